This design comes from an exercise in tuning for small area on the open sky130 flow, not from production work.
Where RTL was checked, it was by simulation tests only, not by an equivalence proof against the original.
Order is by start time. A run may have started before the one above it ended, and the first run may already hold edits.
Some runs may be left out. An edit can pass the tests and still lose a function that they never use.
Function not checked in run 11: the RTL went through the layout flow alone.
No driver is modelled on the clock port, so clocking that relies on it looks cheaper here than on a real chip.

==> design.v <==
module sent_tx_gen_ticks(
	input clk,
	input reset,
	output reg ticks
	);
	localparam divide = 4;
	reg [7:0] counter;
	always @(posedge clk or posedge reset) begin
		if(reset) begin
			ticks <= 0;
			counter <= 0;
		end
		else begin
			if (counter == divide - 1) begin
				ticks <= 1;
				counter <= 0;
			end
			else begin
				ticks <= 0;
				counter <= counter + 1;
			end
		end
	end
endmodule
module sent_tx_crc_gen(
	input [23:0] data_fast6_to_crc,
	input [15:0] data_fast4_to_crc,
	input [11:0] data_fast3_to_crc,
	input [11:0] data_short_to_crc,
	input [23:0] data_enhanced_to_crc,
	input [1:0]  fast_length,  
	output reg [3:0] crc_serial,
	output reg [5:0] crc_enhanced,
	output reg [3:0] crc_fast
	);
	reg [19:0] temp_data_serial;
	reg [31:0] temp_six_nibbles;
	reg [23:0] temp_four_nibbles;
	reg [19:0] temp_three_nibbles;
	reg [35:0] temp_data_enhanced;
	integer p;
	localparam [4:0] poly4 = 5'b11101;
	localparam [6:0] poly6 = 7'b1011001;
	always @(*) begin
		temp_data_serial = {4'b0101, data_short_to_crc, 4'b0};
		for (p = 19; p > 3; p = p - 1) begin
			if (temp_data_serial[p] == 1'b1) begin
				temp_data_serial[p-0] = temp_data_serial[p-0] ^ 1'b1;
				temp_data_serial[p-1] = temp_data_serial[p-1] ^ poly4[3];
				temp_data_serial[p-2] = temp_data_serial[p-2] ^ poly4[2];
				temp_data_serial[p-3] = temp_data_serial[p-3] ^ poly4[1];
				temp_data_serial[p-4] = temp_data_serial[p-4] ^ poly4[0];
			end
		end
		crc_serial = temp_data_serial[3:0];
		temp_six_nibbles = {4'b0101, data_fast6_to_crc, 4'b0};
		for (p = 31; p > 3; p = p - 1) begin
			if (temp_six_nibbles[p] == 1'b1) begin
				temp_six_nibbles[p-0] = temp_six_nibbles[p-0] ^ 1'b1;
				temp_six_nibbles[p-1] = temp_six_nibbles[p-1] ^ poly4[3];
				temp_six_nibbles[p-2] = temp_six_nibbles[p-2] ^ poly4[2];
				temp_six_nibbles[p-3] = temp_six_nibbles[p-3] ^ poly4[1];
				temp_six_nibbles[p-4] = temp_six_nibbles[p-4] ^ poly4[0];
			end
		end
		temp_four_nibbles = {4'b0101, data_fast4_to_crc, 4'b0};
		for (p = 23; p > 3; p = p - 1) begin
			if (temp_four_nibbles[p] == 1'b1) begin
				temp_four_nibbles[p-0] = temp_four_nibbles[p-0] ^ 1'b1;
				temp_four_nibbles[p-1] = temp_four_nibbles[p-1] ^ poly4[3];
				temp_four_nibbles[p-2] = temp_four_nibbles[p-2] ^ poly4[2];
				temp_four_nibbles[p-3] = temp_four_nibbles[p-3] ^ poly4[1];
				temp_four_nibbles[p-4] = temp_four_nibbles[p-4] ^ poly4[0];
			end
		end
		temp_three_nibbles = {4'b0101, data_fast3_to_crc, 4'b0};
		for (p = 19; p > 3; p = p - 1) begin
			if (temp_three_nibbles[p] == 1'b1) begin
				temp_three_nibbles[p-0] = temp_three_nibbles[p-0] ^ 1'b1;
				temp_three_nibbles[p-1] = temp_three_nibbles[p-1] ^ poly4[3];
				temp_three_nibbles[p-2] = temp_three_nibbles[p-2] ^ poly4[2];
				temp_three_nibbles[p-3] = temp_three_nibbles[p-3] ^ poly4[1];
				temp_three_nibbles[p-4] = temp_three_nibbles[p-4] ^ poly4[0];
			end
		end
		if (fast_length == 2'd1) crc_fast = temp_four_nibbles[3:0];
		else if (fast_length == 2'd2) crc_fast = temp_three_nibbles[3:0];
		else crc_fast = temp_six_nibbles[3:0];
		temp_data_enhanced = {6'b010101, data_enhanced_to_crc, 6'b0};
		for (p = 35; p > 5; p = p - 1) begin
			if (temp_data_enhanced[p] == 1'b1) begin
				temp_data_enhanced[p-0] = temp_data_enhanced[p-0] ^ 1'b1;
				temp_data_enhanced[p-1] = temp_data_enhanced[p-1] ^ poly6[5];
				temp_data_enhanced[p-2] = temp_data_enhanced[p-2] ^ poly6[4];
				temp_data_enhanced[p-3] = temp_data_enhanced[p-3] ^ poly6[3];
				temp_data_enhanced[p-4] = temp_data_enhanced[p-4] ^ poly6[2];
				temp_data_enhanced[p-5] = temp_data_enhanced[p-5] ^ poly6[1];
				temp_data_enhanced[p-6] = temp_data_enhanced[p-6] ^ poly6[0];
			end
		end
		crc_enhanced = temp_data_enhanced[5:0];
	end
endmodule
module sent_tx_pulse_gen(
	input clk,
	input ticks,
	input reset,
	input [3:0] data_nibble,
	input pulse,
	input sync,
	input pause,
	output reg pulse_done,
	output reg data_pulse
	);
	reg [3:0] count_zero;
	reg [7:0] count_data;
	reg [8:0] count_ticks;
	always @(posedge clk or posedge reset) begin
		if(reset) begin
			data_pulse <= 1;
			pulse_done <= 0;
			count_zero <= 0;
			count_data <= 0;
			count_ticks <= 0;
		end
		else begin
			if(pulse_done) pulse_done <= 0;
			if(ticks) begin
				if(sync) begin
					if(count_zero == 5) begin
						data_pulse <= 1;
						if(count_data == 50) begin
							count_data <= 0;
							count_zero <= 0;
							pulse_done <= 1;
							count_ticks <= 56;
						end
						else begin
							count_data <= count_data + 1;
						end
					end
					else begin
						count_zero <= count_zero + 1;
						data_pulse <= 0;
					end
				end
				if(pulse) begin
					if(count_zero == 5) begin
						data_pulse <= 1;
						if(count_data == 6 + data_nibble) begin
							count_data <= 0;
							count_zero <= 0;
							pulse_done <= 1;
							count_ticks <= count_ticks + 12 + data_nibble;
						end
						else begin
							count_data <= count_data + 1;
						end
					end
					else begin
						count_zero <= count_zero + 1;
						data_pulse <= 0;
					end
				end
				if(pause) begin
					if(count_zero == 5) begin
						data_pulse <= 1;
						if(count_data == 276 - count_ticks) begin
							count_data <= 0;
							count_zero <= 0;
							pulse_done <= 1;
							count_ticks <= 0;
						end
						else begin
							count_data <= count_data + 1;
						end
					end
					else begin
						count_zero <= count_zero + 1;
						data_pulse <= 0;
					end
				end
				if(!pulse && !sync && !pause) data_pulse <= 1;
			end
		end
	end
endmodule
module sent_tx_control(
	input clk,
	input reset,
	input channel_format,  
	input optional_pause,
	input config_bit,
	input enable,
	input [3:0] id_4bit,
	input [7:0] id_8bit,
	input [11:0] data_12bit,
	input [15:0] data_16bit,
	input [7:0] data_short,
	input [2:0] fast_format,
	input [15:0] data_f1,
	input [11:0] data_f2,
	input [3:0] crc_serial,
	input [5:0] crc_enhanced,
	input [3:0] crc_fast,
	output reg [23:0] data_fast6_to_crc,
	output reg [15:0] data_fast4_to_crc,
	output reg [11:0] data_fast3_to_crc,
	output reg [11:0] data_short_to_crc,
	output reg [23:0] data_enhanced_to_crc,
	output reg [1:0] fast_length,
	input pulse_done,
	output reg [3:0] data_nibble,
	output reg pulse,
	output reg sync,
	output reg pause,
	output busy
	);
	localparam TWO_FAST_CHANNELS_12_12 = 0;
	localparam ONE_FAST_CHANNELS_12 = 1;
	localparam HIGH_SPEED_ONE_FAST_CHANNEL_12 = 2;
	localparam SECURE_SENSOR = 3;
	localparam SINGLE_SENSOR_12_0 = 4;
	localparam TWO_FAST_CHANNELS_14_10 = 5;
	localparam TWO_FAST_CHANNELS_16_8 = 6;
	localparam IDLE = 0;
	localparam SYNC = 1;
	localparam STATUS = 2;
	localparam DATA = 3;
	localparam CRC = 4;
	localparam PAUSE = 5;
	reg [2:0] frame_format;
	reg [2:0] state;
	reg [5:0] count_frame;
	reg [2:0] count_nibble;
	reg [7:0] secure_count;
	reg serial_format;
	reg enable_crc_fast;
	reg [3:0] crc_fast_saved;
	reg [15:0] saved_short_data;
	reg [17:0] saved_enhanced_bit3;
	reg [17:0] saved_enhanced_bit2;
	assign busy = (state != IDLE);
	always @(*) begin
		data_short_to_crc = {id_4bit, data_short};
		if(!config_bit) begin
			data_enhanced_to_crc = {data_12bit[11],1'b0
						,data_12bit[10],config_bit
						,data_12bit[9],id_8bit[7]
						,data_12bit[8],id_8bit[6]
						,data_12bit[7],id_8bit[5]
						,data_12bit[6],id_8bit[4]
						,data_12bit[5],1'b0
						,data_12bit[4],id_8bit[3]
						,data_12bit[3],id_8bit[2]
						,data_12bit[2],id_8bit[1]
						,data_12bit[1],id_8bit[0]
						,data_12bit[0],1'b0
						};
		end
		else begin
			data_enhanced_to_crc = {data_16bit[11],1'b0
						,data_16bit[10],config_bit
						,data_16bit[9],id_4bit[3]
						,data_16bit[8],id_4bit[2]
						,data_16bit[7],id_4bit[1]
						,data_16bit[6],id_4bit[0]
						,data_16bit[5],1'b0
						,data_16bit[4],data_16bit[15]
						,data_16bit[3],data_16bit[14]
						,data_16bit[2],data_16bit[13]
						,data_16bit[1],data_16bit[12]
						,data_16bit[0],1'b0
						};
		end
	end
	always @(*) begin
		if(frame_format == ONE_FAST_CHANNELS_12) fast_length = 2'd2;
		else if(frame_format == HIGH_SPEED_ONE_FAST_CHANNEL_12) fast_length = 2'd1;
		else fast_length = 2'd0;
	end
	always @(posedge clk or posedge reset) begin
		if(reset) begin
			data_nibble <= 0;
			state <= IDLE;
			sync <= 0;
			pause <= 0;
			pulse <= 0;
			count_frame <= 0;
			count_nibble <= 0;
			frame_format <= 0;
			secure_count <= 0;
			serial_format <= 0;
			enable_crc_fast <= 0;
			crc_fast_saved <= 0;
			saved_short_data <= 0;
			saved_enhanced_bit3 <= 0;
			saved_enhanced_bit2 <= 0;
			data_fast6_to_crc <= 0;
			data_fast4_to_crc <= 0;
			data_fast3_to_crc <= 0;
		end
		else begin
			if(enable_crc_fast) begin
				crc_fast_saved <= crc_fast;
				enable_crc_fast <= 0;
			end
			if((state == IDLE && enable) ||
			   (state == CRC && pulse_done && !optional_pause &&
			    !((!serial_format && count_frame == 15) || (serial_format && count_frame == 17))) ||
			   (state == PAUSE && pulse_done &&
			    !((!serial_format && count_frame == 15) || (serial_format && count_frame == 17)))) begin
				frame_format <= fast_format;
				enable_crc_fast <= 1;
				case(fast_format)
					TWO_FAST_CHANNELS_12_12:
						data_fast6_to_crc <= {data_f1[11:0], data_f2[3:0], data_f2[7:4], data_f2[11:8]};
					ONE_FAST_CHANNELS_12:
						data_fast3_to_crc <= data_f1[11:0];
					HIGH_SPEED_ONE_FAST_CHANNEL_12:
						data_fast4_to_crc <= {1'b0,data_f1[11:9],1'b0,data_f1[8:6],1'b0,data_f1[5:3],1'b0,data_f1[2:0]};
					SECURE_SENSOR: begin
						data_fast6_to_crc <= {data_f1[11:0], secure_count, ~data_f1[11:8]};
						secure_count <= secure_count + 1;
					end
					SINGLE_SENSOR_12_0:
						data_fast6_to_crc <= {data_f1[11:0], 12'b0};
					TWO_FAST_CHANNELS_14_10:
						data_fast6_to_crc <= {data_f1[13:0], data_f2[1:0], data_f2[5:2], data_f2[9:6]};
					TWO_FAST_CHANNELS_16_8:
						data_fast6_to_crc <= {data_f1[15:0], data_f2[3:0], data_f2[7:4]};
					default:
						data_fast6_to_crc <= {data_f1[11:0], data_f2[3:0], data_f2[7:4], data_f2[11:8]};
				endcase
			end
			case(state)
				IDLE: begin
					pulse <= 0;
					pause <= 0;
					if(enable) begin
						state <= SYNC;
						sync <= 1;
						count_frame <= 0;
						serial_format <= channel_format;
						saved_short_data <= {id_4bit, data_short, crc_serial};
						if(!config_bit) begin
							saved_enhanced_bit3 <= {7'b1111110, config_bit, id_8bit[7:4], 1'b0, id_8bit[3:0], 1'b0};
							saved_enhanced_bit2 <= {crc_enhanced, data_12bit};
						end
						else begin
							saved_enhanced_bit3 <= {7'b1111110, config_bit, id_4bit, 1'b0, data_16bit[15:12], 1'b0};
							saved_enhanced_bit2 <= {crc_enhanced, data_16bit[11:0]};
						end
					end
				end
				SYNC: begin
					if(pulse_done) begin
						state <= STATUS;
						sync <= 0;
						pulse <= 1;
						if(!serial_format) begin
							data_nibble <= {(count_frame == 0), saved_short_data[15], 2'b00};
							saved_short_data <= {saved_short_data[14:0], 1'b0};
						end
						else begin
							data_nibble <= {saved_enhanced_bit3[17], saved_enhanced_bit2[17], 2'b00};
							saved_enhanced_bit2 <= {saved_enhanced_bit2[16:0], 1'b0};
							saved_enhanced_bit3 <= {saved_enhanced_bit3[16:0], 1'b0};
						end
					end
				end
				STATUS: begin
					if(pulse_done) begin
						state <= DATA;
						count_nibble <= 1;
						if(frame_format == ONE_FAST_CHANNELS_12) begin
							data_nibble <= data_fast3_to_crc[11:8];
							data_fast3_to_crc <= {data_fast3_to_crc[7:0], 4'b0000};
						end
						else if(frame_format == HIGH_SPEED_ONE_FAST_CHANNEL_12) begin
							data_nibble <= data_fast4_to_crc[15:12];
							data_fast4_to_crc <= {data_fast4_to_crc[11:0], 4'b0000};
						end
						else begin
							data_nibble <= data_fast6_to_crc[23:20];
							data_fast6_to_crc <= {data_fast6_to_crc[19:0], 4'b0000};
						end
					end
				end
				DATA: begin
					if(pulse_done) begin
						if( (frame_format == ONE_FAST_CHANNELS_12 && count_nibble == 3) ||
						    (frame_format == HIGH_SPEED_ONE_FAST_CHANNEL_12 && count_nibble == 4) ||
						    (frame_format != ONE_FAST_CHANNELS_12 && frame_format != HIGH_SPEED_ONE_FAST_CHANNEL_12 && count_nibble == 6) ) begin
							state <= CRC;
							count_nibble <= 0;
							data_nibble <= crc_fast_saved;
						end
						else begin
							count_nibble <= count_nibble + 1;
							if(frame_format == ONE_FAST_CHANNELS_12) begin
								data_nibble <= data_fast3_to_crc[11:8];
								data_fast3_to_crc <= {data_fast3_to_crc[7:0], 4'b0000};
							end
							else if(frame_format == HIGH_SPEED_ONE_FAST_CHANNEL_12) begin
								data_nibble <= data_fast4_to_crc[15:12];
								data_fast4_to_crc <= {data_fast4_to_crc[11:0], 4'b0000};
							end
							else begin
								data_nibble <= data_fast6_to_crc[23:20];
								data_fast6_to_crc <= {data_fast6_to_crc[19:0], 4'b0000};
							end
						end
					end
				end
				CRC: begin
					if(pulse_done) begin
						pulse <= 0;
						if(optional_pause) begin
							state <= PAUSE;
							pause <= 1;
						end
						else if((!serial_format && count_frame == 15) || (serial_format && count_frame == 17)) begin
							state <= IDLE;
						end
						else begin
							state <= SYNC;
							sync <= 1;
							count_frame <= count_frame + 1;
						end
					end
				end
				PAUSE: begin
					if(pulse_done) begin
						pause <= 0;
						if((!serial_format && count_frame == 15) || (serial_format && count_frame == 17)) begin
							state <= IDLE;
						end
						else begin
							state <= SYNC;
							sync <= 1;
							count_frame <= count_frame + 1;
						end
					end
				end
				default: state <= IDLE;
			endcase
		end
	end
endmodule
module sent_tx(
	input clk,
	input reset,
	input enable,
	input channel_format,  
	input optional_pause,
	input config_bit,
	input [3:0] id_4bit,
	input [7:0] id_8bit,
	input [11:0] data_12bit,
	input [15:0] data_16bit,
	input [7:0] data_short,
	input [2:0] fast_format,
	input [15:0] data_f1,
	input [11:0] data_f2,
	output data_pulse,
	output busy
	);
	wire ticks;
	wire [3:0] crc_serial;
	wire [5:0] crc_enhanced;
	wire [3:0] crc_fast;
	wire [23:0] data_fast6_to_crc;
	wire [15:0] data_fast4_to_crc;
	wire [11:0] data_fast3_to_crc;
	wire [11:0] data_short_to_crc;
	wire [23:0] data_enhanced_to_crc;
	wire [1:0] fast_length;
	wire [3:0] data_nibble;
	wire pulse;
	wire sync;
	wire pause;
	wire pulse_done;
	sent_tx_gen_ticks sent_tx_gen_ticks(
		.clk(clk),
		.reset(reset),
		.ticks(ticks)
	);
	sent_tx_control sent_tx_control(
		.clk(clk),
		.reset(reset),
		.channel_format(channel_format),
		.optional_pause(optional_pause),
		.config_bit(config_bit),
		.enable(enable),
		.id_4bit(id_4bit),
		.id_8bit(id_8bit),
		.data_12bit(data_12bit),
		.data_16bit(data_16bit),
		.data_short(data_short),
		.fast_format(fast_format),
		.data_f1(data_f1),
		.data_f2(data_f2),
		.crc_serial(crc_serial),
		.crc_enhanced(crc_enhanced),
		.crc_fast(crc_fast),
		.data_fast6_to_crc(data_fast6_to_crc),
		.data_fast4_to_crc(data_fast4_to_crc),
		.data_fast3_to_crc(data_fast3_to_crc),
		.data_short_to_crc(data_short_to_crc),
		.data_enhanced_to_crc(data_enhanced_to_crc),
		.fast_length(fast_length),
		.pulse_done(pulse_done),
		.data_nibble(data_nibble),
		.pulse(pulse),
		.sync(sync),
		.pause(pause),
		.busy(busy)
	);
	sent_tx_pulse_gen sent_tx_pulse_gen(
		.clk(clk),
		.ticks(ticks),
		.reset(reset),
		.data_nibble(data_nibble),
		.pulse(pulse),
		.sync(sync),
		.pause(pause),
		.pulse_done(pulse_done),
		.data_pulse(data_pulse)
	);
	sent_tx_crc_gen sent_tx_crc_gen(
		.data_fast6_to_crc(data_fast6_to_crc),
		.data_fast4_to_crc(data_fast4_to_crc),
		.data_fast3_to_crc(data_fast3_to_crc),
		.data_short_to_crc(data_short_to_crc),
		.data_enhanced_to_crc(data_enhanced_to_crc),
		.fast_length(fast_length),
		.crc_serial(crc_serial),
		.crc_enhanced(crc_enhanced),
		.crc_fast(crc_fast)
	);
endmodule
==> run.sh <==
#!/bin/bash
# synth_recipe.tcl (not shown) runs the flow's synth.tcl, then flattens the netlist and writes it again
# the make line also repeats each setting of config.mk as NAME=value (left out here)
make -C /OpenROAD-flow-scripts/flow DESIGN_CONFIG=/design/flow/config.mk WORK_HOME=/design/flow/orfs CLKGATE_MAP_FILE= SYNTH_SCRIPT=/design/flow/synth_recipe.tcl finish
==> config.mk <==
export PLATFORM = sky130hd
export DESIGN_NAME = sent_tx
export DESIGN_NICKNAME = sent_tx
export VERILOG_FILES = /design/flow/design.v
export SDC_FILE = /design/flow/constraint.sdc
export NUM_CORES = 4
export LEC_CHECK = 0
export CAP_MARGIN = 20
export CORE_MARGIN = 2
export CORE_UTILIZATION = 40
export SLEW_MARGIN = 20
==> constraint.sdc <==
create_clock -name core_clock -period 10.0 [get_ports {clk}]
set_input_delay 2.0000 -clock core_clock [delete_from_list [all_inputs] [get_ports {clk}]]
set_output_delay 2.0000 -clock core_clock [all_outputs]
set_load 0.01 [all_outputs]
==> impl_metrics.ini, run 1 <==
[run_status]
outcome = timing/DRC/antenna clean

[synthesis]
synth_flop_cell = dfrtp_1
ys_seq_area_share_pct = 38.6
synthArstFlopShare_pct = 100
synth_area_um2 = 11100
yosysMostFrequentCell = dfrtp_1
syn_nets = 1363
ys_top_cells_by_count = dfrtp_1, nand2_1, nor2_1, xnor2_1, o21ai_0
synth_top_area_share_pct = 38.4
yosysTopAreaCell = dfrtp_1
ys_types = 68
yosys_warnings = 4
ys_ff_latch = 171
synth_cells = 1254
synth_area_leaders = dfrtp_1, xnor2_1, nand2_1, mux2i_1, nor2_1
syn_avg_cell_area_um2 = 8.84
synth_edf_count = 0

[critical_path]
cp.arrival_ns = 5.58
crit_path_start_kind = primary input
crit_required_ns = 10.29
crit_fanout = 71
crit_type = primary input to register
setup.worst_path.end_class = register

[clocking]
root_buffer = clkbuf_16
clock_latency_ns = 0.44
cts_resized = 0
postCtsSetupRepairBufs = 0
hold_buffers = 0
cts_tree = yes
cts_buffer_depth = 2
cts_htree_levels = 4
clk_pin_slew_ns = 0.08
clock-sinks = 171
cts_buffers = 17

[global_route]
gr-usage-met2_pct = 30.2
antenna_found_initial = 0
busiest_layer = met2
grt_use_met3_pct = 2.79
grtUsageMet1_pct = 26.0
gr-total-overflow = 0
grt_pass1_wl_mm = 43.3
first_global_vias = 8412
grt_max_degree = 72
grt_usage_pct = 18.6

[floorplanning]
start_util_pct = 40.9
ios = 87
die_w_um = 170
num_rows = 60
dieArea_um2 = 29000
core_area_um2 = 27100
die_h_um = 170

[cells_and_area]
syn_to_final_growth_pct = 15.5
num_antenna_cells = 0
design_area_um2 = 12800
nets = 1409
instances_no_fill = 1685
layout-drive-gt1-share_pct = 5.18

[detailed_routing]
wire_per_inst_um = 15.6
drc = 0
vias = 8907
drt-total-wl_mm = 26.3
dr.pass1.iters = 5
viasPerCell = 5.29
ant_nets = 0
drt_iter0_drc = 649

[hold_path]
min_path_type = register to register

[sta]
min_period_ns = 5.29
slew_violations = 0
setup_viol = 0
fmax_mhz = 189
tightestPinTransition_ns = 1.02
timing_hold_violations_final = 0
rsz0062_at_grt = no
skew_ns = 0.0160
setup_tns_ns = 0
finalCritPeriodShare_pct = 52.9
max_slew_margin_pct = 32.1

[place]
numPortBuffers = 86
hpwl_mm = 19.1
placed_cells = 1653
placed_cell_area_um2 = 12200
place_congestion = 0.812

[job]
cap_violations = 0
-- per-layer routing --
metal,vias up,wire [um]
met4,0,359
met2,125,12500
li1,4451,-
met1,4306,12800
met5,-,0
met3,25,642
-- final timing paths --
kind	cells past startpoint	to	from	slack [ns]
min reg2reg	1	sent_tx_gen_ticks.counter[7]$_DFF_PP0_	sent_tx_gen_ticks.counter[7]$_DFF_PP0_	0.47
min in group asynchronous	2	sent_tx_gen_ticks.counter[4]$_DFF_PP0_	reset	1.97
max	11	sent_tx_control.data_fast4_to_crc[10]$_DFF_PP0_	enable	4.71
max reg2reg	10	sent_tx_control.data_fast4_to_crc[10]$_DFF_PP0_	sent_tx_control.state[0]$_DFFE_PP0P_	6.28
max in group asynchronous	3	sent_tx_pulse_gen.count_data[2]$_DFFE_PP0P_	reset	6.84
min	1	sent_tx_gen_ticks.counter[7]$_DFF_PP0_	sent_tx_gen_ticks.counter[7]$_DFF_PP0_	0.47
-- sequential cells by signal (all words and copies together) (netlist names), 6 cells and up --
| register | flops |
|---|---|
| sent_tx_control.count_frame | 6 |
| sent_tx_control.data_fast3_to_crc | 12 |
| sent_tx_control.data_fast4_to_crc | 16 |
| sent_tx_control.data_fast6_to_crc | 24 |
| sent_tx_control.saved_enhanced_bit2 | 18 |
| sent_tx_control.saved_enhanced_bit3 | 17 |
| sent_tx_control.saved_short_data | 16 |
| sent_tx_control.secure_count | 8 |
| sent_tx_gen_ticks.counter | 8 |
| sent_tx_pulse_gen.count_data | 8 |
| sent_tx_pulse_gen.count_ticks | 9 |
-- layout make-up --
type                            count  area [um2]
Fill cell                        2647       14300
Multi-Input combinational cell    979        6410
Sequential cell                   171        4280
Timing Repair Buffer               96         931
Tap cell                          372         465
Clock buffer                       17         425
Clock inverter                     15         156
Inverter                           35         136
-- cell families (layout without fill, tap and decap cells) --
| group | count (synthesis) | after routing | share of synthesized area (%) |
|---|---|---|---|
| AO/OA/AOI/OAI | 321 | 321 | 18.1 |
| XOR/XNOR | 171 | 171 | 15.2 |
| adder cells (fa/ha/maj) | 24 | 24 | 2.78 |
| buffers and inverters | 104 | 163 | 3.70 |
| flip-flops | 171 | 171 | 38.6 |
| multiplexers | 63 | 63 | 6.02 |
| AND/OR/NAND/NOR | 400 | 400 | 15.6 |
-- per-stage QoR --
step / util, % / setup WS [ns] / hold WS (ns)
finish: 47.2 / 4.71 / 0.471
CTS: 47.2 / 4.69 / 0.473
global route: 47.2 / 4.39 / 0.484
floorplan: - / 3.37 / 0.438
global placement: 45.1 / 4.37 / 0.460
detailed placement: 45.1 / 4.24 / 0.459
-- critical path: stages --
cell and delay (ns):
clkdlybuf4s50_1 0.52, nor2b_1 0.37, o21ai_4 0.09, buf_4 0.31, nor2_2 0.43, nor2_1 0.11
buf_4 0.23, inv_2 0.28, nand3b_1 0.72, mux2i_1 0.37, o21ai_0 0.11
-- cell usage in the layout, fill, tap and decap left out, drive strengths merged, types with 7 or more instances in the layout --
master         netlist  final
dfrtp              170    170
nand2              161    161
nor2               139    139
xnor2              121    121
o21ai              104    104
a21oi               85     85
clkdlybuf4s50        0     85
mux2i               60     60
inv                 34     41
xor2                38     38
a22oi               26     26
ha                  23     23
nor3                21     21
nand3               20     20
clkbuf              53     17
a22o                16     16
nor2b               14     14
a31oi               14     14
and3                13     13
xnor3               11     11
buf                 16     11
a221oi              10     10
o2bb2ai              9      9
a211oi               7      7
Power of run 1 is not shown: the default activity estimate is doubtful for this run.
==> run 2: changes to the inputs <==
==> design.v (replaced) <==
module sent_tx(
	input clk,
	input reset,
	input enable,
	input channel_format,  
	input optional_pause,
	input config_bit,
	input [3:0] id_4bit,
	input [7:0] id_8bit,
	input [11:0] data_12bit,
	input [15:0] data_16bit,
	input [7:0] data_short,
	input [2:0] fast_format,
	input [15:0] data_f1,
	input [11:0] data_f2,
	output reg data_pulse,
	output busy
	);
	localparam IDLE = 2'd0;
	localparam SYNC = 2'd1;
	localparam NIB = 2'd2;
	localparam PAUSE = 2'd3;
	function [3:0] crc4_t;
		input [3:0] v;
		integer i;
		begin
			crc4_t = v;
			for (i = 0; i < 4; i = i + 1)
				crc4_t = {crc4_t[2:0], 1'b0} ^ (crc4_t[3] ? 4'b1101 : 4'b0000);
		end
	endfunction
	reg [1:0] tcnt;
	reg ticks;
	always @(posedge clk or posedge reset) begin
		if (reset) begin
			tcnt <= 0;
			ticks <= 0;
		end
		else begin
			tcnt <= tcnt + 1'b1;
			ticks <= (tcnt == 2'd3);
		end
	end
	reg [1:0] state;
	reg pulse_done;
	reg [8:0] fcnt;        
	reg [3:0] pcnt;        
	reg [3:0] nib;         
	reg [2:0] rem;         
	reg [4:0] frame;
	reg ser_fmt;
	reg [7:0] secure_count;
	reg [3:0] crc_fast;
	reg [23:0] fdata;
	reg [11:0] s2;         
	reg [11:0] b3;         
	reg [5:0] crc_ser;     
	assign busy = (state != IDLE);
	wire last = ser_fmt ? (frame == 5'd17) : (frame == 5'd15);
	wire crc_phase = ser_fmt ? (frame < 5'd6) : (frame >= 5'd12);
	wire frame_end = pulse_done && ((state == NIB && rem == 3'd0 && !optional_pause) || state == PAUSE);
	wire frame_start = (state == IDLE && enable) || (frame_end && !last);
	always @(posedge clk or posedge reset) begin
		if (reset) begin
			data_pulse <= 1'b1;
		end
		else if (ticks) begin
			if (state == IDLE) data_pulse <= 1'b1;
			else if (state == SYNC) data_pulse <= (fcnt >= 9'd5);
			else data_pulse <= (pcnt >= 4'd5);
		end
	end
	wire pend = (state == SYNC) ? (fcnt == 9'd55) :
		    (state == NIB) ? (pcnt == 4'd11 && nib == 4'd0) :
		    (fcnt == 9'd281);
	always @(posedge clk) begin
		pulse_done <= ticks && (state != IDLE) && pend;
		if (ticks && state != IDLE) begin
			fcnt <= fcnt + 1'b1;
			if (pend) pcnt <= 0;
			else if (pcnt != 4'd11) pcnt <= pcnt + 1'b1;
		end
		if (ticks && state == NIB && pcnt == 4'd11 && nib != 4'd0)
			nib <= nib - 1'b1;
		if (frame_start) fcnt <= 0;
		if (state == SYNC && pulse_done)
			nib <= {ser_fmt ? (crc_phase | b3[11]) : (frame == 5'd0),
				crc_phase ? crc_ser[5] : s2[11], 2'b00};
		if (state == NIB && pulse_done && rem != 3'd0)
			nib <= (rem == 3'd1) ? crc_fast : fdata[23:20];
	end
	always @(posedge clk or posedge reset) begin
		if (reset) begin
			state <= IDLE;
			frame <= 0;
			ser_fmt <= 0;
			secure_count <= 0;
		end
		else begin
			if (frame_start && fast_format == 3'd3) secure_count <= secure_count + 1'b1;
			case (state)
				IDLE: if (enable) begin
					state <= SYNC;
					frame <= 0;
					ser_fmt <= channel_format;
				end
				SYNC: if (pulse_done) state <= NIB;
				NIB: if (pulse_done && rem == 3'd0) begin
					if (optional_pause) state <= PAUSE;
					else if (last) state <= IDLE;
					else begin
						state <= SYNC;
						frame <= frame + 1'b1;
					end
				end
				PAUSE: if (pulse_done) begin
					if (last) state <= IDLE;
					else begin
						state <= SYNC;
						frame <= frame + 1'b1;
					end
				end
			endcase
		end
	end
	always @(posedge clk) begin
		if (frame_start) begin
			crc_fast <= crc4_t(4'b0101);
			case (fast_format)
				3'd1: rem <= 3'd4;
				3'd2: rem <= 3'd5;
				default: rem <= 3'd7;
			endcase
			case (fast_format)
				3'd1: fdata <= {data_f1[11:0], 12'b0};
				3'd2: fdata <= {1'b0, data_f1[11:9], 1'b0, data_f1[8:6], 1'b0, data_f1[5:3], 1'b0, data_f1[2:0], 8'b0};
				3'd3: fdata <= {data_f1[11:0], secure_count, ~data_f1[11:8]};
				3'd4: fdata <= {data_f1[11:0], 12'b0};
				3'd5: fdata <= {data_f1[13:0], data_f2[1:0], data_f2[5:2], data_f2[9:6]};
				3'd6: fdata <= {data_f1[15:0], data_f2[3:0], data_f2[7:4]};
				default: fdata <= {data_f1[11:0], data_f2[3:0], data_f2[7:4], data_f2[11:8]};
			endcase
		end
		else if (state == NIB && pulse_done && rem != 3'd0) begin
			rem <= rem - 1'b1;
			if (rem != 3'd1) begin
				crc_fast <= crc4_t(crc_fast ^ fdata[23:20]);
				fdata <= {fdata[19:0], 4'b0};
			end
		end
	end
	wire calc = ticks && state == SYNC && frame == 5'd0 && fcnt < 9'd12;
	wire [5:0] c6a = {crc_ser[4:0], 1'b0} ^ ((crc_ser[5] ^ s2[11]) ? 6'b011001 : 6'b0);
	wire [5:0] c6b = {c6a[4:0], 1'b0} ^ ((c6a[5] ^ b3[11]) ? 6'b011001 : 6'b0);
	wire [3:0] c4 = {crc_ser[4:2], 1'b0} ^ ((crc_ser[5] ^ s2[11]) ? 4'b1101 : 4'b0);
	always @(posedge clk) begin
		if (state == IDLE && enable) begin
			crc_ser <= channel_format ? 6'b111011 : 6'b001111;
			s2 <= !channel_format ? {id_4bit, data_short} : config_bit ? data_16bit[11:0] : data_12bit;
			b3 <= config_bit ? {1'b0, 1'b1, id_4bit, 1'b0, data_16bit[15:12], 1'b0}
					 : {1'b0, 1'b0, id_8bit[7:4], 1'b0, id_8bit[3:0], 1'b0};
		end
		else if (calc) begin
			s2 <= {s2[10:0], s2[11]};
			b3 <= {b3[10:0], b3[11]};
			crc_ser <= ser_fmt ? c6b : {c4, crc_ser[1:0]};
		end
		else if (state == SYNC && pulse_done) begin
			if (crc_phase) crc_ser <= {crc_ser[4:0], 1'b0};
			else begin
				s2 <= {s2[10:0], s2[11]};
				b3 <= {b3[10:0], b3[11]};
			end
		end
	end
endmodule
==> impl_metrics.ini, run 2 <==
[run_status]
outcome = timing/DRC/antenna clean

[sta]
slew_violations = 0
max_slew_margin_pct = 31.0
fmax_mhz = 217
fin_hold_ws_ns = 0.432
tightestPinTransition_ns = 1.02
min_period_ns = 4.60
skew_ns = 0.00582
timing_hold_violations_final = 0
setup_viol = 0
setup_tns_ns = 0
rsz0062_at_grt = no
finalCritPeriodShare_pct = 46.0

[floorplanning]
start_util_pct = 41.1
die_h_um = 127
core_area_um2 = 14600
dieArea_um2 = 16100
num_rows = 44
die_w_um = 127
ios = 87

[global_route]
gr-total-overflow = 0
grt_pass1_wl_mm = 23.3
grt_usage_pct = 17.7
first_global_vias = 4612
antenna_found_initial = 0
grt_max_degree = 51

[cells_and_area]
largest_register_ffs = 24
regMostFlops = fdata
final_common_cell = clkdlybuf4s50_1
syn_to_final_growth_pct = 19.9
num_antenna_cells = 0
final_util_pct = 49.3
layout-drive-gt1-share_pct = 6.16
nets = 792
multiInputGateArea_um2 = 3020
fill_cells = 1381
seq_area_um2 = 2730
final_cell_mix = clkdlybuf4s50_1, nand2_1, edfxtp_1, o21ai_0, nor2_1
largestRegisters = fdata: 24 flops, b3: 12 flops, s2: 12 flops

[synthesis]
yosysMostFrequentCell = nand2_1
ys_top_cells_by_count = nand2_1, edfxtp_1, o21ai_0, nor2_1, a21oi_1
synth_top_area_share_pct = 32.4
yosysTopAreaCell = edfxtp_1
yosys_warnings = 1
synthArstFlopShare_pct = 20.2
synth_fa_ha_area_share_pct = 2.91
synth_area_leaders = edfxtp_1, dfrtp_1, o21ai_0, nand2_1, mux2i_1
ys_seq_area_share_pct = 45.4
synth_mux_area_share_pct = 6.38
synth_compound_area_share_pct = 19.7
synth_top_family_by_area = compound AO/OA/AOI/OAI gates
ys_types = 71
synth_edf_count = 65
syn_avg_cell_area_um2 = 9.49
synthSimpleGateAreaFrac_pct = 16.1
ys_ff_latch = 99
synth_flop_cell = edfxtp_1
syn_nets = 734
synth_area_um2 = 6020
synthXorXnorAreaFrac_pct = 4.80
synth_cells = 635

[hold_path]
min_path_type = register to register
hold-path-endpoint = tcnt[0]$_DFF_PP0_
whs_path_depth = 1
min_from = tcnt[0]$_DFF_PP0_

[critical_path]
r2r_cells = 5
crit_path_start_kind = primary input
path_cells = clkdlybuf4s50_1 > nor2b_1 > nor2_1 > a221oi_1 > o21ai_0
reg2reg_from = state[1]$_DFFE_PP0P_
r2r_setup_slack_ns = 6.68
crit_type = primary input to register
setup.worst_path.end_class = register
cp.arrival_ns = 4.69
worst-path-buf-inv = 1
crit_required_ns = 10.09
crit_family = buffers and inverters
startpoint = fast_format[0]
slowest_delay_ns = 1.13
reg2reg_to = secure_count[1]$_DFFE_PP0P_
slowest_stage = clkdlybuf4s50_1
crit_fanout = 31

[detailed_routing]
wl_met1_mm = 6.53
dr.pass1.iters = 4
viasPerCell = 5.53
top_layer = met4
wire_per_inst_um = 15.7
ant_nets = 0
drt_iter0_drc = 383
wl_met2_mm = 6.46
vias = 4881
drc = 0
met3_length_um = 647
drt-total-wl_mm = 13.8

[clocking]
cts_tree = yes
postCtsSetupRepairBufs = 0
cts_buffer_depth = 2
cts_resized = 0
clock_latency_ns = 0.35
root_buffer = clkbuf_16
cts_htree_levels = 3
clk_pin_slew_ns = 0.07
clock-sinks = 99
cts_buffers = 9
hold_buffers = 0

[place]
numPortBuffers = 86
place_congestion = 0.872
hpwl_mm = 9.98

[job]
cap_violations = 0
## run 2: cell types whose count changed in the layout (fill, tap and decap cells not counted), sizes merged, moves of 13 or more
cell	previous run	this run
inv	41	23
xor2	38	15
edfxtp	0	65
o21ai	104	68
dfrtp	170	19
dfxtp	0	14
a22o	16	3
a22oi	26	11
a21oi	85	40
nor2	139	48
xnor2	121	18
nand2	161	78
mux2i	60	29
## run 2: cells by family (layout without fill, tap and decap cells)
| family | after synthesis | in the layout |
|---|---|---|
| flops | 99 | 99 |
| xor+xnor | 33 | 33 |
| buf+inv | 66 | 129 |
| simple gates | 203 | 203 |
| fa+ha+maj | 14 | 14 |
| compound gates | 183 | 183 |
| mux | 37 | 37 |
## run 2: area by class of cell
| class | instances | share of cell area (%) |
|---|---|---|
| Multi-Input combinational cell | 470 | 41.8 |
| Sequential cell | 99 | 37.8 |
| Clock inverter | 7 | 0.624 |
| Timing Repair Buffer | 90 | 12.3 |
| Tap cell | 184 | 3.19 |
| Inverter | 23 | 1.20 |
| Clock buffer | 9 | 3.12 |
## run 2: metrics by stage
step	cells	worst slack (ns)	instance area (um2)
2_1_floorplan	635	6.32	6020
3_3_place_gp	866	5.12	6950
3_5_place_dp	866	5.07	6960
4_1_cts	882	5.43	7230
5_1_grt	882	5.15	7220
6_report	882	5.40	7220
## run 2: how the worst max path moves through the flow
stage,to,slack [ns],cells past startpoint
CTS,secure_count[1]$_DFFE_PP0P_,5.43,5
detailed placement,fdata[12]$_DFFE_PP_,5.07,5
global route,fdata[12]$_DFFE_PP_,5.15,5
finish,fdata[12]$_DFFE_PP_,5.40,5
floorplan,b3[0]$_SDFFCE_PP0P_,6.32,3
global placement,secure_count[1]$_DFFE_PP0P_,5.12,5
## run 2: metal layers
layer	global-route usage, %	vias to the layer above
li1	-	2440
met4	6.66	0
met1	25.2	2295
met3	2.11	14
met2	28.0	132
met5	0	-
Power of run 2 is not shown: the default activity estimate is doubtful for this run.
==> run 3: changes to the inputs <==
==> flow/run.sh (new file) <==
#!/bin/bash
set -euo pipefail
bash standard.sh "BUFFER_PORTS_ARGS=-buffer_cell sky130_fd_sc_hd__buf_1" finish > standard_flow.log 2>&1
==> standard.sh (new file) <==
#!/bin/bash
# synth_recipe.tcl (not shown) runs the flow's synth.tcl, then flattens the netlist and writes it again
# the make line also repeats each setting of config.mk as NAME=value (left out here)
make -C /OpenROAD-flow-scripts/flow DESIGN_CONFIG=/design/flow/config.mk WORK_HOME=/design/flow/orfs CLKGATE_MAP_FILE= SYNTH_SCRIPT=/design/flow/synth_recipe.tcl "${@:-finish}"
removed: run.sh
==> impl_metrics.ini, run 3 <==
[cells_and_area]
fill_cells = 1401
final_cell_mix = buf_1, nand2_1, edfxtp_1, o21ai_0, nor2_1
largest_register_ffs = 24
num_antenna_cells = 0
regMostFlops = fdata
multiInputGateArea_um2 = 3020
seq_area_um2 = 2730
final_common_cell = buf_1
syn_to_final_growth_pct = 12.4
layout-drive-gt1-share_pct = 6.70
instances_no_fill = 885
largestRegisters = fdata: 24 flops, b3: 12 flops, s2: 12 flops
nets = 795
design_area_um2 = 6770

[global_route]
antenna_found_initial = 0
gr-total-overflow = 0
first_global_vias = 4640
grt_usage_pct = 17.1
grt_pass1_wl_mm = 22.6
grt_max_degree = 51

[critical_path]
worst-path-buf-inv = 1
r2r_setup_slack_ns = 6.69
crit_path_start_kind = primary input
cp.arrival_ns = 4.35
crit_fanout = 25
crit_family = simple AND/OR/NAND/NOR gates
slowest_delay_ns = 0.80
crit_type = primary input to register
setup.worst_path.end_class = register
path_cells = buf_1 > nor2b_1 > nor2_1 > a221oi_1 > o21ai_0
crit_required_ns = 10.07
slowest_stage = nor2b_1

[synthesis]
ys_seq_area_share_pct = 45.4
syn_nets = 734
synth_area_um2 = 6020
yosysMostFrequentCell = nand2_1
ys_ff_latch = 99
synthArstFlopShare_pct = 20.2
synth_flop_cell = edfxtp_1
synth_fa_ha_area_share_pct = 2.91
yosysTopAreaCell = edfxtp_1
synth_area_leaders = edfxtp_1, dfrtp_1, o21ai_0, nand2_1, mux2i_1
ys_types = 71
synthXorXnorAreaFrac_pct = 4.80
ys_top_cells_by_count = nand2_1, edfxtp_1, o21ai_0, nor2_1, a21oi_1
synth_top_area_share_pct = 32.4
synthSimpleGateAreaFrac_pct = 16.1
synth_top_family_by_area = compound AO/OA/AOI/OAI gates
synth_cells = 635
synth_mux_area_share_pct = 6.38
synth_compound_area_share_pct = 19.7
yosys_warnings = 1
syn_avg_cell_area_um2 = 9.49
synth_edf_count = 65

[floorplanning]
ios = 87
core_area_um2 = 14600
die_w_um = 127
num_rows = 44
dieArea_um2 = 16100
start_util_pct = 41.1
die_h_um = 127

[place]
place_congestion = 0.896
placed_cell_area_um2 = 6430
placed_cells = 869
hpwl_mm = 9.92
post-place-ws_ns = 5.43
numPortBuffers = 86

[detailed_routing]
wire_per_inst_um = 15.5
dr.pass1.iters = 4
drt_iter0_drc = 304
viasPerCell = 5.53
vias = 4892
drc = 0
ant_nets = 0
drt-total-wl_mm = 13.7

[sta]
setup_tns_ns = 0
finalWorstSetupSlack_ns = 5.72
fmax_mhz = 234
finalCritPeriodShare_pct = 42.8
timing_hold_violations_final = 0
setup_viol = 0
skew_ns = 0.00545
rsz0062_at_grt = no
min_period_ns = 4.28
tightestPinTransition_ns = 0.982
slew_violations = 0
max_slew_margin_pct = 34.5

[clocking]
cts_buffer_depth = 2
clock_latency_ns = 0.34
postCtsSetupRepairBufs = 0
root_buffer = clkbuf_16
cts_resized = 0
hold_buffers = 0
clk_pin_slew_ns = 0.06
clock-sinks = 99
cts_htree_levels = 3
cts_tree = yes
cts_buffers = 9

[hold_path]
min_path_type = register to register

[job]
cap_violations = 0

[run_status]
outcome = timing/DRC/antenna clean
## run 3: stage by stage
step           hold slack [ns]  utilization (%)
2_1_floorplan            0.401                -
3_3_place_gp             0.412             43.9
3_5_place_dp             0.415             43.9
4_1_cts                  0.424             46.2
5_1_grt                  0.481             46.2
6_report                 0.425             46.2
## run 3: logic make-up (layout without fill, tap and decap cells)
group | Yosys count | in the layout
AO/OA/AOI/OAI | 183 | 183
XOR/XNOR | 33 | 33
adder cells (fa/ha/maj) | 14 | 14
buffers and inverters | 66 | 132
flip-flops | 99 | 99
multiplexers | 37 | 37
AND/OR/NAND/NOR | 203 | 203
## run 3: area by class of cell
cell class | instances | share of cell area (%)
Tap cell | 184 | 3.40
Multi-Input combinational cell | 470 | 44.6
Sequential cell | 99 | 40.4
Clock inverter | 6 | 1.29
Timing Repair Buffer | 93 | 5.55
Clock buffer | 10 | 3.53
Inverter | 23 | 1.28
## run 3: path summary, 6_finish.rpt
kind | start | end | depth (start not counted)
worst max-delay path | fast_format[1] | fdata[12]$_DFFE_PP_ | 5
worst min-delay path | tcnt[0]$_DFF_PP0_ | tcnt[0]$_DFF_PP0_ | 1
worst max register to register | state[1]$_DFFE_PP0P_ | secure_count[1]$_DFFE_PP0P_ | 5
worst min register to register | tcnt[0]$_DFF_PP0_ | tcnt[0]$_DFF_PP0_ | 1
max in group asynchronous | reset | frame[0]$_DFFE_PP0P_ | 2
min in group asynchronous | reset | secure_count[1]$_DFFE_PP0P_ | 2
## run 3: routing by layer
layer	part of all wire, %	GRT usage (%)	vias to the layer above
met5	0	0	-
met4	1.0	3.68	0
met3	5.3	2.95	12
met2	48	28.6	139
met1	45	23.4	2287
li1	-	-	2454
Power of run 3 is not shown: the default activity estimate is doubtful for this run.
==> run 4: changes to the inputs <==
--- a/config.mk
+++ b/config.mk
@@ -9,3 +9,3 @@
 export CORE_MARGIN = 2
-export CORE_UTILIZATION = 40
+export CORE_UTILIZATION = 70
 export SLEW_MARGIN = 20
==> impl_metrics.ini, run 4 <==
[floorplanning]
ios = 87
start_util_pct = 72.6
num_rows = 33
die_w_um = 96.8
die_h_um = 96.8
core_area_um2 = 8300
dieArea_um2 = 9360

[cells_and_area]
largestRegisters = fdata: 24 flops, b3: 12 flops, s2: 12 flops
final_cell_mix = buf_1, nand2_1, edfxtp_1, o21ai_0, nor2_1
layout-drive-gt1-share_pct = 6.44
fill_cells = 583
largest_register_ffs = 24
syn_to_final_growth_pct = 8.91
regMostFlops = fdata
instances_no_fill = 804
nets = 793
num_antenna_cells = 0
final_common_cell = buf_1

[global_route]
antenna_found_initial = 0
grt_usage_pct = 29.0
grt_max_degree = 51
first_global_vias = 4842
gr-total-overflow = 0
grt_pass1_wl_mm = 22.6

[clocking]
clock-sinks = 99
clk_pin_slew_ns = 0.09
root_buffer = clkbuf_8
postCtsSetupRepairBufs = 0
cts_tree = yes
cts_buffer_depth = 2
cts_buffers = 9
cts_htree_levels = 3
clock_latency_ns = 0.36
cts_resized = 0
hold_buffers = 0

[sta]
fmax_mhz = 239
setup_tns_ns = 0
setup_viol = 0
finalCritPeriodShare_pct = 41.9
max_slew_margin_pct = 34.3
slew_violations = 0
tightestPinTransition_ns = 0.986
rsz0062_at_grt = no
skew_ns = 0.0132
timing_hold_violations_final = 0
min_period_ns = 4.19

[critical_path]
cp.arrival_ns = 4.44
crit_fanout = 29
crit_required_ns = 10.25
r2r_setup_slack_ns = 6.67
crit_type = primary input to register
crit_path_start_kind = primary input
startpoint = enable
setup.worst_path.end_class = register
reg2reg_from = state[1]$_DFFE_PP0P_

[job]
cap_violations = 0

[synthesis]
synth_edf_count = 65
synth_top_area_share_pct = 32.4
ys_seq_area_share_pct = 45.4
ys_types = 71
synth_flop_cell = edfxtp_1
synth_cells = 635
yosysTopAreaCell = edfxtp_1
yosys_warnings = 1
synth_area_leaders = edfxtp_1, dfrtp_1, o21ai_0, nand2_1, mux2i_1
syn_nets = 734
syn_avg_cell_area_um2 = 9.49
synth_area_um2 = 6020
yosysMostFrequentCell = nand2_1
ys_top_cells_by_count = nand2_1, edfxtp_1, o21ai_0, nor2_1, a21oi_1
synthArstFlopShare_pct = 20.2
ys_ff_latch = 99

[hold_path]
min_from = tcnt[0]$_DFF_PP0_
min_path_type = register to register

[place]
hpwl_mm = 9.67
numPortBuffers = 86
placed_cells = 788
place_congestion = 0.903

[detailed_routing]
ant_nets = 0
dr.pass1.iters = 5
drt-total-wl_mm = 13.6
drc = 0
wire_per_inst_um = 16.9
vias = 5092
viasPerCell = 6.33
drt_iter0_drc = 371

[run_status]
outcome = timing/DRC/antenna clean
[run 4: critical path, stage by stage]
cell     delay, ns
buf_1         0.12
and2_1        0.75
o211a_1       0.94
and2_4        0.31
mux2_4        0.30
[run 4: per-stage QoR]
step / setup WS, ns / utilization [%] / cell area, um2 / hold WS [ns]
floorplan: 6.32 / - / 6020 / 0.401
global placement: 5.59 / 76.2 / 6320 / 0.411
detailed placement: 5.54 / 76.2 / 6320 / 0.444
CTS: 5.89 / 78.9 / 6550 / 0.457
global route: 5.69 / 79.0 / 6560 / 0.489
finish: 5.81 / 79.0 / 6560 / 0.456
[run 4: layout make-up]
class,count,area [um2],area share (%)
timing repair buffer,91,360,5.49
inverter,23,86.3,1.32
sequential,99,2730,41.7
clock buffer,15,223,3.40
multi-input combinational,470,3020,46.0
clock inverter,1,6.26,0.0954
tap,105,131,2.00
[run 4: routing by layer]
layer	GRT usage, %	share of wire [%]
met2	49.4	50
met3	3.90	5.9
met4	10.2	2.3
met5	0	0
met1	38.5	42
[run 4: worst paths after layout]
check | endpoint | cells past startpoint
min in group asynchronous | frame[4]$_DFFE_PP0P_ | 2
min | tcnt[0]$_DFF_PP0_ | 1
min reg2reg | tcnt[0]$_DFF_PP0_ | 1
max | secure_count[1]$_DFFE_PP0P_ | 5
max reg2reg | secure_count[1]$_DFFE_PP0P_ | 5
max in group asynchronous | frame[2]$_DFFE_PP0P_ | 2
[run 4: kinds of logic (layout without fill, tap and decap cells)]
group | after synthesis | after routing | share of synthesized area, %
buffers and inverters | 66 | 130 | 4.72
adder cells (fa/ha/maj) | 14 | 14 | 2.91
multiplexers | 37 | 37 | 6.38
XOR/XNOR | 33 | 33 | 4.80
AND/OR/NAND/NOR | 203 | 203 | 16.1
flip-flops | 99 | 99 | 45.4
AO/OA/AOI/OAI | 183 | 183 | 19.7
Power of run 4 is not shown: the default activity estimate is doubtful for this run.
==> run 5: changes to the inputs <==
==> flow/run.sh (replaced) <==
#!/bin/bash
set -euo pipefail
bash standard.sh \
  "BUFFER_PORTS_ARGS=-buffer_cell sky130_fd_sc_hd__buf_1" \
  "CTS_ARGS=-sink_clustering_enable -repair_clock_nets -dont_use_dummy_load -buf_list sky130_fd_sc_hd__clkbuf_4 -root_buf sky130_fd_sc_hd__clkbuf_8 -sink_clustering_size 12" \
  finish > standard_flow.log 2>&1
--- a/config.mk
+++ b/config.mk
@@ -9,3 +9,3 @@
 export CORE_MARGIN = 2
-export CORE_UTILIZATION = 70
+export CORE_UTILIZATION = 60
 export SLEW_MARGIN = 20
==> impl_metrics.ini, run 5 <==
[run_status]
outcome = timing/DRC/antenna clean

[cells_and_area]
nets = 793
syn_to_final_growth_pct = 7.75
largest_register_ffs = 24
layout-drive-gt1-share_pct = 5.49
largestRegisters = fdata: 24 flops, b3: 12 flops, s2: 12 flops
num_antenna_cells = 0
multiInputGateArea_um2 = 3020
fill_cells = 840
regMostFlops = fdata
final_cell_mix = buf_1, nand2_1, edfxtp_1, o21ai_0, nor2_1
seq_area_um2 = 2730
final_common_cell = buf_1
final_util_pct = 66.4

[floorplanning]
die_w_um = 104
core_area_um2 = 9770
dieArea_um2 = 10900
die_h_um = 104
ios = 87
num_rows = 36
start_util_pct = 61.6

[place]
numPortBuffers = 86
post-place-ws_ns = 5.54
place_congestion = 0.871
hpwl_mm = 9.24

[clocking]
clock-sinks = 99
clk_pin_slew_ns = 0.09
cts_buffers = 9
cts_resized = 0
postCtsSetupRepairBufs = 0
cts_htree_levels = 3
cts_buffer_depth = 2
cts_tree = yes
clock_latency_ns = 0.37
hold_buffers = 0
root_buffer = clkbuf_8

[synthesis]
synth_top_area_share_pct = 32.4
synth_cells = 635
yosys_warnings = 1
syn_nets = 734
yosysTopAreaCell = edfxtp_1
synth_area_leaders = edfxtp_1, dfrtp_1, o21ai_0, nand2_1, mux2i_1
synth_area_um2 = 6020
ys_ff_latch = 99
ys_seq_area_share_pct = 45.4
ys_top_cells_by_count = nand2_1, edfxtp_1, o21ai_0, nor2_1, a21oi_1
synthArstFlopShare_pct = 20.2
yosysMostFrequentCell = nand2_1
synth_edf_count = 65
syn_avg_cell_area_um2 = 9.49
synth_flop_cell = edfxtp_1
ys_types = 71

[sta]
setup_viol = 0
min_period_ns = 4.11
rsz0062_at_grt = no
finalWorstSetupSlack_ns = 5.89
slew_violations = 0
finalCritPeriodShare_pct = 41.1
setup_tns_ns = 0
max_slew_margin_pct = 29.3
tightestPinTransition_ns = 1.05
fmax_mhz = 243
fin_hold_ws_ns = 0.439
skew_ns = 0.0182
timing_hold_violations_final = 0

[global_route]
antenna_found_initial = 0
grt_max_degree = 51
grt_pass1_wl_mm = 21.5
first_global_vias = 4515
gr-total-overflow = 0
grt_usage_pct = 24.2

[critical_path]
crit_type = primary input to register
reg2reg_to = secure_count[1]$_DFFE_PP0P_
path_cells = buf_1 > and2_1 > o211a_1 > and2_4 > mux2_4
crit_path_start_kind = primary input
slowest_stage = o211a_1
reg2reg_from = state[1]$_DFFE_PP0P_
r2r_cells = 5
crit_fanout = 29
slowest_delay_ns = 0.95
cp.arrival_ns = 4.37
r2r_setup_slack_ns = 6.73
setup.worst_path.end_class = register
crit_required_ns = 10.26

[hold_path]
min_path_type = register to register
whs_path_depth = 1
min_from = tcnt[0]$_DFF_PP0_
hold-path-endpoint = tcnt[0]$_DFF_PP0_

[detailed_routing]
wire_per_inst_um = 15.6
drt_iter0_drc = 243
vias = 4943
dr.pass1.iters = 5
viasPerCell = 5.99
ant_nets = 0
drc = 0
drt-total-wl_mm = 12.9

[job]
cap_violations = 0
run 5: worst max path at each step:
stage	startpoint	end	slack, ns	depth (start not counted)
after global placement	enable	secure_count[1]$_DFFE_PP0P_	5.55	5
after detailed placement	enable	secure_count[1]$_DFFE_PP0P_	5.54	5
final	enable	secure_count[1]$_DFFE_PP0P_	5.89	5
after floorplan	enable	b3[0]$_SDFFCE_PP0P_	6.32	3
after global routing	enable	fdata[6]$_DFFE_PP_	5.68	5
after CTS	enable	secure_count[1]$_DFFE_PP0P_	5.93	5
run 5: routing by layer:
metal  global-route usage (%)  wire length [um]
met1                     33.4              5820
met2                     39.2              6210
met3                     2.69               528
met4                     10.0               296
met5                        0                 0
run 5: per-stage QoR:
step                instance area (um2)  cells
floorplan                          6020    635
global placement                   6360    816
detailed placement                 6360    816
CTS                                6480    825
global route                       6490    825
finish                             6490    825
run 5: cell families after synthesis:
logic type	after synthesis	synth area share, %
adders and majority gates	14	2.91
muxes	37	6.38
buffers and inverters	66	4.72
and+or+nand+nor	203	16.1
DFF	99	45.4
AOI/OAI and AO/OA	183	19.7
xor gates and xnor gates	33	4.80
run 5: cell type report:
type	count	share of cell area, %
flip-flops and latches	99	42.1
inverters	23	1.33
well taps	133	2.56
multi-input cells	470	46.5
repair buffers	91	5.55
clock buffers	9	1.91
run 5: critical path, delay by kind of cell:
kind	cells	cell delay, ns
and+or+nand+nor	2	1.00
AOI/OAI and AO/OA	1	0.95
muxes	1	0.29
buffers and inverters	1	0.11
Power of run 5 is not shown: the default activity estimate is doubtful for this run.
==> run 6: changes to the inputs <==
==> flow/run.sh (replaced) <==
#!/bin/bash
set -euo pipefail
bash standard.sh \
  "BUFFER_PORTS_ARGS=-buffer_cell sky130_fd_sc_hd__buf_1" \
  "CTS_ARGS=-sink_clustering_enable -repair_clock_nets -dont_use_dummy_load -buf_list sky130_fd_sc_hd__clkbuf_8 -root_buf sky130_fd_sc_hd__clkbuf_8 -sink_clustering_size 30" \
  finish > standard_flow.log 2>&1
==> impl_metrics.ini, run 6 <==
[synthesis]
ys_types = 71
synth_cells = 635
synth_area_um2 = 6020
synth_area_leaders = edfxtp_1, dfrtp_1, o21ai_0, nand2_1, mux2i_1
yosysTopAreaCell = edfxtp_1
yosys_warnings = 1
ys_ff_latch = 99
syn_nets = 734
synth_top_area_share_pct = 32.4
yosysMostFrequentCell = nand2_1
synth_edf_count = 65
synth_flop_cell = edfxtp_1
ys_seq_area_share_pct = 45.4
syn_avg_cell_area_um2 = 9.49
ys_top_cells_by_count = nand2_1, edfxtp_1, o21ai_0, nor2_1, a21oi_1
synthArstFlopShare_pct = 20.2

[sta]
max_slew_margin_pct = 29.3
slew_violations = 0
setup_viol = 0
skew_ns = 0.0182
setup_tns_ns = 0
fmax_mhz = 243
finalCritPeriodShare_pct = 41.1
timing_hold_violations_final = 0
finalWorstSetupSlack_ns = 5.89
rsz0062_at_grt = no
min_period_ns = 4.11
tightestPinTransition_ns = 1.05

[cells_and_area]
final_common_cell = buf_1
final_util_pct = 66.4
layout-drive-gt1-share_pct = 5.49
largest_register_ffs = 24
final_cell_mix = buf_1, nand2_1, edfxtp_1, o21ai_0, nor2_1
instances_no_fill = 825
regMostFlops = fdata
nets = 793
num_antenna_cells = 0
largestRegisters = fdata: 24 flops, b3: 12 flops, s2: 12 flops
syn_to_final_growth_pct = 7.75

[critical_path]
slowest_delay_ns = 0.95
worst-path-buf-inv = 1
crit_fanout = 29
crit_family = simple AND/OR/NAND/NOR gates
path_cells = buf_1 > and2_1 > o211a_1 > and2_4 > mux2_4
setup.worst_path.end_class = register
cp.arrival_ns = 4.37
crit_type = primary input to register
slowest_stage = o211a_1
r2r_cells = 5
crit_required_ns = 10.26
crit_path_start_kind = primary input
reg2reg_from = state[1]$_DFFE_PP0P_
reg2reg_to = secure_count[1]$_DFFE_PP0P_
r2r_setup_slack_ns = 6.73

[hold_path]
min_from = tcnt[0]$_DFF_PP0_
whs_path_depth = 1
min_path_type = register to register
hold-path-endpoint = tcnt[0]$_DFF_PP0_

[detailed_routing]
drt_iter0_drc = 243
ant_nets = 0
viasPerCell = 5.99
vias = 4943
drt-total-wl_mm = 12.9
wire_per_inst_um = 15.6
drc = 0
dr.pass1.iters = 5

[floorplanning]
num_rows = 36
dieArea_um2 = 10900
ios = 87
die_h_um = 104
start_util_pct = 61.6
core_area_um2 = 9770
die_w_um = 104

[clocking]
hold_buffers = 0
root_buffer = clkbuf_8
cts_buffer_depth = 2
cts_buffers = 9
cts_htree_levels = 3
cts_tree = yes
clk_pin_slew_ns = 0.09
clock_latency_ns = 0.37
cts_resized = 0
postCtsSetupRepairBufs = 0
clock-sinks = 99

[global_route]
gr-total-overflow = 0
grt_max_degree = 51
grt_usage_pct = 24.2
antenna_found_initial = 0
first_global_vias = 4515
grt_pass1_wl_mm = 21.5

[place]
hpwl_mm = 9.24
placed_cells = 816
post-place-ws_ns = 5.54
place_congestion = 0.871
numPortBuffers = 86

[run_status]
outcome = timing/DRC/antenna clean

[job]
cap_violations = 0
==> run 6: final cells by class <==
cell class / count / area, um2
clock buffers: 9 / 124
fillers: 840 / 3280
inverters: 23 / 86.3
multi-input cells: 470 / 3020
flip-flops and latches: 99 / 2730
well taps: 133 / 166
repair buffers: 91 / 360
==> run 6: worst max path at each step <==
stage,startpoint,endpoint,slack [ns],cells past startpoint
2_1_floorplan,enable,b3[0]$_SDFFCE_PP0P_,6.32,3
3_3_place_gp,enable,secure_count[1]$_DFFE_PP0P_,5.55,5
3_5_place_dp,enable,secure_count[1]$_DFFE_PP0P_,5.54,5
4_1_cts,enable,secure_count[1]$_DFFE_PP0P_,5.93,5
5_1_grt,enable,fdata[6]$_DFFE_PP_,5.68,5
6_report,enable,secure_count[1]$_DFFE_PP0P_,5.89,5
==> run 6: worst register-to-register path, cell delays in order, from the launching register on <==
cell     delay [ns]
dfrtp_1        0.59
nor2_1         0.30
and2_1         0.72
o211a_1        0.95
and2_4         0.32
mux2_4         0.29
==> run 6: per-stage QoR <==
step                instance area (um2)  hold WS (ns)
global route                       6490         0.453
CTS                                6480         0.439
detailed placement                 6360         0.425
floorplan                          6020         0.401
finish                             6490         0.439
global placement                   6360         0.411
==> run 6: kinds of logic after synthesis <==
| logic type | count (synthesis) | synth area share (%) |
|---|---|---|
| AND/OR/NAND/NOR | 203 | 16.1 |
| adder cells (fa/ha/maj) | 14 | 2.91 |
| XOR/XNOR | 33 | 4.80 |
| flip-flops | 99 | 45.4 |
| AO/OA/AOI/OAI | 183 | 19.7 |
| buffers and inverters | 66 | 4.72 |
| multiplexers | 37 | 6.38 |
==> run 6: routing by layer <==
layer  GRT usage [%]  up-vias  wire (um)
li1                -     2447          -
met1            33.4     2320       5820
met2            39.2      152       6210
met3            2.69       24        528
met4            10.0        0        296
met5               0        -          0
Power of run 6 is not shown: the default activity estimate is doubtful for this run.
==> run 7: changes to the inputs <==
--- a/design.v
+++ b/design.v
@@ -67,20 +67,20 @@
 		else if (ticks) begin
-			if (state == IDLE) data_pulse <= 1'b1;
-			else if (state == SYNC) data_pulse <= (fcnt >= 9'd5);
-			else data_pulse <= (pcnt >= 4'd5);
+			data_pulse <= (state == IDLE) || (pcnt >= 4'd5);
 		end
 	end
-	wire pend = (state == SYNC) ? (fcnt == 9'd55) :
-		    (state == NIB) ? (pcnt == 4'd11 && nib == 4'd0) :
-		    (fcnt == 9'd281);
+	wire pend = (state == SYNC) ? (fcnt == 9'b101110010) :
+		    (state == NIB) ? (pcnt == 4'd11) :
+		    (fcnt == 9'b101110111);
+	wire nibdec = state == NIB && pcnt == 4'd5 && nib != 4'd0;
 	always @(posedge clk) begin
 		pulse_done <= ticks && (state != IDLE) && pend;
-		if (ticks && state != IDLE) begin
-			fcnt <= fcnt + 1'b1;
+		if (state == IDLE) pcnt <= 0;
+		else if (ticks) begin
+			fcnt <= {fcnt[7:0], fcnt[8] ^ fcnt[4]};
 			if (pend) pcnt <= 0;
-			else if (pcnt != 4'd11) pcnt <= pcnt + 1'b1;
+			else if (pcnt != 4'd15 && !nibdec) pcnt <= pcnt + 1'b1;
 		end
-		if (ticks && state == NIB && pcnt == 4'd11 && nib != 4'd0)
+		if (ticks && nibdec)
 			nib <= nib - 1'b1;
-		if (frame_start) fcnt <= 0;
+		if (frame_start) fcnt <= 9'd1;
 		if (state == SYNC && pulse_done)
@@ -94,4 +94,2 @@
 			state <= IDLE;
-			frame <= 0;
-			ser_fmt <= 0;
 			secure_count <= 0;
@@ -101,7 +99,3 @@
 			case (state)
-				IDLE: if (enable) begin
-					state <= SYNC;
-					frame <= 0;
-					ser_fmt <= channel_format;
-				end
+				IDLE: if (enable) state <= SYNC;
 				SYNC: if (pulse_done) state <= NIB;
@@ -112,3 +106,2 @@
 						state <= SYNC;
-						frame <= frame + 1'b1;
 					end
@@ -117,6 +110,3 @@
 					if (last) state <= IDLE;
-					else begin
-						state <= SYNC;
-						frame <= frame + 1'b1;
-					end
+					else state <= SYNC;
 				end
@@ -124,2 +114,9 @@
 		end
+	end
+	always @(posedge clk) begin
+		if (state == IDLE) begin
+			frame <= 0;
+			ser_fmt <= channel_format;
+		end
+		else if (frame_start) frame <= frame + 1'b1;
 	end
@@ -151,3 +148,3 @@
 	end
-	wire calc = ticks && state == SYNC && frame == 5'd0 && fcnt < 9'd12;
+	wire calc = ticks && state == SYNC && frame == 5'd0 && pcnt < 4'd12;
 	wire [5:0] c6a = {crc_ser[4:0], 1'b0} ^ ((crc_ser[5] ^ s2[11]) ? 6'b011001 : 6'b0);
==> flow/run.sh (replaced) <==
#!/bin/bash
# The standard layout (standard.sh) with three changes:
#  - synthesis maps the logic with the area-oriented ABC script flow/abc_area.script
#    (a copy of ORFS's scripts folder in which only abc_speed.script is replaced);
#  - the port buffers use the smallest buffer cell;
#  - the clock tree uses clkbuf_8 buffers and no dummy loads.
set -euo pipefail
here=$(pwd)
rm -rf "$here/orfs_scripts"
cp -r "$FLOW_HOME/scripts" "$here/orfs_scripts"
cp "$here/flow/abc_area.script" "$here/orfs_scripts/abc_speed.script"
bash standard.sh "SCRIPTS_DIR=$here/orfs_scripts" synth > synth.log 2>&1
bash standard.sh \
  "BUFFER_PORTS_ARGS=-buffer_cell sky130_fd_sc_hd__buf_1" \
  "CTS_ARGS=-sink_clustering_enable -repair_clock_nets -dont_use_dummy_load -buf_list sky130_fd_sc_hd__clkbuf_8 -root_buf sky130_fd_sc_hd__clkbuf_8" \
  finish > layout.log 2>&1
==> flow/abc_area.script (new file) <==
strash
&get -n
&fraig -x
&put
scorr
dc2
strash
&get -n
&dch -f
&nf -R 1000 -p -a
&put
dnsize -c
==> impl_metrics.ini, run 7 <==
[synthesis]
synthArstFlopShare_pct = 14.1
synth_area_leaders = edfxtp_1, dfxtp_1, dfrtp_1, nand2_1, nor2_1
ys_top_cells_by_count = nand2_1, edfxtp_1, nor2_1, o21ai_0, a21oi_1
synth_top_area_share_pct = 36.0
yosys_warnings = 1
synth_edf_count = 62
syn_avg_cell_area_um2 = 10.0
synth_area_um2 = 5170
synth_flop_cell = edfxtp_1
syn_nets = 618
yosysMostFrequentCell = nand2_1
yosysTopAreaCell = edfxtp_1
ys_types = 40
synth_cells = 517
ys_ff_latch = 99
ys_seq_area_share_pct = 51.7

[clocking]
cts_resized = 0
cts_htree_levels = 3
root_buffer = clkbuf_8
clock-sinks = 99
clk_pin_slew_ns = 0.11
cts_buffers = 9
hold_buffers = 0
cts_buffer_depth = 2
clock_latency_ns = 0.38
cts_tree = yes
postCtsSetupRepairBufs = 0

[detailed_routing]
ant_nets = 0
vias = 4319
drt_iter0_drc = 221
wire_per_inst_um = 15.9
dr.pass1.iters = 9
drc = 0
viasPerCell = 5.98
drt-total-wl_mm = 11.5

[global_route]
first_global_vias = 4173
grt_usage_pct = 25.1
gr-total-overflow = 0
antenna_found_initial = 0
grt_max_degree = 55
grt_pass1_wl_mm = 19.4

[sta]
rsz0062_at_grt = no
setup_viol = 0
tightestPinTransition_ns = 1.11
max_slew_margin_pct = 25.9
skew_ns = 0.0372
timing_hold_violations_final = 0
finalCritPeriodShare_pct = 40.8
finalWorstSetupSlack_ns = 5.92
slew_violations = 0
fmax_mhz = 245
min_period_ns = 4.08
setup_tns_ns = 0

[place]
placed_cell_area_um2 = 5680
post-place-ws_ns = 5.52
numPortBuffers = 86
place_congestion = 0.893
hpwl_mm = 8.30

[floorplanning]
dieArea_um2 = 9380
start_util_pct = 62.4
die_h_um = 96.9
num_rows = 33
ios = 87
die_w_um = 96.9
core_area_um2 = 8300

[cells_and_area]
final_common_cell = buf_1
regMostFlops = fdata
num_antenna_cells = 0
final_cell_mix = buf_1, nand2_1, edfxtp_1, nor2_1, o21ai_0
syn_to_final_growth_pct = 12.4
largest_register_ffs = 24
largestRegisters = fdata: 24 flops, b3: 12 flops, s2: 12 flops
layout-drive-gt1-share_pct = 2.92
nets = 720
design_area_um2 = 5820

[critical_path]
r2r_setup_slack_ns = 6.59
reg2reg_from = state[0]$_DFFE_PP0P_
path_cells = buf_1 > nor3_1 > o21ai_0 > o21ai_4 > buf_4 > nor2_1 > clkinv_1
reg2reg_to = fdata[23]$_DFFE_PP_
crit_type = primary input to register
setup.worst_path.end_class = register
r2r_cells = 9
slowest_stage = clkinv_1
cp.arrival_ns = 3.91
crit_fanout = 54
crit_required_ns = 9.83
crit_path_start_kind = primary input
slowest_delay_ns = 0.73

[hold_path]
whs_path_depth = 2
min_path_type = register to register
min_from = fcnt[5]$_SDFFE_PP0P_
hold-path-endpoint = fcnt[6]$_SDFFE_PP0P_

[job]
cap_violations = 0

[run_status]
outcome = timing/DRC/antenna clean
run 7: changes by cell type in the layout (fill, tap and decap cells not counted), sizes merged, moves of 7 or more:
| cell | previous run | this run |
|---|---|---|
| dfxtp | 14 | 23 |
| o21ai | 68 | 39 |
| a22oi | 11 | 22 |
| mux2i | 29 | 20 |
| a31oi | 4 | 18 |
| a222oi | 0 | 14 |
| inv | 23 | 0 |
| mux2 | 8 | 1 |
| a221oi | 16 | 1 |
| nor2 | 48 | 59 |
| clkinv | 0 | 21 |
run 7: worst max-delay path: cells and delay by family:
kind	cells	cell delay [ns]
AND/OR/NAND/NOR	2	0.30
buffers and inverters	3	1.12
AO/OA/AOI/OAI	2	0.46
run 7: worst max path at each step:
stage	start	depth (start not counted)	slack, ns	end
floorplan	optional_pause	5	3.77	fdata[0]$_SDFFCE_PN0P_
global placement	optional_pause	7	5.56	fdata[1]$_SDFFCE_PN0P_
detailed placement	optional_pause	7	5.52	fdata[1]$_SDFFCE_PN0P_
CTS	optional_pause	7	5.89	fdata[23]$_DFFE_PP_
global route	optional_pause	9	5.65	crc_fast[0]$_SDFFE_PP1P_
finish	optional_pause	7	5.92	fdata[23]$_DFFE_PP_
run 7: layer usage:
metal  vias up  GRT usage (%)  share of wire (%)
li1       2127              -                  -
met1      2019           33.4                 43
met2       158           42.1                 50
met3        15           5.49                6.6
met4         0           5.96                1.2
met5         -              0                  0
run 7: metrics by stage:
step	std cells	hold WS, ns	utilization [%]
after global routing	722	0.467	70.1
after floorplan	517	0.427	-
final	722	0.438	70.1
after global placement	713	0.440	68.5
after CTS	722	0.439	70.0
after detailed placement	713	0.459	68.5
run 7: area by class of cell:
type	instances	area, um2
Inverter	21	78.8
Fill cell	675	2480
Multi-Input combinational cell	397	2450
Clock buffer	9	124
Timing Repair Buffer	91	360
Tap cell	105	131
Sequential cell	99	2670
run 7: cells by family after synthesis:
family	Yosys count	share of synthesized area (%)
and+or+nand+nor	180	15.0
AOI/OAI and AO/OA	151	18.9
DFF	99	51.7
xor gates and xnor gates	29	4.91
buffers and inverters	21	1.52
muxes	21	4.09
adders and majority gates	16	3.87
Power of run 7 is not shown: the default activity estimate is doubtful for this run.
==> run 8: changes to the inputs <==
==> flow/abc_area.script (replaced) <==
strash
&get -n
&fraig -x
&put
scorr
dc2
strash
&get -n
&dch -f
&nf -R 1000
&put
dnsize -c
==> impl_metrics.ini, run 8 <==
[run_status]
outcome = timing/DRC/antenna clean

[critical_path]
cp.arrival_ns = 3.95
worst_setup_path_endpoint = fdata[6]$_DFFE_PP_
r2r_cells = 9
startpoint = optional_pause
r2r_setup_slack_ns = 6.59
worst-path-buf-inv = 3
path_cells = buf_1 > nor3_1 > o21ai_0 > o21ai_4 > buf_4 > nor2_1 > clkinv_1
crit_family = buffers and inverters
setup.worst_path.end_class = register
crit_required_ns = 9.81
slowest_delay_ns = 0.75
reg2reg_from = state[0]$_DFFE_PP0P_
slowest_stage = clkinv_1
crit_type = primary input to register
reg2reg_to = fdata[6]$_DFFE_PP_
cp_num_cells = 7
crit_fanout = 54
crit_path_start_kind = primary input

[synthesis]
synth_area_leaders = edfxtp_1, dfxtp_1, dfrtp_1, nand2_1, nor2_1
yosysMostFrequentCell = nand2_1
synthArstFlopShare_pct = 14.1
synth_top_family_by_area = compound AO/OA/AOI/OAI gates
yosys_warnings = 1
ys_types = 40
syn_avg_cell_area_um2 = 10.0
yosysTopAreaCell = edfxtp_1
synth_fa_ha_area_share_pct = 3.87
synth_cells = 517
synth_area_um2 = 5180
ys_seq_area_share_pct = 51.7
ys_ff_latch = 99
synthSimpleGateAreaFrac_pct = 15.2
synth_top_area_share_pct = 36.0
synth_mux_area_share_pct = 4.09
synth_compound_area_share_pct = 18.8
synth_flop_cell = edfxtp_1
ys_top_cells_by_count = nand2_1, edfxtp_1, nor2_1, o21ai_0, a21oi_1
syn_nets = 618
synth_edf_count = 62
synthXorXnorAreaFrac_pct = 4.91

[detailed_routing]
ant_nets = 0
wire_per_inst_um = 15.3
dr.pass1.iters = 5
viasPerCell = 6.00
vias = 4338
drc = 0
drt-total-wl_mm = 11.1
drt_iter0_drc = 288

[sta]
skew_ns = 0.0280
fmax_mhz = 241
min_period_ns = 4.14
setup_viol = 0
timing_hold_violations_final = 0
max_slew_margin_pct = 37.6
setup_tns_ns = 0
rsz0062_at_grt = no
slew_violations = 0
tightestPinTransition_ns = 0.933
finalCritPeriodShare_pct = 41.4

[global_route]
gr-usage-met2_pct = 39.0
busiest_layer = met2
grt_pass1_wl_mm = 18.5
gr-total-overflow = 0
first_global_vias = 3998
grt_usage_pct = 23.7
grt_use_met3_pct = 3.32
grtUsageMet1_pct = 32.8
grt_max_degree = 55
antenna_found_initial = 0

[clocking]
clock-sinks = 99
cts_resized = 0
cts_buffers = 9
hold_buffers = 0
cts_tree = yes
cts_htree_levels = 3
clk_pin_slew_ns = 0.10
cts_buffer_depth = 2
root_buffer = clkbuf_8
clock_latency_ns = 0.36
postCtsSetupRepairBufs = 0

[place]
place_congestion = 0.904
numPortBuffers = 86
hpwl_mm = 8.13

[floorplanning]
start_util_pct = 62.4
dieArea_um2 = 9390
die_w_um = 96.9
ios = 87
num_rows = 33
core_area_um2 = 8300
die_h_um = 96.9

[hold_path]
whs_path_depth = 2
min_path_type = register to register
min_from = fcnt[5]$_SDFFE_PP0P_

[job]
cap_violations = 0

[cells_and_area]
fill_cells = 682
num_antenna_cells = 0
largestRegisters = fdata: 24 flops, b3: 12 flops, s2: 12 flops
largest_register_ffs = 24
final_common_cell = buf_1
syn_to_final_growth_pct = 12.6
regMostFlops = fdata
final_cell_mix = buf_1, nand2_1, edfxtp_1, nor2_1, o21ai_0
layout-drive-gt1-share_pct = 3.07
nets = 721
run 8: how the worst min path moves through the flow:
stage / end
6_report: fcnt[6]$_SDFFE_PP0P_
5_1_grt: tcnt[0]$_DFF_PP0_
4_1_cts: fcnt[6]$_SDFFE_PP0P_
3_5_place_dp: tcnt[0]$_DFF_PP0_
3_3_place_gp: tcnt[0]$_DFF_PP0_
2_1_floorplan: tcnt[0]$_DFF_PP0_
run 8: routing by layer:
layer | share of wire (%) | vias up
met5 | 0 | -
met4 | 1.6 | 0
met3 | 5.8 | 19
met2 | 48 | 140
met1 | 45 | 2039
li1 | - | 2140
run 8: stage by stage:
step	hold WS (ns)	cells	utilization (%)	area, um2	setup WS [ns]
4_1_cts	0.459	722	70.0	5810	5.86
3_3_place_gp	0.440	713	68.5	5680	5.56
5_1_grt	0.484	723	70.2	5830	5.61
3_5_place_dp	0.452	713	68.5	5680	5.51
2_1_floorplan	0.427	517	-	5180	3.77
6_report	0.452	723	70.2	5830	5.86
run 8: logic make-up after synthesis:
| logic type | count (synthesis) |
|---|---|
| AO/OA/AOI/OAI | 150 |
| flip-flops | 99 |
| buffers and inverters | 21 |
| adder cells (fa/ha/maj) | 16 |
| multiplexers | 21 |
| XOR/XNOR | 29 |
| AND/OR/NAND/NOR | 181 |
run 8: worst min-delay path: cells and delay by family, from the launching register on:
kind | cells | cell delay (ns)
DFF | 1 | 0.32
and+or+nand+nor | 1 | 0.06
AOI/OAI and AO/OA | 1 | 0.05
run 8: layout make-up:
cell class / count / area (um2) / share of cell area, %
clock buffer: 9 / 124 / 2.13
inverter: 21 / 78.8 / 1.35
multi-input combinational: 397 / 2450 / 42.1
sequential: 99 / 2670 / 45.9
tap: 105 / 131 / 2.25
timing repair buffer: 92 / 368 / 6.31
Power of run 8 is not shown: the default activity estimate is doubtful for this run.
==> run 9: changes to the inputs <==
--- a/flow/run.sh
+++ b/flow/run.sh
@@ -14,3 +14,3 @@
   "BUFFER_PORTS_ARGS=-buffer_cell sky130_fd_sc_hd__buf_1" \
-  "CTS_ARGS=-sink_clustering_enable -repair_clock_nets -dont_use_dummy_load -buf_list sky130_fd_sc_hd__clkbuf_8 -root_buf sky130_fd_sc_hd__clkbuf_8" \
+  "CTS_ARGS=-sink_clustering_enable -repair_clock_nets -dont_use_dummy_load -buf_list sky130_fd_sc_hd__clkbuf_8 -root_buf sky130_fd_sc_hd__clkbuf_8 -sink_clustering_size 25 -sink_clustering_max_diameter 80" \
   finish > layout.log 2>&1
==> impl_metrics.ini, run 9 <==
[run_status]
outcome = timing/DRC/antenna clean

[critical_path]
crit_fanout = 54
crit_type = primary input to register
cp.arrival_ns = 3.95
crit_required_ns = 9.81
crit_path_start_kind = primary input
reg2reg_from = state[0]$_DFFE_PP0P_
reg2reg_to = fdata[6]$_DFFE_PP_
setup.worst_path.end_class = register
r2r_setup_slack_ns = 6.59
r2r_cells = 9

[clocking]
cts_buffers = 9
postCtsSetupRepairBufs = 0
cts_resized = 0
root_buffer = clkbuf_8
clk_pin_slew_ns = 0.10
clock-sinks = 99
cts_tree = yes
cts_buffer_depth = 2
cts_htree_levels = 3
clock_latency_ns = 0.36
hold_buffers = 0

[synthesis]
synth_cells = 517
synth_fa_ha_area_share_pct = 3.87
ys_ff_latch = 99
synth_flop_cell = edfxtp_1
ys_top_cells_by_count = nand2_1, edfxtp_1, nor2_1, o21ai_0, a21oi_1
syn_avg_cell_area_um2 = 10.0
synthSimpleGateAreaFrac_pct = 15.2
synth_top_family_by_area = compound AO/OA/AOI/OAI gates
synth_mux_area_share_pct = 4.09
synth_compound_area_share_pct = 18.8
synth_area_leaders = edfxtp_1, dfxtp_1, dfrtp_1, nand2_1, nor2_1
syn_nets = 618
ys_types = 40
ys_seq_area_share_pct = 51.7
yosys_warnings = 1
synth_edf_count = 62
yosysMostFrequentCell = nand2_1
synth_top_area_share_pct = 36.0
synthXorXnorAreaFrac_pct = 4.91
yosysTopAreaCell = edfxtp_1
synthArstFlopShare_pct = 14.1
synth_area_um2 = 5180

[detailed_routing]
wire_per_inst_um = 15.3
dr.pass1.iters = 5
viasPerCell = 6.00
ant_nets = 0
drt-total-wl_mm = 11.1
drt_iter0_drc = 288
vias = 4338
drc = 0

[hold_path]
min_path_type = register to register
min_from = fcnt[5]$_SDFFE_PP0P_
hold-path-endpoint = fcnt[6]$_SDFFE_PP0P_
whs_path_depth = 2

[floorplanning]
die_w_um = 96.9
core_area_um2 = 8300
dieArea_um2 = 9390
ios = 87
num_rows = 33
start_util_pct = 62.4
die_h_um = 96.9

[sta]
slew_violations = 0
setup_viol = 0
fmax_mhz = 241
max_slew_margin_pct = 37.6
min_period_ns = 4.14
tightestPinTransition_ns = 0.933
finalWorstSetupSlack_ns = 5.86
rsz0062_at_grt = no
setup_tns_ns = 0
skew_ns = 0.0280
finalCritPeriodShare_pct = 41.4
timing_hold_violations_final = 0

[cells_and_area]
final_cell_mix = buf_1, nand2_1, edfxtp_1, nor2_1, o21ai_0
num_antenna_cells = 0
layout-drive-gt1-share_pct = 3.07
instances_no_fill = 723
syn_to_final_growth_pct = 12.6
final_util_pct = 70.2
regMostFlops = fdata
nets = 721
largest_register_ffs = 24
final_common_cell = buf_1
largestRegisters = fdata: 24 flops, b3: 12 flops, s2: 12 flops

[place]
hpwl_mm = 8.13
post-place-ws_ns = 5.51
place_congestion = 0.904
numPortBuffers = 86
placed_cells = 713

[global_route]
first_global_vias = 3998
gr-total-overflow = 0
antenna_found_initial = 0
grt_pass1_wl_mm = 18.5
grt_usage_pct = 23.7
grt_max_degree = 55

[job]
cap_violations = 0
run 9: cell counts in the layout (fill, tap and decap cells not counted):
No cell type changed its count.
run 9: logic make-up (layout without fill, tap and decap cells):
| logic type | Yosys count | count (layout) |
|---|---|---|
| adders and majority gates | 16 | 16 |
| buffers and inverters | 21 | 122 |
| AOI/OAI and AO/OA | 150 | 150 |
| DFF | 99 | 99 |
| xor gates and xnor gates | 29 | 29 |
| and+or+nand+nor | 181 | 181 |
| muxes | 21 | 21 |
run 9: worst max-delay path by stage:
stage              startpoint                endpoint
3_5_place_dp   optional_pause  fdata[1]$_SDFFCE_PN0P_
4_1_cts        optional_pause      fdata[6]$_DFFE_PP_
5_1_grt        optional_pause      fdata[6]$_DFFE_PP_
3_3_place_gp   optional_pause  fdata[1]$_SDFFCE_PN0P_
6_report       optional_pause      fdata[6]$_DFFE_PP_
2_1_floorplan  optional_pause  fdata[0]$_SDFFCE_PN0P_
run 9: worst max-delay path, cell delays in order:
cell and delay (ns):
buf_1 0.11, nor3_1 0.06, o21ai_0 0.39, o21ai_4 0.06
buf_4 0.29, nor2_1 0.25, clkinv_1 0.75
run 9: layer usage:
| metal | GRT usage (%) | share of wire, % | vias to the layer above |
|---|---|---|---|
| met5 | 0 | 0 | - |
| met4 | 7.26 | 1.6 | 0 |
| met3 | 3.32 | 5.8 | 19 |
| met2 | 39.0 | 48 | 140 |
| met1 | 32.8 | 45 | 2039 |
| li1 | - | - | 2140 |
run 9: final cells by class:
cell class              count  area, um2
fillers                   682       2470
flip-flops and latches     99       2670
multi-input cells         397       2450
well taps                 105        131
inverters                  21       78.8
clock buffers               9        124
repair buffers             92        368
run 9: metrics by stage:
stage / hold WS (ns) / area [um2]
detailed placement: 0.452 / 5680
finish: 0.452 / 5830
CTS: 0.459 / 5810
global placement: 0.440 / 5680
floorplan: 0.427 / 5180
global route: 0.484 / 5830
Power of run 9 is not shown: the default activity estimate is doubtful for this run.
==> run 10: changes to the inputs <==
--- a/flow/run.sh
+++ b/flow/run.sh
@@ -14,3 +14,3 @@
   "BUFFER_PORTS_ARGS=-buffer_cell sky130_fd_sc_hd__buf_1" \
-  "CTS_ARGS=-sink_clustering_enable -repair_clock_nets -dont_use_dummy_load -buf_list sky130_fd_sc_hd__clkbuf_8 -root_buf sky130_fd_sc_hd__clkbuf_8 -sink_clustering_size 25 -sink_clustering_max_diameter 80" \
+  "CTS_ARGS=-sink_clustering_enable -repair_clock_nets -dont_use_dummy_load -buf_list sky130_fd_sc_hd__clkbuf_16 -root_buf sky130_fd_sc_hd__clkbuf_8 -sink_clustering_size 40 -sink_clustering_max_diameter 100" \
   finish > layout.log 2>&1
==> impl_metrics.ini, run 10 <==
[sta]
min_period_ns = 4.14
fmax_mhz = 241
setup_tns_ns = 0
slew_violations = 0
skew_ns = 0.0280
rsz0062_at_grt = no
tightestPinTransition_ns = 0.933
max_slew_margin_pct = 37.6
setup_viol = 0
timing_hold_violations_final = 0
finalCritPeriodShare_pct = 41.4

[clocking]
cts_buffers = 9
cts_tree = yes
clock-sinks = 99
clock_latency_ns = 0.36
root_buffer = clkbuf_8
cts_buffer_depth = 2
postCtsSetupRepairBufs = 0
cts_htree_levels = 3
clk_pin_slew_ns = 0.10
hold_buffers = 0
cts_resized = 0

[synthesis]
syn_nets = 618
synth_cells = 517
synth_area_um2 = 5180
ys_seq_area_share_pct = 51.7
synthArstFlopShare_pct = 14.1
synth_area_leaders = edfxtp_1, dfxtp_1, dfrtp_1, nand2_1, nor2_1
synth_top_area_share_pct = 36.0
yosys_warnings = 1
yosysMostFrequentCell = nand2_1
ys_top_cells_by_count = nand2_1, edfxtp_1, nor2_1, o21ai_0, a21oi_1
synth_flop_cell = edfxtp_1
ys_ff_latch = 99
synth_edf_count = 62
ys_types = 40
yosysTopAreaCell = edfxtp_1
syn_avg_cell_area_um2 = 10.0

[critical_path]
cp.arrival_ns = 3.95
crit_path_start_kind = primary input
startpoint = optional_pause
crit_fanout = 54
reg2reg_from = state[0]$_DFFE_PP0P_
slowest_delay_ns = 0.75
r2r_cells = 9
worst-path-buf-inv = 3
crit_required_ns = 9.81
setup.worst_path.end_class = register
crit_type = primary input to register
cp_num_cells = 7
r2r_setup_slack_ns = 6.59
path_cells = buf_1 > nor3_1 > o21ai_0 > o21ai_4 > buf_4 > nor2_1 > clkinv_1
slowest_stage = clkinv_1
reg2reg_to = fdata[6]$_DFFE_PP_
crit_family = buffers and inverters

[cells_and_area]
design_area_um2 = 5830
final_common_cell = buf_1
final_cell_mix = buf_1, nand2_1, edfxtp_1, nor2_1, o21ai_0
largestRegisters = fdata: 24 flops, b3: 12 flops, s2: 12 flops
layout-drive-gt1-share_pct = 3.07
nets = 721
seq_area_um2 = 2670
num_antenna_cells = 0
syn_to_final_growth_pct = 12.6
multiInputGateArea_um2 = 2450
largest_register_ffs = 24
regMostFlops = fdata
fill_cells = 682

[detailed_routing]
wire_per_inst_um = 15.3
viasPerCell = 6.00
vias = 4338
drt_iter0_drc = 288
ant_nets = 0
drc = 0
drt-total-wl_mm = 11.1
dr.pass1.iters = 5

[floorplanning]
num_rows = 33
die_h_um = 96.9
dieArea_um2 = 9390
start_util_pct = 62.4
core_area_um2 = 8300
die_w_um = 96.9
ios = 87

[place]
placed_cell_area_um2 = 5680
hpwl_mm = 8.13
place_congestion = 0.904
numPortBuffers = 86

[hold_path]
min_path_type = register to register
hold-path-endpoint = fcnt[6]$_SDFFE_PP0P_
whs_path_depth = 2
min_from = fcnt[5]$_SDFFE_PP0P_

[global_route]
grt_pass1_wl_mm = 18.5
antenna_found_initial = 0
gr-total-overflow = 0
grt_max_degree = 55
first_global_vias = 3998
grt_usage_pct = 23.7

[job]
cap_violations = 0

[run_status]
outcome = timing/DRC/antenna clean
[run 10: how the worst max path moves through the flow]
| stage | end | slack [ns] |
|---|---|---|
| after global placement | fdata[1]$_SDFFCE_PN0P_ | 5.56 |
| after global routing | fdata[6]$_DFFE_PP_ | 5.61 |
| after floorplan | fdata[0]$_SDFFCE_PN0P_ | 3.77 |
| final | fdata[6]$_DFFE_PP_ | 5.86 |
| after detailed placement | fdata[1]$_SDFFCE_PN0P_ | 5.51 |
| after CTS | fdata[6]$_DFFE_PP_ | 5.86 |
[run 10: layout make-up]
class	count	share of cell area [%]
multi-input combinational	397	42.1
sequential	99	45.9
tap	105	2.25
clock buffer	9	2.13
inverter	21	1.35
timing repair buffer	92	6.31
[run 10: cell families (layout without fill, tap and decap cells)]
family | after synthesis | count (layout) | synth area share (%)
buf+inv | 21 | 122 | 1.52
xor+xnor | 29 | 29 | 4.91
compound gates | 150 | 150 | 18.8
mux | 21 | 21 | 4.09
flops | 99 | 99 | 51.7
fa+ha+maj | 16 | 16 | 3.87
simple gates | 181 | 181 | 15.2
[run 10: worst min-delay path: cells and delay by family, from the launching register on]
| kind | cells | cell delay (ns) |
|---|---|---|
| flip-flops | 1 | 0.32 |
| AND/OR/NAND/NOR | 1 | 0.06 |
| AO/OA/AOI/OAI | 1 | 0.05 |
[run 10: layer usage]
layer / global-route usage (%) / up-vias / part of all wire (%)
li1: - / 2140 / -
met1: 32.8 / 2039 / 45
met2: 39.0 / 140 / 48
met3: 3.32 / 19 / 5.8
met4: 7.26 / 0 / 1.6
met5: 0 / - / 0
[run 10: metrics by stage]
| stage | utilization [%] | setup slack, ns | hold slack, ns | cells |
|---|---|---|---|---|
| floorplan | - | 3.77 | 0.427 | 517 |
| global placement | 68.5 | 5.56 | 0.440 | 713 |
| detailed placement | 68.5 | 5.51 | 0.452 | 713 |
| CTS | 70.0 | 5.86 | 0.459 | 722 |
| global route | 70.2 | 5.61 | 0.484 | 723 |
| finish | 70.2 | 5.86 | 0.452 | 723 |
Power of run 10 is not shown: the default activity estimate is doubtful for this run.
==> run 11: changes to the inputs <==
--- a/design.v
+++ b/design.v
@@ -54,2 +54,3 @@
 	reg [23:0] fdata;
+	reg st;                
 	reg [11:0] s2;         
@@ -122,5 +123,6 @@
 	end
+	wire cfb = crc_fast[3] ^ fdata[23];
 	always @(posedge clk) begin
 		if (frame_start) begin
-			crc_fast <= crc4_t(4'b0101);
+			crc_fast <= 4'b0011;   
 			case (fast_format)
@@ -140,9 +142,10 @@
 		end
-		else if (state == NIB && pulse_done && rem != 3'd0) begin
-			rem <= rem - 1'b1;
-			if (rem != 3'd1) begin
-				crc_fast <= crc4_t(crc_fast ^ fdata[23:20]);
-				fdata <= {fdata[19:0], 4'b0};
+		else begin
+			if (state == NIB && pulse_done && rem != 3'd0) rem <= rem - 1'b1;
+			if (ticks && state == NIB && !st && pcnt < 4'd4) begin
+				crc_fast <= {crc_fast[2] ^ cfb, crc_fast[1] ^ cfb, crc_fast[0], cfb};
+				fdata <= {fdata[22:0], 1'b0};
 			end
 		end
+		if (pulse_done) st <= (state == SYNC);
 	end
--- a/flow/run.sh
+++ b/flow/run.sh
@@ -14,3 +14,3 @@
   "BUFFER_PORTS_ARGS=-buffer_cell sky130_fd_sc_hd__buf_1" \
-  "CTS_ARGS=-sink_clustering_enable -repair_clock_nets -dont_use_dummy_load -buf_list sky130_fd_sc_hd__clkbuf_16 -root_buf sky130_fd_sc_hd__clkbuf_8 -sink_clustering_size 40 -sink_clustering_max_diameter 100" \
+  "CTS_ARGS=-sink_clustering_enable -repair_clock_nets -dont_use_dummy_load -buf_list sky130_fd_sc_hd__clkbuf_8 -root_buf sky130_fd_sc_hd__clkbuf_8" \
   finish > layout.log 2>&1
==> impl_metrics.ini, run 11 <==
[run_status]
outcome = timing/DRC/antenna clean

[global_route]
gr-total-overflow = 0
grt_max_degree = 52
antenna_found_initial = 0
grt_usage_pct = 24.8
grt_pass1_wl_mm = 19.2
first_global_vias = 4080

[floorplanning]
core_area_um2 = 8260
ios = 87
dieArea_um2 = 9360
die_w_um = 96.7
num_rows = 33
start_util_pct = 62.5
die_h_um = 96.7

[place]
numPortBuffers = 86
placed_cell_area_um2 = 5650
hpwl_mm = 8.32
placed_cells = 687
post-place-ws_ns = 5.71
place_congestion = 0.898

[cells_and_area]
num_antenna_cells = 0
largest_register_ffs = 24
nets = 695
final_common_cell = buf_1
instances_no_fill = 697
design_area_um2 = 5780
largestRegisters = fdata: 24 flops, b3: 12 flops, s2: 12 flops
syn_to_final_growth_pct = 12.0
fill_cells = 640
final_cell_mix = buf_1, nand2_1, edfxtp_1, nor2_1, o21ai_0
layout-drive-gt1-share_pct = 2.53
regMostFlops = fdata

[clocking]
root_buffer = clkbuf_8
cts_buffer_depth = 2
postCtsSetupRepairBufs = 0
clk_pin_slew_ns = 0.11
cts_buffers = 9
cts_tree = yes
cts_htree_levels = 3
clock_latency_ns = 0.37
hold_buffers = 0
cts_resized = 0
clock-sinks = 100

[critical_path]
crit_required_ns = 10.10
slowest_delay_ns = 0.87
setup.worst_path.end_class = register
cp.arrival_ns = 4.15
crit_type = primary input to register
crit_fanout = 23
slowest_stage = and2_0
crit_path_start_kind = primary input
r2r_setup_slack_ns = 6.91
path_cells = buf_1 > nor2b_1 > and2_0 > nor2_1 > a222oi_1 > o21ai_0

[synthesis]
ys_seq_area_share_pct = 52.4
synth_compound_area_share_pct = 18.7
syn_avg_cell_area_um2 = 10.5
synth_cells = 493
synthXorXnorAreaFrac_pct = 4.24
synth_area_um2 = 5160
syn_nets = 594
synth_top_family_by_area = compound AO/OA/AOI/OAI gates
yosysTopAreaCell = edfxtp_1
synth_flop_cell = edfxtp_1
synth_mux_area_share_pct = 5.28
synth_area_leaders = edfxtp_1, dfxtp_1, dfrtp_1, nand2_1, mux2i_1
synth_edf_count = 63
synthSimpleGateAreaFrac_pct = 14.2
yosys_warnings = 1
yosysMostFrequentCell = nand2_1
synth_top_area_share_pct = 36.7
synthArstFlopShare_pct = 14.0
ys_types = 44
synth_fa_ha_area_share_pct = 3.88
ys_ff_latch = 100
ys_top_cells_by_count = nand2_1, edfxtp_1, nor2_1, o21ai_0, mux2i_1

[sta]
timing_hold_violations_final = 0
setup_tns_ns = 0
skew_ns = 0.0363
setup_viol = 0
max_slew_margin_pct = 27.3
finalCritPeriodShare_pct = 40.6
min_period_ns = 4.06
rsz0062_at_grt = no
finalWorstSetupSlack_ns = 5.94
tightestPinTransition_ns = 1.09
fmax_mhz = 247
slew_violations = 0

[hold_path]
min_path_type = register to register

[detailed_routing]
drc = 0
wire_per_inst_um = 16.6
drt-total-wl_mm = 11.6
viasPerCell = 6.07
vias = 4230
drt_iter0_drc = 335
dr.pass1.iters = 6
ant_nets = 0

[job]
cap_violations = 0
## run 11: cell count changes after synthesis, sizes merged, moves of 4 or more
cell    delta
xor2       +5
nor3       -4
xnor2      -9
mux2i      +5
o211ai     +6
nor2      -16
o21a       +5
a21oi     -18
a22oi      -4
## run 11: cell families (layout without fill, tap and decap cells)
family | Yosys count | after routing
simple gates | 164 | 164
compound gates | 143 | 143
flops | 100 | 100
mux | 27 | 27
xor+xnor | 25 | 25
buf+inv | 18 | 117
fa+ha+maj | 16 | 16
## run 11: final timing paths
path	start	to	cells after the start
max	fast_format[2]	fdata[19]$_DFFE_PP_	6
min	tcnt[0]$_DFF_PP0_	tcnt[0]$_DFF_PP0_	1
max reg2reg	state[0]$_DFFE_PP0P_	s2[4]$_DFFE_PP_	6
min reg2reg	tcnt[0]$_DFF_PP0_	tcnt[0]$_DFF_PP0_	1
max in group asynchronous	reset	state[1]$_DFFE_PP0P_	2
min in group asynchronous	reset	tcnt[1]$_DFF_PP0_	2
## run 11: critical path: cells and delay by family
family	cells	cell delay [ns]
AO/OA/AOI/OAI	2	0.53
buffers and inverters	1	0.15
AND/OR/NAND/NOR	3	1.47
## run 11: per-stage QoR
step / hold WS, ns / utilization, %
6_report: 0.462 / 70.0
4_1_cts: 0.465 / 69.9
3_5_place_dp: 0.447 / 68.4
5_1_grt: 0.471 / 70.0
2_1_floorplan: 0.427 / -
3_3_place_gp: 0.442 / 68.3
## run 11: final cells by class
cell class	count	area, um2	area share [%]
Tap cell	105	131	2.27
Inverter	18	67.6	1.17
Clock buffer	9	124	2.14
Sequential cell	100	2700	46.8
Timing Repair Buffer	90	350	6.06
Multi-Input combinational cell	375	2400	41.6
## run 11: layer usage
metal / wire length, um / part of all wire, % / track usage [%] / up-vias
met4: 174 / 1.5 / 6.93 / 0
met2: 5440 / 47 / 39.6 / 154
met5: 0 / 0 / 0 / -
met1: 5260 / 45 / 34.7 / 1980
met3: 707 / 6.1 / 5.35 / 19
li1: - / - / - / 2077
Power of run 11 is not shown: the default activity estimate is doubtful for this run.
==> run 12: changes to the inputs <==
--- a/design.v
+++ b/design.v
@@ -54,3 +54,2 @@
 	reg [23:0] fdata;
-	reg st;                
 	reg [11:0] s2;         
@@ -123,6 +122,5 @@
 	end
-	wire cfb = crc_fast[3] ^ fdata[23];
 	always @(posedge clk) begin
 		if (frame_start) begin
-			crc_fast <= 4'b0011;   
+			crc_fast <= crc4_t(4'b0101);
 			case (fast_format)
@@ -142,10 +140,9 @@
 		end
-		else begin
-			if (state == NIB && pulse_done && rem != 3'd0) rem <= rem - 1'b1;
-			if (ticks && state == NIB && !st && pcnt < 4'd4) begin
-				crc_fast <= {crc_fast[2] ^ cfb, crc_fast[1] ^ cfb, crc_fast[0], cfb};
-				fdata <= {fdata[22:0], 1'b0};
+		else if (state == NIB && pulse_done && rem != 3'd0) begin
+			rem <= rem - 1'b1;
+			if (rem != 3'd1) begin
+				crc_fast <= crc4_t(crc_fast ^ fdata[23:20]);
+				fdata <= {fdata[19:0], 4'b0};
 			end
 		end
-		if (pulse_done) st <= (state == SYNC);
 	end
--- a/config.mk
+++ b/config.mk
@@ -7,5 +7,5 @@
 export LEC_CHECK = 0
-export CAP_MARGIN = 20
+export CAP_MARGIN = 0
 export CORE_MARGIN = 2
 export CORE_UTILIZATION = 60
-export SLEW_MARGIN = 20
+export SLEW_MARGIN = 0
==> impl_metrics.ini, run 12 <==
[sta]
max_slew_margin_pct = 21.8
timing_hold_violations_final = 0
slew_violations = 0
rsz0062_at_grt = no
fin_hold_ws_ns = 0.458
setup_viol = 0
fmax_mhz = 243
tightestPinTransition_ns = 1.16
skew_ns = 0.0219
setup_tns_ns = 0
min_period_ns = 4.12
finalCritPeriodShare_pct = 41.2

[floorplanning]
ios = 87
start_util_pct = 62.4
die_w_um = 96.9
num_rows = 33
die_h_um = 96.9
dieArea_um2 = 9390
core_area_um2 = 8300

[global_route]
grt_usage_pct = 23.7
grt_use_met3_pct = 3.32
grtUsageMet1_pct = 32.8
grt_pass1_wl_mm = 18.5
first_global_vias = 3998
grt_max_degree = 55
gr-usage-met2_pct = 39.0
gr-total-overflow = 0
antenna_found_initial = 0
busiest_layer = met2

[clocking]
hold_buffers = 0
clock_latency_ns = 0.36
clk_pin_slew_ns = 0.09
cts_buffer_depth = 2
root_buffer = clkbuf_8
cts_resized = 0
postCtsSetupRepairBufs = 0
cts_buffers = 9
cts_htree_levels = 3
clock-sinks = 99
cts_tree = yes

[critical_path]
cp.arrival_ns = 3.93
r2r_cells = 9
r2r_setup_slack_ns = 6.62
worst_setup_path_endpoint = fdata[6]$_DFFE_PP_
setup.worst_path.end_class = register
reg2reg_to = fdata[6]$_DFFE_PP_
reg2reg_from = state[0]$_DFFE_PP0P_
crit_fanout = 54
startpoint = optional_pause
crit_path_start_kind = primary input
crit_type = primary input to register
crit_required_ns = 9.82

[detailed_routing]
drt_iter0_drc = 284
ant_nets = 0
drc = 0
dr.pass1.iters = 6
wire_per_inst_um = 15.4
viasPerCell = 6.01
vias = 4342
drt-total-wl_mm = 11.1

[cells_and_area]
largest_register_ffs = 24
final_cell_mix = buf_1, nand2_1, edfxtp_1, nor2_1, o21ai_0
largestRegisters = fdata: 24 flops, b3: 12 flops, s2: 12 flops
layout-drive-gt1-share_pct = 2.76
regMostFlops = fdata
final_common_cell = buf_1
nets = 720
syn_to_final_growth_pct = 12.2
num_antenna_cells = 0

[synthesis]
synth_area_leaders = edfxtp_1, dfxtp_1, dfrtp_1, nand2_1, nor2_1
ys_ff_latch = 99
ys_types = 40
syn_avg_cell_area_um2 = 10.0
synth_flop_cell = edfxtp_1
yosysTopAreaCell = edfxtp_1
yosysMostFrequentCell = nand2_1
synth_top_area_share_pct = 36.0
yosys_warnings = 1
synth_cells = 517
syn_nets = 618
synth_edf_count = 62
ys_top_cells_by_count = nand2_1, edfxtp_1, nor2_1, o21ai_0, a21oi_1
synthArstFlopShare_pct = 14.1
ys_seq_area_share_pct = 51.7
synth_area_um2 = 5180

[place]
hpwl_mm = 8.13
place_congestion = 0.904
numPortBuffers = 86

[job]
cap_violations = 0

[run_status]
outcome = timing/DRC/antenna clean

[hold_path]
min_path_type = register to register
-- run 12: cell count changes after synthesis, moves of 3 or more --
cell	previous run	this run
a21oi_1	18	36
nor2_1	45	61
xnor2_1	11	20
o211ai_1	8	2
mux2i_1	25	20
o21a_1	5	0
xor2_1	14	9
a22oi_1	18	22
nor3_1	7	11
a222oi_1	17	14
clkinv_1	18	21
nand4_1	6	3
-- run 12: kinds of logic (layout without fill, tap and decap cells) --
group           count (synthesis)  count (layout)  share of synthesized area, %
compound gates                150             150                          18.8
xor+xnor                       29              29                          4.91
fa+ha+maj                      16              16                          3.87
buf+inv                        21             121                          1.52
flops                          99              99                          51.7
mux                            21              21                          4.09
simple gates                  181             181                          15.2
-- run 12: worst min-delay path by stage --
stage                          from                    to  slack [ns]  cells after the start
5_1_grt           tcnt[0]$_DFF_PP0_     tcnt[0]$_DFF_PP0_        0.48                      1
3_3_place_gp      tcnt[0]$_DFF_PP0_     tcnt[0]$_DFF_PP0_        0.44                      1
3_5_place_dp      tcnt[0]$_DFF_PP0_     tcnt[0]$_DFF_PP0_        0.45                      1
4_1_cts        fcnt[5]$_SDFFE_PP0P_  fcnt[6]$_SDFFE_PP0P_        0.46                      2
2_1_floorplan     tcnt[0]$_DFF_PP0_     tcnt[0]$_DFF_PP0_        0.43                      1
6_report       fcnt[5]$_SDFFE_PP0P_  fcnt[6]$_SDFFE_PP0P_        0.46                      2
-- run 12: critical path, stage by stage --
cell	delay (ns)
buf_1	0.11
nor3_1	0.06
o21ai_0	0.39
o21ai_4	0.06
buf_4	0.29
nor2_1	0.25
clkinv_1	0.74
-- run 12: cell type report --
| cell class | instances | area (um2) |
|---|---|---|
| Clock buffer | 9 | 124 |
| Fill cell | 682 | 2490 |
| Inverter | 21 | 78.8 |
| Multi-Input combinational cell | 397 | 2440 |
| Sequential cell | 99 | 2670 |
| Tap cell | 105 | 131 |
| Timing Repair Buffer | 91 | 360 |
-- run 12: metal layers --
metal	up-vias	share of wire, %	wire (um)
met4	0	1.6	180
li1	2133	-	-
met1	2038	43	4830
met5	-	0	0
met2	153	48	5390
met3	18	6.5	720
-- run 12: per-stage QoR --
step / utilization [%] / instances / instance area [um2] / setup WS (ns)
6_report: 70.0 / 722 / 5810 / 5.88
3_3_place_gp: 68.5 / 713 / 5680 / 5.56
5_1_grt: 70.0 / 722 / 5810 / 5.61
2_1_floorplan: - / 517 / 5180 / 3.77
4_1_cts: 70.0 / 722 / 5810 / 5.86
3_5_place_dp: 68.5 / 713 / 5680 / 5.51
Power of run 12 is not shown: the default activity estimate is doubtful for this run.
==> run 13: changes to the inputs <==
--- a/config.mk
+++ b/config.mk
@@ -10,2 +10,4 @@
 export CORE_UTILIZATION = 60
+export GPL_ROUTABILITY_DRIVEN = 0
+export GPL_TIMING_DRIVEN = 0
 export SLEW_MARGIN = 0
==> impl_metrics.ini, run 13 <==
[run_status]
outcome = timing/DRC/antenna clean

[clocking]
root_buffer = clkbuf_8
cts_htree_levels = 3
cts_tree = yes
cts_buffer_depth = 2
postCtsSetupRepairBufs = 0
clock-sinks = 99
clock_latency_ns = 0.36
cts_buffers = 9
hold_buffers = 0
clk_pin_slew_ns = 0.10
cts_resized = 0

[detailed_routing]
drt_iter0_drc = 350
viasPerCell = 5.97
ant_nets = 0
dr.pass1.iters = 6
drt-total-wl_mm = 11.1
wire_per_inst_um = 15.5
vias = 4291
drc = 0

[sta]
tightestPinTransition_ns = 1.20
slew_violations = 0
setup_viol = 0
rsz0062_at_grt = no
finalWorstSetupSlack_ns = 5.23
min_period_ns = 4.77
skew_ns = 0.0336
timing_hold_violations_final = 0
fmax_mhz = 210
setup_tns_ns = 0
max_slew_margin_pct = 19.7
finalCritPeriodShare_pct = 47.7

[floorplanning]
die_w_um = 96.9
die_h_um = 96.9
core_area_um2 = 8300
start_util_pct = 62.4
dieArea_um2 = 9390
num_rows = 33
ios = 87

[critical_path]
crit_required_ns = 9.79
setup.worst_path.end_class = register
crit_path_start_kind = primary input
crit_fanout = 43
r2r_cells = 7
crit_type = primary input to register
cp.arrival_ns = 4.56

[synthesis]
syn_nets = 618
syn_avg_cell_area_um2 = 10.0
yosysMostFrequentCell = nand2_1
synth_cells = 517
ys_top_cells_by_count = nand2_1, edfxtp_1, nor2_1, o21ai_0, a21oi_1
yosys_warnings = 1
synth_area_leaders = edfxtp_1, dfxtp_1, dfrtp_1, nand2_1, nor2_1
synth_edf_count = 62
synth_flop_cell = edfxtp_1
synthArstFlopShare_pct = 14.1
ys_types = 40
synth_area_um2 = 5180
ys_seq_area_share_pct = 51.7
ys_ff_latch = 99
yosysTopAreaCell = edfxtp_1
synth_top_area_share_pct = 36.0

[cells_and_area]
regMostFlops = fdata
largestRegisters = fdata: 24 flops, b3: 12 flops, s2: 12 flops
syn_to_final_growth_pct = 12.2
final_common_cell = buf_1
final_cell_mix = buf_1, nand2_1, edfxtp_1, nor2_1, o21ai_0
largest_register_ffs = 24
nets = 717
num_antenna_cells = 0
layout-drive-gt1-share_pct = 2.44

[global_route]
grt_max_degree = 44
grt_usage_pct = 23.8
first_global_vias = 4065
grt_pass1_wl_mm = 18.5
gr-total-overflow = 0
antenna_found_initial = 0

[job]
cap_violations = 0

[hold_path]
whs_path_depth = 1
min_path_type = register to register

[place]
post-place-ws_ns = 4.87
numPortBuffers = 86
hpwl_mm = 7.99
## run 13: cell count changes in the layout (fill, tap and decap cells not counted)
cell	before	now
buf_12	0	1
clkbuf_2	0	1
buf_4	5	0
buf_8	0	1
buf_1	86	85
## run 13: final cells by class
| cell class | instances | area (um2) |
|---|---|---|
| clock buffer | 9 | 124 |
| inverter | 21 | 78.8 |
| timing repair buffer | 88 | 359 |
| multi-input combinational | 397 | 2440 |
| tap | 105 | 131 |
| sequential | 99 | 2670 |
| fill | 696 | 2490 |
## run 13: cell families (layout without fill, tap and decap cells)
| kind of cell | count (synthesis) | after routing | synth area share (%) |
|---|---|---|---|
| AO/OA/AOI/OAI | 150 | 150 | 18.8 |
| multiplexers | 21 | 21 | 4.09 |
| flip-flops | 99 | 99 | 51.7 |
| AND/OR/NAND/NOR | 181 | 181 | 15.2 |
| buffers and inverters | 21 | 118 | 1.52 |
| adder cells (fa/ha/maj) | 16 | 16 | 3.87 |
| XOR/XNOR | 29 | 29 | 4.91 |
## run 13: layer usage
metal,track usage (%),part of all wire [%],vias to the layer above
li1,-,-,2124
met1,33.5,44,2005
met2,38.2,49,153
met3,4.77,6.5,9
met4,6.07,0.77,0
met5,0,0,-
## run 13: path summary, 6_finish.rpt
kind	slack, ns	to	start
max reg2reg	5.92	fdata[8]$_DFFE_PP_	state[0]$_DFFE_PP0P_
max in group asynchronous	8.15	data_pulse$_DFFE_PP1P_	reset
max	5.23	fdata[8]$_DFFE_PP_	enable
min	0.45	tcnt[0]$_DFF_PP0_	tcnt[0]$_DFF_PP0_
min in group asynchronous	1.56	tcnt[1]$_DFF_PP0_	reset
min reg2reg	0.45	tcnt[0]$_DFF_PP0_	tcnt[0]$_DFF_PP0_
## run 13: worst max-delay path, cell delays in order
cell and delay (ns):
buf_1 0.09, nand2_1 0.87, o21ai_4 0.31, buf_12 0.28, nor2_1 0.20, clkinv_1 0.79
## run 13: metrics by stage
stage               area (um2)  std cells  hold WS (ns)  utilization, %
floorplan                 5180        517         0.427               -
global placement          5630        708         0.441            67.8
detailed placement        5680        710         0.445            68.4
CTS                       5800        719         0.462            69.9
global route              5810        719         0.485            70.0
finish                    5810        719         0.453            70.0
Power of run 13 is not shown: the default activity estimate is doubtful for this run.
==> run 14: changes to the inputs <==
--- a/design.v
+++ b/design.v
@@ -54,2 +54,3 @@
 	reg [23:0] fdata;
+	reg st;                
 	reg [11:0] s2;         
@@ -59,3 +60,2 @@
 	wire last = ser_fmt ? (frame == 5'd17) : (frame == 5'd15);
-	wire crc_phase = ser_fmt ? (frame < 5'd6) : (frame >= 5'd12);
 	wire frame_end = pulse_done && ((state == NIB && rem == 3'd0 && !optional_pause) || state == PAUSE);
@@ -86,4 +86,4 @@
 		if (state == SYNC && pulse_done)
-			nib <= {ser_fmt ? (crc_phase | b3[11]) : (frame == 5'd0),
-				crc_phase ? crc_ser[5] : s2[11], 2'b00};
+			nib <= {ser_fmt ? (frame < 5'd6 || b3[11]) : (frame == 5'd0),
+				ser_fmt ? crc_ser[5] : s2[11], 2'b00};
 		if (state == NIB && pulse_done && rem != 3'd0)
@@ -122,5 +122,6 @@
 	end
+	wire cfb = crc_fast[3] ^ fdata[23];
 	always @(posedge clk) begin
 		if (frame_start) begin
-			crc_fast <= crc4_t(4'b0101);
+			crc_fast <= 4'b0011;   
 			case (fast_format)
@@ -140,9 +141,10 @@
 		end
-		else if (state == NIB && pulse_done && rem != 3'd0) begin
-			rem <= rem - 1'b1;
-			if (rem != 3'd1) begin
-				crc_fast <= crc4_t(crc_fast ^ fdata[23:20]);
-				fdata <= {fdata[19:0], 4'b0};
+		else begin
+			if (state == NIB && pulse_done && rem != 3'd0) rem <= rem - 1'b1;
+			if (ticks && state == NIB && !st && pcnt < 4'd4) begin
+				crc_fast <= {crc_fast[2] ^ cfb, crc_fast[1] ^ cfb, crc_fast[0], cfb};
+				fdata <= {fdata[22:0], 1'b0};
 			end
 		end
+		if (pulse_done) st <= (state == SYNC);
 	end
@@ -165,7 +167,5 @@
 		else if (state == SYNC && pulse_done) begin
-			if (crc_phase) crc_ser <= {crc_ser[4:0], 1'b0};
-			else begin
-				s2 <= {s2[10:0], s2[11]};
-				b3 <= {b3[10:0], b3[11]};
-			end
+			s2 <= {s2[10:0], crc_ser[5]};
+			crc_ser <= {crc_ser[4:0], s2[11]};
+			if (frame >= 5'd6) b3 <= {b3[10:0], b3[11]};
 		end
--- a/flow/abc_area.script
+++ b/flow/abc_area.script
@@ -8,2 +8,3 @@
 &get -n
+&deepsyn -T 60
 &dch -f
--- a/config.mk
+++ b/config.mk
@@ -10,4 +10,2 @@
 export CORE_UTILIZATION = 60
-export GPL_ROUTABILITY_DRIVEN = 0
-export GPL_TIMING_DRIVEN = 0
 export SLEW_MARGIN = 0
==> impl_metrics.ini, run 14 <==
[synthesis]
ys_seq_area_share_pct = 54.4
synthSimpleGateAreaFrac_pct = 14.7
synth_flop_cell = edfxtp_1
synth_compound_area_share_pct = 20.0
ys_ff_latch = 100
ys_top_cells_by_count = edfxtp_1, nand2_1, nor2_1, clkinv_1, a222oi_1
synth_top_area_share_pct = 38.1
yosys_warnings = 1
synth_edf_count = 63
synth_mux_area_share_pct = 0.831
syn_nets = 566
ys_types = 42
yosysTopAreaCell = edfxtp_1
synth_top_family_by_area = compound AO/OA/AOI/OAI gates
synth_fa_ha_area_share_pct = 4.28
synthArstFlopShare_pct = 14.0
yosysMostFrequentCell = edfxtp_1
synth_area_um2 = 4970
synth_area_leaders = edfxtp_1, dfxtp_1, dfrtp_1, a222oi_1, ha_1
synthXorXnorAreaFrac_pct = 3.52
syn_avg_cell_area_um2 = 10.7
synth_cells = 464

[global_route]
grt_max_degree = 35
first_global_vias = 3986
grt_usage_pct = 26.6
grt_pass1_wl_mm = 18.6
antenna_found_initial = 0
gr-total-overflow = 0

[cells_and_area]
seq_area_um2 = 2700
fill_cells = 681
largest_register_ffs = 24
final_util_pct = 68.5
largestRegisters = fdata: 24 flops, b3: 12 flops, s2: 12 flops
layout-drive-gt1-share_pct = 2.49
regMostFlops = fdata
final_common_cell = buf_1
syn_to_final_growth_pct = 12.1
multiInputGateArea_um2 = 2150
nets = 666
num_antenna_cells = 0
final_cell_mix = buf_1, edfxtp_1, nand2_1, nor2_1, clkinv_1

[clocking]
cts_resized = 0
root_buffer = clkbuf_8
cts_buffer_depth = 2
postCtsSetupRepairBufs = 0
hold_buffers = 0
cts_htree_levels = 3
clock_latency_ns = 0.36
cts_tree = yes
clock-sinks = 100
cts_buffers = 9
clk_pin_slew_ns = 0.09

[detailed_routing]
wire_per_inst_um = 17.5
drt-total-wl_mm = 11.7
drt_iter0_drc = 384
ant_nets = 0
dr.pass1.iters = 6
viasPerCell = 6.30
drc = 0
vias = 4205

[place]
numPortBuffers = 86
place_congestion = 0.871
hpwl_mm = 8.28

[critical_path]
crit_required_ns = 10.18
r2r_setup_slack_ns = 5.93
crit_type = primary input to register
reg2reg_from = state[0]$_DFFE_PP0P_
crit_path_start_kind = primary input
crit_fanout = 34
startpoint = optional_pause
cp.arrival_ns = 5.02
setup.worst_path.end_class = register

[job]
cap_violations = 0

[sta]
min_period_ns = 4.85
fmax_mhz = 206
tightestPinTransition_ns = 1.20
rsz0062_at_grt = no
timing_hold_violations_final = 0
setup_tns_ns = 0
max_slew_margin_pct = 20.2
finalCritPeriodShare_pct = 48.5
slew_violations = 0
skew_ns = 0.0254
setup_viol = 0

[run_status]
outcome = timing/DRC/antenna clean

[floorplanning]
core_area_um2 = 8130
die_w_um = 95.0
dieArea_um2 = 9030
die_h_um = 95.0
num_rows = 33
ios = 87
start_util_pct = 61.1

[hold_path]
min_from = tcnt[0]$_DFF_PP0_
min_path_type = register to register
[run 14: changes by cell type after synthesis, moves of 6 or more]
cell	delta
nand2_1	-20
clkinv_1	+10
o21ai_0	-23
a222oi_1	+16
nor2_1	-19
o22ai_1	+27
a21oi_1	-14
mux2i_1	-17
a22o_1	+6
a31oi_1	-13
a22oi_1	-8
xnor2_1	-6
[run 14: cells by family after synthesis]
kind of cell | after synthesis
buffers and inverters | 31
adders and majority gates | 17
AOI/OAI and AO/OA | 138
DFF | 100
muxes | 4
and+or+nand+nor | 154
xor gates and xnor gates | 20
[run 14: layout make-up]
class / count / share of cell area (%)
tap: 105 / 2.36
clock buffer: 9 / 2.22
timing repair buffer: 89 / 6.20
inverter: 31 / 2.09
multi-input combinational: 333 / 38.6
sequential: 100 / 48.5
[run 14: path summary, 6_finish.rpt]
kind | endpoint | cells after the start
setup / recovery | fdata[1]$_DFFE_PP_ | 10
hold / removal | tcnt[0]$_DFF_PP0_ | 1
setup reg to reg | fdata[1]$_DFFE_PP_ | 11
hold reg to reg | tcnt[0]$_DFF_PP0_ | 1
max in group asynchronous | data_pulse$_DFFE_PP1P_ | 2
min in group asynchronous | state[0]$_DFFE_PP0P_ | 2
[run 14: through the flow]
| step | std cells | hold WS, ns | setup slack (ns) | cell area (um2) |
|---|---|---|---|---|
| floorplan | 464 | 0.427 | 5.14 | 4970 |
| global placement | 658 | 0.440 | 4.98 | 5450 |
| detailed placement | 658 | 0.450 | 4.89 | 5450 |
| CTS | 667 | 0.466 | 5.26 | 5570 |
| global route | 667 | 0.474 | 4.87 | 5570 |
| finish | 667 | 0.455 | 5.15 | 5570 |
[run 14: metal layers]
layer  global-route usage, %  wire [um]
met1                    35.3       4880
met3                    3.40        766
met5                       0          0
met4                    9.78        189
met2                    45.2       5820
[run 14: critical path, cell delays in order]
cell and delay (ns):
buf_1 0.10, nor3b_1 0.20, o21ai_0 0.10, nor3_1 0.74, nor2_2 0.04, buf_4 0.26
nor2_1 0.27, and2_0 0.88, a222oi_1 0.28, o211ai_1 0.14
Power of run 14 is not shown: the default activity estimate is doubtful for this run.
==> run 15: changes to the inputs <==
--- a/flow/run.sh
+++ b/flow/run.sh
@@ -14,3 +14,3 @@
   "BUFFER_PORTS_ARGS=-buffer_cell sky130_fd_sc_hd__buf_1" \
-  "CTS_ARGS=-sink_clustering_enable -repair_clock_nets -dont_use_dummy_load -buf_list sky130_fd_sc_hd__clkbuf_8 -root_buf sky130_fd_sc_hd__clkbuf_8" \
+  "CTS_ARGS=-sink_clustering_enable -repair_clock_nets -dont_use_dummy_load -buf_list sky130_fd_sc_hd__clkbuf_16 -root_buf sky130_fd_sc_hd__clkbuf_8 -sink_buffer_max_cap_derate 1.0 -sink_clustering_size 50" \
   finish > layout.log 2>&1
==> impl_metrics.ini, run 15 <==
[clocking]
postCtsSetupRepairBufs = 0
cts_htree_levels = 3
root_buffer = clkbuf_8
cts_resized = 0
cts_tree = yes
clock-sinks = 100
hold_buffers = 0
clk_pin_slew_ns = 0.09
cts_buffers = 9
clock_latency_ns = 0.36
cts_buffer_depth = 2

[cells_and_area]
seq_area_um2 = 2700
nets = 666
instances_no_fill = 667
final_cell_mix = buf_1, edfxtp_1, nand2_1, nor2_1, clkinv_1
num_antenna_cells = 0
fill_cells = 681
largest_register_ffs = 24
layout-drive-gt1-share_pct = 2.49
syn_to_final_growth_pct = 12.1
multiInputGateArea_um2 = 2150
largestRegisters = fdata: 24 flops, b3: 12 flops, s2: 12 flops
final_common_cell = buf_1
regMostFlops = fdata
final_util_pct = 68.5

[sta]
timing_hold_violations_final = 0
slew_violations = 0
fmax_mhz = 206
max_slew_margin_pct = 20.2
skew_ns = 0.0254
min_period_ns = 4.85
setup_viol = 0
finalCritPeriodShare_pct = 48.5
tightestPinTransition_ns = 1.20
rsz0062_at_grt = no
setup_tns_ns = 0
finalWorstSetupSlack_ns = 5.15

[synthesis]
yosys_warnings = 1
syn_avg_cell_area_um2 = 10.7
ys_types = 42
synth_mux_area_share_pct = 0.831
synth_cells = 464
synth_compound_area_share_pct = 20.0
ys_ff_latch = 100
synth_area_um2 = 4970
yosysTopAreaCell = edfxtp_1
synthArstFlopShare_pct = 14.0
ys_seq_area_share_pct = 54.4
synth_flop_cell = edfxtp_1
syn_nets = 566
synth_fa_ha_area_share_pct = 4.28
ys_top_cells_by_count = edfxtp_1, nand2_1, nor2_1, clkinv_1, a222oi_1
synth_top_area_share_pct = 38.1
synth_top_family_by_area = compound AO/OA/AOI/OAI gates
synthSimpleGateAreaFrac_pct = 14.7
synthXorXnorAreaFrac_pct = 3.52
yosysMostFrequentCell = edfxtp_1
synth_edf_count = 63
synth_area_leaders = edfxtp_1, dfxtp_1, dfrtp_1, a222oi_1, ha_1

[global_route]
grt_usage_pct = 26.6
first_global_vias = 3986
grt_max_degree = 35
gr-total-overflow = 0
antenna_found_initial = 0
grt_pass1_wl_mm = 18.6

[detailed_routing]
ant_nets = 0
drt-total-wl_mm = 11.7
viasPerCell = 6.30
dr.pass1.iters = 6
vias = 4205
drc = 0
drt_iter0_drc = 384
wire_per_inst_um = 17.5

[critical_path]
startpoint = optional_pause
crit_path_start_kind = primary input
r2r_cells = 11
reg2reg_from = state[0]$_DFFE_PP0P_
crit_required_ns = 10.18
cp.arrival_ns = 5.02
crit_fanout = 34
crit_type = primary input to register
r2r_setup_slack_ns = 5.93
reg2reg_to = fdata[1]$_DFFE_PP_
worst_setup_path_endpoint = fdata[1]$_DFFE_PP_
setup.worst_path.end_class = register

[floorplanning]
num_rows = 33
die_h_um = 95.0
dieArea_um2 = 9030
die_w_um = 95.0
start_util_pct = 61.1
ios = 87
core_area_um2 = 8130

[place]
place_congestion = 0.871
post-place-ws_ns = 4.89
numPortBuffers = 86
placed_cells = 658
hpwl_mm = 8.28

[job]
cap_violations = 0

[hold_path]
min_path_type = register to register

[run_status]
outcome = timing/DRC/antenna clean
## run 15: cell counts after synthesis
Identical to the previous run, type by type.
## run 15: per-stage QoR
stage                     cell area, um2  hold slack [ns]
final                               5570            0.455
after global routing                5570            0.474
after CTS                           5570            0.466
after detailed placement            5450            0.450
after global placement              5450            0.440
after floorplan                     4970            0.427
## run 15: layer usage
metal	GRT usage (%)	wire, um
met5	0	0
met4	9.78	189
met3	3.40	766
met2	45.2	5820
met1	35.3	4880
## run 15: worst max-delay path, cell delays in order
cell and delay [ns]:
buf_1 0.10, nor3b_1 0.20, o21ai_0 0.10, nor3_1 0.74, nor2_2 0.04, buf_4 0.26, nor2_1 0.27, and2_0 0.88
a222oi_1 0.28, o211ai_1 0.14
## run 15: cell type report
cell class,count,share of cell area (%)
Tap cell,105,2.36
Clock buffer,9,2.22
Multi-Input combinational cell,333,38.6
Inverter,31,2.09
Timing Repair Buffer,89,6.20
Sequential cell,100,48.5
## run 15: worst min-delay path by stage
stage,start,to,slack [ns],depth (start not counted)
after floorplan,tcnt[0]$_DFF_PP0_,tcnt[0]$_DFF_PP0_,0.43,1
after global placement,tcnt[0]$_DFF_PP0_,tcnt[0]$_DFF_PP0_,0.44,1
after detailed placement,tcnt[0]$_DFF_PP0_,tcnt[0]$_DFF_PP0_,0.45,1
after CTS,tcnt[0]$_DFF_PP0_,tcnt[0]$_DFF_PP0_,0.47,1
after global routing,tcnt[0]$_DFF_PP0_,tcnt[0]$_DFF_PP0_,0.47,1
final,tcnt[0]$_DFF_PP0_,tcnt[0]$_DFF_PP0_,0.46,1
## run 15: cells by family (layout without fill, tap and decap cells)
family	Yosys count	count (layout)
adders and majority gates	17	17
and+or+nand+nor	154	154
DFF	100	100
buffers and inverters	31	129
muxes	4	4
xor gates and xnor gates	20	20
AOI/OAI and AO/OA	138	138
Power of run 15 is not shown: the default activity estimate is doubtful for this run.
==> run 16: changes to the inputs <==
--- a/flow/run.sh
+++ b/flow/run.sh
@@ -14,3 +14,3 @@
   "BUFFER_PORTS_ARGS=-buffer_cell sky130_fd_sc_hd__buf_1" \
-  "CTS_ARGS=-sink_clustering_enable -repair_clock_nets -dont_use_dummy_load -buf_list sky130_fd_sc_hd__clkbuf_16 -root_buf sky130_fd_sc_hd__clkbuf_8 -sink_buffer_max_cap_derate 1.0 -sink_clustering_size 50" \
+  "CTS_ARGS=-sink_clustering_enable -repair_clock_nets -dont_use_dummy_load -buf_list sky130_fd_sc_hd__clkbuf_8 -root_buf sky130_fd_sc_hd__clkbuf_8 -sink_buffer_max_cap_derate 1.0 -sink_clustering_size 30" \
   finish > layout.log 2>&1
==> impl_metrics.ini, run 16 <==
[global_route]
gr-total-overflow = 0
grt_max_degree = 35
antenna_found_initial = 0
grt_pass1_wl_mm = 18.6
first_global_vias = 3986
grt_usage_pct = 26.6

[detailed_routing]
dr.pass1.iters = 6
drc = 0
wire_per_inst_um = 17.5
ant_nets = 0
viasPerCell = 6.30
vias = 4205
drt_iter0_drc = 384
drt-total-wl_mm = 11.7

[sta]
fmax_mhz = 206
slew_violations = 0
setup_viol = 0
setup_tns_ns = 0
timing_hold_violations_final = 0
finalCritPeriodShare_pct = 48.5
max_slew_margin_pct = 20.2
fin_hold_ws_ns = 0.455
tightestPinTransition_ns = 1.20
rsz0062_at_grt = no
min_period_ns = 4.85
skew_ns = 0.0254

[clocking]
cts_resized = 0
cts_buffers = 9
clk_pin_slew_ns = 0.09
hold_buffers = 0
root_buffer = clkbuf_8
clock-sinks = 100
cts_htree_levels = 3
cts_tree = yes
postCtsSetupRepairBufs = 0
cts_buffer_depth = 2
clock_latency_ns = 0.36

[run_status]
outcome = timing/DRC/antenna clean

[synthesis]
yosysMostFrequentCell = edfxtp_1
synth_fa_ha_area_share_pct = 4.28
ys_ff_latch = 100
synth_top_family_by_area = compound AO/OA/AOI/OAI gates
synth_flop_cell = edfxtp_1
ys_top_cells_by_count = edfxtp_1, nand2_1, nor2_1, clkinv_1, a222oi_1
ys_types = 42
synth_compound_area_share_pct = 20.0
synthSimpleGateAreaFrac_pct = 14.7
synth_mux_area_share_pct = 0.831
yosysTopAreaCell = edfxtp_1
synth_top_area_share_pct = 38.1
synthArstFlopShare_pct = 14.0
synth_area_um2 = 4970
synth_cells = 464
yosys_warnings = 1
ys_seq_area_share_pct = 54.4
synth_edf_count = 63
syn_nets = 566
synth_area_leaders = edfxtp_1, dfxtp_1, dfrtp_1, a222oi_1, ha_1
synthXorXnorAreaFrac_pct = 3.52
syn_avg_cell_area_um2 = 10.7

[critical_path]
crit_type = primary input to register
r2r_setup_slack_ns = 5.93
path_cells = buf_1 > nor3b_1 > o21ai_0 > nor3_1 > nor2_2 > buf_4 > nor2_1 > and2_0 > a222oi_1 > o211ai_1
crit_path_start_kind = primary input
cp.arrival_ns = 5.02
crit_fanout = 34
slowest_stage = and2_0
setup.worst_path.end_class = register
crit_required_ns = 10.18
slowest_delay_ns = 0.88

[place]
hpwl_mm = 8.28
numPortBuffers = 86
place_congestion = 0.871
placed_cell_area_um2 = 5450
placed_cells = 658

[floorplanning]
start_util_pct = 61.1
core_area_um2 = 8130
die_h_um = 95.0
die_w_um = 95.0
dieArea_um2 = 9030
ios = 87
num_rows = 33

[cells_and_area]
final_common_cell = buf_1
num_antenna_cells = 0
largest_register_ffs = 24
nets = 666
instances_no_fill = 667
layout-drive-gt1-share_pct = 2.49
largestRegisters = fdata: 24 flops, b3: 12 flops, s2: 12 flops
design_area_um2 = 5570
final_cell_mix = buf_1, edfxtp_1, nand2_1, nor2_1, clkinv_1
regMostFlops = fdata
syn_to_final_growth_pct = 12.1

[hold_path]
min_path_type = register to register

[job]
cap_violations = 0
-- run 16: cell counts after synthesis --
No cell type changed its count.
-- run 16: routing by layer --
layer  vias to the layer above  GRT usage (%)  wire length, um
met5                         -              0                0
met2                       203           45.2             5820
li1                       2007              -                -
met1                      1977           35.3             4880
met3                        18           3.40              766
met4                         0           9.78              189
-- run 16: logic make-up (layout without fill, tap and decap cells) --
| group | count (synthesis) | after routing |
|---|---|---|
| AOI/OAI and AO/OA | 138 | 138 |
| muxes | 4 | 4 |
| DFF | 100 | 100 |
| buffers and inverters | 31 | 129 |
| xor gates and xnor gates | 20 | 20 |
| adders and majority gates | 17 | 17 |
| and+or+nand+nor | 154 | 154 |
-- run 16: worst paths after layout --
check,startpoint,endpoint,cells past startpoint
setup / recovery,optional_pause,fdata[1]$_DFFE_PP_,10
hold / removal,tcnt[0]$_DFF_PP0_,tcnt[0]$_DFF_PP0_,1
setup reg to reg,state[0]$_DFFE_PP0P_,fdata[1]$_DFFE_PP_,11
hold reg to reg,tcnt[0]$_DFF_PP0_,tcnt[0]$_DFF_PP0_,1
max in group asynchronous,reset,data_pulse$_DFFE_PP1P_,2
min in group asynchronous,reset,state[0]$_DFFE_PP0P_,2
-- run 16: final cells by class --
class	instances	area [um2]
clock buffer	9	124
fill	681	2560
tap	105	131
sequential	100	2700
timing repair buffer	89	345
inverter	31	116
multi-input combinational	333	2150
-- run 16: stage by stage --
stage	setup WS, ns	util, %
5_1_grt	4.87	68.5
3_5_place_dp	4.89	67.0
6_report	5.15	68.5
2_1_floorplan	5.14	-
4_1_cts	5.26	68.5
3_3_place_gp	4.98	67.0
-- run 16: worst max-delay path: cells and delay by family --
kind                   cells  cell delay, ns
buffers and inverters      2            0.36
and+or+nand+nor            5            2.13
AOI/OAI and AO/OA          3            0.52
Power of run 16 is not shown: the default activity estimate is doubtful for this run.
==> run 17: changes to the inputs <==
--- a/flow/run.sh
+++ b/flow/run.sh
@@ -14,3 +14,3 @@
   "BUFFER_PORTS_ARGS=-buffer_cell sky130_fd_sc_hd__buf_1" \
-  "CTS_ARGS=-sink_clustering_enable -repair_clock_nets -dont_use_dummy_load -buf_list sky130_fd_sc_hd__clkbuf_8 -root_buf sky130_fd_sc_hd__clkbuf_8 -sink_buffer_max_cap_derate 1.0 -sink_clustering_size 30" \
+  "CTS_ARGS=-sink_clustering_enable -repair_clock_nets -dont_use_dummy_load -buf_list sky130_fd_sc_hd__clkbuf_8 -root_buf sky130_fd_sc_hd__clkbuf_8" \
   finish > layout.log 2>&1
--- a/config.mk
+++ b/config.mk
@@ -9,3 +9,3 @@
 export CORE_MARGIN = 2
-export CORE_UTILIZATION = 60
+export CORE_UTILIZATION = 70
 export SLEW_MARGIN = 0
==> impl_metrics.ini, run 17 <==
[run_status]
outcome = timing/DRC/antenna clean

[synthesis]
synth_area_leaders = edfxtp_1, dfxtp_1, dfrtp_1, a222oi_1, ha_1
ys_ff_latch = 100
synth_top_area_share_pct = 38.1
synthArstFlopShare_pct = 14.0
synth_edf_count = 63
yosysMostFrequentCell = edfxtp_1
syn_nets = 566
syn_avg_cell_area_um2 = 10.7
synth_area_um2 = 4970
yosysTopAreaCell = edfxtp_1
synth_cells = 464
ys_types = 42
ys_seq_area_share_pct = 54.4
synth_flop_cell = edfxtp_1
ys_top_cells_by_count = edfxtp_1, nand2_1, nor2_1, clkinv_1, a222oi_1
yosys_warnings = 1

[floorplanning]
ios = 87
num_rows = 30
dieArea_um2 = 7790
die_w_um = 88.3
core_area_um2 = 6830
die_h_um = 88.3
start_util_pct = 72.8

[sta]
tightestPinTransition_ns = 1.15
max_slew_margin_pct = 23.5
finalCritPeriodShare_pct = 48.6
fmax_mhz = 206
timing_hold_violations_final = 0
skew_ns = 0.0222
slew_violations = 0
setup_viol = 0
rsz0062_at_grt = no
setup_tns_ns = 0
min_period_ns = 4.86

[detailed_routing]
met3_length_um = 952
drt-total-wl_mm = 11.8
wl_met2_mm = 5.88
top_layer = met4
drt_iter0_drc = 619
drc = 0
ant_nets = 0
vias = 4285
wire_per_inst_um = 17.9
viasPerCell = 6.50
dr.pass1.iters = 6
wl_met1_mm = 4.73

[cells_and_area]
design_area_um2 = 5570
largestRegisters = fdata: 24 flops, b3: 12 flops, s2: 12 flops
syn_to_final_growth_pct = 12.1
fill_cells = 447
num_antenna_cells = 0
nets = 667
regMostFlops = fdata
layout-drive-gt1-share_pct = 2.66
final_cell_mix = buf_1, edfxtp_1, nand2_1, nor2_1, clkinv_1
largest_register_ffs = 24
final_common_cell = buf_1

[global_route]
grt_pass1_wl_mm = 18.7
first_global_vias = 4088
grt_usage_pct = 31.2
grt_max_degree = 35
gr-total-overflow = 0
antenna_found_initial = 0

[clocking]
root_buffer = clkbuf_8
clk_pin_slew_ns = 0.09
clock_latency_ns = 0.37
hold_buffers = 0
clock-sinks = 100
cts_resized = 0
postCtsSetupRepairBufs = 0
cts_htree_levels = 3
cts_buffers = 9
cts_tree = yes
cts_buffer_depth = 2

[place]
placed_cell_area_um2 = 5450
numPortBuffers = 86
hpwl_mm = 8.34
place_congestion = 0.861

[critical_path]
crit_required_ns = 10.20
crit_type = primary input to register
cp.arrival_ns = 5.06
crit_fanout = 34
setup.worst_path.end_class = register
crit_path_start_kind = primary input

[job]
cap_violations = 0

[hold_path]
min_path_type = register to register
run 17: logic make-up after synthesis:
family | after synthesis | synth area share, %
flops | 100 | 54.4
mux | 4 | 0.831
compound gates | 138 | 20.0
fa+ha+maj | 17 | 4.28
xor+xnor | 20 | 3.52
simple gates | 154 | 14.7
buf+inv | 31 | 2.34
run 17: critical path, stage by stage:
cell	delay, ns
buf_1	0.08
nor3b_1	0.25
o21ai_0	0.12
nor3_1	0.72
nor2_2	0.03
buf_4	0.26
nor2_1	0.29
and2_0	0.86
a222oi_1	0.28
o211ai_1	0.15
run 17: final timing paths:
| check | start | end | slack (ns) | cells after the start |
|---|---|---|---|---|
| max reg2reg | state[0]$_DFFE_PP0P_ | fdata[3]$_DFFE_PP_ | 5.96 | 11 |
| min reg2reg | tcnt[0]$_DFF_PP0_ | tcnt[0]$_DFF_PP0_ | 0.46 | 1 |
| min in group asynchronous | reset | state[1]$_DFFE_PP0P_ | 1.56 | 2 |
| min | tcnt[0]$_DFF_PP0_ | tcnt[0]$_DFF_PP0_ | 0.46 | 1 |
| max | optional_pause | fdata[3]$_DFFE_PP_ | 5.14 | 10 |
| max in group asynchronous | reset | data_pulse$_DFFE_PP1P_ | 8.14 | 2 |
run 17: per-stage QoR:
stage	setup WS (ns)	hold WS [ns]	utilization (%)	cells
after floorplan	5.14	0.427	-	464
after global placement	5.14	0.440	79.7	650
after detailed placement	4.88	0.447	79.7	650
after CTS	5.23	0.459	81.5	659
after global routing	4.78	0.469	81.5	659
final	5.14	0.457	81.5	659
run 17: routing by layer:
| layer | vias to the layer above | track usage, % |
|---|---|---|
| met2 | 226 | 52.1 |
| met1 | 2024 | 41.5 |
| met3 | 31 | 5.60 |
| met5 | - | 0 |
| met4 | 0 | 10.7 |
| li1 | 2004 | - |
run 17: final cells by class:
cell class	instances	area, um2	area share, %
clock buffer	9	124	2.22
inverter	31	116	2.09
multi-input combinational	333	2150	38.7
sequential	100	2700	48.5
tap	96	120	2.16
timing repair buffer	90	353	6.33
Power of run 17 is not shown: the default activity estimate is doubtful for this run.
==> run 18: changes to the inputs <==
==> run.sh (new file) <==
#!/bin/bash
# synth_recipe.tcl (not shown) runs the flow's synth.tcl, then flattens the netlist and writes it again
# the make line also repeats each setting of config.mk as NAME=value (left out here)
make -C /OpenROAD-flow-scripts/flow DESIGN_CONFIG=/design/flow/config.mk WORK_HOME=/design/flow/orfs CLKGATE_MAP_FILE= SYNTH_SCRIPT=/design/flow/synth_recipe.tcl finish
--- a/config.mk
+++ b/config.mk
@@ -9,3 +9,3 @@
 export CORE_MARGIN = 2
-export CORE_UTILIZATION = 70
+export CORE_UTILIZATION = 60
 export SLEW_MARGIN = 0
removed: flow/run.sh
removed: flow/abc_area.script
removed: standard.sh
==> impl_metrics.ini, run 18 <==
[synthesis]
synth_fa_ha_area_share_pct = 3.50
ys_seq_area_share_pct = 44.5
synth_top_area_share_pct = 31.1
synth_area_um2 = 6080
yosys_warnings = 1
synth_area_leaders = edfxtp_1, dfxtp_1, nand2_1, mux2i_1, dfrtp_1
ys_types = 64
synth_top_family_by_area = compound AO/OA/AOI/OAI gates
synth_cells = 658
synth_flop_cell = edfxtp_1
syn_nets = 760
yosysTopAreaCell = edfxtp_1
syn_avg_cell_area_um2 = 9.24
synth_mux_area_share_pct = 6.28
synthXorXnorAreaFrac_pct = 3.23
ys_top_cells_by_count = nand2_1, edfxtp_1, a21oi_1, nor2_1, mux2i_1
synthSimpleGateAreaFrac_pct = 17.5
synthArstFlopShare_pct = 14.0
ys_ff_latch = 100
synth_edf_count = 63
synth_compound_area_share_pct = 20.5
yosysMostFrequentCell = nand2_1

[critical_path]
slowest_stage = clkdlybuf4s50_1
cp.arrival_ns = 4.46
setup.worst_path.end_class = register
path_cells = clkdlybuf4s50_1 > nor2b_1 > a21boi_0 > a221oi_1 > a21oi_1
startpoint = fast_format[1]
crit_family = compound AO/OA/AOI/OAI gates
crit_type = primary input to register
crit_path_start_kind = primary input
worst-path-buf-inv = 1
crit_required_ns = 10.08
crit_fanout = 29
reg2reg_from = state[0]$_DFFE_PP0P_
slowest_delay_ns = 0.90

[clocking]
hold_buffers = 0
clock-sinks = 100
cts_htree_levels = 3
clk_pin_slew_ns = 0.09
cts_tree = yes
postCtsSetupRepairBufs = 0
clock_latency_ns = 0.37
cts_buffer_depth = 2
cts_buffers = 9
cts_resized = 0
root_buffer = clkbuf_8

[detailed_routing]
viasPerCell = 5.91
ant_nets = 0
drt-total-wl_mm = 14.1
wire_per_inst_um = 16.6
drc = 0
vias = 5030
dr.pass1.iters = 5
drt_iter0_drc = 313

[sta]
fin_hold_ws_ns = 0.430
skew_ns = 0.00830
finalCritPeriodShare_pct = 43.8
setup_tns_ns = 0
tightestPinTransition_ns = 1.06
max_slew_margin_pct = 29.1
setup_viol = 0
slew_violations = 0
finalWorstSetupSlack_ns = 5.62
timing_hold_violations_final = 0
rsz0062_at_grt = no
min_period_ns = 4.38
fmax_mhz = 228

[cells_and_area]
largest_register_ffs = 24
largestRegisters = fdata: 24 flops, b3: 12 flops, s2: 12 flops
final_common_cell = nand2_1
num_antenna_cells = 0
layout-drive-gt1-share_pct = 4.46
syn_to_final_growth_pct = 17.1
regMostFlops = fdata
nets = 815
final_cell_mix = nand2_1, clkdlybuf4s50_1, edfxtp_1, a21oi_1, nor2_1

[floorplanning]
ios = 87
dieArea_um2 = 11000
die_h_um = 105
die_w_um = 105
num_rows = 36
start_util_pct = 61.9
core_area_um2 = 9820

[place]
hpwl_mm = 10.4
place_congestion = 0.896
numPortBuffers = 86
post-place-ws_ns = 5.27

[global_route]
gr-total-overflow = 0
first_global_vias = 4757
grt_usage_pct = 26.0
grt_pass1_wl_mm = 22.9
antenna_found_initial = 0
grt_max_degree = 53

[hold_path]
min_from = tcnt[0]$_DFF_PP0_
min_path_type = register to register

[run_status]
outcome = timing/DRC/antenna clean

[job]
cap_violations = 0
[run 18: kinds of logic after synthesis]
group,Yosys count
multiplexers,38
flip-flops,100
AO/OA/AOI/OAI,196
adder cells (fa/ha/maj),17
AND/OR/NAND/NOR,223
buffers and inverters,64
XOR/XNOR,20
[run 18: final timing paths]
check,end,slack (ns),cells past startpoint
max,fdata[20]$_DFFE_PP_,5.62,5
min,tcnt[0]$_DFF_PP0_,0.43,1
max reg2reg,fdata[16]$_DFFE_PP_,6.92,6
min reg2reg,tcnt[0]$_DFF_PP0_,0.43,1
max in group asynchronous,data_pulse$_DFFE_PP1P_,7.65,2
min in group asynchronous,secure_count[0]$_DFFE_PP0P_,1.97,2
[run 18: metrics by stage]
stage | utilization, % | cell area, um2 | std cells
after floorplan | - | 6080 | 658
after global placement | 70.6 | 6930 | 835
after detailed placement | 70.6 | 6930 | 835
after CTS | 72.5 | 7120 | 851
after global routing | 72.5 | 7120 | 851
final | 72.5 | 7120 | 851
[run 18: area by class of cell]
cell class,count,area [um2]
Clock buffer,14,174
Tap cell,133,166
Inverter,17,63.8
Sequential cell,100,2700
Timing Repair Buffer,91,898
Multi-Input combinational cell,494,3100
Fill cell,768,2700
Clock inverter,2,15.0
[run 18: per-layer routing]
layer	GRT usage [%]	wire length [um]	vias up
met5	0	0	-
met4	7.52	214	0
met3	4.12	836	23
met2	45.6	7200	161
met1	33.3	5880	2350
li1	-	-	2496
Power of run 18 is not shown: the default activity estimate is doubtful for this run.
==> run 19: changes to the inputs <==
==> flow/run.sh (new file) <==
#!/bin/bash
# The standard layout (standard.sh) with three changes:
#  - synthesis maps the logic with the area-oriented ABC script flow/abc_area.script
#    (a copy of ORFS's scripts folder in which only abc_speed.script is replaced);
#  - the port buffers use the smallest buffer cell;
#  - the clock tree uses clkbuf_8 buffers and no dummy loads, and flow/post_cts.tcl
#    then downsizes the root buffer and the leaf buffers with small fanout.
set -euo pipefail
here=$(pwd)
rm -rf "$here/orfs_scripts"
cp -r "$FLOW_HOME/scripts" "$here/orfs_scripts"
cp "$here/flow/abc_area.script" "$here/orfs_scripts/abc_speed.script"
bash standard.sh "SCRIPTS_DIR=$here/orfs_scripts" synth > synth.log 2>&1
bash standard.sh \
  "BUFFER_PORTS_ARGS=-buffer_cell sky130_fd_sc_hd__buf_1" \
  "CTS_ARGS=-sink_clustering_enable -repair_clock_nets -dont_use_dummy_load -buf_list sky130_fd_sc_hd__clkbuf_8 -root_buf sky130_fd_sc_hd__clkbuf_8" \
  "POST_CTS_TCL=$here/flow/post_cts.tcl" \
  finish > layout.log 2>&1
==> flow/abc_area.script (new file) <==
strash
&get -n
&fraig -x
&put
scorr
dc2
strash
&get -n
&deepsyn -T 60
&dch -f
&nf -R 1000
&put
dnsize -c
==> flow/post_cts.tcl (new file) <==
# After clock tree synthesis: the root clock buffer only drives the eight leaf
# buffers, so it becomes a clkbuf_2; leaf buffers driving at most 11 flip-flops
# become clkbuf_4. Both keep the flip-flop clock slew well under the limit.
foreach inst [[ord::get_db_block] getInsts] {
  set name [$inst getName]
  set master [[$inst getMaster] getName]
  if {$master ne "sky130_fd_sc_hd__clkbuf_8" || ![string match "clkbuf_*_clk" $name]} {
    continue
  }
  set fanout [expr {[llength [[[$inst findITerm X] getNet] getITerms]] - 1}]
  if {$name eq "clkbuf_0_clk"} {
    replace_cell $name sky130_fd_sc_hd__clkbuf_2
  } elseif {$fanout <= 11} {
    replace_cell $name sky130_fd_sc_hd__clkbuf_4
  }
}
estimate_parasitics -placement
==> standard.sh (new file) <==
#!/bin/bash
# synth_recipe.tcl (not shown) runs the flow's synth.tcl, then flattens the netlist and writes it again
# the make line also repeats each setting of config.mk as NAME=value (left out here)
make -C /OpenROAD-flow-scripts/flow DESIGN_CONFIG=/design/flow/config.mk WORK_HOME=/design/flow/orfs CLKGATE_MAP_FILE= SYNTH_SCRIPT=/design/flow/synth_recipe.tcl "${@:-finish}"
removed: run.sh
==> impl_metrics.ini, run 19 <==
[synthesis]
synthArstFlopShare_pct = 14.0
synth_area_leaders = edfxtp_1, dfxtp_1, dfrtp_1, a222oi_1, ha_1
synth_area_um2 = 4970
ys_seq_area_share_pct = 54.4
yosys_warnings = 1
synth_top_family_by_area = compound AO/OA/AOI/OAI gates
ys_ff_latch = 100
yosysTopAreaCell = edfxtp_1
synth_flop_cell = edfxtp_1
syn_avg_cell_area_um2 = 10.7
syn_nets = 566
synthSimpleGateAreaFrac_pct = 14.7
ys_types = 42
yosysMostFrequentCell = edfxtp_1
synth_mux_area_share_pct = 0.831
synth_top_area_share_pct = 38.1
ys_top_cells_by_count = edfxtp_1, nand2_1, nor2_1, clkinv_1, a222oi_1
synth_fa_ha_area_share_pct = 4.28
synth_cells = 464
synthXorXnorAreaFrac_pct = 3.52
synth_compound_area_share_pct = 20.0
synth_edf_count = 63

[clocking]
clock_latency_ns = 0.53
cts_tree = yes
clk_pin_slew_ns = 0.09
clock-sinks = 100

[floorplanning]
dieArea_um2 = 9030
start_util_pct = 61.1
die_w_um = 95.0
die_h_um = 95.0
core_area_um2 = 8130
ios = 87
num_rows = 33

[cells_and_area]
syn_to_final_growth_pct = 11.6
final_common_cell = buf_1
num_antenna_cells = 0
multiInputGateArea_um2 = 2150
layout-drive-gt1-share_pct = 2.49
largestRegisters = fdata: 24 flops, b3: 12 flops, s2: 12 flops
seq_area_um2 = 2700
fill_cells = 687
final_cell_mix = buf_1, edfxtp_1, nand2_1, nor2_1, clkinv_1
largest_register_ffs = 24
regMostFlops = fdata
nets = 666

[global_route]
antenna_found_initial = 0
gr-total-overflow = 0
grt_max_degree = 35
first_global_vias = 3988
grt_pass1_wl_mm = 18.6
grt_usage_pct = 26.7

[hold_path]
min_path_type = register to register
whs_path_depth = 1

[sta]
fin_hold_ws_ns = 0.456
setup_viol = 0
min_period_ns = 4.66
tightestPinTransition_ns = 1.19
max_slew_margin_pct = 20.3
skew_ns = 0.0345
slew_violations = 0
fmax_mhz = 215
timing_hold_violations_final = 0
rsz0062_at_grt = no
setup_tns_ns = 0
finalCritPeriodShare_pct = 46.6

[critical_path]
crit_path_start_kind = primary input
crit_family = simple AND/OR/NAND/NOR gates
slowest_stage = and2_0
cp.arrival_ns = 5.00
worst-path-buf-inv = 2
crit_type = primary input to register
setup.worst_path.end_class = register
cp_num_cells = 10
crit_fanout = 34
path_cells = buf_1 > nor3b_1 > o21ai_0 > nor3_1 > nor2_2 > buf_4 > nor2_1 > and2_0 > a222oi_1 > o211ai_1
slowest_delay_ns = 0.88
crit_required_ns = 10.35
r2r_cells = 11

[detailed_routing]
drt-total-wl_mm = 11.7
drt_iter0_drc = 360
wire_per_inst_um = 17.5
dr.pass1.iters = 5
ant_nets = 0
viasPerCell = 6.31
vias = 4206
drc = 0

[run_status]
outcome = timing/DRC/antenna clean

[place]
numPortBuffers = 86
place_congestion = 0.871
hpwl_mm = 8.28

[job]
cap_violations = 0
## run 19: cells by family after synthesis
| family | count (synthesis) |
|---|---|
| simple gates | 154 |
| mux | 4 |
| fa+ha+maj | 17 |
| xor+xnor | 20 |
| compound gates | 138 |
| flops | 100 |
| buf+inv | 31 |
## run 19: area by class of cell
| cell class | instances | area share (%) |
|---|---|---|
| clock buffer | 9 | 1.74 |
| timing repair buffer | 89 | 6.23 |
| sequential | 100 | 48.7 |
| tap | 105 | 2.37 |
| multi-input combinational | 333 | 38.8 |
| inverter | 31 | 2.10 |
## run 19: layer usage
metal / wire [um] / track usage (%) / share of wire [%] / vias up
met4: 189 / 9.78 / 1.6 / 0
li1: - / - / - / 2009
met2: 5790 / 45.2 / 50 / 189
met3: 791 / 3.40 / 6.8 / 21
met1: 4890 / 35.3 / 42 / 1987
met5: 0 / 0 / 0 / -
## run 19: path summary, 6_finish.rpt
| path | start | to | slack, ns |
|---|---|---|---|
| max in group asynchronous | reset | data_pulse$_DFFE_PP1P_ | 8.29 |
| min in group asynchronous | reset | secure_count[0]$_DFFE_PP0P_ | 1.38 |
| max reg2reg | state[0]$_DFFE_PP0P_ | fdata[2]$_DFFE_PP_ | 5.96 |
| min reg2reg | tcnt[0]$_DFF_PP0_ | tcnt[0]$_DFF_PP0_ | 0.46 |
| min | tcnt[0]$_DFF_PP0_ | tcnt[0]$_DFF_PP0_ | 0.46 |
| max | optional_pause | fdata[2]$_DFFE_PP_ | 5.34 |
## run 19: through the flow
step | instance area (um2) | instances | utilization, % | worst slack, ns
6_report | 5550 | 667 | 68.2 | 5.34
5_1_grt | 5550 | 667 | 68.2 | 5.03
3_5_place_dp | 5450 | 658 | 67.0 | 4.89
3_3_place_gp | 5450 | 658 | 67.0 | 4.98
2_1_floorplan | 4970 | 464 | - | 5.14
Power of run 19 is not shown: the default activity estimate is doubtful for this run.

[port drivers added, routing unchanged]
How much do the figures lean on ideal ports? The routed layouts below were timed once more, with nothing changed but the port constraints. Step 1, drivers: a clkbuf_16 drives clk and a buf_2 each remaining input, both assumed. Step 2 adds t to the input delays and takes it off the output delays; t is the mean of the earliest and latest rising clock arrival at the registers after step 1. Input paths then give back, and output paths get back, about the clock's delay inside the block. Three values: no drivers, after step 1, after step 2; two values: the first two.
run	shift t [ns]	setup slack, ns	slew at the worst register clock pin (ns)	worst slew at a driven data input, ns	cell pins on the clock port's net
run 1	0.478	4.706 / 4.730 / 4.251	0.08 / 0.08	0.05	1
run 2	0.388	5.400 / 5.419 / 5.031	0.07 / 0.07	0.04	1
run 3	0.375	5.721 / 5.734 / 5.359	0.07 / 0.07	0.04	1
run 4	0.391	5.812 / 5.822 / 5.432	0.10 / 0.10	0.03	1
run 5	0.393	5.892 / 5.893 / 5.500	0.09 / 0.09	0.04	1
run 6	0.393	5.892 / 5.893 / 5.500	0.09 / 0.09	0.04	1
run 7	0.396	5.917 / 5.930 / 5.533	0.11 / 0.11	0.04	1
run 8	0.379	5.856 / 5.869 / 5.490	0.10 / 0.10	0.03	1
run 9	0.379	5.856 / 5.869 / 5.490	0.10 / 0.10	0.03	1
run 10	0.379	5.856 / 5.869 / 5.490	0.10 / 0.10	0.03	1
run 11	0.388	5.944 / 5.957 / 5.570	0.11 / 0.11	0.04	1
run 12	0.380	5.881 / 5.893 / 5.513	0.09 / 0.09	0.04	1
run 13	0.376	5.231 / 5.244 / 4.868	0.10 / 0.10	0.04	1
run 14	0.382	5.151 / 5.160 / 4.779	0.10 / 0.10	0.04	1
run 15	0.382	5.151 / 5.160 / 4.779	0.10 / 0.10	0.04	1
run 16	0.382	5.151 / 5.160 / 4.779	0.10 / 0.10	0.04	1
run 17	0.387	5.140 / 5.153 / 4.766	0.09 / 0.09	0.04	1
run 18	0.399	5.616 / 5.626 / 5.227	0.09 / 0.09	0.05	1
run 19	0.549	5.344 / 5.351 / 4.802	0.12 / 0.12	0.04	1
After both steps every run listed still meets setup and hold. For run 19, which loses most, drivers alone change the setup slack by +0.007 ns; drivers and shift together by -0.542 ns.
